This is an optimization exercise on Yosys and OpenROAD, whose aim is small area, not a production implementation.
At most, simulation tests tie the RTL to the original design; equivalence was not proved.
The runs stand in the order in which they began. Some may have run side by side, so a run need not build on the results above it, and the first need not be the original design.
Not every run is shown, and edits may drop behaviour that the tests do not exercise.
The RTL of runs 4 and 5 was laid out without a check of its function.
Power figures rest on the tool's default switching activity, not on a simulated workload.

### config.mk
export PLATFORM = sky130hd
export DESIGN_NAME = top
export DESIGN_NICKNAME = top
export VERILOG_FILES = /design/flow/design.v
export SDC_FILE = /design/flow/constraint.sdc
export NUM_CORES = 4
export LEC_CHECK = 0
export CAP_MARGIN = 20
export CORE_MARGIN = 2
export CORE_UTILIZATION = 40
export SLEW_MARGIN = 20
### constraint.sdc
create_clock -name core_clock -period 10.0 [get_ports {clk_12m}]
set_input_delay 2.0000 -clock core_clock [delete_from_list [all_inputs] [get_ports {clk_12m}]]
set_output_delay 2.0000 -clock core_clock [all_outputs]
set_load 0.01 [all_outputs]
### design.v
module LED_shining (
input clk,       
input rst_n,     
output led1,     
output led2      
);
parameter CNT_1S = 'd12_000 - 1;
parameter CNT_05S = CNT_1S>>1; 
reg [23:0] cnt; 
always @(posedge clk or negedge rst_n) begin
  if (!rst_n) cnt <= 1'b0;
  else if (cnt >= CNT_1S) 
	  cnt <= 1'b0;
  else cnt <= cnt + 1'b1;
end
wire clkdiv = (cnt>CNT_05S)? 1'b1 : 1'b0;
assign led1 = clkdiv; 
assign led2 = ~clkdiv;
endmodule
module baud # (
		parameter				BPS_PARA = 1250  
	)(
		input					clk,			 
		input					rst_n,		 
		input					bps_en,		 
		output	reg		bps_clk		 
	);	
reg				[12:0]	cnt;
always @ (posedge clk or negedge rst_n) begin
	if(!rst_n) 
		cnt <= 1'b0;
	else if((cnt >= BPS_PARA-1)||(!bps_en))  
		cnt <= 1'b0;	                     
	else 
		cnt <= cnt + 1'b1;
end
always @ (posedge clk or negedge rst_n) begin
	if(!rst_n) 
		bps_clk <= 1'b0;
	else if(cnt == (BPS_PARA>>1))  
		bps_clk <= 1'b1;	
	else 
		bps_clk <= 1'b0;
end
endmodule
module uart_rx(
		input					clk,			 
		input					rst_n,			 
		output	reg		bps_en,			 
		input					bps_clk,		 
		input					uart_rx,		 
		output	reg		rx_data_valid,	 
		output	reg		[7:0]	rx_data_out		 
	);	
reg	uart_rx0,uart_rx1,uart_rx2;	
always @ (posedge clk) begin
	uart_rx0 <= uart_rx;
	uart_rx1 <= uart_rx0;
	uart_rx2 <= uart_rx1;
end
wire	neg_uart_rx = uart_rx2 & ~uart_rx1;	
reg				[3:0]	num;			
always @ (posedge clk or negedge rst_n) begin
	if(!rst_n)
		bps_en <= 1'b0;
	else if(neg_uart_rx && (!bps_en))	 
		bps_en <= 1'b1;		
	else if(num==4'd9)		             
		bps_en <= 1'b0;			
end
reg				[7:0]	rx_data;
always @ (posedge clk or negedge rst_n) begin
	if(!rst_n) begin
		num <= 4'd0;
		rx_data <= 8'd0;
	end else if(bps_en) begin	
		if(bps_clk) begin			
			num <= num + 1'b1;
			if(num<=4'd8) rx_data[num-1] <= uart_rx1;  
		end else if(num == 4'd9) begin		           
			num <= 4'd0;				
		end
	end else begin
		num <= 4'd0;
	end
end
always @ (posedge clk or negedge rst_n) begin
	if(!rst_n) begin
		rx_data_out <= 8'd0;
		rx_data_valid <= 1'b0;
	end else if(num == 4'd9) begin	
		rx_data_out <= rx_data;
		rx_data_valid <= 1'b1;
	end else begin
		rx_data_out <= rx_data_out;
		rx_data_valid <= 1'b0;
	end
end
endmodule
module uart_tx(
		input					clk,				 
		input					rst_n,			 
		output	reg		bps_en,			 
		input					bps_clk,			 
		input					tx_data_valid,	 
		input			[7:0]	tx_data_in,		 
		output	reg		uart_tx			 
	);
reg				[3:0]	num;
reg				[9:0]	tx_data_r;	 
always @ (posedge clk or negedge rst_n) begin
	if(!rst_n) begin
		bps_en <= 1'b0;
		tx_data_r <= 10'd0;
	end else if(tx_data_valid && (!bps_en))begin	
		bps_en <= 1'b1;		 
		tx_data_r <= {1'b1,tx_data_in,1'b0};	
	end else if(num==4'd10) begin	
		bps_en <= 1'b0;		 
	end
end
always @ (posedge clk or negedge rst_n) begin
	if(!rst_n) begin
		num <= 1'b0;
		uart_tx <= 1'b1;
	end else if(bps_en) begin
		if(bps_clk) begin
			num <= num + 1'b1;
			uart_tx <= tx_data_r[num];
		end else if(num>=4'd10) 
			num <= 4'd0;	
	end
end
endmodule
module uart_bus #(
		parameter				BPS_PARA = 20  	 
	)(
		input					clk,			 
		input					rst_n,			 
		input					uart_rx,		 
		output				rx_data_valid,	 
		output	[7:0]		rx_data_out,		 
		input					tx_data_valid,	 
		input			[7:0]	tx_data_in,		 
		output				uart_tx			 
);	
wire					bps_en_rx,bps_clk_rx;
baud #(
		.BPS_PARA(BPS_PARA)
	)baud_rx(	
		.clk(clk),				 
		.rst_n(rst_n),			 
		.bps_en(bps_en_rx),	 
		.bps_clk(bps_clk_rx)	 
	);
uart_rx uart_rx_uut(
		.clk(clk),							 
		.rst_n(rst_n),						 
		.bps_en(bps_en_rx),				 
		.bps_clk(bps_clk_rx),			 
		.uart_rx(uart_rx),				 
		.rx_data_valid(rx_data_valid), 
		.rx_data_out(rx_data_out)		 
	);
wire					bps_en_tx,bps_clk_tx;
baud # (
		.BPS_PARA				(BPS_PARA		)
	) baud_tx(
		.clk(clk),				 
		.rst_n(rst_n),			 
		.bps_en(bps_en_tx),	 
		.bps_clk(bps_clk_tx)	 
	);
uart_tx uart_tx_uut(
		.clk(clk),							 
		.rst_n(rst_n),						 
		.bps_en(bps_en_tx),				 
		.bps_clk(bps_clk_tx),			 
		.tx_data_valid(tx_data_valid), 
		.tx_data_in(tx_data_in),		 
		.uart_tx(uart_tx)					 
	);
endmodule
module pwm #(
		parameter	WIDTH = 32	 
	)
	(
		input					clk,
		input					rst_n,
		input	[WIDTH-1:0]	cycle,	 
		input	[WIDTH-1:0]	duty,		 
		output	reg		pwm_out
);
reg	[WIDTH-1:0]	cnt;
always @(posedge clk or negedge rst_n)
	if(!rst_n) 
		cnt <= 1'b1;
	else if(cnt >= cycle) 
		cnt <= 1'b1;
	else 
		cnt <= cnt + 1'b1;
always @(posedge clk or negedge rst_n)
	if(!rst_n) 
		pwm_out <= 1'b1;
	else if(cnt < duty) 
		pwm_out <= 1'b1;
	else 
		pwm_out <= 1'b0;
endmodule
module music_to_tone
(
input			[4:0]	choose,
output	reg		[15:0]	cycle
);
always@(*) begin
	case(choose)
        5'd0: cycle = 16'd0; 
		5'd1: cycle = 16'd45872;	 
		5'd2: cycle = 16'd40858;	 
		5'd3: cycle = 16'd36408;	 
		5'd4: cycle = 16'd34364;	 
		5'd5: cycle = 16'd30612;	 
		5'd6: cycle = 16'd27273;	 
		5'd7: cycle = 16'd24296;	 
		5'd8: cycle = 16'd22931;	 
		5'd9: cycle = 16'd20432;	 
		5'd10: cycle = 16'd18201;	 
		5'd11: cycle = 16'd17180;	 
		5'd12: cycle = 16'd15306;	 
		5'd13: cycle = 16'd13636;	 
		5'd14: cycle = 16'd12148;	 
		5'd15: cycle = 16'd11478;	 
		5'd16: cycle = 16'd10215;	 
        5'd17: cycle = 16'd9105;	 
		5'd18: cycle = 16'd8596;	 
        5'd19: cycle = 16'd7654;	 
		5'd20: cycle = 16'd6819;	 
        5'd21: cycle = 16'd6073;	 
		default:  cycle = 16'd0;		 
	endcase
end
endmodule
module electric_piano(
		input				clk,			 
		input				rst_n,		 
		output reg  [7:0]	addr,
		input    [4:0]	 data,
		input 	songs_choose,
		output			beeper
	);  
wire [15:0]	cycle;
reg	 [4:0]	note_c;
reg no_flag;
reg [23:0]cnt_1s;
music_to_tone u2(
		.choose(note_c),
		.cycle(cycle)
);
pwm #(
		.WIDTH(16)			 
	) u3(
		.clk(clk),
		.rst_n(rst_n),
		.cycle(cycle),		 
		.duty(cycle>>1),	 
		.pwm_out(beeper)
);
reg [1:0]songs_temp; 
always @(posedge clk or negedge rst_n)
	if(!rst_n) 
		songs_temp <=0;
	else if(songs_temp[0] !=songs_choose)
		songs_temp <= {songs_temp[0],songs_choose};
	else
		songs_temp <=songs_temp ;
always @(posedge clk or negedge rst_n)
	if(!rst_n) 
		note_c <= 5'd0;
	else if(no_flag)
		note_c <= data;
	else if(no_flag == 1'd0)
		note_c <= 5'd0;
	else 
		note_c <= note_c;
always @(posedge clk or negedge rst_n)
	if(!rst_n) 
		addr <= 8'b0;
	else if(songs_temp[0] != songs_choose)
		addr <= songs_choose ? 8'd48 : 8'b0;
	else if(addr == 8'd47 && !songs_choose&& cnt_1s == 32'd95999) 
		addr <= 8'b0; 
	else if(addr == 8'd83 && songs_choose&& cnt_1s == 32'd95999) 
		addr <= 8'd48; 
	else if(cnt_1s == 32'd95999) 
		addr <= addr+1'b1;
	else 
		addr  <= addr;
always @(posedge clk or negedge rst_n)
	if(!rst_n) 
		cnt_1s <= 24'd0;
	else if(cnt_1s == 32'd119999)
        cnt_1s <= 24'd0;
	else if(cnt_1s < 32'd119999)
		cnt_1s <= cnt_1s +1'd1;
	else
		cnt_1s <= cnt_1s;
always @(posedge clk or negedge rst_n)
	if(!rst_n) 
		no_flag<= 1'b0;
	else if(cnt_1s == 32'd0)
		no_flag <=1'b1;
	else if(cnt_1s == 32'd95999)
		no_flag <=1'b0;
	else
	no_flag<= no_flag;
endmodule
module music_store_ram #(parameter DATA_WDTH = 4'd5,    
                      parameter COL = 100,            
                      parameter COL_BITS = 8)
                     (input clk,
                      input rst_n,                     
                      input [COL_BITS-1:0] addra,    
                      input [DATA_WDTH-1:0] dina,    
                      input W_EN, 
                      input [COL_BITS-1:0] addrb,    
                      output reg [DATA_WDTH-1:0] doutb);
reg [DATA_WDTH-1:0] mem[0:COL-1];  
always @(posedge clk) begin
    if(W_EN)
        mem[addra] <= dina;
end
always @(posedge clk or negedge rst_n) begin
    if(!rst_n)
        doutb <= {DATA_WDTH{1'b0}};
    else if(!W_EN)
        doutb <= mem[addrb];
end
endmodule
module array_keyboard #
(
	parameter			CNT_200HZ = 600
)
(
	input					clk,
	input					rst_n,
	input			[3:0]	col,
	output reg	[3:0]	row,
	output reg	[15:0]key_out,
	output		[15:0]key_pulse
);
	localparam			STATE0 = 2'b00;
	localparam			STATE1 = 2'b01;
	localparam			STATE2 = 2'b10;
	localparam			STATE3 = 2'b11;
	reg	[15:0]	cnt;
	reg				clk_200hz;
	always@(posedge clk or negedge rst_n) begin   
		if(!rst_n) begin
			cnt <= 16'd0;
			clk_200hz <= 1'b0;
		end else begin
			if(cnt >= ((CNT_200HZ>>1) - 1)) begin   
				cnt <= 16'd0;
				clk_200hz <= ~clk_200hz;   
			end else begin
				cnt <= cnt + 1'b1;
				clk_200hz <= clk_200hz;
			end
		end
	end
	reg		[1:0]		c_state;
	wire			tick_200hz = (cnt >= ((CNT_200HZ>>1) - 1));
	wire			rise_200hz = tick_200hz & ~clk_200hz;
	wire			fall_200hz = tick_200hz & clk_200hz;
	always@(posedge clk or negedge rst_n) begin
		if(!rst_n) begin
			c_state <= STATE0;
			row <= 4'b1110;
		end else if(rise_200hz) begin
			case(c_state)
				STATE0: begin c_state <= STATE1; row <= 4'b1101; end
				STATE1: begin c_state <= STATE2; row <= 4'b1011; end
				STATE2: begin c_state <= STATE3; row <= 4'b0111; end
				STATE3: begin c_state <= STATE0; row <= 4'b1110; end
				default:begin c_state <= STATE0; row <= 4'b1110; end
			endcase
		end
	end
	reg	[15:0]	key,key_r;
	always@(posedge clk or negedge rst_n) begin
		if(!rst_n) begin
			key_out <= 16'hffff; key_r <= 16'hffff; key <= 16'hffff; 
		end else if(fall_200hz) begin
			case(c_state)
				STATE0: begin key_out[ 3: 0] <= key_r[ 3: 0]|key[ 3: 0]; key_r[ 3: 0] <= key[ 3: 0]; key[ 3: 0] <= col; end
				STATE1: begin key_out[ 7: 4] <= key_r[ 7: 4]|key[ 7: 4]; key_r[ 7: 4] <= key[ 7: 4]; key[ 7: 4] <= col; end
				STATE2: begin key_out[11: 8] <= key_r[11: 8]|key[11: 8]; key_r[11: 8] <= key[11: 8]; key[11: 8] <= col; end
				STATE3: begin key_out[15:12] <= key_r[15:12]|key[15:12]; key_r[15:12] <= key[15:12]; key[15:12] <= col; end
				default:begin key_out <= 16'hffff; key_r <= 16'hffff; key <= 16'hffff; end
			endcase
		end
	end
	reg		[15:0]		key_out_r;
	always @ ( posedge clk  or  negedge rst_n )
		if (!rst_n) key_out_r <= 16'hffff;
		else  key_out_r <= key_out;    
	assign key_pulse= key_out_r & ( ~key_out);    
endmodule
module In_Out_Handle (input				clk,
                      input				rst_n,
                      input		[3:0]	col,
                      output	 [3:0]	row,
                      input         uart_rx,
                      output        uart_tx,
                      output	reg				rx_data_valid_temp,
                      output	reg		[7:0]	rx_data_out_temp,
                      input					    tx_data_valid_temp,
                      input			    [7:0]	tx_data_in_temp,
                      output led_song,
                      output			beeper);
    parameter SIZE_MUSIC_MAX = 8'd83;
    wire rx_data_valid;
    wire [7:0]	rx_data_out;
    reg tx_data_valid;
    reg [7:0]	tx_data_in;
    reg tx_data_valid_here;
    reg [7:0]	tx_data_in_here;
    reg rx_data_valid_here;
    reg [7:0] rx_data_out_here;
    reg songs_choose;
    assign led_song = songs_choose;
    reg [7:0] rx_addr_in_index;
    reg [4:0] rx_data_temp;
    wire [7:0] addr_out_index;
    wire [4:0] out_data; 
    reg W_EN;
    reg finished_music_RX;
    reg back_music_RX;
    reg switch_pulse;
    wire			[15:0]	key_out;
    wire			[15:0]	key_pulse;
    array_keyboard u1(
    .clk(clk),
    .rst_n(rst_n),
    .col(col),
    .row(row),
    .key_out(key_out),
    .key_pulse(key_pulse)
    );
reg [1:0]switch_counters;
always @ (posedge clk or negedge rst_n)
    if (!rst_n)  
        switch_counters <= 0;
    else if(switch_pulse==1'b1)
        switch_counters <= switch_counters +1'd1;
    else if(switch_counters == 2'd2)
        switch_counters <= 0;
    else
    switch_counters <= switch_counters;
always @ (posedge clk or negedge rst_n)
    if (!rst_n)  begin
        songs_choose <= 1'b0;
        switch_pulse <= 1'b0;
    end
    else if(!key_out[0] && key_pulse)
        songs_choose <= 1'b1 ;
    else if(!key_out[1]  && key_pulse)
        songs_choose <= 1'b0 ;   
    else if(!key_out[2] && key_pulse)
        switch_pulse <= 1'b1;
    else if(switch_counters==1'b1)
        switch_pulse <= 1'b0;
    else begin
        songs_choose <= songs_choose ;
         switch_pulse <= switch_pulse ;
    end
    uart_bus u2(
    .clk(clk),							 
    .rst_n(rst_n),						
    .uart_rx(uart_rx),				 
    .rx_data_valid(rx_data_valid),
    .rx_data_out(rx_data_out),		
    .tx_data_valid(tx_data_valid),	
    .tx_data_in(tx_data_in),		
    .uart_tx(uart_tx)			 
    );
    electric_piano u_electric_piano(
    .clk(clk),			 
    .rst_n(rst_n),		 
    .addr(addr_out_index),
    .data(out_data),
    .songs_choose(songs_choose),
    .beeper(beeper)
    );
    music_store_ram u_music_store_ram(
    .clk(clk),
    .rst_n(rst_n),                     
    .addra(rx_addr_in_index),    
    .dina(rx_data_out_here[4:0]),    
    .W_EN(W_EN),
    .addrb(addr_out_index),    
    .doutb(out_data)
    );
always @ (posedge clk or negedge rst_n)
    if (!rst_n)  begin
      rx_data_out_temp <= 0;
      rx_data_valid_temp <= 0;
      rx_data_out_here <= 0;
      rx_data_valid_here <=0;
    end
    else if(W_EN) begin
         rx_data_out_here <= rx_data_out;
         rx_data_valid_here <= rx_data_valid;
         rx_data_valid_temp <= 0;
    end
    else if(!W_EN) begin
        rx_data_out_temp <= rx_data_out;
        rx_data_valid_temp <= rx_data_valid;
        rx_data_valid_here <= 0;
    end
    else begin
        rx_data_out_temp <=  rx_data_out_temp;
        rx_data_valid_temp<=  rx_data_out_here;
        rx_data_out_here <= rx_data_out_here;
        rx_data_valid_here <= rx_data_valid_here;
    end
always @ (posedge clk or negedge rst_n)
    if (!rst_n)  begin
         tx_data_valid <= 1'b0;
         tx_data_in <= 8'd0;
    end
    else if(switch_pulse) begin 
         tx_data_valid<= 1'b1;
         tx_data_in <= 8'd66;
    end
    else if(!W_EN) begin
         tx_data_valid<= tx_data_valid_temp;
         tx_data_in <= tx_data_in_temp ;
    end
    else if(W_EN) begin
         tx_data_valid<= tx_data_valid_here;
         tx_data_in <= tx_data_in_here ;
    end
    else begin
      tx_data_in <= tx_data_in;
      tx_data_valid <= tx_data_valid;
    end
always @ (posedge clk or negedge rst_n)
    if (!rst_n)   begin 
        W_EN <= 1'b1;
        tx_data_valid_here <= 1'b0;
        tx_data_in_here <= 8'd0;
    end
    else if(back_music_RX) begin 
        W_EN <= 1'b0;
        tx_data_valid_here <= 1'b0;
      end
    else if(finished_music_RX) begin 
        tx_data_valid_here <= 1'b1;
        tx_data_in_here <= 8'd66;
    end
    else begin 
        W_EN <= W_EN ;
        tx_data_valid_here <= tx_data_valid_here ;
        tx_data_in_here <=tx_data_in_here ;
    end
always @ (posedge clk or negedge rst_n)
    if (!rst_n)  
        back_music_RX <= 1'b0;
    else if(finished_music_RX) 
        back_music_RX <= 1'b1;
    else
    back_music_RX <= back_music_RX ;
always @ (posedge clk or negedge rst_n)
    if (!rst_n)  begin
        rx_addr_in_index <= 8'd0;
        finished_music_RX          <= 1'b0;
    end
    else if (rx_addr_in_index == SIZE_MUSIC_MAX)
    begin
        finished_music_RX          <= 1'b1;
    end
    else if (rx_addr_in_index < SIZE_MUSIC_MAX && rx_data_valid_here)
    begin
    rx_addr_in_index <= rx_addr_in_index + 8'd1;
    end
    else
        begin
        rx_addr_in_index  <=  rx_addr_in_index;
        finished_music_RX          <=  finished_music_RX;	
    end
endmodule
module row_ram #(parameter DATA_WDTH = 4'd8,    
                      parameter COL = 480,            
                      parameter COL_BITS = 9)
                     (input clk,                     
                      input [COL_BITS-1:0] addra,    
                      input [DATA_WDTH-1:0] dina,    
                      input W_EN, 
                      input Choice,
                      input [COL_BITS-1:0] addrb,    
                      output reg [DATA_WDTH-1:0] doutb);
reg [DATA_WDTH-1:0] mem[0:COL-1];  
always @(posedge clk) begin
    if(W_EN)
        mem[addra] <= dina;
    else
        doutb <= mem[addrb];
end
endmodule
module uart_to_ram (input wire clk_12m,
                    input wire clk,
                    input wire rst_n,
                    input	wire				rx_data_valid,
                    input	wire		[7:0]	rx_data_out,
                    input wire [8:0] addr_out_index,
                    input	wire show_row_done,
                    output	reg				tx_data_valid,
                    output	reg		[7:0]	tx_data_out,
                    output wire [7:0] out_data,
                    output reg [8:0] col_pos,
                    output reg W_EN,
                    output reg row_finished_flag);
    parameter  PIC_SIZE      = 18'd153599;
    parameter SIZE_WIDTH_MAX = 9'd479;
    wire [7:0] rx_data_temp  = rx_data_out;
    reg [8:0] addr_in_index;
    wire W_EN_temp = W_EN;
    reg [8:0]  length_index;
    reg show_row_done_flag;
    reg show_row_done_flag2;
    always @ (posedge clk_12m or negedge rst_n) begin
        if (!rst_n)
            length_index <= 9'd0;
        else if (length_index == 9'd480)
            length_index <= 9'd0;
        else if (rx_data_valid == 1'b1)
            length_index <= length_index + 9'd1;
        else
            length_index <= length_index ;
    end
    always @ (posedge clk_12m or negedge rst_n)
        if (!rst_n)  begin
            addr_in_index <= 9'd0;
            W_EN          <= 1'b0;
        end
    else if (show_row_done_flag)
    addr_in_index <= 9'd0;
    else if (addr_in_index == SIZE_WIDTH_MAX)
    begin
    W_EN <= 1'b0;
    end
    else if (addr_in_index < SIZE_WIDTH_MAX && rx_data_valid)
    begin
    addr_in_index <= addr_in_index + 9'd1;
    W_EN          <= 1'b1;
    end
    else
    begin
    addr_in_index <= addr_in_index;
    W_EN          <= W_EN;
    end
    always @ (posedge clk or negedge rst_n)
        if (!rst_n)  begin
            row_finished_flag <= 1'b0;
        end
        else if (length_index == 9'd480)
        begin
            row_finished_flag <= 1'b1;
        end
        else
        begin
            row_finished_flag <= 1'b0;
        end
    always @ (posedge clk or negedge rst_n)
        if (!rst_n)  begin
            col_pos            <= 9'd0;
            show_row_done_flag <= 1'd0;
        end
    else if (col_pos == 9'd320)
    col_pos <= 0;
    else if (show_row_done)
    begin
    col_pos <= col_pos + 9'd1;
    show_row_done_flag <= 1'd1;
    end
    else if (show_row_done_flag2)
    show_row_done_flag <= 1'd0;
    else
    begin
    col_pos            <= col_pos;
    show_row_done_flag <= show_row_done_flag;
    end
    always @ (posedge clk_12m or negedge rst_n)
        if (!rst_n)  begin
            tx_data_out         <= 8'd0;
            tx_data_valid       <= 1'b0;
            show_row_done_flag2 <= 1'b0;
        end
        else if (show_row_done_flag == 1'b1)
        begin
            tx_data_valid       <= 1'b1;
            tx_data_out         <= 8'd65;
            show_row_done_flag2 <= 1'b1;
        end
        else
        begin
            tx_data_valid       <= 1'b0;
            show_row_done_flag2 <= 1'b0;
        end
    row_ram u_row_ram
    (.clk(clk),                     
    .addra(addr_in_index),    
    .dina(rx_data_temp),    
    .W_EN(W_EN | rx_data_valid),  
    .Choice(),
    .addrb(addr_out_index),    
    .doutb(out_data)
    );
endmodule
module  lcd_write
(
    input   wire            sys_clk_50MHz       ,
    input   wire            sys_rst_n           ,
    input   wire    [8:0]   data                ,
    input   wire            en_write            ,
    output  reg             wr_done             ,
    output  wire            cs                  ,
    output  wire            dc                  ,
    output  reg             sclk                ,
    output  reg             mosi                
);
parameter CPOL = 1'b0;   
parameter CPHA = 1'b0;   
parameter DELAY_TIME = 3'd4;  
parameter CNT_SCLK_MAX = 4'd4;  
parameter STATE0 = 4'b0_001;
parameter STATE1 = 4'b0_010;
parameter STATE2 = 4'b0_100;
parameter DONE   = 4'b1_000;
reg     [3:0]   state;
reg     [4:0]   cnt_delay;
reg     [3:0]   cnt1;
reg     [3:0]   cnt_sclk;
reg             sclk_flag;
reg             state2_finish_flag;
always@(posedge sys_clk_50MHz or negedge sys_rst_n)
    if(!sys_rst_n)
        state <= STATE0;
    else
        case(state)
            STATE0 : state <= (en_write) ? STATE1 : STATE0; 
            STATE1 : state <= (cnt_delay == DELAY_TIME) ? STATE2 : STATE1; 
            STATE2 : state <= (state2_finish_flag) ? DONE : STATE2;
            DONE   : state <= STATE0;
        endcase
always@(posedge sys_clk_50MHz or negedge sys_rst_n)
    if(!sys_rst_n)
        cnt_delay <= 'd0;
    else if(state ==  DONE)
        cnt_delay <= 'd0;
    else if(state == STATE1 && cnt_delay < DELAY_TIME)
        cnt_delay <= cnt_delay + 1'b1;
    else
        cnt_delay <= 'd0;
always@(posedge sys_clk_50MHz or negedge sys_rst_n)
    if(!sys_rst_n)
        cnt1 <= 'd0;
    else if(state == STATE1)
        cnt1 <= 'd0;
    else if(state == STATE2 && cnt_sclk == CNT_SCLK_MAX)
        cnt1 <= cnt1 + 1'b1;
always@(posedge sys_clk_50MHz or negedge sys_rst_n)
    if(!sys_rst_n)
        cnt_sclk <= 'd0;
    else if(cnt_sclk == CNT_SCLK_MAX)
        cnt_sclk <= 'd0;
    else if(state == STATE2 && cnt_sclk < CNT_SCLK_MAX)
        cnt_sclk <= cnt_sclk + 1'b1;
always@(posedge sys_clk_50MHz or negedge sys_rst_n)
    if(!sys_rst_n)
        sclk_flag <= 1'b0;
    else if(CPHA == 1'b1 && state == STATE1 && (cnt_delay == DELAY_TIME - 1'b1))
        sclk_flag <= 1'b1;
    else if(cnt_sclk == CNT_SCLK_MAX - 1'b1)
        sclk_flag <= 1'b1;
    else
        sclk_flag <= 1'b0;
always@(posedge sys_clk_50MHz or negedge sys_rst_n)
    if(!sys_rst_n)
        state2_finish_flag <= 1'b0;
    else if(cnt1 == 'd15 && (cnt_sclk == CNT_SCLK_MAX - 1'b1))
        state2_finish_flag <= 1'b1;
    else
        state2_finish_flag <= 1'b0;
always@(posedge sys_clk_50MHz or negedge sys_rst_n)
    if(!sys_rst_n)
        sclk <= 1'b0;
    else if(CPOL == 1'b1 && state == STATE0)
        sclk <= 1'b1;
    else if(CPOL == 1'b0 && state == STATE0)
        sclk <= 1'b0;
    else if(sclk_flag)   
        sclk <= ~sclk;
    else
        sclk <= sclk;
always@(posedge sys_clk_50MHz or negedge sys_rst_n)
    if(!sys_rst_n)
        mosi <= 1'b0;
    else if(state == STATE0)
        mosi <= 1'b0;
    else if(state == STATE1 && cnt_delay == CNT_SCLK_MAX)
        mosi <= data[7];
    else if(state == STATE2 && sclk_flag)
        case(cnt1)
            1 : mosi <= data[6];
            3 : mosi <= data[5];
            5 : mosi <= data[4];
            7 : mosi <= data[3];
            9 : mosi <= data[2];
            11: mosi <= data[1];
            13: mosi <= data[0];
            15: mosi <= 1'b0;
            default: mosi <= mosi;
        endcase
    else 
        mosi <= mosi;
always@(posedge sys_clk_50MHz or negedge sys_rst_n)
    if(!sys_rst_n)
        wr_done <= 1'b0;
    else if(state == DONE)
        wr_done <= 1'b1;
    else
        wr_done <= 1'b0;
assign cs = (state == STATE2) ? 1'b0 : 1'b1;
assign dc = data[8]; 
endmodule
module  control
(
    input   wire             sys_clk_50MHz       ,   
    input   wire             sys_rst_n           ,
    input   wire     [8:0]   init_data           ,
    input   wire             en_write_init       ,
    input   wire             init_done           ,
    input   wire     [8:0]   show_pic_data      ,
    input   wire             en_write_show_pic  ,
	input   wire				  show_pic_done,
    output reg [8:0]col_pos,
	 output  reg             show_pic_flag      ,
    output  reg      [8:0]   data                ,
    output  reg              en_write      
);
reg     [1:0]   cnt1;
always@(posedge sys_clk_50MHz or negedge sys_rst_n)
    if(!sys_rst_n)
        col_pos <= 9'd0;
    else if(show_pic_done && col_pos< 9'd319)
        col_pos <=col_pos+9'd1;
    else 
        col_pos <=col_pos;
always@(posedge sys_clk_50MHz or negedge sys_rst_n)
    if(!sys_rst_n)
        data <= 'd0;
    else if(init_done == 1'b0)
        data <= init_data;
    else if(init_done == 1'b1)
        data <= show_pic_data;
    else
        data <= data;
always@(posedge sys_clk_50MHz or negedge sys_rst_n)
    if(!sys_rst_n)
        en_write <= 'd0;
    else if(init_done == 1'b0)
        en_write <= en_write_init ;
    else if(init_done == 1'b1)
        en_write <= en_write_show_pic;
    else
        en_write <= en_write;
always@(posedge sys_clk_50MHz or negedge sys_rst_n)
    if(!sys_rst_n)
        cnt1 <= 'd0;
    else if(show_pic_flag)
        cnt1 <= 'd0;
    else if(init_done && cnt1 < 'd3)
        cnt1 <= cnt1 + 1'b1;
    else
        cnt1 <= cnt1;
always@(posedge sys_clk_50MHz or negedge sys_rst_n)
    if(!sys_rst_n)
        show_pic_flag <= 1'b0;
    else if(cnt1 == 'd2 || show_pic_done)
        show_pic_flag <= 1'b1;
    else
        show_pic_flag <= 1'b0;        
endmodule
module lcd_init
 #( 
     parameter   TIME100MS    = 23'd5_000,   
                 TIME150MS    = 23'd7_500,   
                 TIME120MS    = 23'd6_000,   
                 TIMES4MAX    = 18'd493 ,   
                 DATA_IDLE    = 9'b0_0000_0000
 )
(
    input   wire            sys_clk_50MHz ,
    input   wire            sys_rst_n     ,
    input   wire            wr_done       ,
    output  reg             lcd_rst       ,
    output  reg     [8:0]   init_data     ,
    output  wire            en_write      ,
    output  wire            init_done
);
parameter   WHITE   = 16'hFFFF,
            BLACK   = 16'h0000,	  
            BLUE    = 16'h001F,  
            BRED    = 16'hF81F,
            GRED 	= 16'hFFE0,
            GBLUE	= 16'h07FF,
            RED     = 16'hF800,
            MAGENTA = 16'hF81F,
            GREEN   = 16'h07E0,
            CYAN    = 16'h7FFF,
            YELLOW  = 16'hFFE0,
            BROWN 	= 16'hBC40,  
            BRRED 	= 16'hFC07,  
            GRAY  	= 16'h8430;  
reg [5:0]   state;
parameter   S0_DELAY100MS         = 6'b000_001, 
            S1_DELAY50MS          = 6'b000_010,
            S2_WR_90              = 6'b000_100,
            S3_DELAY120MS         = 6'b001_000,
            S4_WR_DIRECTION_CLEAR = 6'b010_000,
            DONE                  = 6'b100_000;
reg [22:0]  cnt_150ms;
reg         lcd_rst_high_flag;
reg [6:0]   cnt_s2_num;
reg         cnt_s2_num_done; 
reg [17:0]  cnt_s4_num;
reg         cnt_s4_num_done;   
always@(posedge sys_clk_50MHz or negedge sys_rst_n)
    if(!sys_rst_n)
        state <= S0_DELAY100MS;
    else
        case(state)
            S0_DELAY100MS:
                state <= (cnt_150ms == TIME100MS) ? S1_DELAY50MS : S0_DELAY100MS;
            S1_DELAY50MS:
                state <= (cnt_150ms == TIME150MS) ? S2_WR_90 : S1_DELAY50MS;
            S2_WR_90:
                state <= (cnt_s2_num_done) ? S3_DELAY120MS : S2_WR_90;
            S3_DELAY120MS:
                state <= (cnt_150ms == TIME120MS) ? S4_WR_DIRECTION_CLEAR : S3_DELAY120MS; 
            S4_WR_DIRECTION_CLEAR:
                state <= (cnt_s4_num_done) ? DONE : S4_WR_DIRECTION_CLEAR;
            DONE:
                state <= DONE;
            default:
                state <= S0_DELAY100MS;
        endcase
always@(posedge sys_clk_50MHz or negedge sys_rst_n)
    if(!sys_rst_n)
        cnt_150ms <= 23'd0;
    else if(state == S0_DELAY100MS || state == S1_DELAY50MS || state == S3_DELAY120MS )
        cnt_150ms <= cnt_150ms + 1'b1;
    else
        cnt_150ms <= 23'd0;
always@(posedge sys_clk_50MHz or negedge sys_rst_n)
    if(!sys_rst_n)
        lcd_rst_high_flag <= 1'b0;
    else if(state == S0_DELAY100MS && (cnt_150ms == TIME100MS - 1'b1))
        lcd_rst_high_flag <= 1'b1;
    else
        lcd_rst_high_flag <= 1'b0;
always@(posedge sys_clk_50MHz or negedge sys_rst_n)
    if(!sys_rst_n)
        lcd_rst <= 1'b0;
    else if(lcd_rst_high_flag)
        lcd_rst <= 1'b1;
    else
        lcd_rst <= lcd_rst;
always@(posedge sys_clk_50MHz or negedge sys_rst_n)
    if(!sys_rst_n)
        cnt_s2_num <= 7'd0;
    else if(state != S2_WR_90)
        cnt_s2_num <= 7'd0;
    else if(wr_done && state == S2_WR_90)
        cnt_s2_num <= cnt_s2_num + 1'b1;
    else
        cnt_s2_num <= cnt_s2_num;
always@(posedge sys_clk_50MHz or negedge sys_rst_n)
    if(!sys_rst_n)
        cnt_s2_num_done <= 1'b0;
    else if(cnt_s2_num == 7'd57 && wr_done == 1'b1)
        cnt_s2_num_done <= 1'b1;
    else
        cnt_s2_num_done <= 1'b0;
always@(posedge sys_clk_50MHz or negedge sys_rst_n)
    if(!sys_rst_n)
        init_data <= DATA_IDLE;
    else if(state == S2_WR_90)
        case(cnt_s2_num)     
				7'd0:  init_data <= 9'h011 ;
            7'd1:  init_data <= 9'h036 ;
				7'd2:  init_data <= 9'h100 ;
            7'd3 :  init_data <= 9'h03a ; 
            7'd4 :  init_data <= 9'h105 ;                        
            7'd5 :  init_data <= 9'h0b2 ;                        
            7'd6 :  init_data <= 9'h10c ;                        
            7'd7 :  init_data <= 9'h10c ;  
            7'd8 :  init_data <= 9'h100 ;                        
            7'd9 :  init_data <= 9'h133 ;                        
            7'd10 :  init_data <= 9'h133 ;                        
            7'd11 :  init_data <= 9'h0b7 ;                        
            7'd12 :  init_data <= 9'h135 ;  
            7'd13:  init_data <= 9'h0bb ;                        
            7'd14:  init_data <= 9'h132 ;                        
            7'd15:  init_data <= 9'h0c2 ;                        
            7'd16:  init_data <= 9'h101 ;  
            7'd17:  init_data <= 9'h0c3 ;                        
            7'd18:  init_data <= 9'h115 ;                        
            7'd19:  init_data <= 9'h0c4 ;                        
            7'd20:  init_data <= 9'h120 ;                        
            7'd21:  init_data <= 9'h0c6 ;                        
            7'd22:  init_data <= 9'h10f ;	
            7'd23:  init_data <= 9'h0d0 ;                        
            7'd24:  init_data <= 9'h1a4 ;  
            7'd25:  init_data <= 9'h1a1 ;                        
            7'd26:  init_data <= 9'h0e0 ;                        
            7'd27:  init_data <= 9'h1d0 ;  
            7'd28:  init_data <= 9'h108 ;                        
            7'd29:  init_data <= 9'h10e ;  
            7'd30:  init_data <= 9'h109 ;                        
            7'd31:  init_data <= 9'h109 ;  
            7'd32:  init_data <= 9'h105 ;                        
            7'd33:  init_data <= 9'h131 ;                        
            7'd34:  init_data <= 9'h133 ;  
            7'd35:  init_data <= 9'h148 ;                        
            7'd36:  init_data <= 9'h117 ;  
            7'd37:  init_data <= 9'h114 ;                        
            7'd38:  init_data <= 9'h115 ;				
            7'd39:  init_data <= 9'h131 ;                        
            7'd40:  init_data <= 9'h134 ;  
            7'd41:  init_data <= 9'h0e1 ;                        
            7'd42:  init_data <= 9'h1d0 ;                        
            7'd43:  init_data <= 9'h108 ;  
            7'd44:  init_data <= 9'h10e ;                        
            7'd45:  init_data <= 9'h109 ;                        
            7'd46:  init_data <= 9'h109 ;  
            7'd47:  init_data <= 9'h115 ;                        
            7'd48:  init_data <= 9'h131 ;  
            7'd49:  init_data <= 9'h133 ;                        
            7'd50:  init_data <= 9'h148 ;  
            7'd51:  init_data <= 9'h117 ;                        
            7'd52:  init_data <= 9'h114 ;                        
            7'd53:  init_data <= 9'h115 ;                        
            7'd54:  init_data <= 9'h131 ;                        
            7'd55:  init_data <= 9'h134 ;                        
            7'd56:  init_data <= 9'h021 ;                        
            7'd57:  init_data <= 9'h029 ;
            default: init_data <= DATA_IDLE;
        endcase
    else if(state == S4_WR_DIRECTION_CLEAR)
        case(cnt_s4_num)
            'd0 :  init_data <= 9'h029;
            'd1 :  init_data <= 9'h036;
            'd2 :  init_data <= 9'h100;
            'd3 :  init_data <= 9'h02a;
            'd4 :  init_data <= 9'h100;
            'd5 :  init_data <= 9'h100;
            'd6 :  init_data <= 9'h100;
            'd7 :  init_data <= 9'h1ef;
            'd8 :  init_data <= 9'h02b;
            'd9 :  init_data <= 9'h100;
            'd10:  init_data <= 9'h100;
            'd11:  init_data <= 9'h101;
            'd12:  init_data <= 9'h13f;
            'd13:  init_data <= 9'h02c;
            default : 
                if(cnt_s4_num >= 'd14 && cnt_s4_num[0] == 0)
                    init_data <= {1'b1,WHITE[15:8]};
                else if(cnt_s4_num >= 'd14 && cnt_s4_num[0] == 1)
                    init_data <= {1'b1,WHITE[7:0]};
                else
                    init_data <= DATA_IDLE;
        endcase
    else
        init_data <= DATA_IDLE;
always@(posedge sys_clk_50MHz or negedge sys_rst_n)
    if(!sys_rst_n)
        cnt_s4_num <= 18'd0;
    else if(state != S4_WR_DIRECTION_CLEAR)
        cnt_s4_num <= 18'd0;
    else if(wr_done && state == S4_WR_DIRECTION_CLEAR)
        cnt_s4_num <= cnt_s4_num + 1'b1;
    else                   
        cnt_s4_num <= cnt_s4_num;
always@(posedge sys_clk_50MHz or negedge sys_rst_n)
    if(!sys_rst_n)
        cnt_s4_num_done <= 1'b0;
    else if(cnt_s4_num == TIMES4MAX && wr_done == 1'b1)
        cnt_s4_num_done <= 1'b1;
    else
        cnt_s4_num_done <= 1'b0;  
assign en_write = (state == S2_WR_90 || state == S4_WR_DIRECTION_CLEAR) ? 1'b1 : 1'b0;      
assign init_done = (state == DONE) ? 1'b1 : 1'b0;        
endmodule
module lcd_show_row (input wire sys_clk,
                     input wire sys_rst_n,
                     input wire wr_done,
                     input wire show_pic_flag,        
                     input wire [8:0] col_pos,
                     input wire [7:0] rom_q,
                     output wire [8:0] rom_addr,
                     output wire [8:0] show_pic_data, 
                     output wire show_pic_done,
                     output wire en_write_show_pic);
    parameter SIZE_WIDTH_MAX  = 9'd479;
    parameter SIZE_LENGTH_MAX = 9'd319;
    parameter STATE0 = 4'b0_001;
    parameter STATE1 = 4'b0_010;
    parameter STATE2 = 4'b0_100;
    parameter DONE   = 4'b1_000;
    reg  [3:0] state;
    reg          the1_wr_done;
    reg  [3:0] cnt_set_windows;
    reg          state1_finish_flag;
    reg  [2:0] cnt_rom_prepare;
    reg  [15:0] temp;
    reg          length_num_flag;
    reg  [8:0] cnt_length_num;
    reg  [9:0] cnt_wr_color_data;
    reg  [8:0] data;
    wire         state2_finish_flag;
    reg [8:0] col_pos_temp;
    always @(*)
        col_pos_temp <= col_pos+1'b1;
    always @(posedge sys_clk or negedge sys_rst_n)
        if (!sys_rst_n) state <= STATE0;
        else
        case (state)
            STATE0: state <= (show_pic_flag) ? STATE1 : STATE0;
            STATE1: state <= (state1_finish_flag) ? STATE2 : STATE1;
            STATE2: state <= (state2_finish_flag) ? DONE : STATE2;
            DONE:   state <= STATE0;
        endcase
        always @(posedge sys_clk or negedge sys_rst_n)
            if (!sys_rst_n) the1_wr_done   <= 1'b0;
            else if (wr_done) the1_wr_done <= 1'b1;
            else the1_wr_done              <= 1'b0;
    always @(posedge sys_clk or negedge sys_rst_n)
        if (!sys_rst_n) cnt_set_windows <= 'd0;
        else if (state == STATE1 && the1_wr_done) cnt_set_windows <= cnt_set_windows + 1'b1;
        else cnt_set_windows <= cnt_set_windows;
    always @(posedge sys_clk or negedge sys_rst_n)
        if (!sys_rst_n) state1_finish_flag <= 1'b0;
        else if (cnt_set_windows == 'd10 && the1_wr_done) state1_finish_flag <= 1'b1;
        else state1_finish_flag <= 1'b0;
    reg en_state2_flag;
    always@(posedge sys_clk or negedge sys_rst_n)
        if (!sys_rst_n)  en_state2_flag <= 1'b0;
        else if (state == STATE2) en_state2_flag<= 1'b1;
        else if (state == DONE) en_state2_flag<= 1'b0;
        else en_state2_flag <= en_state2_flag;
    reg [8:0] rom_data_index;
    assign rom_addr = rom_data_index;
    always @(posedge sys_clk or negedge sys_rst_n)
        if (!sys_rst_n) rom_data_index <= 0;
        else if (state == STATE0)  rom_data_index <= 0;
        else if (state == STATE2 && the1_wr_done && rom_data_index < SIZE_WIDTH_MAX)  rom_data_index <= rom_data_index+1'b1;
        else  rom_data_index <= rom_data_index;
    always @(posedge sys_clk or negedge sys_rst_n)
        if (!sys_rst_n)  temp <= 16'd0;
        else temp             <= {temp[7:0],rom_q};
    always@(posedge sys_clk or negedge sys_rst_n)
        if (!sys_rst_n)
            length_num_flag <= 1'b0;
            else if (
            state == STATE2 &&
            rom_data_index == SIZE_WIDTH_MAX &&
            the1_wr_done
            )
            length_num_flag <= 1'b1;
        else
            length_num_flag <= 1'b0;
    always @(posedge sys_clk or negedge sys_rst_n)
        if (!sys_rst_n) data <= 9'h000;
        else if (state == STATE1)
        case (cnt_set_windows)
            0: data       <= 9'h02A;
            1: data       <= {1'b1, 8'h00};
            2: data       <= {1'b1, 8'h00};
            3: data       <= {1'b1, 8'h00};
            4: data       <= {1'b1, 8'hef};   
            5: data       <= 9'h02B;
            6: data       <= {1'b1, 7'h00,col_pos[8]};
            7: data       <= {1'b1, col_pos[7:0]};
            8: data       <= {1'b1, 7'h00,col_pos_temp[8]};
            9: data       <= {1'b1, col_pos_temp[7:0]};   
            10: data      <= 9'h02C;
            default: data <= 9'h000;
        endcase
        else if (state == STATE2)
        data <= {1'b1,temp[15:8]};
    else data <= data;
    assign state2_finish_flag = (
    (
    (rom_data_index == SIZE_WIDTH_MAX)
    ) &&
    length_num_flag
    ) ? 1'b1 : 1'b0;
    assign show_pic_data     = data;
    assign en_write_show_pic = (state == STATE1 || en_state2_flag) ? 1'b1 : 1'b0;
    assign show_pic_done     = (state == DONE) ? 1'b1 : 1'b0;
endmodule
module  picture_display
(
    input           	clk			,
    input               clk_50MHz,
    input           	rst_n		   ,
    input               rx_data_valid,
    input               [7:0]	rx_data_out,
    output              tx_data_valid,
    output               [7:0]	tx_data_in,
    output          	lcd_rst     ,
	output				lcd_blk		,
    output          	lcd_dc      ,
    output          	lcd_sclk    ,
    output          	lcd_mosi    ,
    output          	lcd_cs      
);
wire    [8:0]   data;   
wire            en_write;
wire            wr_done; 
wire    [8:0]   init_data;
wire            en_write_init;
wire            init_done;
wire            en_size            ;
wire            show_pic_flag     ;
wire    [6:0]   ascii_num          ;
wire    [8:0]   start_x            ;
wire    [8:0]   start_y            ;
wire    [8:0]   show_pic_data     ;
wire            en_write_show_pic  ;
wire            show_char_done     ;  
wire     [8:0]  rom_addr;
wire    [7:0]   rom_q; 
wire show_pic_done;
wire [8:0]col_pos;
assign			lcd_blk = 1'b1;
wire W_EN;
wire row_finished_flag;
lcd_write  lcd_write_inst
(
    .sys_clk_50MHz(clk_50MHz	  ),
    .sys_rst_n    (rst_n  		  ),
    .data         (data         ),
    .en_write     (en_write     ),
    .wr_done      (wr_done      ),
    .cs           (lcd_cs       ),
    .dc           (lcd_dc       ),
    .sclk         (lcd_sclk     ),
    .mosi         (lcd_mosi     )
);
control  control_inst
(
    .sys_clk_50MHz          (clk_50MHz 	       ), 
    .sys_rst_n              (rst_n		          ),
    .init_data              (init_data           ),
    .en_write_init          (en_write_init       ),
    .init_done              (init_done           ),
    .show_pic_data         (show_pic_data      ),
    .en_write_show_pic     (en_write_show_pic  ),
    .show_pic_done   (show_pic_done),
	.show_pic_flag	      (show_pic_flag     ),
    .data                   (data                ),
    .en_write               (en_write            )
);
lcd_init  lcd_init_inst
(
    .sys_clk_50MHz(clk_50MHz		),
    .sys_rst_n    (rst_n	     ),
    .wr_done      (wr_done      ),
    .lcd_rst      (lcd_rst      ),
    .init_data    (init_data    ),
    .en_write     (en_write_init),
    .init_done    (init_done    )
);
reg show_temp;
always@(posedge clk or negedge rst_n)
    if(!rst_n)
        show_temp <= 1'b0;
    else if(show_pic_flag)
        show_temp <= 1'b1;
    else if(row_finished_flag)
        show_temp <= 1'b0;
    else
    show_temp <=show_temp;
lcd_show_row u_lcd_show_row
(
    .sys_clk			(clk_50MHz    ),
    .sys_rst_n        	(rst_n        ),
    .wr_done          	(wr_done      ),
    .show_pic_flag    	(show_temp && row_finished_flag), 
	.col_pos  (col_pos),
	.rom_addr	 		(rom_addr), 
	.rom_q				(rom_q),
	.show_pic_data    	(show_pic_data     ),   
    .en_write_show_pic  (en_write_show_pic ),
    .show_pic_done   (show_pic_done)  
);
uart_to_ram  u_uart_to_ram
(
    .clk_12m(clk),
    .clk(clk_50MHz),
    .rst_n(rst_n),
    .rx_data_valid(rx_data_valid),
    .rx_data_out(rx_data_out),
    .addr_out_index(rom_addr),
    .show_row_done(show_pic_done),
    .tx_data_valid(tx_data_valid),
    .tx_data_out(tx_data_in),
    .out_data(rom_q),
    .col_pos(col_pos),
    .W_EN(W_EN),
    .row_finished_flag(row_finished_flag)
                   );
endmodule
module top (
input clk_12m,       
input rst_n,     
output led1,     
output led2,      
output          	lcd_rst     ,
output				lcd_blk		,
output          	lcd_dc      ,
output          	lcd_sclk    ,
output          	lcd_mosi    ,
output          	lcd_cs   ,
input				uart_rx,		 
output				uart_tx,
input		[3:0]	col,
output	    [3:0]	row,
output led_song,
output			    beeper
);
wire  clk_48m = clk_12m;
LED_shining  u_LED_shining (
    .clk                     ( clk_12m     ),
    .rst_n                   ( rst_n   ),
    .led1                    ( led1  ),
    .led2                    (     )
);
LED_shining  u2_LED_shining (
    .clk                     (  clk_48m     ),
    .rst_n                   ( rst_n   ),
    .led1                    (  led2  ),
    .led2                    (     )
);
wire rx_data_valid;
wire [7:0]	rx_data_out;
wire tx_data_valid;
wire [7:0]	tx_data_in;
picture_display u_picture_display(
    .clk		( clk_12m)	,
    .clk_50MHz ( clk_48m)	,
    .rst_n		 (rst_n)  ,
    .rx_data_valid(rx_data_valid),
    .rx_data_out(rx_data_out),
    .tx_data_valid(tx_data_valid),
    .tx_data_in(tx_data_in),
    .lcd_rst     (lcd_rst),
	.lcd_blk	(lcd_blk)	,
    .lcd_dc      (lcd_dc),
    .lcd_sclk    (lcd_sclk),
    .lcd_mosi    (lcd_mosi),
    .lcd_cs  (lcd_cs)
);
In_Out_Handle  u_In_Out_Handle(
    .clk(clk_12m),
    .rst_n(rst_n),
    .col(col),
    .row(row),
    .uart_rx(uart_rx),
    .uart_tx(uart_tx),
    .rx_data_valid_temp(rx_data_valid),
    .rx_data_out_temp(rx_data_out),
    .tx_data_valid_temp(tx_data_valid),
    .tx_data_in_temp(tx_data_in),
    .led_song(led_song),
    .beeper(beeper)
);
endmodule
### run.sh
#!/bin/bash
# synth_recipe.tcl (not shown) runs the flow's synth.tcl, then flattens the netlist and writes it again
# the make line also repeats each setting of config.mk as NAME=value (left out here)
make -C /OpenROAD-flow-scripts/flow DESIGN_CONFIG=/design/flow/config.mk WORK_HOME=/design/flow/orfs CLKGATE_MAP_FILE= SYNTH_SCRIPT=/design/flow/synth_recipe.tcl finish
==> results of run 1 <==
==> cell type report <==
cell class / instances / area (um2)
multi-input combinational: 4283 / 45950
tap: 6400 / 8008
antenna: 5 / 12.51
timing repair buffer: 185 / 1810
fill: 39858 / 263700
inverter: 101 / 380.4
clock inverter: 266 / 2389
clock buffer: 627 / 12830
sequential: 4824 / 142600
==> state kept, by name (all words and copies together) (netlist names), 13 cells and up <==
register                                       flops
u_In_Out_Handle.u1.key_r                          16
u_In_Out_Handle.u1.key                            16
u_picture_display.lcd_init_inst.cnt_150ms         23
u2_LED_shining.cnt                                24
u_In_Out_Handle.u_electric_piano.u3.cnt           16
u_picture_display.u_lcd_show_row.temp             16
u_picture_display.u_uart_to_ram.u_row_ram.mem   3840
u_In_Out_Handle.u1.cnt                            16
u_In_Out_Handle.u_electric_piano.cnt_1s           24
u_In_Out_Handle.u_music_store_ram.mem            500
u_picture_display.lcd_init_inst.cnt_s4_num        18
u_In_Out_Handle.u2.baud_tx.cnt                    13
u_LED_shining.cnt                                 24
u_In_Out_Handle.u2.baud_rx.cnt                    13
u_In_Out_Handle.u1.key_out                        16
u_In_Out_Handle.u1.key_out_r                      16
==> layer usage <==
| metal | wire length (um) | track usage, % |
|---|---|---|
| met1 | 193700 | 26.87 |
| met2 | 228300 | 31.22 |
| met3 | 36440 | 3.088 |
| met4 | 14540 | 5.663 |
| met5 | 30 | 0 |
==> cells by family after synthesis <==
family                     Yosys count  share of synthesized area [%]
and+or+nand+nor                   1741                          4.039
adders and majority gates          111                         0.7243
xor gates and xnor gates           146                         0.6681
muxes                             1465                          15.71
buffers and inverters              664                          1.724
AOI/OAI and AO/OA                  774                          2.647
DFF                               4824                          74.48
other                                2                       0.003924
==> worst max-delay path by stage <==
stage,slack (ps),from,endpoint,cells past startpoint
after CTS,4590,flip-flop,u_picture_display.u_uart_to_ram.u_row_ram.doutb[2],8
final,4660,flip-flop,u_picture_display.u_uart_to_ram.u_row_ram.doutb[3],9
after floorplan,2970,u_In_Out_Handle.rx_data_out_temp[0],flip-flop,0
after detailed placement,4630,flip-flop,u_picture_display.u_uart_to_ram.u_row_ram.doutb[2],8
after global placement,4620,flip-flop,u_picture_display.u_uart_to_ram.u_row_ram.doutb[3],8
after global routing,4270,flip-flop,u_picture_display.u_uart_to_ram.u_row_ram.doutb[3],8
==> where the power goes <==
part           switching (mW)  internal (mW)  leakage [nW]  total (mW)
clock network            7.71           9.77          7.45        17.5
registers               0.198           22.0          36.0        22.2
logic                   0.504          0.447          11.3       0.951
total                    8.41           32.2          54.7        40.6
==> through the flow <==
step / cells / hold WS (ps) / cell area (um2) / utilization (%) / power (mW)
finish: 16691 / 357.5 / 214000 / 44.80 / 40.59
global route: 16687 / 374.5 / 214000 / 44.80 / 41.75
CTS: 16683 / 359.4 / 213900 / 44.77 / 40.92
detailed placement: 15790 / 347.7 / 198600 / 41.59 / 23.56
global placement: 15789 / 344.7 / 198600 / 41.58 / 23.51
floorplan: 9771 / 309.6 / 191600 / - / 23.27
==> cells in the mapped netlist, types with 14 or more instances <==
master	count	area [um2]
nand3b_1	15	112.6
buf_2	109	545.5
a22o_1	15	131.4
buf_6	49	551.8
xnor2_1	69	604.3
o22ai_1	41	256.5
inv_1	98	367.9
a211oi_1	45	337.8
and3_1	32	200.2
a21oi_1	166	830.8
buf_4	39	292.8
nand3_1	118	590.6
clkbuf_1	312	1171
dfrtp_1	399	9985
buf_1	41	153.9
xor2_1	77	674.4
nand4_1	48	300.3
nor4_1	35	219.0
a31oi_1	34	212.7
edfxtp_1	4348	130600
nor3b_1	14	105.1
a22oi_1	122	915.9
nand2b_1	40	250.2
mux2_2	75	844.6
o21ai_0	163	815.8
a221oi_1	31	271.5
o211ai_1	25	187.7
mux4_2	1224	27570
a21o_1	21	157.7
or3_1	19	118.9
dfstp_2	74	1944
nor2_1	876	3288
and2_1	28	175.2
ha_1	110	1376
nor2b_1	52	325.3
nor3_1	44	220.2
nand2_1	366	1374
mux2i_1	166	1662
==> worst max-delay path, stage by stage, from the launching register on <==
cell and delay (ps):
dfrtp_4 980, buf_4 470, buf_4 480, mux4_2 560
a22oi_1 210, a21oi_1 110, o21ai_0 580, o211ai_1 520
nor3_1 920, a21oi_1 180
==> placed cells by master (no fill, tap or decap), types with 47 or more instances in the layout <==
cell type,Yosys,routed
edfxtp_1,4348,4348
mux4_2,1224,1224
nor2_1,876,860
clkbuf_16,0,483
dfrtp_1,399,377
nand2_1,366,351
mux2i_1,166,166
a21oi_1,166,165
o21ai_0,163,163
buf_4,39,132
clkbuf_1,312,124
a22oi_1,122,122
nand3_1,118,118
ha_1,110,110
clkinv_2,0,99
inv_1,98,97
clkinv_1,3,96
xor2_1,77,77
mux2_2,75,75
dfstp_2,74,74
xnor2_1,69,69
nand4_1,48,48
nor2b_1,52,47
==> run summary, run 1 <==
Synth cell types 83; chip width about 700 um; Max-slew headroom about a fifth; arrival time worst endpoint 6090 ps; unrepaired setup endpoints after global routing no; worst-case clock skew 82.86 ps; clk latency of the worst-skew pair 1050 ps; result of the run finished clean; Power Dens Cells 189.7 mW/mm2; Routed Antenna Nets 0; Setup Crit Path Kind flip-flop to flip-flop; drt pass-1 iters 5; hold crit path type flip-flop to flip-flop; grt ovf 0; starting density of the core 40.07%; hold_buf cts 0; Bufs on Longest Clock Path 4; pre-CTS setup slack 4632 ps; Hold EP u_picture_display.u_lcd_show_row.temp[15]; die span in y 695.7 um; Via-to-Cell Ratio 5.725; Syn. warnings 17; CP Launch Type flip-flop; setup bufs post-CTS 0; drt wl/cell 28.34 um; core area approximately 0.48 mm2; data required time of the worst path 10,760 ps; Die Area 0.4840 mm2; global-route wire length before repair between 600 and 700 mm; Area Growth Syn to Fin 11.81%; GRT Util Overall 19.21%; mean post-synth cell area approximately 20 um2; Port Buffers 20; Critical Path End Type flip-flop; FF-to-FF End u_picture_display.u_uart_to_ram.u_row_ram.doutb[3]; CTS tree done; Mapped Area 0.1914 mm2; largest net degree at the start of global routing 217; setup tns final 0 ps; clk slew on worst S/H paths 60 ps; cts repair resizes 0; dpl hpwl 281.0 mm; final period utilization a little over half; Mapped Cells 9,727; Clock Tree Root clkbuf_16; share of flip-flops with an asynchronous set or reset roughly a tenth; layout cells sized above 1 22.44%; Worst IR Drop VDD 0.0001630 V; total length of routed wires approximately 470 mm; P_leak 54.72 nW; Seq/Total Area, Yosys 74.48%; final hold violation count 0; ys flop type edfxtp_1; Final #Nets 9,992; hold path depth 0; vias in the first global route 96,299; setup violators final 0; 1st-iter DRT viols 11,741; Vias around 96,000; Post-synth EDFFs 4,348; initial antenna violation count 16; drc violations 0; GPL Wtd Cong 0.8215; CTS Sinks 4,824; H-tree depth 5; post-layout min period 5335 ps; Synth Register Bits around 4,800; Hold Startpoint u_picture_display.u_lcd_show_row.temp[7]; FF-to-FF path depth 9; Max Cap Violations 0; top achievable clock speed 187.4 MHz; final setup margin 4665 ps; Worst-Margin Slew between 1000 and 1500 ps; CP Max Fanout 31; I/O pins 22; reg-to-reg setup timing slack 4660 ps; Inserted Clock Buffers 480; Slew Viols, Final 0; # rows 254
==> run 2, diff against run 1 <==
--- a/design.v
+++ b/design.v
@@ -1,56 +1,56 @@
 module LED_shining (
-input clk,       
-input rst_n,     
-output led1,     
-output led2      
+input clk,
+input rst_n,
+output led1,
+output led2
 );
 parameter CNT_1S = 'd12_000 - 1;
-parameter CNT_05S = CNT_1S>>1; 
-reg [23:0] cnt; 
+parameter CNT_05S = CNT_1S>>1;
+reg [13:0] cnt;
 always @(posedge clk or negedge rst_n) begin
   if (!rst_n) cnt <= 1'b0;
-  else if (cnt >= CNT_1S) 
+  else if (cnt >= CNT_1S)
 	  cnt <= 1'b0;
   else cnt <= cnt + 1'b1;
 end
 wire clkdiv = (cnt>CNT_05S)? 1'b1 : 1'b0;
-assign led1 = clkdiv; 
+assign led1 = clkdiv;
 assign led2 = ~clkdiv;
 endmodule
 module baud # (
-		parameter				BPS_PARA = 1250  
+		parameter				BPS_PARA = 1250
 	)(
-		input					clk,			 
-		input					rst_n,		 
-		input					bps_en,		 
-		output	reg		bps_clk		 
-	);	
-reg				[12:0]	cnt;
+		input					clk,
+		input					rst_n,
+		input					bps_en,
+		output	reg		bps_clk
+	);
+reg				[4:0]	cnt;
 always @ (posedge clk or negedge rst_n) begin
-	if(!rst_n) 
+	if(!rst_n)
 		cnt <= 1'b0;
-	else if((cnt >= BPS_PARA-1)||(!bps_en))  
-		cnt <= 1'b0;	                     
-	else 
+	else if((cnt >= BPS_PARA-1)||(!bps_en))
+		cnt <= 1'b0;
+	else
 		cnt <= cnt + 1'b1;
 end
 always @ (posedge clk or negedge rst_n) begin
-	if(!rst_n) 
+	if(!rst_n)
 		bps_clk <= 1'b0;
-	else if(cnt == (BPS_PARA>>1))  
-		bps_clk <= 1'b1;	
-	else 
+	else if(cnt == (BPS_PARA>>1))
+		bps_clk <= 1'b1;
+	else
 		bps_clk <= 1'b0;
 end
 endmodule
 module uart_rx(
 		input					clk,			 
-		input					rst_n,			 
-		output	reg		bps_en,			 
-		input					bps_clk,		 
+		input					rst_n,			
+		output	reg		bps_en,			
+		input					bps_clk,		
 		input					uart_rx,		 
-		output	reg		rx_data_valid,	 
-		output	reg		[7:0]	rx_data_out		 
+		output	reg		rx_data_valid,	
+		output	reg		[7:0]	rx_data_out		
 	);	
 reg	uart_rx0,uart_rx1,uart_rx2;	
 always @ (posedge clk) begin
@@ -99,21 +99,21 @@
 endmodule
 module uart_tx(
 		input					clk,				 
-		input					rst_n,			 
-		output	reg		bps_en,			 
-		input					bps_clk,			 
-		input					tx_data_valid,	 
-		input			[7:0]	tx_data_in,		 
+		input					rst_n,			
+		output	reg		bps_en,			
+		input					bps_clk,			
+		input					tx_data_valid,	
+		input			[7:0]	tx_data_in,		
 		output	reg		uart_tx			 
 	);
 reg				[3:0]	num;
-reg				[9:0]	tx_data_r;	 
+reg				[9:0]	tx_data_r;	
 always @ (posedge clk or negedge rst_n) begin
 	if(!rst_n) begin
 		bps_en <= 1'b0;
 		tx_data_r <= 10'd0;
 	end else if(tx_data_valid && (!bps_en))begin	
-		bps_en <= 1'b1;		 
+		bps_en <= 1'b1;		
 		tx_data_r <= {1'b1,tx_data_in,1'b0};	
 	end else if(num==4'd10) begin	
 		bps_en <= 1'b0;		 
@@ -136,12 +136,12 @@
 		parameter				BPS_PARA = 20  	 
 	)(
 		input					clk,			 
-		input					rst_n,			 
+		input					rst_n,			
 		input					uart_rx,		 
-		output				rx_data_valid,	 
-		output	[7:0]		rx_data_out,		 
-		input					tx_data_valid,	 
-		input			[7:0]	tx_data_in,		 
+		output				rx_data_valid,	
+		output	[7:0]		rx_data_out,		
+		input					tx_data_valid,	
+		input			[7:0]	tx_data_in,		
 		output				uart_tx			 
 );	
 wire					bps_en_rx,bps_clk_rx;
@@ -149,35 +149,35 @@
 		.BPS_PARA(BPS_PARA)
 	)baud_rx(	
 		.clk(clk),				 
-		.rst_n(rst_n),			 
-		.bps_en(bps_en_rx),	 
-		.bps_clk(bps_clk_rx)	 
+		.rst_n(rst_n),			
+		.bps_en(bps_en_rx),	
+		.bps_clk(bps_clk_rx)	
 	);
 uart_rx uart_rx_uut(
 		.clk(clk),							 
-		.rst_n(rst_n),						 
-		.bps_en(bps_en_rx),				 
-		.bps_clk(bps_clk_rx),			 
+		.rst_n(rst_n),						
+		.bps_en(bps_en_rx),				
+		.bps_clk(bps_clk_rx),			
 		.uart_rx(uart_rx),				 
-		.rx_data_valid(rx_data_valid), 
-		.rx_data_out(rx_data_out)		 
+		.rx_data_valid(rx_data_valid),
+		.rx_data_out(rx_data_out)		
 	);
 wire					bps_en_tx,bps_clk_tx;
 baud # (
 		.BPS_PARA				(BPS_PARA		)
 	) baud_tx(
 		.clk(clk),				 
-		.rst_n(rst_n),			 
-		.bps_en(bps_en_tx),	 
-		.bps_clk(bps_clk_tx)	 
+		.rst_n(rst_n),			
+		.bps_en(bps_en_tx),	
+		.bps_clk(bps_clk_tx)	
 	);
 uart_tx uart_tx_uut(
 		.clk(clk),							 
-		.rst_n(rst_n),						 
-		.bps_en(bps_en_tx),				 
-		.bps_clk(bps_clk_tx),			 
-		.tx_data_valid(tx_data_valid), 
-		.tx_data_in(tx_data_in),		 
+		.rst_n(rst_n),						
+		.bps_en(bps_en_tx),				
+		.bps_clk(bps_clk_tx),			
+		.tx_data_valid(tx_data_valid),
+		.tx_data_in(tx_data_in),		
 		.uart_tx(uart_tx)					 
 	);
 endmodule
@@ -241,99 +241,116 @@
 end
 endmodule
 module electric_piano(
-		input				clk,			 
-		input				rst_n,		 
-		output reg  [7:0]	addr,
+		input				clk,
+		input				rst_n,
+		output reg  [6:0]	addr,
+		output reg  [6:0]	addr_nxt,
 		input    [4:0]	 data,
 		input 	songs_choose,
 		output			beeper
-	);  
+	);
 wire [15:0]	cycle;
 reg	 [4:0]	note_c;
 reg no_flag;
-reg [23:0]cnt_1s;
+reg [16:0] cnt_1s;
 music_to_tone u2(
 		.choose(note_c),
 		.cycle(cycle)
 );
 pwm #(
-		.WIDTH(16)			 
+		.WIDTH(16)
 	) u3(
 		.clk(clk),
 		.rst_n(rst_n),
-		.cycle(cycle),		 
-		.duty(cycle>>1),	 
+		.cycle(cycle),
+		.duty(cycle>>1),
 		.pwm_out(beeper)
 );
-reg [1:0]songs_temp; 
+reg songs_temp;
 always @(posedge clk or negedge rst_n)
-	if(!rst_n) 
-		songs_temp <=0;
-	else if(songs_temp[0] !=songs_choose)
-		songs_temp <= {songs_temp[0],songs_choose};
+	if(!rst_n)
+		songs_temp <= 1'b0;
 	else
-		songs_temp <=songs_temp ;
+		songs_temp <= songs_choose;
 always @(posedge clk or negedge rst_n)
-	if(!rst_n) 
+	if(!rst_n)
 		note_c <= 5'd0;
 	else if(no_flag)
 		note_c <= data;
-	else if(no_flag == 1'd0)
+	else
 		note_c <= 5'd0;
-	else 
-		note_c <= note_c;
-always @(posedge clk or negedge rst_n)
-	if(!rst_n) 
-		addr <= 8'b0;
-	else if(songs_temp[0] != songs_choose)
-		addr <= songs_choose ? 8'd48 : 8'b0;
-	else if(addr == 8'd47 && !songs_choose&& cnt_1s == 32'd95999) 
-		addr <= 8'b0; 
-	else if(addr == 8'd83 && songs_choose&& cnt_1s == 32'd95999) 
-		addr <= 8'd48; 
-	else if(cnt_1s == 32'd95999) 
-		addr <= addr+1'b1;
-	else 
-		addr  <= addr;
+wire last = (cnt_1s == 17'd95999);
+always @(*)
+	if(songs_temp != songs_choose)
+		addr_nxt = songs_choose ? 7'd48 : 7'd0;
+	else if(addr == 7'd47 && !songs_choose && last)
+		addr_nxt = 7'd0;
+	else if(addr == 7'd83 && songs_choose && last)
+		addr_nxt = 7'd48;
+	else if(last)
+		addr_nxt = addr + 7'd1;
+	else
+		addr_nxt = addr;
 always @(posedge clk or negedge rst_n)
-	if(!rst_n) 
-		cnt_1s <= 24'd0;
-	else if(cnt_1s == 32'd119999)
-        cnt_1s <= 24'd0;
-	else if(cnt_1s < 32'd119999)
-		cnt_1s <= cnt_1s +1'd1;
+	if(!rst_n)
+		addr <= 7'd0;
 	else
-		cnt_1s <= cnt_1s;
+		addr <= addr_nxt;
 always @(posedge clk or negedge rst_n)
-	if(!rst_n) 
-		no_flag<= 1'b0;
-	else if(cnt_1s == 32'd0)
-		no_flag <=1'b1;
-	else if(cnt_1s == 32'd95999)
-		no_flag <=1'b0;
+	if(!rst_n)
+		cnt_1s <= 17'd0;
+	else if(cnt_1s == 17'd119999)
+		cnt_1s <= 17'd0;
 	else
-	no_flag<= no_flag;
+		cnt_1s <= cnt_1s + 17'd1;
+always @(posedge clk or negedge rst_n)
+	if(!rst_n)
+		no_flag <= 1'b0;
+	else if(cnt_1s == 17'd0)
+		no_flag <= 1'b1;
+	else if(last)
+		no_flag <= 1'b0;
 endmodule
-module music_store_ram #(parameter DATA_WDTH = 4'd5,    
-                      parameter COL = 100,            
-                      parameter COL_BITS = 8)
-                     (input clk,
-                      input rst_n,                     
-                      input [COL_BITS-1:0] addra,    
-                      input [DATA_WDTH-1:0] dina,    
-                      input W_EN, 
-                      input [COL_BITS-1:0] addrb,    
-                      output reg [DATA_WDTH-1:0] doutb);
-reg [DATA_WDTH-1:0] mem[0:COL-1];  
+module music_store_ram (
+    input            clk,
+    input            rst_n,
+    input      [6:0] addra,
+    input      [4:0] dina,
+    input            dina_new,     
+    input            W_EN,
+    input      [6:0] addrb,
+    input      [6:0] addrb_nxt,
+    output reg [4:0] doutb
+);
+reg [6:0] ph;
+always @(posedge clk)
+    ph <= (ph >= 7'd83) ? 7'd0 : ph + 7'd1;
+reg  [5*84-1:0] sr;
+wire [4:0] rout = sr[5*84-1 -: 5];
+wire [6:0] am1  = addra - 7'd1;
+wire       cmt  = (ph == addra) || (ph == am1 && addra != 7'd0 && !dina_new);
+wire [4:0] rin  = cmt ? dina : rout;
+always @(posedge clk)
+    sr <= {sr[5*83-1:0], rin};
+reg [4:0] M0, M48, M;
+wire [4:0] M0n  = (W_EN && addra == 7'd0)  ? dina : M0;
+wire [4:0] M48n = (W_EN && addra == 7'd48) ? dina : M48;
 always @(posedge clk) begin
-    if(W_EN)
-        mem[addra] <= dina;
+    M0  <= M0n;
+    M48 <= M48n;
+    if (addrb_nxt != addrb) begin
+        if (addrb_nxt == 7'd0) M <= M0n;
+        else if (addrb_nxt == 7'd48) M <= M48n;
+    end else if (W_EN && addra == addrb)
+        M <= dina;
+    else if (ph == addrb)
+        M <= rin;
 end
 always @(posedge clk or negedge rst_n) begin
-    if(!rst_n)
-        doutb <= {DATA_WDTH{1'b0}};
-    else if(!W_EN)
-        doutb <= mem[addrb];
+    if (!rst_n)
+        doutb <= 5'd0;
+    else if (!W_EN)
+        doutb <= M;
 end
 endmodule
 module array_keyboard #
@@ -345,66 +362,62 @@
 	input					rst_n,
 	input			[3:0]	col,
 	output reg	[3:0]	row,
-	output reg	[15:0]key_out,
-	output		[15:0]key_pulse
+	output		[2:0]	key_out,
+	output reg			key_pulse
 );
-	localparam			STATE0 = 2'b00;
-	localparam			STATE1 = 2'b01;
-	localparam			STATE2 = 2'b10;
-	localparam			STATE3 = 2'b11;
-	reg	[15:0]	cnt;
+	reg	[8:0]	cnt;
 	reg				clk_200hz;
-	always@(posedge clk or negedge rst_n) begin   
+	wire			tick_200hz = (cnt >= ((CNT_200HZ>>1) - 1));
+	always@(posedge clk or negedge rst_n) begin
 		if(!rst_n) begin
-			cnt <= 16'd0;
+			cnt <= 9'd0;
 			clk_200hz <= 1'b0;
-		end else begin
-			if(cnt >= ((CNT_200HZ>>1) - 1)) begin   
-				cnt <= 16'd0;
-				clk_200hz <= ~clk_200hz;   
-			end else begin
-				cnt <= cnt + 1'b1;
-				clk_200hz <= clk_200hz;
-			end
-		end
+		end else if(tick_200hz) begin
+			cnt <= 9'd0;
+			clk_200hz <= ~clk_200hz;
+		end else
+			cnt <= cnt + 1'b1;
 	end
 	reg		[1:0]		c_state;
-	wire			tick_200hz = (cnt >= ((CNT_200HZ>>1) - 1));
 	wire			rise_200hz = tick_200hz & ~clk_200hz;
 	wire			fall_200hz = tick_200hz & clk_200hz;
 	always@(posedge clk or negedge rst_n) begin
 		if(!rst_n) begin
-			c_state <= STATE0;
+			c_state <= 2'd0;
 			row <= 4'b1110;
 		end else if(rise_200hz) begin
-			case(c_state)
-				STATE0: begin c_state <= STATE1; row <= 4'b1101; end
-				STATE1: begin c_state <= STATE2; row <= 4'b1011; end
-				STATE2: begin c_state <= STATE3; row <= 4'b0111; end
-				STATE3: begin c_state <= STATE0; row <= 4'b1110; end
-				default:begin c_state <= STATE0; row <= 4'b1110; end
-			endcase
+			c_state <= c_state + 2'd1;
+			row <= {row[2:0], row[3]};
 		end
 	end
-	reg	[15:0]	key,key_r;
+	reg	[15:0]	key,key_r,kout;
+	assign key_out = kout[2:0];
+	wire [3:0] kout_g = c_state == 2'd0 ? kout[ 3: 0] :
+	                    c_state == 2'd1 ? kout[ 7: 4] :
+	                    c_state == 2'd2 ? kout[11: 8] : kout[15:12];
+	wire [3:0] key_g  = c_state == 2'd0 ? key[ 3: 0] :
+	                    c_state == 2'd1 ? key[ 7: 4] :
+	                    c_state == 2'd2 ? key[11: 8] : key[15:12];
+	wire [3:0] keyr_g = c_state == 2'd0 ? key_r[ 3: 0] :
+	                    c_state == 2'd1 ? key_r[ 7: 4] :
+	                    c_state == 2'd2 ? key_r[11: 8] : key_r[15:12];
 	always@(posedge clk or negedge rst_n) begin
 		if(!rst_n) begin
-			key_out <= 16'hffff; key_r <= 16'hffff; key <= 16'hffff; 
+			kout <= 16'hffff; key_r <= 16'hffff; key <= 16'hffff;
 		end else if(fall_200hz) begin
 			case(c_state)
-				STATE0: begin key_out[ 3: 0] <= key_r[ 3: 0]|key[ 3: 0]; key_r[ 3: 0] <= key[ 3: 0]; key[ 3: 0] <= col; end
-				STATE1: begin key_out[ 7: 4] <= key_r[ 7: 4]|key[ 7: 4]; key_r[ 7: 4] <= key[ 7: 4]; key[ 7: 4] <= col; end
-				STATE2: begin key_out[11: 8] <= key_r[11: 8]|key[11: 8]; key_r[11: 8] <= key[11: 8]; key[11: 8] <= col; end
-				STATE3: begin key_out[15:12] <= key_r[15:12]|key[15:12]; key_r[15:12] <= key[15:12]; key[15:12] <= col; end
-				default:begin key_out <= 16'hffff; key_r <= 16'hffff; key <= 16'hffff; end
+				2'd0: begin kout[ 3: 0] <= key_r[ 3: 0]|key[ 3: 0]; key_r[ 3: 0] <= key[ 3: 0]; key[ 3: 0] <= col; end
+				2'd1: begin kout[ 7: 4] <= key_r[ 7: 4]|key[ 7: 4]; key_r[ 7: 4] <= key[ 7: 4]; key[ 7: 4] <= col; end
+				2'd2: begin kout[11: 8] <= key_r[11: 8]|key[11: 8]; key_r[11: 8] <= key[11: 8]; key[11: 8] <= col; end
+				2'd3: begin kout[15:12] <= key_r[15:12]|key[15:12]; key_r[15:12] <= key[15:12]; key[15:12] <= col; end
 			endcase
 		end
 	end
-	reg		[15:0]		key_out_r;
-	always @ ( posedge clk  or  negedge rst_n )
-		if (!rst_n) key_out_r <= 16'hffff;
-		else  key_out_r <= key_out;    
-	assign key_pulse= key_out_r & ( ~key_out);    
+	always@(posedge clk or negedge rst_n)
+		if(!rst_n)
+			key_pulse <= 1'b0;
+		else
+			key_pulse <= fall_200hz && |(kout_g & ~(keyr_g | key_g));
 endmodule
 module In_Out_Handle (input				clk,
                       input				rst_n,
@@ -418,27 +431,27 @@
                       input			    [7:0]	tx_data_in_temp,
                       output led_song,
                       output			beeper);
-    parameter SIZE_MUSIC_MAX = 8'd83;
     wire rx_data_valid;
     wire [7:0]	rx_data_out;
     reg tx_data_valid;
-    reg [7:0]	tx_data_in;
+    reg [1:0] tx_code;                  
+    wire [7:0] tx_data_in = {1'b0, |tx_code, 4'b0000, tx_code};
     reg tx_data_valid_here;
-    reg [7:0]	tx_data_in_here;
+    reg tx_data_in_here;                
     reg rx_data_valid_here;
-    reg [7:0] rx_data_out_here;
+    reg [4:0] rx_data_out_here;
     reg songs_choose;
     assign led_song = songs_choose;
-    reg [7:0] rx_addr_in_index;
-    reg [4:0] rx_data_temp;
-    wire [7:0] addr_out_index;
-    wire [4:0] out_data; 
+    reg [6:0] rx_addr_in_index;
+    wire [6:0] addr_out_index;
+    wire [6:0] addr_out_nxt;
+    wire [4:0] out_data;
     reg W_EN;
     reg finished_music_RX;
     reg back_music_RX;
     reg switch_pulse;
-    wire			[15:0]	key_out;
-    wire			[15:0]	key_pulse;
+    wire [2:0] key_out;
+    wire       key_pulse;
     array_keyboard u1(
     .clk(clk),
     .rst_n(rst_n),
@@ -449,14 +462,12 @@
     );
 reg [1:0]switch_counters;
 always @ (posedge clk or negedge rst_n)
-    if (!rst_n)  
+    if (!rst_n)
         switch_counters <= 0;
     else if(switch_pulse==1'b1)
         switch_counters <= switch_counters +1'd1;
     else if(switch_counters == 2'd2)
         switch_counters <= 0;
-    else
-    switch_counters <= switch_counters;
 always @ (posedge clk or negedge rst_n)
     if (!rst_n)  begin
         songs_choose <= 1'b0;
@@ -465,40 +476,39 @@
     else if(!key_out[0] && key_pulse)
         songs_choose <= 1'b1 ;
     else if(!key_out[1]  && key_pulse)
-        songs_choose <= 1'b0 ;   
+        songs_choose <= 1'b0 ;
     else if(!key_out[2] && key_pulse)
         switch_pulse <= 1'b1;
-    else if(switch_counters==1'b1)
+    else if(switch_counters==2'd1)
         switch_pulse <= 1'b0;
-    else begin
-        songs_choose <= songs_choose ;
-         switch_pulse <= switch_pulse ;
-    end
     uart_bus u2(
-    .clk(clk),							 
-    .rst_n(rst_n),						
-    .uart_rx(uart_rx),				 
+    .clk(clk),
+    .rst_n(rst_n),
+    .uart_rx(uart_rx),
     .rx_data_valid(rx_data_valid),
-    .rx_data_out(rx_data_out),		
-    .tx_data_valid(tx_data_valid),	
-    .tx_data_in(tx_data_in),		
-    .uart_tx(uart_tx)			 
+    .rx_data_out(rx_data_out),
+    .tx_data_valid(tx_data_valid),
+    .tx_data_in(tx_data_in),
+    .uart_tx(uart_tx)
     );
     electric_piano u_electric_piano(
-    .clk(clk),			 
-    .rst_n(rst_n),		 
+    .clk(clk),
+    .rst_n(rst_n),
     .addr(addr_out_index),
+    .addr_nxt(addr_out_nxt),
     .data(out_data),
     .songs_choose(songs_choose),
     .beeper(beeper)
     );
     music_store_ram u_music_store_ram(
     .clk(clk),
-    .rst_n(rst_n),                     
-    .addra(rx_addr_in_index),    
-    .dina(rx_data_out_here[4:0]),    
+    .rst_n(rst_n),
+    .addra(rx_addr_in_index),
+    .dina(rx_data_out_here),
+    .dina_new(rx_data_valid_here),
     .W_EN(W_EN),
-    .addrb(addr_out_index),    
+    .addrb(addr_out_index),
+    .addrb_nxt(addr_out_nxt),
     .doutb(out_data)
     );
 always @ (posedge clk or negedge rst_n)
@@ -509,103 +519,141 @@
       rx_data_valid_here <=0;
     end
     else if(W_EN) begin
-         rx_data_out_here <= rx_data_out;
+         rx_data_out_here <= rx_data_out[4:0];
          rx_data_valid_here <= rx_data_valid;
          rx_data_valid_temp <= 0;
     end
-    else if(!W_EN) begin
+    else begin
         rx_data_out_temp <= rx_data_out;
         rx_data_valid_temp <= rx_data_valid;
         rx_data_valid_here <= 0;
     end
-    else begin
-        rx_data_out_temp <=  rx_data_out_temp;
-        rx_data_valid_temp<=  rx_data_out_here;
-        rx_data_out_here <= rx_data_out_here;
-        rx_data_valid_here <= rx_data_valid_here;
-    end
 always @ (posedge clk or negedge rst_n)
     if (!rst_n)  begin
          tx_data_valid <= 1'b0;
-         tx_data_in <= 8'd0;
+         tx_code <= 2'd0;
     end
-    else if(switch_pulse) begin 
+    else if(switch_pulse) begin
          tx_data_valid<= 1'b1;
-         tx_data_in <= 8'd66;
+         tx_code <= 2'd2;
     end
     else if(!W_EN) begin
          tx_data_valid<= tx_data_valid_temp;
-         tx_data_in <= tx_data_in_temp ;
-    end
-    else if(W_EN) begin
-         tx_data_valid<= tx_data_valid_here;
-         tx_data_in <= tx_data_in_here ;
+         tx_code <= {1'b0, tx_data_in_temp[0]};
     end
     else begin
-      tx_data_in <= tx_data_in;
-      tx_data_valid <= tx_data_valid;
+         tx_data_valid<= tx_data_valid_here;
+         tx_code <= {tx_data_in_here, 1'b0};
     end
 always @ (posedge clk or negedge rst_n)
-    if (!rst_n)   begin 
+    if (!rst_n)   begin
         W_EN <= 1'b1;
         tx_data_valid_here <= 1'b0;
-        tx_data_in_here <= 8'd0;
+        tx_data_in_here <= 1'b0;
     end
-    else if(back_music_RX) begin 
+    else if(back_music_RX) begin
         W_EN <= 1'b0;
         tx_data_valid_here <= 1'b0;
       end
-    else if(finished_music_RX) begin 
+    else if(finished_music_RX) begin
         tx_data_valid_here <= 1'b1;
-        tx_data_in_here <= 8'd66;
-    end
-    else begin 
-        W_EN <= W_EN ;
-        tx_data_valid_here <= tx_data_valid_here ;
-        tx_data_in_here <=tx_data_in_here ;
+        tx_data_in_here <= 1'b1;
     end
 always @ (posedge clk or negedge rst_n)
-    if (!rst_n)  
+    if (!rst_n)
         back_music_RX <= 1'b0;
-    else if(finished_music_RX) 
+    else if(finished_music_RX)
         back_music_RX <= 1'b1;
-    else
-    back_music_RX <= back_music_RX ;
 always @ (posedge clk or negedge rst_n)
     if (!rst_n)  begin
-        rx_addr_in_index <= 8'd0;
+        rx_addr_in_index <= 7'd0;
         finished_music_RX          <= 1'b0;
     end
-    else if (rx_addr_in_index == SIZE_MUSIC_MAX)
-    begin
+    else if (rx_addr_in_index == 7'd83)
         finished_music_RX          <= 1'b1;
-    end
-    else if (rx_addr_in_index < SIZE_MUSIC_MAX && rx_data_valid_here)
-    begin
-    rx_addr_in_index <= rx_addr_in_index + 8'd1;
-    end
-    else
-        begin
-        rx_addr_in_index  <=  rx_addr_in_index;
-        finished_music_RX          <=  finished_music_RX;	
-    end
+    else if (rx_data_valid_here)
+        rx_addr_in_index <= rx_addr_in_index + 7'd1;
 endmodule
-module row_ram #(parameter DATA_WDTH = 4'd8,    
-                      parameter COL = 480,            
-                      parameter COL_BITS = 9)
-                     (input clk,                     
-                      input [COL_BITS-1:0] addra,    
-                      input [DATA_WDTH-1:0] dina,    
-                      input W_EN, 
-                      input Choice,
-                      input [COL_BITS-1:0] addrb,    
-                      output reg [DATA_WDTH-1:0] doutb);
-reg [DATA_WDTH-1:0] mem[0:COL-1];  
+module row_ram (
+    input            clk,
+    input            rst_n,
+    input            we,
+    input      [8:0] p,
+    input            p_chg,
+    input      [7:0] x,
+    input      [8:0] r,
+    input            r_inc,
+    output reg [7:0] doutb
+);
+reg  [5:0] ph;
+always @(posedge clk)
+    ph <= ph + 6'd1;
+wire [7:0] rout [0:7];
+wire [7:0] rin  [0:7];
+wire       cmt;
+wire [2:0] cseg;
+wire [7:0] cdat;
+genvar g;
+generate
+    for (g = 0; g < 7; g = g + 1) begin : seg
+        reg [8*64-1:0] sr;
+        always @(posedge clk)
+            sr <= {sr[8*63-1:0], rin[g]};
+        assign rout[g] = sr[8*64-1 -: 8];
+        assign rin[g]  = (cmt && cseg == g) ? cdat : rout[g];
+    end
+endgenerate
+reg [8*32-1:0] sr7;
+always @(posedge clk)
+    sr7 <= {sr7[8*31-1:0], rin[7]};
+assign rout[7] = sr7[8*32-1 -: 8];
+assign rin[7]  = (cmt && cseg == 3'd7) ? cdat : rout[7];
+function at_end;
+    input [8:0] a;
+    input [5:0] ph_;
+    at_end = (a[8:6] == 3'd7) ? (a[4:0] == ph_[4:0]) : (a[5:0] == ph_);
+endfunction
+reg lv;
+reg       o1v, o2v;
+reg [8:0] o1a, o2a;
+reg [7:0] o1d, o2d;
+wire push   = p_chg && (lv || we);
+wire o1hit  = o1v && (o1a == p);
+wire o2hit  = o2v && (o2a == p);
+wire c1     = o1v && at_end(o1a, ph);
+wire c2     = o2v && at_end(o2a, ph) && !c1;
+assign cmt  = c1 || c2;
+assign cseg = c1 ? o1a[8:6] : o2a[8:6];
+assign cdat = c1 ? o1d : o2d;
+wire put1 = push && (o1hit || (!o2hit && !o1v));
+wire put2 = push && !put1 && (o2hit || !o2v);
+always @(posedge clk or negedge rst_n)
+    if (!rst_n) begin
+        lv  <= 1'b0;
+        o1v <= 1'b0;
+        o2v <= 1'b0;
+    end else begin
+        lv  <= p_chg ? 1'b0 : (lv || we);
+        o1v <= put1 ? 1'b1 : (c1 ? 1'b0 : o1v);
+        o2v <= put2 ? 1'b1 : (c2 ? 1'b0 : o2v);
+    end
 always @(posedge clk) begin
-    if(W_EN)
-        mem[addra] <= dina;
-    else
-        doutb <= mem[addrb];
+    if (put1) begin o1a <= p; o1d <= x; end
+    if (put2) begin o2a <= p; o2d <= x; end
+end
+wire [8:0] q = r + 9'd1;
+wire [7:0] qmerged = (lv && p == q)        ? x   :
+                     (o1v && o1a == q)     ? o1d :
+                     (o2v && o2a == q)     ? o2d : rout[q[8:6]];
+wire wq = we && (p == q);
+reg [7:0] Z, C, N;
+always @(posedge clk) begin
+    if (we && p == 9'd0) Z <= x;
+    if (wq) N <= x;
+    else if (at_end(q, ph)) N <= qmerged;
+    if (r_inc) C <= wq ? x : N;
+    else if (we && p == r) C <= x;
+    if (!we) doutb <= (r == 9'd0) ? Z : C;
 end
 endmodule
 module uart_to_ram (input wire clk_12m,
@@ -614,19 +662,19 @@
                     input	wire				rx_data_valid,
                     input	wire		[7:0]	rx_data_out,
                     input wire [8:0] addr_out_index,
+                    input wire addr_out_inc,
                     input	wire show_row_done,
                     output	reg				tx_data_valid,
-                    output	reg		[7:0]	tx_data_out,
+                    output	wire	[7:0]	tx_data_out,
                     output wire [7:0] out_data,
                     output reg [8:0] col_pos,
                     output reg W_EN,
                     output reg row_finished_flag);
-    parameter  PIC_SIZE      = 18'd153599;
     parameter SIZE_WIDTH_MAX = 9'd479;
-    wire [7:0] rx_data_temp  = rx_data_out;
     reg [8:0] addr_in_index;
-    wire W_EN_temp = W_EN;
     reg [8:0]  length_index;
+    reg tx_a;                           
+    assign tx_data_out = {1'b0, tx_a, 5'b00000, tx_a};
     reg show_row_done_flag;
     reg show_row_done_flag2;
     always @ (posedge clk_12m or negedge rst_n) begin
@@ -636,85 +684,64 @@
             length_index <= 9'd0;
         else if (rx_data_valid == 1'b1)
             length_index <= length_index + 9'd1;
-        else
-            length_index <= length_index ;
     end
+    wire at_max = (addr_in_index == SIZE_WIDTH_MAX);
+    wire addr_chg = show_row_done_flag ? (addr_in_index != 9'd0) : (!at_max && rx_data_valid);
     always @ (posedge clk_12m or negedge rst_n)
         if (!rst_n)  begin
             addr_in_index <= 9'd0;
             W_EN          <= 1'b0;
         end
-    else if (show_row_done_flag)
-    addr_in_index <= 9'd0;
-    else if (addr_in_index == SIZE_WIDTH_MAX)
-    begin
-    W_EN <= 1'b0;
-    end
-    else if (addr_in_index < SIZE_WIDTH_MAX && rx_data_valid)
-    begin
-    addr_in_index <= addr_in_index + 9'd1;
-    W_EN          <= 1'b1;
-    end
-    else
-    begin
-    addr_in_index <= addr_in_index;
-    W_EN          <= W_EN;
-    end
+        else if (show_row_done_flag)
+            addr_in_index <= 9'd0;
+        else if (at_max)
+            W_EN <= 1'b0;
+        else if (rx_data_valid) begin
+            addr_in_index <= addr_in_index + 9'd1;
+            W_EN          <= 1'b1;
+        end
     always @ (posedge clk or negedge rst_n)
-        if (!rst_n)  begin
+        if (!rst_n)
             row_finished_flag <= 1'b0;
-        end
-        else if (length_index == 9'd480)
-        begin
-            row_finished_flag <= 1'b1;
-        end
         else
-        begin
-            row_finished_flag <= 1'b0;
-        end
+            row_finished_flag <= (length_index == 9'd480);
     always @ (posedge clk or negedge rst_n)
         if (!rst_n)  begin
             col_pos            <= 9'd0;
             show_row_done_flag <= 1'd0;
         end
-    else if (col_pos == 9'd320)
-    col_pos <= 0;
-    else if (show_row_done)
-    begin
-    col_pos <= col_pos + 9'd1;
-    show_row_done_flag <= 1'd1;
-    end
-    else if (show_row_done_flag2)
-    show_row_done_flag <= 1'd0;
-    else
-    begin
-    col_pos            <= col_pos;
-    show_row_done_flag <= show_row_done_flag;
-    end
+        else if (col_pos == 9'd320)
+            col_pos <= 0;
+        else if (show_row_done) begin
+            col_pos <= col_pos + 9'd1;
+            show_row_done_flag <= 1'd1;
+        end
+        else if (show_row_done_flag2)
+            show_row_done_flag <= 1'd0;
     always @ (posedge clk_12m or negedge rst_n)
         if (!rst_n)  begin
-            tx_data_out         <= 8'd0;
+            tx_a                <= 1'b0;
             tx_data_valid       <= 1'b0;
             show_row_done_flag2 <= 1'b0;
         end
-        else if (show_row_done_flag == 1'b1)
-        begin
+        else if (show_row_done_flag == 1'b1) begin
             tx_data_valid       <= 1'b1;
-            tx_data_out         <= 8'd65;
+            tx_a                <= 1'b1;
             show_row_done_flag2 <= 1'b1;
         end
-        else
-        begin
+        else begin
             tx_data_valid       <= 1'b0;
             show_row_done_flag2 <= 1'b0;
         end
     row_ram u_row_ram
-    (.clk(clk),                     
-    .addra(addr_in_index),    
-    .dina(rx_data_temp),    
-    .W_EN(W_EN | rx_data_valid),  
-    .Choice(),
-    .addrb(addr_out_index),    
+    (.clk(clk),
+    .rst_n(rst_n),
+    .we(W_EN | rx_data_valid),
+    .p(addr_in_index),
+    .p_chg(addr_chg),
+    .x(rx_data_out),
+    .r(addr_out_index),
+    .r_inc(addr_out_inc),
     .doutb(out_data)
     );
 endmodule
@@ -730,8 +757,8 @@
     output  reg             sclk                ,
     output  reg             mosi                
 );
-parameter CPOL = 1'b0;   
-parameter CPHA = 1'b0;   
+parameter CPOL = 1'b0;  
+parameter CPHA = 1'b0;  
 parameter DELAY_TIME = 3'd4;  
 parameter CNT_SCLK_MAX = 4'd4;  
 parameter STATE0 = 4'b0_001;
@@ -739,9 +766,9 @@
 parameter STATE2 = 4'b0_100;
 parameter DONE   = 4'b1_000;
 reg     [3:0]   state;
-reg     [4:0]   cnt_delay;
+reg     [2:0]   cnt_delay;
 reg     [3:0]   cnt1;
-reg     [3:0]   cnt_sclk;
+reg     [2:0]   cnt_sclk;
 reg             sclk_flag;
 reg             state2_finish_flag;
 always@(posedge sys_clk_50MHz or negedge sys_rst_n)
@@ -921,9 +948,9 @@
             GREEN   = 16'h07E0,
             CYAN    = 16'h7FFF,
             YELLOW  = 16'hFFE0,
-            BROWN 	= 16'hBC40,  
-            BRRED 	= 16'hFC07,  
-            GRAY  	= 16'h8430;  
+            BROWN 	= 16'hBC40, 
+            BRRED 	= 16'hFC07, 
+            GRAY  	= 16'h8430; 
 reg [5:0]   state;
 parameter   S0_DELAY100MS         = 6'b000_001, 
             S1_DELAY50MS          = 6'b000_010,
@@ -931,11 +958,11 @@
             S3_DELAY120MS         = 6'b001_000,
             S4_WR_DIRECTION_CLEAR = 6'b010_000,
             DONE                  = 6'b100_000;
-reg [22:0]  cnt_150ms;
+reg [12:0]  cnt_150ms;
 reg         lcd_rst_high_flag;
-reg [6:0]   cnt_s2_num;
+reg [5:0]   cnt_s2_num;
 reg         cnt_s2_num_done; 
-reg [17:0]  cnt_s4_num;
+reg [8:0]  cnt_s4_num;
 reg         cnt_s4_num_done;   
 always@(posedge sys_clk_50MHz or negedge sys_rst_n)
     if(!sys_rst_n)
@@ -959,11 +986,11 @@
         endcase
 always@(posedge sys_clk_50MHz or negedge sys_rst_n)
     if(!sys_rst_n)
-        cnt_150ms <= 23'd0;
+        cnt_150ms <= 13'd0;
     else if(state == S0_DELAY100MS || state == S1_DELAY50MS || state == S3_DELAY120MS )
         cnt_150ms <= cnt_150ms + 1'b1;
     else
-        cnt_150ms <= 23'd0;
+        cnt_150ms <= 13'd0;
 always@(posedge sys_clk_50MHz or negedge sys_rst_n)
     if(!sys_rst_n)
         lcd_rst_high_flag <= 1'b0;
@@ -980,9 +1007,9 @@
         lcd_rst <= lcd_rst;
 always@(posedge sys_clk_50MHz or negedge sys_rst_n)
     if(!sys_rst_n)
-        cnt_s2_num <= 7'd0;
+        cnt_s2_num <= 6'd0;
     else if(state != S2_WR_90)
-        cnt_s2_num <= 7'd0;
+        cnt_s2_num <= 6'd0;
     else if(wr_done && state == S2_WR_90)
         cnt_s2_num <= cnt_s2_num + 1'b1;
     else
@@ -1087,9 +1114,9 @@
         init_data <= DATA_IDLE;
 always@(posedge sys_clk_50MHz or negedge sys_rst_n)
     if(!sys_rst_n)
-        cnt_s4_num <= 18'd0;
+        cnt_s4_num <= 9'd0;
     else if(state != S4_WR_DIRECTION_CLEAR)
-        cnt_s4_num <= 18'd0;
+        cnt_s4_num <= 9'd0;
     else if(wr_done && state == S4_WR_DIRECTION_CLEAR)
         cnt_s4_num <= cnt_s4_num + 1'b1;
     else                   
@@ -1111,6 +1138,7 @@
                      input wire [8:0] col_pos,
                      input wire [7:0] rom_q,
                      output wire [8:0] rom_addr,
+                     output wire rom_inc,
                      output wire [8:0] show_pic_data, 
                      output wire show_pic_done,
                      output wire en_write_show_pic);
@@ -1163,6 +1191,7 @@
         else en_state2_flag <= en_state2_flag;
     reg [8:0] rom_data_index;
     assign rom_addr = rom_data_index;
+    assign rom_inc  = state == STATE2 && the1_wr_done && rom_data_index < SIZE_WIDTH_MAX;
     always @(posedge sys_clk or negedge sys_rst_n)
         if (!sys_rst_n) rom_data_index <= 0;
         else if (state == STATE0)  rom_data_index <= 0;
@@ -1245,6 +1274,7 @@
 wire     [8:0]  rom_addr;
 wire    [7:0]   rom_q; 
 wire show_pic_done;
+wire rom_inc;
 wire [8:0]col_pos;
 assign			lcd_blk = 1'b1;
 wire W_EN;
@@ -1303,6 +1333,7 @@
     .show_pic_flag    	(show_temp && row_finished_flag), 
 	.col_pos  (col_pos),
 	.rom_addr	 		(rom_addr), 
+	.rom_inc			(rom_inc),
 	.rom_q				(rom_q),
 	.show_pic_data    	(show_pic_data     ),   
     .en_write_show_pic  (en_write_show_pic ),
@@ -1316,6 +1347,7 @@
     .rx_data_valid(rx_data_valid),
     .rx_data_out(rx_data_out),
     .addr_out_index(rom_addr),
+    .addr_out_inc(rom_inc),
     .show_row_done(show_pic_done),
     .tx_data_valid(tx_data_valid),
     .tx_data_out(tx_data_in),
@@ -1350,12 +1382,7 @@
     .led1                    ( led1  ),
     .led2                    (     )
 );
-LED_shining  u2_LED_shining (
-    .clk                     (  clk_48m     ),
-    .rst_n                   ( rst_n   ),
-    .led1                    (  led2  ),
-    .led2                    (     )
-);
+assign led2 = led1;
 wire rx_data_valid;
 wire [7:0]	rx_data_out;
 wire tx_data_valid;
==> run summary, run 2 <==
post-synth top area cell dfxtp_1; Critical Path End Type primary output; GRT Util Overall 10.67%; dpl hpwl 86.17 mm; final period utilization between 40% and 50%; most common cell in the netlist dfxtp_1; grt ovf 0; core area 0.2765 mm2; setup bufs post-CTS 0; mean post-synth cell area roughly 16 um2; I/O pins 22; post-layout min period between 4000 and 5000 ps; drc violations 0; Area Growth Syn to Fin 16.97%; Slew Viols, Final 0; ys flop type dfxtp_1; total length of routed wires 152.0 mm; setup violators final 0; H-tree depth 5; fin util 47.06%; top flop regs u_picture_display.u_uart_to_ram.u_row_ram.seg.sr x3584, u_In_Out_Handle.u_music_store_ram.sr x420, u_picture_display.u_uart_to_ram.u_row_ram.sr7 x256; Max-slew headroom 20.45%; Worst-Margin Slew 1177 ps; largest cells by area after synthesis dfxtp_1 (77%), dfrtp_1 (7.0%), edfxtp_1 (1.9%); arrival time worst endpoint ~2500 ps; initial antenna violation count 3; Synth Register Bits approximately 4,700; # rows 193; global-route wire length before repair 249.6 mm; max FFs per register 3,584; result of the run finished clean; cts repair resizes 0; Power Dens Cells 270.1 mW/mm2; Inserted Clock Buffers 418; drt pass-1 iters 7; Routed Antenna Nets 0; placed instance area 0.1157 mm2; Die Area 0.2823 mm2; Clock Tree Root clkbuf_16; design area 0.1301 mm2; commonest non-fill, non-tap cell in the layout dfxtp_1; Final #Nets 7,364; hold_buf cts 0; unrepaired setup endpoints after global routing no; Mapped Area 0.1112 mm2; top cell type's share of synthesized area 77.14%; Vias around 47,000; layout cells sized above 1 around an eighth; starting density of the core 40.23%; Setup Crit Path Kind flip-flop to primary output; vias in the first global route roughly 47,000; 1st-iter DRT viols 2,543; final setup margin 5470 ps; CP Launch Type flip-flop; CTS tree done; Top reg by flops u_picture_display.u_uart_to_ram.u_row_ram.seg.sr; Post-synth EDFFs 71; Bufs on Longest Clock Path 4; worst-case clock skew 78.12 ps; Via-to-Cell Ratio 4.129; drt wl/cell around 13 um; CTS Sinks 4,728; GPL Wtd Cong between 0.7 and 0.8; Mapped Cells about 6,900; Syn. warnings 17; hold crit path type flip-flop to flip-flop; chip width 531.3 um; Max Cap Violations 0; share of flip-flops with an asynchronous set or reset 7.847%; P_leak 52.41 nW; Synth cell types a little under 90; Worst IR Drop VDD about 0.00017 V; CP Max Fanout 10; Seq/Total Area, Yosys 87.47%; clk latency of the worst-skew pair 930 ps; clk slew on worst S/H paths 60 ps; die span in y 531.3 um; top achievable clock speed 220.7 MHz; PnR Total Power approximately 35 mW; setup tns final 0 ps; final hold violation count 0; most frequent cells in the layout dfxtp_1 (4,286), clkbuf_16 (420), dfrtp_1 (313), nor2_1 (280), nand2_1 (236); largest net degree at the start of global routing ~160; most instantiated cells after synthesis dfxtp_1 (4,286), dfrtp_1 (313), nor2_1 (285); data required time of the worst path 8000 ps; pre-CTS setup slack 5613 ps; Port Buffers 20
## run 2: cell types whose count changed in the layout (fill, tap and decap cells not counted), sizes merged, moves of 45 or more
cell,previous run,this run
a22oi,122,15
buf,166,18
clkinv,215,96
conb,46,1
dfrtp,399,313
dfxtp,3,4286
edfxtp,4348,71
mux2i,166,39
mux4,1224,3
nand2,366,236
nor2,876,286
xnor2,69,135
## run 2: worst paths after layout
path	cells past startpoint	endpoint	slack, ps	startpoint
setup / recovery	4	lcd_cs	5470	u_picture_display.lcd_write_inst.state[0]
hold / removal	0	u_In_Out_Handle.u_music_store_ram.sr[11]	280	u_In_Out_Handle.u_music_store_ram.sr[6]
setup reg to reg	9	u_picture_display.u_uart_to_ram.u_row_ram.N[1]	5640	flip-flop
hold reg to reg	0	u_In_Out_Handle.u_music_store_ram.sr[11]	280	u_In_Out_Handle.u_music_store_ram.sr[6]
max in group asynchronous	3	asynchronous set/reset pin	6660	rst_n
min in group asynchronous	1	u_picture_display.lcd_write_inst.cnt1[3]	1140	rst_n
## run 2: power breakdown
part           total [mW]  switching [mW]  leakage (nW)  internal [mW]
clock                16.1            6.69          7.05           9.38
combinational       0.144          0.0918          5.35         0.0520
sequential           18.9          0.0206          40.0           18.9
## run 2: routing by layer
| layer | vias to the layer above | wire (um) | track usage [%] |
|---|---|---|---|
| li1 | 23252 | - | - |
| met1 | 22331 | 77590 | 15.36 |
| met2 | 713 | 62670 | 15.39 |
| met3 | 387 | 6195 | 2.216 |
| met4 | 0 | 5594 | 4.851 |
| met5 | - | 0 | 0 |
## run 2: worst max-delay path, cell delays in order, from the launching register on
cell and delay (ps):
dfstp_2 610, nor2_1 70, and3_1 260, inv_1 120
clkdlybuf4s50_1 580
## run 2: kinds of logic after synthesis
logic type	share of synthesized area [%]
AOI/OAI and AO/OA	2.948
xor gates and xnor gates	1.870
adders and majority gates	1.249
DFF	87.47
buffers and inverters	0.8257
other	0.003371
muxes	1.566
and+or+nand+nor	4.070
## run 2: layout make-up
cell class / instances / area [um2]
diodes: 7 / 17.52
clock buffers: 613 / 12220
clock inverters: 156 / 2140
fillers: 23264 / 146400
inverters: 97 / 364.1
multi-input cells: 1964 / 13100
flip-flops and latches: 4728 / 97290
well taps: 3705 / 4636
repair buffers: 37 / 345.3
## run 2: metrics by stage
stage / hold slack [ps] / cells
4_1_cts: 275.8 / 11299
3_5_place_dp: 312.1 / 10530
6_report: 282.1 / 11307
5_1_grt: 287.4 / 11301
3_3_place_gp: 309.5 / 10530
2_1_floorplan: 309.6 / 6932
==> run 3, diff against run 2 <==
--- a/config.mk
+++ b/config.mk
@@ -5,6 +5,7 @@
 export SDC_FILE = /design/flow/constraint.sdc
 export NUM_CORES = 4
 export LEC_CHECK = 0
+export ABC_AREA = 1
 export CAP_MARGIN = 20
 export CORE_MARGIN = 2
 export CORE_UTILIZATION = 40
==> run summary, run 3 <==
result of the run finished clean; CTS tree done; register area between 0.09 and 0.1 mm2; die span in y approximately 530 um; arrival time worst endpoint 2690 ps; hold crit path type flip-flop to flip-flop; vias in the first global route about 52,000; Inserted Clock Buffers 415; Mapped Cells 7,706; CP Launch Type flip-flop; global-route wire length before repair 274.5 mm; H-tree depth 5; CP max stage cell clkdlybuf4s50_1; total length of routed wires 166.6 mm; ys flop type dfxtp_1; Port Buffers 20; most instantiated cells after synthesis dfxtp_1 (4,286), nand2_1 (892), inv_1 (458); Setup Crit Path Kind flip-flop to primary output; CTS Sinks 4,728; most frequent CP cell inv_1; cts repair resizes 0; hold_buf cts 0; Mapped Area 0.1123 mm2; largest net degree at the start of global routing 112; max FFs per register 3,584; Slowest Stage Delay on Critical Path around 520 ps; setup violators final 0; final hold violation count 0; Max-slew headroom around 33%; fill count approximately 24,000; CP bufs+invs 3; top flop regs u_picture_display.u_uart_to_ram.u_row_ram.seg.sr x3584, u_In_Out_Handle.u_music_store_ram.sr x420, u_picture_display.u_uart_to_ram.u_row_ram.sr7 x256; data required time of the worst path roughly 8000 ps; drt wl/cell 13.71 um; Final #Nets 8,187; final period utilization 46.90%; initial antenna violation count 6; cell family with most CP delay buffers and inverters; Bufs on Longest Clock Path 4; GRT Util Overall 11.69%; post-layout min period 4690 ps; worst-case clock skew 61.02 ps; Via-to-Cell Ratio 4.138; setup tns final 0 ps; setup bufs post-CTS 0; starting density of the core roughly 40%; Routed Antenna Nets 0; Seq/Total Area, Yosys about 87%; clk slew on worst S/H paths about 70 ps; largest cells by area after synthesis dfxtp_1 (76%), dfrtp_1 (7.0%), nand2_1 (3.0%); CP Max Fanout 7; Critical Path End Type primary output; mean post-synth cell area 14.57 um2; I/O pins 22; # rows 194; dpl hpwl 98.30 mm; grt ovf 0; Top reg by flops u_picture_display.u_uart_to_ram.u_row_ram.seg.sr; Syn. warnings 17; chip width 533.8 um; post-synth top area cell dfxtp_1; GPL Wtd Cong 0.8037; unrepaired setup endpoints after global routing no; drt pass-1 iters 8; commonest non-fill, non-tap cell in the layout dfxtp_1; footprint of the multi-input gates 0.01275 mm2; drc violations 0; top achievable clock speed 213.2 MHz; share of flip-flops with an asynchronous set or reset between 7 and 8%; most common cell in the netlist dfxtp_1; crit path cell chain nor2_1 > inv_1 > nor3_1 > inv_1 > clkdlybuf4s50_1; core area 0.2791 mm2; clk latency of the worst-skew pair 940 ps; Vias 50,270; Worst-Margin Slew 993.9 ps; Synth cell types between 60 and 70; top cell type's share of synthesized area 76.43%; most frequent cells in the layout dfxtp_1 (4,286), nand2_1 (892), inv_1 (458), clkbuf_16 (424), dfrtp_1 (313); Die Area 0.2849 mm2; Synth Register Bits approximately 4,700; Area Growth Syn to Fin 16.98%; layout cells sized above 1 10.12%; Clock Tree Root clkbuf_16; Slew Viols, Final 0; Post-synth EDFFs 71; 1st-iter DRT viols 2,770; Max Cap Violations 0
## run 3: final cells by class
class	count	share of cell area, %
inverters	477	1.365
flip-flops and latches	4728	74.09
well taps	3724	3.548
clock inverters	163	1.690
multi-input cells	2416	9.713
clock buffers	604	9.371
diodes	4	0.007622
repair buffers	31	0.2191
## run 3: cells by family (layout without fill, tap and decap cells)
group                      Yosys count  after routing  share of synthesized area [%]
and+or+nand+nor                   1718           1718                          6.713
AOI/OAI and AO/OA                  469            469                          2.453
other                                1              5                       0.003341
DFF                               4728           4728                          86.67
xor gates and xnor gates           107            107                         0.8482
buffers and inverters              562           1275                          1.976
muxes                               10             10                         0.1003
adders and majority gates          111            111                          1.237
## run 3: routing by layer
layer	vias up	wire length [um]	GRT usage, %
met4	0	5463	4.562
li1	25179	-	-
met5	-	0	0
met2	870	71640	17.85
met3	400	6979	2.288
met1	23821	82510	16.37
## run 3: path summary, 6_finish.rpt
kind                                                            start                                          to  slack (ps)  depth (start not counted)
min in group asynchronous                                       rst_n                       u_LED_shining.cnt[12]        1130                          1
min reg2reg                                                 flip-flop                                   flip-flop         270                          0
min                                                         flip-flop                                   flip-flop         270                          0
max                         u_picture_display.lcd_write_inst.state[1]                                      lcd_cs        5310                          5
max reg2reg                u_In_Out_Handle.u_electric_piano.note_c[3]  u_In_Out_Handle.u_electric_piano.u3.cnt[6]        6150                          8
max in group asynchronous                                       rst_n               u_In_Out_Handle.back_music_RX        7230                          2
## run 3: stage by stage
stage / instances / hold WS [ps] / util, % / area (um2) / setup slack (ps)
final: 12147 / 274.5 / 47.04 / 131300 / 5310
after global routing: 12144 / 282.7 / 47.04 / 131300 / 5002
after CTS: 12143 / 264.3 / 47.04 / 131300 / 5181
after detailed placement: 11376 / 312.1 / 41.84 / 116800 / 6164
after global placement: 11376 / 309.6 / 41.84 / 116800 / 6141
after floorplan: 7706 / 309.6 / - / 112300 / 6798
Power of run 3 is not shown: the default activity estimate is doubtful for this run.
==> run 4, diff against run 3 <==
--- a/design.v
+++ b/design.v
@@ -2,20 +2,35 @@
 input clk,
 input rst_n,
 output led1,
-output led2
+output led2,
+output tick_kb,         
+output [5:0] jcnt,
+output c1s_zero,        
+output c1s_last         
 );
-parameter CNT_1S = 'd12_000 - 1;
-parameter CNT_05S = CNT_1S>>1;
-reg [13:0] cnt;
+reg [8:0] i;
+reg [5:0] j;
+reg [3:0] k;
+wire i_end = (i == 9'd299);
+wire j_end = (j == 6'd39);
 always @(posedge clk or negedge rst_n) begin
-  if (!rst_n) cnt <= 1'b0;
-  else if (cnt >= CNT_1S)
-	  cnt <= 1'b0;
-  else cnt <= cnt + 1'b1;
+  if (!rst_n) begin
+    i <= 9'd0; j <= 6'd0; k <= 4'd0;
+  end else begin
+    i <= i_end ? 9'd0 : i + 9'd1;
+    if (i_end) begin
+      j <= j_end ? 6'd0 : j + 6'd1;
+      if (j_end) k <= (k == 4'd9) ? 4'd0 : k + 4'd1;
+    end
+  end
 end
-wire clkdiv = (cnt>CNT_05S)? 1'b1 : 1'b0;
+wire clkdiv = (j >= 6'd20);
 assign led1 = clkdiv;
 assign led2 = ~clkdiv;
+assign tick_kb = i_end;
+assign jcnt = j;
+assign c1s_zero = (k == 4'd0) && (j == 6'd0) && (i == 9'd0);
+assign c1s_last = (k == 4'd7) && j_end && i_end;
 endmodule
 module baud # (
 		parameter				BPS_PARA = 1250
@@ -247,12 +262,13 @@
 		output reg  [6:0]	addr_nxt,
 		input    [4:0]	 data,
 		input 	songs_choose,
+		input	c1s_zero,       
+		input	c1s_last,       
 		output			beeper
 	);
 wire [15:0]	cycle;
 reg	 [4:0]	note_c;
 reg no_flag;
-reg [16:0] cnt_1s;
 music_to_tone u2(
 		.choose(note_c),
 		.cycle(cycle)
@@ -279,7 +295,7 @@
 		note_c <= data;
 	else
 		note_c <= 5'd0;
-wire last = (cnt_1s == 17'd95999);
+wire last = c1s_last;
 always @(*)
 	if(songs_temp != songs_choose)
 		addr_nxt = songs_choose ? 7'd48 : 7'd0;
@@ -298,15 +314,8 @@
 		addr <= addr_nxt;
 always @(posedge clk or negedge rst_n)
 	if(!rst_n)
-		cnt_1s <= 17'd0;
-	else if(cnt_1s == 17'd119999)
-		cnt_1s <= 17'd0;
-	else
-		cnt_1s <= cnt_1s + 17'd1;
-always @(posedge clk or negedge rst_n)
-	if(!rst_n)
 		no_flag <= 1'b0;
-	else if(cnt_1s == 17'd0)
+	else if(c1s_zero)
 		no_flag <= 1'b1;
 	else if(last)
 		no_flag <= 1'b0;
@@ -361,35 +370,24 @@
 	input					clk,
 	input					rst_n,
 	input			[3:0]	col,
+	input					tick_kb,
+	input			[5:0]	jcnt,
 	output reg	[3:0]	row,
 	output		[2:0]	key_out,
 	output reg			key_pulse
 );
-	reg	[8:0]	cnt;
-	reg				clk_200hz;
-	wire			tick_200hz = (cnt >= ((CNT_200HZ>>1) - 1));
-	always@(posedge clk or negedge rst_n) begin
-		if(!rst_n) begin
-			cnt <= 9'd0;
-			clk_200hz <= 1'b0;
-		end else if(tick_200hz) begin
-			cnt <= 9'd0;
-			clk_200hz <= ~clk_200hz;
-		end else
-			cnt <= cnt + 1'b1;
-	end
-	reg		[1:0]		c_state;
-	wire			rise_200hz = tick_200hz & ~clk_200hz;
+	wire			tick_200hz = tick_kb;
+	wire			clk_200hz = jcnt[0];
 	wire			fall_200hz = tick_200hz & clk_200hz;
-	always@(posedge clk or negedge rst_n) begin
-		if(!rst_n) begin
-			c_state <= 2'd0;
-			row <= 4'b1110;
-		end else if(rise_200hz) begin
-			c_state <= c_state + 2'd1;
-			row <= {row[2:0], row[3]};
-		end
-	end
+	wire	[2:0]	jp1 = jcnt[2:0] + 3'd1;
+	wire	[1:0]	c_state = jp1[2:1];
+	always @(*)
+		case (c_state)
+			2'd0: row = 4'b1110;
+			2'd1: row = 4'b1101;
+			2'd2: row = 4'b1011;
+			default: row = 4'b0111;
+		endcase
 	reg	[15:0]	key,key_r,kout;
 	assign key_out = kout[2:0];
 	wire [3:0] kout_g = c_state == 2'd0 ? kout[ 3: 0] :
@@ -430,6 +428,10 @@
                       input					    tx_data_valid_temp,
                       input			    [7:0]	tx_data_in_temp,
                       output led_song,
+                      input tick_kb,
+                      input [5:0] jcnt,
+                      input c1s_zero,
+                      input c1s_last,
                       output			beeper);
     wire rx_data_valid;
     wire [7:0]	rx_data_out;
@@ -456,6 +458,8 @@
     .clk(clk),
     .rst_n(rst_n),
     .col(col),
+    .tick_kb(tick_kb),
+    .jcnt(jcnt),
     .row(row),
     .key_out(key_out),
     .key_pulse(key_pulse)
@@ -498,6 +502,8 @@
     .addr_nxt(addr_out_nxt),
     .data(out_data),
     .songs_choose(songs_choose),
+    .c1s_zero(c1s_zero),
+    .c1s_last(c1s_last),
     .beeper(beeper)
     );
     music_store_ram u_music_store_ram(
@@ -1197,9 +1203,8 @@
         else if (state == STATE0)  rom_data_index <= 0;
         else if (state == STATE2 && the1_wr_done && rom_data_index < SIZE_WIDTH_MAX)  rom_data_index <= rom_data_index+1'b1;
         else  rom_data_index <= rom_data_index;
-    always @(posedge sys_clk or negedge sys_rst_n)
-        if (!sys_rst_n)  temp <= 16'd0;
-        else temp             <= {temp[7:0],rom_q};
+    always @(posedge sys_clk)
+        temp <= {temp[7:0],rom_q};
     always@(posedge sys_clk or negedge sys_rst_n)
         if (!sys_rst_n)
             length_num_flag <= 1'b0;
@@ -1376,11 +1381,17 @@
 output			    beeper
 );
 wire  clk_48m = clk_12m;
+wire tick_kb, c1s_zero, c1s_last;
+wire [5:0] jcnt;
 LED_shining  u_LED_shining (
     .clk                     ( clk_12m     ),
     .rst_n                   ( rst_n   ),
     .led1                    ( led1  ),
-    .led2                    (     )
+    .led2                    (     ),
+    .tick_kb                 ( tick_kb ),
+    .jcnt                    ( jcnt ),
+    .c1s_zero                ( c1s_zero ),
+    .c1s_last                ( c1s_last )
 );
 assign led2 = led1;
 wire rx_data_valid;
@@ -1414,6 +1425,10 @@
     .tx_data_valid_temp(tx_data_valid),
     .tx_data_in_temp(tx_data_in),
     .led_song(led_song),
+    .tick_kb(tick_kb),
+    .jcnt(jcnt),
+    .c1s_zero(c1s_zero),
+    .c1s_last(c1s_last),
     .beeper(beeper)
 );
 endmodule
--- a/config.mk
+++ b/config.mk
@@ -5,8 +5,10 @@
 export SDC_FILE = /design/flow/constraint.sdc
 export NUM_CORES = 4
 export LEC_CHECK = 0
-export ABC_AREA = 1
 export CAP_MARGIN = 20
 export CORE_MARGIN = 2
 export CORE_UTILIZATION = 40
+export CTS_BUF_LIST = sky130_fd_sc_hd__clkbuf_16
+export CTS_CLUSTER_DIAMETER = 50
+export CTS_CLUSTER_SIZE = 25
 export SLEW_MARGIN = 20
==> run summary, run 4 <==
Hold Slack 269.1 ps; CTS Sinks 4,700; Via-to-Cell Ratio 4.129; Die Area 0.2798 mm2; post-synth top area cell dfxtp_1; reg-to-reg setup timing slack 5810 ps; fin cells 10,908; ys flop type dfxtp_1; GPL Wtd Cong 0.8030; GR Util met3 under 10%; Synth cell types 90; final period utilization 46.35%; FF-to-FF path depth 14; Power Dens Cells around 260 mW/mm2; top flop regs u_picture_display.u_uart_to_ram.u_row_ram.seg.sr x3584, u_In_Out_Handle.u_music_store_ram.sr x420, u_picture_display.u_uart_to_ram.u_row_ram.sr7 x256; most frequent cells in the layout dfxtp_1 (4,302), clkbuf_16 (327), nor2_1 (272), dfrtp_1 (272), nand2_1 (241); Synth Register Bits approximately 4,700; CP Launch Type flip-flop; top cell type's share of synthesized area 78.14%; starting density of the core 40.24%; CP max stage cell clkdlybuf4s50_1; Routed Antenna Nets 0; Area Growth Syn to Fin 14.22%; vias in the first global route 44,959; Top Usage Layer GRT met1; drc violations 0; share of flip-flops with an asynchronous set or reset under 10%; hold path depth 0; Crit path depth 5; result of the run finished clean; Final #Nets 7,177; CTS tree done; drt pass-1 iters 5; Setup Crit Path Kind flip-flop to primary output; Top reg by flops u_picture_display.u_uart_to_ram.u_row_ram.seg.sr; cts repair resizes 0; arrival time worst endpoint ~2600 ps; CP Max Fanout 6; top achievable clock speed roughly 220 MHz; 1st-iter DRT viols about 2,300; PnR Total Power 32.65 mW; unrepaired setup endpoints after global routing no; setup bufs post-CTS 0; fin util ~46%; clk slew on worst S/H paths 90 ps; Worst-Margin Slew 1099 ps; CP bufs+invs 2; cell family with most CP delay buffers and inverters; layout cells sized above 1 10.94%; dpl hpwl 85.14 mm; Bufs on Longest Clock Path 4; Mapped Area between 0.1 and 0.15 mm2; core area 0.2739 mm2; Port Buffers 20; Max Cap Violations 0; worst-case clock skew 87.08 ps; P_leak 50.41 nW; largest net degree at the start of global routing 102; H-tree depth 5; Syn. warnings 17; setup tns final 0 ps; die span in y 528.9 um; met1 usage 15.41%; data required time of the worst path 8000 ps; Worst IR Drop VDD 0.0001568 V; hold crit path type flip-flop to flip-flop; Critical Path End Type primary output; clk latency of the worst-skew pair between 800 and 900 ps; most instantiated cells after synthesis dfxtp_1 (4,302), nor2_1 (274), dfrtp_1 (272); post-layout min period around 4600 ps; most common cell in the netlist dfxtp_1; Vias between 40,000 and 50,000; hold_buf cts 0; mean post-synth cell area 16.10 um2; initial antenna violation count 8; chip width 528.9 um; commonest non-fill, non-tap cell in the layout dfxtp_1; final hold violation count 0; setup violators final 0; placed cell count 10,327; largest cells by area after synthesis dfxtp_1 (78%), dfrtp_1 (6.2%), edfxtp_1 (1.9%); # rows 192; Slowest Stage Delay on Critical Path 470 ps; crit path cell chain ha_1 > xor2_1 > and2_1 > inv_1 > clkdlybuf4s50_1; drt wl/cell 13.44 um; global-route wire length before repair 239.9 mm; GRT Util Overall 10.45%; Max-slew headroom a little over a quarter; max FFs per register 3,584; Clock Tree Root clkbuf_16; Inserted Clock Buffers 322; Slew Viols, Final 0; Post-synth EDFFs 71; Mapped Cells 6,846; Seq/Total Area, Yosys between 80% and 90%; I/O pins 22; grt ovf 0; total length of routed wires 146.6 mm; met2 Usage GRT about 15%
==> run 4: changes by cell type after synthesis, sizes merged, moves of 52 or more <==
cell	change
mux2	+104
inv	-364
clkbuf	+75
nand3	-130
o21ai	-73
nor3	-60
xnor2	+71
nand2	-669
nor2	-52
==> run 4: cell families (layout without fill, tap and decap cells) <==
kind of cell    after synthesis  count (layout)  share of synthesized area [%]
flops                      4700            4700                          87.56
simple gates                945             945                          4.206
compound gates              479             479                          2.697
buf+inv                     248             715                         0.8911
xor+xnor                    202             202                          1.694
mux                         164             164                          1.732
fa+ha+maj                   107             107                          1.215
other cells                   1               7                       0.003402
==> run 4: cell type report <==
type / count / area (um2)
clock buffer: 327 / 8183
clock inverter: 247 / 3167
tap: 3589 / 4491
multi-input combinational: 1898 / 12780
antenna: 6 / 15.01
timing repair buffer: 40 / 370.4
fill: 23374 / 148000
sequential: 4700 / 96510
inverter: 101 / 379.1
==> run 4: worst paths after layout <==
kind                                                       startpoint                                     endpoint
setup / recovery                                   u_LED_shining.j[1]                                       row[2]
hold / removal              u_In_Out_Handle.u_music_store_ram.sr[133]    u_In_Out_Handle.u_music_store_ram.sr[138]
setup reg to reg           u_In_Out_Handle.u_electric_piano.note_c[3]   u_In_Out_Handle.u_electric_piano.u3.cnt[0]
hold reg to reg             u_In_Out_Handle.u_music_store_ram.sr[133]    u_In_Out_Handle.u_music_store_ram.sr[138]
max in group asynchronous                                       rst_n  u_In_Out_Handle.u_electric_piano.u3.cnt[13]
min in group asynchronous                                       rst_n   u_In_Out_Handle.u_electric_piano.note_c[3]
==> run 4: power breakdown <==
group / switching, mW / internal (mW) / total, mW
clock network: 6.80 / 6.92 / 13.7
registers: 0.0208 / 18.8 / 18.8
logic: 0.0876 / 0.0494 / 0.137
==> run 4: routing by layer <==
| metal | share of wire, % | wire (um) | vias up |
|---|---|---|---|
| li1 | - | - | 22716 |
| met1 | 52 | 75740 | 21357 |
| met2 | 41 | 60410 | 622 |
| met3 | 3.8 | 5593 | 349 |
| met4 | 3.3 | 4825 | 0 |
| met5 | 0 | 0 | - |
==> run 4: stage by stage <==
stage	setup slack [ps]	cell area, um2
5_1_grt	5169	125900
2_1_floorplan	6250	110200
6_report	5365	125900
3_3_place_gp	5929	114500
3_5_place_dp	5849	114500
4_1_cts	5302	125800
==> run 5, diff against run 4 <==
--- a/config.mk
+++ b/config.mk
@@ -9,6 +9,6 @@
 export CORE_MARGIN = 2
 export CORE_UTILIZATION = 40
 export CTS_BUF_LIST = sky130_fd_sc_hd__clkbuf_16
-export CTS_CLUSTER_DIAMETER = 50
-export CTS_CLUSTER_SIZE = 25
+export CTS_CLUSTER_DIAMETER = 35
+export CTS_CLUSTER_SIZE = 32
 export SLEW_MARGIN = 20
==> run summary, run 5 <==
Clock Tree Root clkbuf_16; top cell type's share of synthesized area 78.14%; Hold Startpoint u_In_Out_Handle.u_music_store_ram.sr[188]; design area about 0.13 mm2; post-synthesis mux area share roughly 1.7%; Internal 28.60 mW; Setup Crit Path Kind flip-flop to primary output; final hold violation count 0; chip width 528.9 um; footprint of the multi-input gates 0.01278 mm2; commonest non-fill, non-tap cell in the layout dfxtp_1; arrival time worst endpoint ~2700 ps; Top reg by flops u_picture_display.u_uart_to_ram.u_row_ram.seg.sr; hold crit path type flip-flop to flip-flop; most frequent cells in the layout dfxtp_1 (4,302), clkbuf_16 (452), nor2_1 (272), dfrtp_1 (272), nand2_1 (241); CTS tree done; Mapped Area 0.1102 mm2; Routed Antenna Nets 0; H-tree depth 5; Psw 7.852 mW; setup tns final 0 ps; Hold Slack 248.8 ps; GPL Wtd Cong 0.8030; drc violations 0; Compound-Gate Fraction of Synth Area 2.697%; worst-case clock skew 111.6 ps; share of flip-flops with an asynchronous set or reset 6.957%; CP max stage cell clkdlybuf4s50_1; most instantiated cells after synthesis dfxtp_1 (4,302), nor2_1 (274), dfrtp_1 (272); Comb power frac less than 1%; Final #Nets 7,303; fill count around 23,000; vias in the first global route 46,427; Critical Path End Type primary output; Area Growth Syn to Fin 18.58%; CTS Sinks about 4,700; dpl hpwl 85.14 mm; hold_buf cts 0; 1st-iter DRT viols ~2,300; sequential share of power approximately half; reg-to-reg setup timing slack 5820 ps; adder-cell share of the synthesized area 1.215%; cts repair resizes 0; global-route wire length before repair 244.9 mm; FF-to-FF End u_In_Out_Handle.u_electric_piano.u3.cnt[0]; Via-to-Cell Ratio 4.120; clk slew on worst S/H paths 70 ps; result of the run finished clean; drt wl/cell approximately 13 um; FF-to-FF path depth 14; Port Buffers 20; starting density of the core 40.24%; Inserted Clock Buffers 449; register area 0.09651 mm2; max FFs per register 3,584; Clk pwr share 48.0%; Mapped Cells 6,846; top flop regs u_picture_display.u_uart_to_ram.u_row_ram.seg.sr x3584, u_In_Out_Handle.u_music_store_ram.sr x420, u_picture_display.u_uart_to_ram.u_row_ram.sr7 x256; Hold EP u_In_Out_Handle.u_music_store_ram.sr[193]; largest family of logic cells by synthesized area simple AND/OR/NAND/NOR gates; Worst IR Drop VDD 0.0001908 V; top achievable clock speed 212.8 MHz; Max Cap Violations 0; P_leak approximately 53 nW; placed instance area approximately 0.11 mm2; ys flop type dfxtp_1; unrepaired setup endpoints after global routing no; core area 0.2739 mm2; drt pass-1 iters 5; Vias 46,039; Worst-Margin Slew around 1100 ps; mean post-synth cell area around 16 um2; clk latency of the worst-skew pair ~900 ps; GRT Util Overall 10.66%; fin cells 11,175; # rows 192; grt ovf 0; hold path depth 0; Bufs on Longest Clock Path 4; layout cells sized above 1 13.80%; post-layout min period 4698 ps; Post-synth EDFFs between 70 and 80; setup violators final 0; placed cell count 10,327; die span in y approximately 530 um; Slew Viols, Final 0; R2R Path Start u_In_Out_Handle.u_electric_piano.note_c[3]; Syn. warnings 17; Die Area 0.2798 mm2; initial antenna violation count 11; final period utilization about 47%; switching share of total power roughly 22%; largest cells by area after synthesis dfxtp_1 (78%), dfrtp_1 (6.2%), edfxtp_1 (1.9%); I/O pins 22; Synth Register Bits 4,700; data required time of the worst path 8000 ps; crit path cell chain ha_1 > xor2_1 > and2_1 > inv_1 > clkdlybuf4s50_1; Power Dens Cells around 280 mW/mm2; Seq/Total Area, Yosys between 80% and 90%; total length of routed wires 150.0 mm; Slowest Stage Delay on Critical Path approximately 470 ps; post-synthesis simple-gate area fraction around 4.2%; Synth Area in XOR/XNOR 1.694%; CP Max Fanout 6; largest net degree at the start of global routing 102; CP Launch Type flip-flop; post-synth top area cell dfxtp_1; Synth cell types 90; Max-slew headroom 25.75%; setup bufs post-CTS 0; most common cell in the netlist dfxtp_1
## run 5: cell counts after synthesis
No cell type changed its count.
## run 5: cell families after synthesis
group                      count (synthesis)
AOI/OAI and AO/OA                        479
xor gates and xnor gates                 202
adders and majority gates                107
buffers and inverters                    248
DFF                                     4700
muxes                                    164
other                                      1
and+or+nand+nor                          945
## run 5: routing by layer
metal	routed length [um]	global-route usage, %	share of wire (%)
met5	0	0	0
met4	4745	4.515	3.2
met3	6396	2.223	4.3
met2	62580	15.47	42
met1	76240	15.38	51
## run 5: power groups by stage
stage	logic [mW]	clock network, mW	registers (mW)
2_1_floorplan	0.0901	0	19.2
3_3_place_gp	0.133	0	19.2
3_5_place_dp	0.140	0	19.2
4_1_cts	0.142	18.0	18.8
5_1_grt	0.160	18.8	18.8
6_report	0.138	17.5	18.8
## run 5: worst max-delay path by stage
| stage | to | cells past startpoint | from |
|---|---|---|---|
| after floorplan | u_In_Out_Handle.u2.uart_rx_uut.rx_data[4] | 15 | u_In_Out_Handle.u2.uart_rx_uut.num[0] |
| after global placement | u_In_Out_Handle.u_electric_piano.u3.cnt[0] | 14 | u_In_Out_Handle.u_electric_piano.note_c[3] |
| after detailed placement | u_In_Out_Handle.u_electric_piano.u3.cnt[0] | 14 | u_In_Out_Handle.u_electric_piano.note_c[3] |
| after CTS | row[2] | 5 | u_LED_shining.j[1] |
| after global routing | row[2] | 5 | u_LED_shining.j[1] |
| final | row[2] | 5 | u_LED_shining.j[1] |
## run 5: per-stage QoR
stage                     util [%]  total power, mW  setup WS [ps]
after global routing         47.72            37.72           5132
after detailed placement     41.81            19.37           5849
final                        47.72            36.45           5302
after CTS                    47.71            36.93           5232
after global placement       41.80            19.36           5929
after floorplan                  -            19.31           6250
## run 5: area by class of cell
cell class | instances | share of cell area [%]
Antenna cell | 7 | 0.01340
Clock buffer | 452 | 8.654
Clock inverter | 389 | 3.714
Inverter | 101 | 0.2901
Multi-Input combinational cell | 1898 | 9.776
Sequential cell | 4700 | 73.84
Tap cell | 3589 | 3.436
Timing Repair Buffer | 39 | 0.2776
## run 5: worst max-delay path: cells and delay by family (launching register included)
| kind | cells | cell delay, ps |
|---|---|---|
| XOR/XNOR | 1 | 390 |
| flip-flops | 1 | 390 |
| adder cells (fa/ha/maj) | 1 | 270 |
| AND/OR/NAND/NOR | 1 | 240 |
| buffers and inverters | 2 | 520 |
==> run 6, diff against run 5 <==
--- a/design.v
+++ b/design.v
@@ -259,7 +259,6 @@
 		input				clk,
 		input				rst_n,
 		output reg  [6:0]	addr,
-		output reg  [6:0]	addr_nxt,
 		input    [4:0]	 data,
 		input 	songs_choose,
 		input	c1s_zero,       
@@ -296,6 +295,7 @@
 	else
 		note_c <= 5'd0;
 wire last = c1s_last;
+reg [6:0] addr_nxt;
 always @(*)
 	if(songs_temp != songs_choose)
 		addr_nxt = songs_choose ? 7'd48 : 7'd0;
@@ -328,8 +328,7 @@
     input            dina_new,     
     input            W_EN,
     input      [6:0] addrb,
-    input      [6:0] addrb_nxt,
-    output reg [4:0] doutb
+    output     [4:0] doutb
 );
 reg [6:0] ph;
 always @(posedge clk)
@@ -342,25 +341,26 @@
 always @(posedge clk)
     sr <= {sr[5*83-1:0], rin};
 reg [4:0] M0, M48, M;
-wire [4:0] M0n  = (W_EN && addra == 7'd0)  ? dina : M0;
-wire [4:0] M48n = (W_EN && addra == 7'd48) ? dina : M48;
 always @(posedge clk) begin
-    M0  <= M0n;
-    M48 <= M48n;
-    if (addrb_nxt != addrb) begin
-        if (addrb_nxt == 7'd0) M <= M0n;
-        else if (addrb_nxt == 7'd48) M <= M48n;
-    end else if (W_EN && addra == addrb)
+    if (W_EN && addra == 7'd0)  M0  <= dina;
+    if (W_EN && addra == 7'd48) M48 <= dina;
+    if (addrb == 7'd0)
+        M <= M0;
+    else if (addrb == 7'd48)
+        M <= M48;
+    else if (W_EN && addra == addrb)
         M <= dina;
     else if (ph == addrb)
         M <= rin;
 end
+reg W_EN_d;
 always @(posedge clk or negedge rst_n) begin
     if (!rst_n)
-        doutb <= 5'd0;
-    else if (!W_EN)
-        doutb <= M;
+        W_EN_d <= 1'b1;
+    else
+        W_EN_d <= W_EN;
 end
+assign doutb = W_EN_d ? 5'd0 : M;
 endmodule
 module array_keyboard #
 (
@@ -424,7 +424,7 @@
                       input         uart_rx,
                       output        uart_tx,
                       output	reg				rx_data_valid_temp,
-                      output	reg		[7:0]	rx_data_out_temp,
+                      output	wire	[7:0]	rx_data_out_temp,
                       input					    tx_data_valid_temp,
                       input			    [7:0]	tx_data_in_temp,
                       output led_song,
@@ -445,8 +445,8 @@
     reg songs_choose;
     assign led_song = songs_choose;
     reg [6:0] rx_addr_in_index;
+    assign rx_data_out_temp = rx_data_out;
     wire [6:0] addr_out_index;
-    wire [6:0] addr_out_nxt;
     wire [4:0] out_data;
     reg W_EN;
     reg finished_music_RX;
@@ -499,7 +499,6 @@
     .clk(clk),
     .rst_n(rst_n),
     .addr(addr_out_index),
-    .addr_nxt(addr_out_nxt),
     .data(out_data),
     .songs_choose(songs_choose),
     .c1s_zero(c1s_zero),
@@ -514,12 +513,10 @@
     .dina_new(rx_data_valid_here),
     .W_EN(W_EN),
     .addrb(addr_out_index),
-    .addrb_nxt(addr_out_nxt),
     .doutb(out_data)
     );
 always @ (posedge clk or negedge rst_n)
     if (!rst_n)  begin
-      rx_data_out_temp <= 0;
       rx_data_valid_temp <= 0;
       rx_data_out_here <= 0;
       rx_data_valid_here <=0;
@@ -530,7 +527,6 @@
          rx_data_valid_temp <= 0;
     end
     else begin
-        rx_data_out_temp <= rx_data_out;
         rx_data_valid_temp <= rx_data_valid;
         rx_data_valid_here <= 0;
     end
@@ -966,9 +962,9 @@
             DONE                  = 6'b100_000;
 reg [12:0]  cnt_150ms;
 reg         lcd_rst_high_flag;
-reg [5:0]   cnt_s2_num;
+wire [5:0]  cnt_s2_num = cnt_150ms[5:0];
 reg         cnt_s2_num_done; 
-reg [8:0]  cnt_s4_num;
+wire [8:0]  cnt_s4_num = cnt_150ms[8:0];
 reg         cnt_s4_num_done;   
 always@(posedge sys_clk_50MHz or negedge sys_rst_n)
     if(!sys_rst_n)
@@ -993,10 +989,14 @@
 always@(posedge sys_clk_50MHz or negedge sys_rst_n)
     if(!sys_rst_n)
         cnt_150ms <= 13'd0;
-    else if(state == S0_DELAY100MS || state == S1_DELAY50MS || state == S3_DELAY120MS )
-        cnt_150ms <= cnt_150ms + 1'b1;
-    else
-        cnt_150ms <= 13'd0;
+    else case(state)
+        S0_DELAY100MS:         cnt_150ms <= cnt_150ms + 1'b1;
+        S1_DELAY50MS:          cnt_150ms <= (cnt_150ms == TIME150MS) ? 13'd0 : cnt_150ms + 1'b1;
+        S2_WR_90:              cnt_150ms <= cnt_s2_num_done ? 13'd0 : (wr_done ? cnt_150ms + 1'b1 : cnt_150ms);
+        S3_DELAY120MS:         cnt_150ms <= (cnt_150ms == TIME120MS) ? 13'd0 : cnt_150ms + 1'b1;
+        S4_WR_DIRECTION_CLEAR: cnt_150ms <= wr_done ? cnt_150ms + 1'b1 : cnt_150ms;
+        default:               cnt_150ms <= 13'd0;
+    endcase
 always@(posedge sys_clk_50MHz or negedge sys_rst_n)
     if(!sys_rst_n)
         lcd_rst_high_flag <= 1'b0;
@@ -1013,17 +1013,8 @@
         lcd_rst <= lcd_rst;
 always@(posedge sys_clk_50MHz or negedge sys_rst_n)
     if(!sys_rst_n)
-        cnt_s2_num <= 6'd0;
-    else if(state != S2_WR_90)
-        cnt_s2_num <= 6'd0;
-    else if(wr_done && state == S2_WR_90)
-        cnt_s2_num <= cnt_s2_num + 1'b1;
-    else
-        cnt_s2_num <= cnt_s2_num;
-always@(posedge sys_clk_50MHz or negedge sys_rst_n)
-    if(!sys_rst_n)
         cnt_s2_num_done <= 1'b0;
-    else if(cnt_s2_num == 7'd57 && wr_done == 1'b1)
+    else if(state == S2_WR_90 && cnt_s2_num == 7'd57 && wr_done == 1'b1)
         cnt_s2_num_done <= 1'b1;
     else
         cnt_s2_num_done <= 1'b0;
@@ -1120,17 +1111,8 @@
         init_data <= DATA_IDLE;
 always@(posedge sys_clk_50MHz or negedge sys_rst_n)
     if(!sys_rst_n)
-        cnt_s4_num <= 9'd0;
-    else if(state != S4_WR_DIRECTION_CLEAR)
-        cnt_s4_num <= 9'd0;
-    else if(wr_done && state == S4_WR_DIRECTION_CLEAR)
-        cnt_s4_num <= cnt_s4_num + 1'b1;
-    else                   
-        cnt_s4_num <= cnt_s4_num;
-always@(posedge sys_clk_50MHz or negedge sys_rst_n)
-    if(!sys_rst_n)
         cnt_s4_num_done <= 1'b0;
-    else if(cnt_s4_num == TIMES4MAX && wr_done == 1'b1)
+    else if(state == S4_WR_DIRECTION_CLEAR && cnt_s4_num == TIMES4MAX && wr_done == 1'b1)
         cnt_s4_num_done <= 1'b1;
     else
         cnt_s4_num_done <= 1'b0;  
--- a/config.mk
+++ b/config.mk
@@ -7,8 +7,9 @@
 export LEC_CHECK = 0
 export CAP_MARGIN = 20
 export CORE_MARGIN = 2
-export CORE_UTILIZATION = 40
+export CORE_UTILIZATION = 70
 export CTS_BUF_LIST = sky130_fd_sc_hd__clkbuf_16
-export CTS_CLUSTER_DIAMETER = 35
-export CTS_CLUSTER_SIZE = 32
+export CTS_CLUSTER_DIAMETER = 60
+export CTS_CLUSTER_SIZE = 27
+export PLACE_DENSITY = 0.85
 export SLEW_MARGIN = 20
==> run summary, run 6 <==
Port Buffers 20; Synth cell types 91; dpl hpwl 114.7 mm; Slowest Stage Delay on Critical Path 840 ps; chip width between 300 and 400 um; cell family with most CP delay compound AO/OA/AOI/OAI gates; Via-to-Cell Ratio 5.239; setup bufs post-CTS 0; post-layout min period 4697 ps; placed instance area approximately 0.11 mm2; CP Max Fanout 15; share of flip-flops with an asynchronous set or reset 6.420%; total length of routed wires 205.5 mm; Worst-Margin Slew roughly 1300 ps; # rows approximately 150; grt ovf 0; max FFs per register 3,584; largest net degree at the start of global routing about 120; Slew Viols, Final 0; top achievable clock speed 212.9 MHz; CTS tree done; initial antenna violation count 13; most instantiated cells after synthesis dfxtp_1 (4,292), dfrtp_1 (244), nor2_1 (199); drc violations 0; Internal 22.65 mW; setup violators final 0; Worst IR Drop VDD 0.0002797 V; final period utilization 46.97%; worst-case clock skew 60.79 ps; Hold Slack 279.4 ps; switching share of total power 20.59%; die span in y 399.6 um; CP max stage cell o21ai_0; Syn. warnings 17; Final #Nets 6,972; hold crit path type flip-flop to flip-flop; arrival time worst endpoint between 5000 and 6000 ps; CP bufs+invs 0; Seq/Total Area, Yosys 87.59%; setup tns final 0 ps; sequential share of power 65.5%; Bufs on Longest Clock Path 3; Clk pwr share 34.0%; cts repair resizes 0; commonest non-fill, non-tap cell in the layout dfxtp_1; Die Area ~0.16 mm2; most common cell in the netlist dfxtp_1; placed cell count 8,710; Mapped Cells 6,764; GPL Wtd Cong about 0.86; Clock Tree Root clkbuf_16; Setup Crit Path Kind flip-flop to flip-flop; unrepaired setup endpoints after global routing no; result of the run finished clean; Critical Path End Type flip-flop; core area between 0.15 and 0.2 mm2; clk slew on worst S/H paths about 110 ps; Power Dens Cells 241.8 mW/mm2; drt wl/cell between 20 and 25 um; 1st-iter DRT viols about 4,400; most frequent cells in the layout dfxtp_1 (4,292), dfrtp_1 (243), clkbuf_16 (208), nor2_1 (196), nand2_1 (195); Post-synth EDFFs 81; data required time of the worst path 10,570 ps; CTS Sinks 4,673; final hold violation count 0; GRT Util Overall 26.24%; layout cells sized above 1 7.553%; I/O pins 22; hold_buf cts 0; Max-slew headroom 11.51%; mean post-synth cell area about 16 um2; largest cells by area after synthesis dfxtp_1 (78%), dfrtp_1 (5.6%), edfxtp_1 (2.2%); Comb power frac 0.5%; Top reg by flops u_picture_display.u_uart_to_ram.u_row_ram.seg.sr; crit path cell chain ha_1 > nand4_1 > o21ai_0 > a21oi_1 > o32ai_1 > nand2b_1 > a211oi_1 > o21ai_0; Mapped Area 0.1095 mm2; Psw 5.874 mW; H-tree depth 4; drt pass-1 iters 9; most frequent CP cell o21ai_0; clk latency of the worst-skew pair 880 ps; Area Growth Syn to Fin 7.712%; starting density of the core 70.28%; global-route wire length before repair 312.6 mm; Synth Register Bits around 4,700; Inserted Clock Buffers slightly above 200; CP Launch Type flip-flop; Vias 47,071; ys flop type dfxtp_1; post-synth top area cell dfxtp_1; top cell type's share of synthesized area 78.45%; vias in the first global route between 50,000 and 60,000; Max Cap Violations 0; top flop regs u_picture_display.u_uart_to_ram.u_row_ram.seg.sr x3584, u_In_Out_Handle.u_music_store_ram.sr x420, u_picture_display.u_uart_to_ram.u_row_ram.sr7 x256; design area 0.1180 mm2; fin cells around 9,000; Routed Antenna Nets 0; P_leak 47.68 nW
-- run 6: path summary, 6_finish.rpt --
kind | slack, ps | depth (start not counted) | startpoint | end
worst max-delay path | 5300 | 8 | flip-flop | u_picture_display.u_uart_to_ram.u_row_ram.N[2]
worst min-delay path | 280 | 0 | u_picture_display.u_lcd_show_row.temp[0] | u_picture_display.u_lcd_show_row.temp[8]
worst max register to register | 5300 | 8 | flip-flop | u_picture_display.u_uart_to_ram.u_row_ram.N[2]
worst min register to register | 280 | 0 | u_picture_display.u_lcd_show_row.temp[0] | u_picture_display.u_lcd_show_row.temp[8]
max in group asynchronous | 6490 | 3 | rst_n | u_In_Out_Handle.u2.baud_tx.cnt[2]
min in group asynchronous | 1130 | 1 | rst_n | u_picture_display.lcd_write_inst.cnt_sclk[0]
-- run 6: layout make-up --
type | count | area [um2]
sequential | 4673 | 95930
fill | 8031 | 37880
multi-input combinational | 1854 | 12700
clock buffer | 208 | 5205
tap | 2058 | 2575
clock inverter | 62 | 868.3
timing repair buffer | 38 | 347.8
inverter | 89 | 334.1
antenna | 2 | 5.005
-- run 6: stage by stage --
step           power [mW]  util, %  worst slack (ps)
6_report            28.53    75.70              5303
5_1_grt             29.30    75.69              5127
3_3_place_gp        19.25    71.77              5624
3_5_place_dp        19.26    71.77              5564
2_1_floorplan       19.21        -              6312
4_1_cts             28.68    75.67              5380
-- run 6: routing by layer --
metal	routed length [um]	up-vias	GRT usage (%)
met4	6621	4	7.982
met2	106400	1470	46.66
met3	10360	489	4.732
li1	-	22080	-
met5	32	-	0
met1	82090	23028	32.68
-- run 6: cell families after synthesis --
family,Yosys count,synth area share (%)
xor gates and xnor gates,177,1.428
and+or+nand+nor,872,4.088
AOI/OAI and AO/OA,524,3.038
buffers and inverters,237,0.8614
muxes,178,1.824
other,1,0.003424
DFF,4673,87.59
adders and majority gates,102,1.165
-- run 6: power groups by stage --
stage	clock [mW]	combinational [mW]	sequential [mW]
after floorplan	0	0.0915	19.1
after CTS	9.84	0.141	18.7
final	9.69	0.139	18.7
after global routing	10.4	0.158	18.7
after detailed placement	0	0.139	19.1
after global placement	0	0.128	19.1
==> run 7, diff against run 6 <==
==> flow/run.sh (new file) <==
#!/bin/bash
set -euo pipefail
export CTS_ARGS="-sink_clustering_enable -repair_clock_nets -sink_clustering_size 27 -sink_clustering_max_diameter 60 -buf_list sky130_fd_sc_hd__clkbuf_16 -dont_use_dummy_load"
bash standard.sh > standard.log 2>&1
==> standard.sh (new file) <==
#!/bin/bash
# synth_recipe.tcl (not shown) runs the flow's synth.tcl, then flattens the netlist and writes it again
# the make line also repeats each setting of config.mk as NAME=value (left out here)
make -C /OpenROAD-flow-scripts/flow DESIGN_CONFIG=/design/flow/config.mk WORK_HOME=/design/flow/orfs CLKGATE_MAP_FILE= SYNTH_SCRIPT=/design/flow/synth_recipe.tcl "${@:-finish}"
--- a/config.mk
+++ b/config.mk
@@ -8,8 +8,5 @@
 export CAP_MARGIN = 20
 export CORE_MARGIN = 2
 export CORE_UTILIZATION = 70
-export CTS_BUF_LIST = sky130_fd_sc_hd__clkbuf_16
-export CTS_CLUSTER_DIAMETER = 60
-export CTS_CLUSTER_SIZE = 27
 export PLACE_DENSITY = 0.85
 export SLEW_MARGIN = 20
removed: run.sh
==> run summary, run 7 <==
result of the run finished clean; CP Max Fanout 15; 1st-iter DRT viols 4,164; commonest non-fill, non-tap cell in the layout dfxtp_1; clk latency of the worst-skew pair 840 ps; worst-case clock skew 91.91 ps; Clock Tree Root clkbuf_16; unrepaired setup endpoints after global routing no; Syn. warnings 17; global-route wire length before repair approximately 310 mm; mean post-synth cell area 16.19 um2; PnR Total Power 27.88 mW; ys flop type dfxtp_1; fill count between 8,000 and 9,000; CP Launch Type flip-flop; drc violations 0; Setup Crit Path Kind flip-flop to flip-flop; pre-CTS setup slack 5564 ps; setup bufs post-CTS 0; total length of routed wires 205.2 mm; data required time of the worst path 10,530 ps; Top reg by flops u_picture_display.u_uart_to_ram.u_row_ram.seg.sr; top achievable clock speed 217.2 MHz; setup tns final 0 ps; GR Util met3 5.042%; sequential share of power around 67%; footprint of the multi-input gates 0.01271 mm2; Psw 5.458 mW; max FFs per register approximately 3,600; Inserted Clock Buffers approximately 210; Via-to-Cell Ratio 5.262; Bufs on Longest Clock Path 3; Slew Viols, Final 0; Comb power frac 0.5%; Internal around 22 mW; arrival time worst endpoint 5130 ps; Synth Register Bits approximately 4,700; Vias roughly 47,000; Hold Slack 277.1 ps; Die Area 0.1596 mm2; FF-to-FF path depth 8; Mapped Cells 6,764; initial antenna violation count 15; dpl hpwl 114.7 mm; Clk pwr share roughly a third; # rows 145; die span in y 399.6 um; setup violators final 0; vias in the first global route about 50,000; grt ovf 0; hold crit path type flip-flop to flip-flop; Max-slew headroom about a fifth; Final #Nets 6,972; starting density of the core 70.28%; Synth cell types 91; cts repair resizes 0; hold_buf cts 0; Post-synth EDFFs just over 80; drt wl/cell around 23 um; most instantiated cells after synthesis dfxtp_1 (4,292), dfrtp_1 (244), nor2_1 (199); final setup margin about 5400 ps; Power Dens Cells 238.1 mW/mm2; H-tree depth 4; post-synth top area cell dfxtp_1; Seq/Total Area, Yosys 87.59%; Area Growth Syn to Fin 6.915%; most frequent cells in the layout dfxtp_1 (4,292), dfrtp_1 (243), clkbuf_16 (207), nor2_1 (196), nand2_1 (195); largest cells by area after synthesis dfxtp_1 (78%), dfrtp_1 (5.6%), edfxtp_1 (2.2%); drt pass-1 iters 8; Worst-Margin Slew between 1000 and 1500 ps; Worst IR Drop VDD 0.0003301 V; Routed Antenna Nets 0; GRT Util Overall 26.19%; layout cells sized above 1 6.894%; final hold violation count 0; hold path depth 0; Critical Path End Type flip-flop; Port Buffers 20; CTS Sinks between 4,000 and 5,000; switching share of total power 19.57%; Max Cap Violations 0; met1 usage about a third; CTS tree done; Top Usage Layer GRT met2; largest net degree at the start of global routing 117; I/O pins 22; chip width 399.6 um; top flop regs u_picture_display.u_uart_to_ram.u_row_ram.seg.sr x3584, u_In_Out_Handle.u_music_store_ram.sr x420, u_picture_display.u_uart_to_ram.u_row_ram.sr7 x256; top cell type's share of synthesized area 78.45%; post-layout min period ~4600 ps; met2 Usage GRT 46.76%; most common cell in the netlist dfxtp_1; register area 0.09593 mm2; fin cells 8,924; clk slew on worst S/H paths 100 ps; GPL Wtd Cong approximately 0.86; final period utilization a little under half; core area 0.1558 mm2; placed cell count a little under 9,000; Mapped Area 0.1095 mm2; share of flip-flops with an asynchronous set or reset under 10%; P_leak 47.26 nW
==> run 7: worst paths after layout <==
path | endpoint | slack [ps] | startpoint
setup / recovery | u_picture_display.u_uart_to_ram.u_row_ram.N[7] | 5400 | flip-flop
hold / removal | u_In_Out_Handle.u_music_store_ram.sr[374] | 280 | u_In_Out_Handle.u_music_store_ram.sr[369]
setup reg to reg | u_picture_display.u_uart_to_ram.u_row_ram.N[7] | 5400 | flip-flop
hold reg to reg | u_In_Out_Handle.u_music_store_ram.sr[374] | 280 | u_In_Out_Handle.u_music_store_ram.sr[369]
max in group asynchronous | u_In_Out_Handle.u2.baud_tx.cnt[2] | 6440 | rst_n
min in group asynchronous | u_picture_display.lcd_write_inst.cnt_sclk[0] | 1200 | rst_n
==> run 7: cells by family (layout without fill, tap and decap cells) <==
logic type | after synthesis | in the layout | synth area share (%)
compound gates | 524 | 524 | 3.038
xor+xnor | 177 | 177 | 1.428
fa+ha+maj | 102 | 102 | 1.165
buf+inv | 237 | 334 | 0.8614
flops | 4673 | 4673 | 87.59
mux | 178 | 178 | 1.824
other cells | 1 | 6 | 0.003424
simple gates | 872 | 872 | 4.088
==> run 7: cell type report <==
type	count	share of cell area, %
clock buffers	207	4.424
flip-flops and latches	4673	81.93
inverters	89	0.2853
multi-input cells	1854	10.86
well taps	2058	2.199
diodes	5	0.01069
repair buffers	38	0.2971
==> run 7: metrics by stage <==
step / instance area (um2) / util (%)
4_1_cts: 117000 / 75.10
5_1_grt: 117100 / 75.13
2_1_floorplan: 109500 / -
3_5_place_dp: 111900 / 71.77
6_report: 117100 / 75.14
3_3_place_gp: 111900 / 71.77
==> run 7: power by group through the flow <==
stage / clock, mW / combinational, mW / sequential (mW)
3_5_place_dp: 0 / 0.139 / 19.1
2_1_floorplan: 0 / 0.0915 / 19.1
4_1_cts: 9.19 / 0.142 / 18.7
3_3_place_gp: 0 / 0.128 / 19.1
6_report: 9.05 / 0.139 / 18.7
5_1_grt: 9.76 / 0.159 / 18.7
==> run 7: layer usage <==
layer | share of wire [%] | wire length (um)
met4 | 3.3 | 6688
met5 | 0.025 | 51
met2 | 52 | 106500
met3 | 4.9 | 10110
met1 | 40 | 81800
==> run 7: worst max-delay path, cell delays in order, from the launching register on <==
cell and delay, ps:
dfrtp_1 650, ha_1 560, nand4_1 600, o31ai_1 910
nand2_1 240, xnor2_1 260, nand4b_1 460, o31ai_1 540
a21oi_1 90
==> run 8, diff against run 7 <==
--- a/design.v
+++ b/design.v
@@ -332,14 +332,14 @@
 );
 reg [6:0] ph;
 always @(posedge clk)
-    ph <= (ph >= 7'd83) ? 7'd0 : ph + 7'd1;
-reg  [5*84-1:0] sr;
-wire [4:0] rout = sr[5*84-1 -: 5];
+    ph <= (ph >= 7'd82) ? 7'd0 : ph + 7'd1;
+reg  [5*83-1:0] sr;
+wire [4:0] rout = sr[5*83-1 -: 5];
 wire [6:0] am1  = addra - 7'd1;
 wire       cmt  = (ph == addra) || (ph == am1 && addra != 7'd0 && !dina_new);
 wire [4:0] rin  = cmt ? dina : rout;
 always @(posedge clk)
-    sr <= {sr[5*83-1:0], rin};
+    sr <= {sr[5*82-1:0], rin};
 reg [4:0] M0, M48, M;
 always @(posedge clk) begin
     if (W_EN && addra == 7'd0)  M0  <= dina;
@@ -350,7 +350,7 @@
         M <= M48;
     else if (W_EN && addra == addrb)
         M <= dina;
-    else if (ph == addrb)
+    else if (ph == ((addrb == 7'd83) ? 7'd82 : addrb))
         M <= rin;
 end
 reg W_EN_d;
@@ -763,11 +763,11 @@
 parameter CPHA = 1'b0;  
 parameter DELAY_TIME = 3'd4;  
 parameter CNT_SCLK_MAX = 4'd4;  
-parameter STATE0 = 4'b0_001;
-parameter STATE1 = 4'b0_010;
-parameter STATE2 = 4'b0_100;
-parameter DONE   = 4'b1_000;
-reg     [3:0]   state;
+parameter STATE0 = 2'd0;
+parameter STATE1 = 2'd1;
+parameter STATE2 = 2'd2;
+parameter DONE   = 2'd3;
+reg     [1:0]   state;
 reg     [2:0]   cnt_delay;
 reg     [3:0]   cnt1;
 reg     [2:0]   cnt_sclk;
@@ -953,13 +953,13 @@
             BROWN 	= 16'hBC40, 
             BRRED 	= 16'hFC07, 
             GRAY  	= 16'h8430; 
-reg [5:0]   state;
-parameter   S0_DELAY100MS         = 6'b000_001, 
-            S1_DELAY50MS          = 6'b000_010,
-            S2_WR_90              = 6'b000_100,
-            S3_DELAY120MS         = 6'b001_000,
-            S4_WR_DIRECTION_CLEAR = 6'b010_000,
-            DONE                  = 6'b100_000;
+reg [2:0]   state;
+parameter   S0_DELAY100MS         = 3'd0, 
+            S1_DELAY50MS          = 3'd1,
+            S2_WR_90              = 3'd2,
+            S3_DELAY120MS         = 3'd3,
+            S4_WR_DIRECTION_CLEAR = 3'd4,
+            DONE                  = 3'd5;
 reg [12:0]  cnt_150ms;
 reg         lcd_rst_high_flag;
 wire [5:0]  cnt_s2_num = cnt_150ms[5:0];
@@ -1132,11 +1132,11 @@
                      output wire en_write_show_pic);
     parameter SIZE_WIDTH_MAX  = 9'd479;
     parameter SIZE_LENGTH_MAX = 9'd319;
-    parameter STATE0 = 4'b0_001;
-    parameter STATE1 = 4'b0_010;
-    parameter STATE2 = 4'b0_100;
-    parameter DONE   = 4'b1_000;
-    reg  [3:0] state;
+    parameter STATE0 = 2'd0;
+    parameter STATE1 = 2'd1;
+    parameter STATE2 = 2'd2;
+    parameter DONE   = 2'd3;
+    reg  [1:0] state;
     reg          the1_wr_done;
     reg  [3:0] cnt_set_windows;
     reg          state1_finish_flag;
==> run.sh (new file) <==
#!/bin/bash
# synth_recipe.tcl (not shown) runs the flow's synth.tcl, then flattens the netlist and writes it again
# the make line also repeats each setting of config.mk as NAME=value (left out here)
make -C /OpenROAD-flow-scripts/flow DESIGN_CONFIG=/design/flow/config.mk WORK_HOME=/design/flow/orfs CLKGATE_MAP_FILE= SYNTH_SCRIPT=/design/flow/synth_recipe.tcl finish
--- a/config.mk
+++ b/config.mk
@@ -8,5 +8,8 @@
 export CAP_MARGIN = 20
 export CORE_MARGIN = 2
 export CORE_UTILIZATION = 70
+export CTS_BUF_LIST = sky130_fd_sc_hd__clkbuf_16
+export CTS_CLUSTER_DIAMETER = 60
+export CTS_CLUSTER_SIZE = 27
 export PLACE_DENSITY = 0.85
 export SLEW_MARGIN = 20
removed: flow/run.sh
removed: standard.sh
==> run summary, run 8 <==
1st-iter DRT viols 3,533; grt ovf 0; drt pass-1 iters 7; vias in the first global route 49,936; Inserted Clock Buffers 204; Critical Path End Type primary output; Final #Nets 6,958; Synth Register Bits 4,661; Max-slew headroom between 20% and 30%; clk latency of the worst-skew pair between 800 and 900 ps; CP max stage cell clkdlybuf4s50_1; Syn. warnings 17; placed instance area 0.1117 mm2; Area Growth Syn to Fin 7.462%; Die Area about 0.16 mm2; most instantiated cells after synthesis dfxtp_1 (4,287), dfrtp_1 (240), nand2_1 (226); clk slew on worst S/H paths ~100 ps; hold crit path type flip-flop to flip-flop; share of flip-flops with an asynchronous set or reset 6.286%; Via-to-Cell Ratio 5.199; drt wl/cell 22.19 um; design area 0.1176 mm2; CP bufs+invs 2; # rows 145; data required time of the worst path 8000 ps; Worst setup endpoint row[0]; drc violations 0; Port Buffers 20; CTS tree done; Worst IR Drop VDD 0.0002644 V; layout cells sized above 1 7.026%; Setup Crit Path Kind flip-flop to primary output; Synth cell types about 110; CP Launch Type flip-flop; Slowest Stage Delay on Critical Path 530 ps; initial antenna violation count 8; P_leak around 47 nW; starting density of the core 70.31%; setup violators final 0; GRT Util Overall 25.34%; Post-synth EDFFs 81; setup tns final 0 ps; final period utilization 46.35%; Crit path depth 5; PnR Total Power 28.36 mW; Seq/Total Area, Yosys 87.40%; reg-to-reg setup timing slack just under 6000 ps; cell family with most CP delay buffers and inverters; post-synth top area cell dfxtp_1; Mapped Area 0.1094 mm2; top cell type's share of synthesized area 78.42%; Slew Viols, Final 0; fin cells 8,962; commonest non-fill, non-tap cell in the layout dfxtp_1; ys flop type dfxtp_1; CP startpoint u_LED_shining.j[1]; unrepaired setup endpoints after global routing no; worst-case clock skew 49.54 ps; H-tree depth 4; max FFs per register 3,584; Top reg by flops u_picture_display.u_uart_to_ram.u_row_ram.seg.sr; Power Dens Cells 241.1 mW/mm2; arrival time worst endpoint 2640 ps; hold_buf cts 0; core area 0.1557 mm2; dpl hpwl 110.7 mm; Worst-Margin Slew approximately 1200 ps; cts repair resizes 0; top achievable clock speed 215.7 MHz; setup bufs post-CTS 0; Hold Slack just over 300 ps; CP Max Fanout 5; result of the run finished clean; total length of routed wires 198.8 mm; mean post-synth cell area 16.20 um2; chip width 399.4 um; Mapped Cells 6,754; placed cell count 8,695; FF-to-FF path depth 7; crit path cell chain ha_1 > xor2_1 > nor2_1 > inv_1 > clkdlybuf4s50_1; post-layout min period 4635 ps; I/O pins 22; GPL Wtd Cong roughly 0.84; largest net degree at the start of global routing 94; most common cell in the netlist dfxtp_1; Max Cap Violations 0; top flop regs u_picture_display.u_uart_to_ram.u_row_ram.seg.sr x3584, u_In_Out_Handle.u_music_store_ram.sr x415, u_picture_display.u_uart_to_ram.u_row_ram.sr7 x256; final hold violation count 0; most frequent cells in the layout dfxtp_1 (4,287), dfrtp_1 (240), nand2_1 (226), clkbuf_16 (208), nor2_1 (205); FF-to-FF End u_picture_display.u_uart_to_ram.u_row_ram.N[7]; die span in y ~400 um; Bufs on Longest Clock Path 3; Vias 46,591; global-route wire length before repair 304.0 mm; Routed Antenna Nets 0; CTS Sinks around 4,700; largest cells by area after synthesis dfxtp_1 (78%), dfrtp_1 (5.5%), edfxtp_1 (2.2%); Clock Tree Root clkbuf_16
## run 8: stage by stage
stage / setup slack (ps) / util (%)
final: 5365 / 75.55
after CTS: 5337 / 75.54
after detailed placement: 5859 / 71.74
after floorplan: 6496 / -
after global placement: 5933 / 71.74
after global routing: 5267 / 75.55
## run 8: metal layers
layer | global-route usage [%] | share of wire, % | routed length, um | vias to the layer above
met1 | 31.51 | 40 | 80460 | 22763
met4 | 8.989 | 3.9 | 7754 | 6
met3 | 4.068 | 4.3 | 8593 | 529
li1 | - | - | - | 21982
met2 | 44.90 | 51 | 102000 | 1311
met5 | 0 | 0.023 | 46 | -
## run 8: worst register-to-register path: stages (launching register included)
cell,delay [ps]
dfrtp_1,780
nand3_1,560
o21ai_2,490
and2_0,860
o2111ai_1,460
a41oi_1,420
mux2i_1,140
a211oi_1,290
## run 8: worst min-delay path by stage
stage                                                    startpoint                                         to  cells after the start
after floorplan             u_In_Out_Handle.u2.uart_rx_uut.uart_rx0    u_In_Out_Handle.u2.uart_rx_uut.uart_rx1                      0
after global placement    u_In_Out_Handle.u_music_store_ram.sr[284]  u_In_Out_Handle.u_music_store_ram.sr[289]                      0
after detailed placement  u_In_Out_Handle.u_music_store_ram.sr[298]  u_In_Out_Handle.u_music_store_ram.sr[303]                      0
after CTS                                                 flip-flop                                  flip-flop                      0
after global routing                                      flip-flop                                  flip-flop                      0
final                                                     flip-flop                                  flip-flop                      0
## run 8: cells by family after synthesis
family | synth area share, %
compound gates | 3.207
xor+xnor | 1.491
fa+ha+maj | 1.223
buf+inv | 0.9501
flops | 87.40
mux | 1.782
other cells | 0.003426
simple gates | 3.942
## run 8: layout make-up
type,count,area (um2)
inverter,104,390.4
fill,8215,38050
sequential,4661,95650
tap,2058,2575
timing repair buffer,31,291.5
multi-input combinational,1842,12780
clock inverter,57,713.2
clock buffer,208,5205
antenna,1,2.502
## run 8: report_power, final
group | switching (mW) | internal (mW) | total, mW
Combinational | 0.0920 | 0.0521 | 0.144
Clock | 5.68 | 3.88 | 9.57
Sequential | 0.0218 | 18.6 | 18.6
==> run 9, diff against run 8 <==
--- a/design.v
+++ b/design.v
@@ -388,26 +388,26 @@
 			2'd2: row = 4'b1011;
 			default: row = 4'b0111;
 		endcase
-	reg	[15:0]	key,key_r,kout;
-	assign key_out = kout[2:0];
-	wire [3:0] kout_g = c_state == 2'd0 ? kout[ 3: 0] :
-	                    c_state == 2'd1 ? kout[ 7: 4] :
-	                    c_state == 2'd2 ? kout[11: 8] : kout[15:12];
-	wire [3:0] key_g  = c_state == 2'd0 ? key[ 3: 0] :
-	                    c_state == 2'd1 ? key[ 7: 4] :
-	                    c_state == 2'd2 ? key[11: 8] : key[15:12];
-	wire [3:0] keyr_g = c_state == 2'd0 ? key_r[ 3: 0] :
-	                    c_state == 2'd1 ? key_r[ 7: 4] :
-	                    c_state == 2'd2 ? key_r[11: 8] : key_r[15:12];
+	reg	[15:0]	nkey,nkey_r,nkout;
+	assign key_out = ~nkout[2:0];
+	wire [3:0] nkout_g = c_state == 2'd0 ? nkout[ 3: 0] :
+	                     c_state == 2'd1 ? nkout[ 7: 4] :
+	                     c_state == 2'd2 ? nkout[11: 8] : nkout[15:12];
+	wire [3:0] nkey_g  = c_state == 2'd0 ? nkey[ 3: 0] :
+	                     c_state == 2'd1 ? nkey[ 7: 4] :
+	                     c_state == 2'd2 ? nkey[11: 8] : nkey[15:12];
+	wire [3:0] nkeyr_g = c_state == 2'd0 ? nkey_r[ 3: 0] :
+	                     c_state == 2'd1 ? nkey_r[ 7: 4] :
+	                     c_state == 2'd2 ? nkey_r[11: 8] : nkey_r[15:12];
 	always@(posedge clk or negedge rst_n) begin
 		if(!rst_n) begin
-			kout <= 16'hffff; key_r <= 16'hffff; key <= 16'hffff;
+			nkout <= 16'h0000; nkey_r <= 16'h0000; nkey <= 16'h0000;
 		end else if(fall_200hz) begin
 			case(c_state)
-				2'd0: begin kout[ 3: 0] <= key_r[ 3: 0]|key[ 3: 0]; key_r[ 3: 0] <= key[ 3: 0]; key[ 3: 0] <= col; end
-				2'd1: begin kout[ 7: 4] <= key_r[ 7: 4]|key[ 7: 4]; key_r[ 7: 4] <= key[ 7: 4]; key[ 7: 4] <= col; end
-				2'd2: begin kout[11: 8] <= key_r[11: 8]|key[11: 8]; key_r[11: 8] <= key[11: 8]; key[11: 8] <= col; end
-				2'd3: begin kout[15:12] <= key_r[15:12]|key[15:12]; key_r[15:12] <= key[15:12]; key[15:12] <= col; end
+				2'd0: begin nkout[ 3: 0] <= nkey_r[ 3: 0]&nkey[ 3: 0]; nkey_r[ 3: 0] <= nkey[ 3: 0]; nkey[ 3: 0] <= ~col; end
+				2'd1: begin nkout[ 7: 4] <= nkey_r[ 7: 4]&nkey[ 7: 4]; nkey_r[ 7: 4] <= nkey[ 7: 4]; nkey[ 7: 4] <= ~col; end
+				2'd2: begin nkout[11: 8] <= nkey_r[11: 8]&nkey[11: 8]; nkey_r[11: 8] <= nkey[11: 8]; nkey[11: 8] <= ~col; end
+				2'd3: begin nkout[15:12] <= nkey_r[15:12]&nkey[15:12]; nkey_r[15:12] <= nkey[15:12]; nkey[15:12] <= ~col; end
 			endcase
 		end
 	end
@@ -415,7 +415,7 @@
 		if(!rst_n)
 			key_pulse <= 1'b0;
 		else
-			key_pulse <= fall_200hz && |(kout_g & ~(keyr_g | key_g));
+			key_pulse <= fall_200hz && |(~nkout_g & nkeyr_g & nkey_g);
 endmodule
 module In_Out_Handle (input				clk,
                       input				rst_n,
@@ -439,7 +439,7 @@
     reg [1:0] tx_code;                  
     wire [7:0] tx_data_in = {1'b0, |tx_code, 4'b0000, tx_code};
     reg tx_data_valid_here;
-    reg tx_data_in_here;                
+    wire tx_data_in_here;               
     reg rx_data_valid_here;
     reg [4:0] rx_data_out_here;
     reg songs_choose;
@@ -551,7 +551,6 @@
     if (!rst_n)   begin
         W_EN <= 1'b1;
         tx_data_valid_here <= 1'b0;
-        tx_data_in_here <= 1'b0;
     end
     else if(back_music_RX) begin
         W_EN <= 1'b0;
@@ -559,8 +558,8 @@
       end
     else if(finished_music_RX) begin
         tx_data_valid_here <= 1'b1;
-        tx_data_in_here <= 1'b1;
     end
+assign tx_data_in_here = back_music_RX;
 always @ (posedge clk or negedge rst_n)
     if (!rst_n)
         back_music_RX <= 1'b0;
==> flow/run.sh (new file) <==
#!/bin/bash
set -euo pipefail
export CTS_ARGS="-sink_clustering_enable -repair_clock_nets -sink_clustering_size 27 -sink_clustering_max_diameter 60 -buf_list sky130_fd_sc_hd__clkbuf_16 -dont_use_dummy_load"
bash standard.sh > standard.log 2>&1
==> standard.sh (new file) <==
#!/bin/bash
# synth_recipe.tcl (not shown) runs the flow's synth.tcl, then flattens the netlist and writes it again
# the make line also repeats each setting of config.mk as NAME=value (left out here)
make -C /OpenROAD-flow-scripts/flow DESIGN_CONFIG=/design/flow/config.mk WORK_HOME=/design/flow/orfs CLKGATE_MAP_FILE= SYNTH_SCRIPT=/design/flow/synth_recipe.tcl "${@:-finish}"
--- a/config.mk
+++ b/config.mk
@@ -8,8 +8,5 @@
 export CAP_MARGIN = 20
 export CORE_MARGIN = 2
 export CORE_UTILIZATION = 70
-export CTS_BUF_LIST = sky130_fd_sc_hd__clkbuf_16
-export CTS_CLUSTER_DIAMETER = 60
-export CTS_CLUSTER_SIZE = 27
 export PLACE_DENSITY = 0.85
 export SLEW_MARGIN = 20
removed: run.sh
==> run summary, run 9 <==
unrepaired setup endpoints after global routing no; Die Area ~0.16 mm2; Slew Viols, Final 0; Synth Register Bits 4,660; register area 0.09557 mm2; arrival time worst endpoint roughly 5600 ps; clk slew on worst S/H paths 100 ps; Internal 22.31 mW; drc violations 0; starting density of the core 70.54%; post-layout min period 4896 ps; Setup Crit Path Kind flip-flop to flip-flop; CP Max Fanout 15; switching share of total power between 10% and 20%; CP max stage cell dfrtp_1; crit path cell chain inv_1 > ha_1 > xnor2_1 > nand4_1 > ha_1 > or4_1 > nor4_1 > nand4_1 > a211oi_2 > nand2_1 > or3_1 > nor2_1 > mux2_2; Hold Slack 279.4 ps; top cell type's share of synthesized area between 70% and 80%; setup bufs post-CTS 0; sequential share of power ~67%; mean post-synth cell area 15.97 um2; setup violators final 0; largest cells by area after synthesis dfxtp_1 (79%), dfrtp_1 (6.6%), edfxtp_1 (2.2%); initial antenna violation count 20; CP Launch Type flip-flop; CP bufs+invs 1; post-synth top area cell dfxtp_1; Mapped Area approximately 0.11 mm2; global-route wire length before repair 321.3 mm; CTS tree done; Syn. warnings 17; most common cell in the netlist dfxtp_1; Inserted Clock Buffers ~200; Slowest Stage Delay on Critical Path 700 ps; fill count 7,974; total length of routed wires 213.5 mm; Max-slew headroom 15.00%; layout cells sized above 1 4.761%; drt wl/cell 23.89 um; Seq/Total Area, Yosys 87.95%; Worst IR Drop VDD slightly above 0.0002 V; clk latency of the worst-skew pair 870 ps; cts repair resizes 0; chip width about 400 um; data required time of the worst path 10,710 ps; hold_buf cts 0; Power Dens Cells 240.0 mW/mm2; 1st-iter DRT viols between 4,000 and 5,000; Bufs on Longest Clock Path 3; Top reg by flops u_picture_display.u_uart_to_ram.u_row_ram.seg.sr; Via-to-Cell Ratio 5.309; hold crit path type flip-flop to flip-flop; dpl hpwl 118.2 mm; Clock Tree Root clkbuf_16; Worst-Margin Slew 1275 ps; core area 0.1540 mm2; final hold violation count 0; Final #Nets 7,006; footprint of the multi-input gates 0.01220 mm2; Critical Path End Type flip-flop; cell family with most CP delay simple AND/OR/NAND/NOR gates; P_leak 46.88 nW; commonest non-fill, non-tap cell in the layout dfxtp_1; worst-case clock skew ~120 ps; most frequent cells in the layout dfxtp_1 (4,287), nand2_1 (291), dfrtp_1 (287), nor2_1 (253), clkbuf_16 (203); max FFs per register 3,584; Clk pwr share 32.5%; Comb power frac less than 1%; H-tree depth 4; Post-synth EDFFs 81; Synth cell types 96; I/O pins 22; top achievable clock speed between 200 and 250 MHz; GPL Wtd Cong 0.8699; largest net degree at the start of global routing 191; Psw 5.553 mW; final period utilization 48.96%; Max Cap Violations 0; die span in y ~400 um; ys flop type dfxtp_1; vias in the first global route 51,051; share of flip-flops with an asynchronous set or reset 6.266%; setup tns final 0 ps; Port Buffers 20; drt pass-1 iters 10; GRT Util Overall 27.41%; result of the run finished clean; CTS Sinks 4,660; grt ovf 0; most instantiated cells after synthesis dfxtp_1 (4,287), nand2_1 (291), dfrtp_1 (287); top flop regs u_picture_display.u_uart_to_ram.u_row_ram.seg.sr x3584, u_In_Out_Handle.u_music_store_ram.sr x415, u_picture_display.u_uart_to_ram.u_row_ram.sr7 x256; Mapped Cells 6,805; Routed Antenna Nets 0; Vias 47,447; # rows roughly 140; Area Growth Syn to Fin 6.849%
==> run 9: cell types whose count changed after synthesis, sizes merged, moves of 12 or more <==
cell,change
mux2,-91
a21oi,+72
nand2,+64
dfstp,-48
dfrtp,+47
nor2,+43
nand3,-28
clkbuf,+21
o22ai,+21
buf,-17
nor4,+13
a221oi,-12
==> run 9: per-layer routing <==
metal | wire (um) | vias up | track usage, % | share of wire (%)
met5 | 76 | - | 0 | 0.036
met4 | 10460 | 12 | 11.80 | 4.9
met3 | 10950 | 702 | 4.872 | 5.1
met2 | 110600 | 1724 | 48.67 | 52
met1 | 81330 | 23047 | 32.76 | 38
li1 | - | 21962 | - | -
==> run 9: power groups by stage <==
stage               logic (mW)  clock network (mW)  registers [mW]
floorplan               0.0934                   0            19.1
global route             0.183                9.73            18.7
global placement         0.142                   0            19.1
finish                   0.168                9.05            18.6
CTS                      0.165                9.15            18.6
detailed placement       0.145                   0            19.1
==> run 9: final cells by class <==
| type | instances | area share (%) |
|---|---|---|
| diodes | 3 | 0.006466 |
| flip-flops and latches | 4660 | 82.31 |
| clock buffers | 203 | 4.375 |
| well taps | 2044 | 2.203 |
| multi-input cells | 1897 | 10.50 |
| inverters | 97 | 0.3136 |
| repair buffers | 33 | 0.2888 |
==> run 9: final timing paths <==
kind / start / end / slack (ps) / cells past startpoint
max: u_In_Out_Handle.u2.uart_rx_uut.num[0] / u_In_Out_Handle.u2.uart_rx_uut.rx_data[2] / 5100 / 13
max reg2reg: u_In_Out_Handle.u2.uart_rx_uut.num[0] / u_In_Out_Handle.u2.uart_rx_uut.rx_data[2] / 5100 / 13
min: u_picture_display.u_uart_to_ram.u_row_ram.sr7[214] / u_picture_display.u_uart_to_ram.u_row_ram.sr7[222] / 280 / 0
max in group asynchronous: rst_n / u_picture_display.u_uart_to_ram.addr_in_index[4] / 7220 / 3
min reg2reg: u_picture_display.u_uart_to_ram.u_row_ram.sr7[214] / u_picture_display.u_uart_to_ram.u_row_ram.sr7[222] / 280 / 0
min in group asynchronous: rst_n / u_picture_display.lcd_init_inst.lcd_rst / 1120 / 1
==> run 9: kinds of logic after synthesis <==
family	Yosys count	share of synthesized area [%]
other	1	0.003451
adder cells (fa/ha/maj)	107	1.232
buffers and inverters	248	0.9108
AO/OA/AOI/OAI	562	3.188
XOR/XNOR	184	1.551
flip-flops	4660	87.95
AND/OR/NAND/NOR	954	4.276
multiplexers	89	0.8923
==> run 9: metrics by stage <==
stage / power [mW] / utilization, % / instances / worst slack, ps / area (um2)
after floorplan: 19.15 / - / 6805 / 6152 / 108700
after global routing: 28.57 / 75.37 / 8935 / 4962 / 116100
after global placement: 19.21 / 72.02 / 8730 / 5652 / 110900
after detailed placement: 19.21 / 72.02 / 8730 / 5622 / 111000
after CTS: 27.96 / 75.32 / 8933 / 5257 / 116000
final: 27.86 / 75.37 / 8937 / 5104 / 116100
==> run 10, diff against run 9 <==
==> flow/run.sh (replaced) <==
#!/bin/bash
set -euo pipefail
export CTS_ARGS="-sink_clustering_enable -repair_clock_nets -sink_clustering_size 32 -sink_clustering_max_diameter 45 -buf_list sky130_fd_sc_hd__clkbuf_16 -dont_use_dummy_load"
bash standard.sh > standard.log 2>&1
--- a/config.mk
+++ b/config.mk
@@ -7,6 +7,6 @@
 export LEC_CHECK = 0
 export CAP_MARGIN = 20
 export CORE_MARGIN = 2
-export CORE_UTILIZATION = 70
-export PLACE_DENSITY = 0.85
+export CORE_UTILIZATION = 75
+export PLACE_DENSITY = 0.92
 export SLEW_MARGIN = 20
==> run summary, run 10 <==
H-tree depth 4; Synth Register Bits 4,660; top cell type's share of synthesized area 78.98%; post-synthesis mux area share 0.8923%; Syn. warnings 17; largest family of logic cells by synthesized area simple AND/OR/NAND/NOR gates; chip width 384.6 um; ys flop type dfxtp_1; Compound-Gate Fraction of Synth Area 3.188%; dpl hpwl 144.7 mm; Mapped Area 0.1087 mm2; most common cell in the netlist dfxtp_1; mean post-synth cell area approximately 16 um2; post-synthesis simple-gate area fraction ~4.3%; Synth Area in XOR/XNOR approximately 1.6%; Seq/Total Area, Yosys 87.95%; post-synth top area cell dfxtp_1; result of the run stopped before the end; starting density of the core 75.64%; placed cell count 8,591; stopping stage clock tree synthesis (4_1_cts); Inserted Clock Buffers about 230; # rows 139; Clock Tree Root clkbuf_16; setup bufs post-CTS 0; largest cells by area after synthesis dfxtp_1 (79%), dfrtp_1 (6.6%), edfxtp_1 (2.2%); most instantiated cells after synthesis dfxtp_1 (4,287), nand2_1 (291), dfrtp_1 (287); Mapped Cells 6,805; Err [ERROR DPL-0033] detailed placement checks failed during check placement.; CTS Sinks 4,660; adder-cell share of the synthesized area 1.232%; cts repair resizes 0; GPL Wtd Cong around 0.87; hold_buf cts 0; Bufs on Longest Clock Path 3; Port Buffers 20; share of flip-flops with an asynchronous set or reset 6.266%; I/O pins 22; Post-synth EDFFs 81; Synth cell types 96; die span in y 384.6 um
## run 10: per-stage QoR
| stage | hold slack [ps] | util, % | area, um2 | power, mW | setup slack [ps] |
|---|---|---|---|---|---|
| after global placement | 309.6 | 77.11 | 110800 | 19.21 | 5651 |
| after floorplan | 309.6 | - | 108700 | 19.15 | 6152 |
| after detailed placement | 312.1 | 77.11 | 110800 | 19.24 | 5045 |
## run 10: kinds of logic after synthesis
| group | after synthesis |
|---|---|
| flip-flops | 4660 |
| AND/OR/NAND/NOR | 954 |
| AO/OA/AOI/OAI | 562 |
| buffers and inverters | 248 |
| XOR/XNOR | 184 |
| adder cells (fa/ha/maj) | 107 |
| multiplexers | 89 |
| other | 1 |
## run 10: power groups by stage
stage                     Combinational, mW  Sequential (mW)  Clock [mW]
after floorplan                      0.0934             19.1           0
after detailed placement              0.168             19.1           0
after global placement                0.144             19.1           0
## run 10: how the worst max path moves through the flow
stage                                                     start                                         to  slack (ps)  depth (start not counted)
after floorplan           u_In_Out_Handle.u2.uart_rx_uut.num[0]  u_In_Out_Handle.u2.uart_rx_uut.rx_data[2]        6150                         14
after global placement    u_In_Out_Handle.u2.uart_rx_uut.num[0]  u_In_Out_Handle.u2.uart_rx_uut.rx_data[6]        5650                         13
after detailed placement  u_In_Out_Handle.u2.uart_rx_uut.num[0]  u_In_Out_Handle.u2.uart_rx_uut.rx_data[2]        5050                         13
==> run 11, diff against run 10 <==
==> flow/run.sh (replaced) <==
#!/bin/bash
set -euo pipefail
export CTS_ARGS="-sink_clustering_enable -repair_clock_nets -sink_clustering_size 29 -sink_clustering_max_diameter 60 -buf_list sky130_fd_sc_hd__clkbuf_16 -dont_use_dummy_load"
bash standard.sh > standard.log 2>&1
--- a/config.mk
+++ b/config.mk
@@ -7,6 +7,6 @@
 export LEC_CHECK = 0
 export CAP_MARGIN = 20
 export CORE_MARGIN = 2
-export CORE_UTILIZATION = 75
-export PLACE_DENSITY = 0.92
+export CORE_UTILIZATION = 70
+export PLACE_DENSITY = 0.85
 export SLEW_MARGIN = 20
==> run summary, run 11 <==
initial antenna violation count 10; GRT Util Overall about a quarter; Die Area 0.1584 mm2; Internal approximately 22 mW; Via-to-Cell Ratio 5.259; max FFs per register ~3,600; Inserted Clock Buffers just under 200; Clock Tree Root clkbuf_16; post-layout min period 4524 ps; Worst-Margin Slew 1100 ps; hold_buf cts 0; Psw 5.424 mW; GPL Wtd Cong 0.8699; # rows about 140; setup violators final 0; clk latency of the worst-skew pair 870 ps; global-route wire length before repair roughly 310 mm; R2R Path Start u_In_Out_Handle.u2.uart_rx_uut.num[0]; vias in the first global route between 50,000 and 60,000; CTS tree done; switching share of total power about a fifth; CTS Sinks approximately 4,700; Port Buffers 20; Synth Register Bits between 4,000 and 5,000; share of flip-flops with an asynchronous set or reset under 10%; result of the run finished clean; Area Growth Syn to Fin 6.640%; final period utilization about 45%; top flop regs u_picture_display.u_uart_to_ram.u_row_ram.seg.sr x3584, u_In_Out_Handle.u_music_store_ram.sr x415, u_picture_display.u_uart_to_ram.u_row_ram.sr7 x256; arrival time worst endpoint 2520 ps; Slew Viols, Final 0; starting density of the core 70.54%; Mapped Area 0.1087 mm2; cts repair resizes 0; Power Dens Cells ~240 mW/mm2; Critical Path End Type primary output; commonest non-fill, non-tap cell in the layout dfxtp_1; Synth cell types between 90 and 100; top achievable clock speed 221.1 MHz; final hold violation count 0; data required time of the worst path 8000 ps; ys flop type dfxtp_1; worst-case clock skew between 100 and 150 ps; setup tns final 0 ps; Final #Nets 6,997; CP startpoint u_LED_shining.j[0]; reg-to-reg setup timing slack 5540 ps; unrepaired setup endpoints after global routing no; drt wl/cell 23.29 um; largest cells by area after synthesis dfxtp_1 (79%), dfrtp_1 (6.6%), edfxtp_1 (2.2%); most instantiated cells after synthesis dfxtp_1 (4,287), nand2_1 (291), dfrtp_1 (287); die span in y between 300 and 400 um; CP Launch Type flip-flop; Vias 46,962; sequential share of power 67.7%; top cell type's share of synthesized area 78.98%; dpl hpwl 118.2 mm; most common cell in the netlist dfxtp_1; Syn. warnings 17; Comb power frac less than 1%; Top reg by flops u_picture_display.u_uart_to_ram.u_row_ram.seg.sr; drt pass-1 iters 9; largest net degree at the start of global routing 191; H-tree depth 4; Worst IR Drop VDD 0.0002135 V; setup bufs post-CTS 0; Mapped Cells 6,805; Max-slew headroom between 20% and 30%; Post-synth EDFFs about 80; Setup Crit Path Kind flip-flop to primary output; post-synth top area cell dfxtp_1; most frequent cells in the layout dfxtp_1 (4,287), nand2_1 (291), dfrtp_1 (287), nor2_1 (253), clkbuf_16 (193); I/O pins 22; mean post-synth cell area 15.97 um2; Max Cap Violations 0; hold crit path type flip-flop to flip-flop; P_leak about 47 nW; grt ovf 0; core area 0.1540 mm2; Clk pwr share 31.8%; total length of routed wires 208.0 mm; drc violations 0; Bufs on Longest Clock Path 3; PnR Total Power 27.56 mW; clk slew on worst S/H paths 110 ps; Routed Antenna Nets 0; layout cells sized above 1 4.665%; chip width slightly below 400 um; CP Max Fanout 6; Seq/Total Area, Yosys 87.95%; 1st-iter DRT viols between 3,000 and 4,000
==> run 11: cell counts after synthesis <==
Identical to the previous run, type by type.
==> run 11: metal layers <==
metal | wire length (um) | GRT usage (%) | up-vias | part of all wire (%)
met5 | 61 | 0 | - | 0.029
met4 | 9668 | 10.90 | 10 | 4.6
met3 | 10180 | 4.848 | 645 | 4.9
met2 | 107900 | 47.58 | 1531 | 52
met1 | 80180 | 32.06 | 22811 | 39
li1 | - | - | 21965 | -
==> run 11: final timing paths <==
check,cells past startpoint,to
setup reg to reg,13,u_In_Out_Handle.u2.uart_rx_uut.rx_data[2]
min in group asynchronous,1,u_picture_display.lcd_init_inst.lcd_rst
max in group asynchronous,3,u_In_Out_Handle.rx_addr_in_index[6]
hold / removal,0,flip-flop
hold reg to reg,0,flip-flop
setup / recovery,4,row[1]
==> run 11: kinds of logic after synthesis <==
group	count (synthesis)	synth area share, %
flops	4660	87.95
compound gates	562	3.188
buf+inv	248	0.9108
other cells	1	0.003451
simple gates	954	4.276
mux	89	0.8923
xor+xnor	184	1.551
fa+ha+maj	107	1.232
==> run 11: cell type report <==
class	instances	area [um2]
sequential	4660	95570
fill	7987	38170
multi-input combinational	1897	12210
clock buffer	193	4830
tap	2044	2557
inverter	97	364.1
timing repair buffer	34	342.8
antenna	5	12.51
==> run 11: per-stage QoR <==
step                      worst slack (ps)  std cells  hold slack [ps]  utilization, %  instance area (um2)
after global placement                5652       8730            309.5           72.02               110900
after floorplan                       6152       6805            309.6               -               108700
after detailed placement              5622       8730            312.1           72.02               111000
after CTS                             5415       8923            252.1           75.16               115800
final                                 5477       8930            239.0           75.23               115900
after global routing                  5292       8925            242.0           75.22               115900
==> run 11: power groups by stage <==
stage / logic, mW / clock network, mW / registers (mW)
finish: 0.157 / 8.76 / 18.6
global route: 0.174 / 9.45 / 18.7
CTS: 0.155 / 8.86 / 18.6
detailed placement: 0.145 / 0 / 19.1
global placement: 0.142 / 0 / 19.1
floorplan: 0.0934 / 0 / 19.1
==> run 11: worst max-delay path, stage by stage, from the launching register on <==
cell             delay, ps
dfrtp_1                440
ha_1                   280
xnor2_1                340
nand2_1                160
clkdlybuf4s50_1        530

## port drivers added, routing unchanged
The results above use ideal ports. As a check the final layouts listed here were re-extracted and re-timed, cells and wires unchanged.
Step 1, drivers: a clkbuf_16 drives clk_12m and a buf_2 each remaining input, both assumed.
Step 2 also shifts input and output timing later by t, the mid clock arrival at the registers, as if the neighbouring blocks saw the same clock.
Slacks: no drivers / after step 1 / after step 2; pairs: no drivers / after step 1.
| run | t, ns | slack for setup (ns) | worst setup path after step 2 | worst slew at a driven data input, ns |
|---|---|---|---|---|
| run 1 | 1.114 | 4.665 / 4.665 / 4.665 | register to register | 0.07 |
| run 2 | 0.976 | 5.470 / 5.386 / 5.644 | register to register | 0.05 |
| run 3 | 0.989 | 5.310 / 5.218 / 6.153 | register to register | 0.05 |
| run 4 | 0.908 | 5.365 / 5.278 / 5.806 | register to register | 0.06 |
| run 5 | 0.948 | 5.302 / 5.216 / 5.817 | register to register | 0.06 |
| run 6 | 0.936 | 5.303 / 5.303 / 5.303 | register to register | 0.05 |
| run 7 | 0.897 | 5.397 / 5.397 / 5.397 | register to register | 0.05 |
| run 8 | 0.907 | 5.365 / 5.284 / 5.840 | register to register | 0.05 |
| run 9 | 0.889 | 5.104 / 5.104 / 5.104 | register to register | 0.08 |
| run 11 | 0.883 | 5.476 / 5.399 / 5.540 | register to register | 0.09 |
After both steps setup and hold are still met in every run listed.
